Background: an optimization exercise with open tools, aiming at small area, a short achievable clock period and few clock cycles. Do not read the settings as production practice.
At most, simulation tests tie the RTL to the original design; equivalence was not proved.
Order is by start time. A run may have started before the one above it ended, and the first run may already hold edits.
Some runs may be left out. An edit can pass the tests and still lose a function that they never use.
The RTL of runs 4 to 10, 14 to 24, 33 and 34 was laid out without a check of its function.
No activity file was given, so power comes from the tool's default toggle rates.

File: flow/run.sh
#!/bin/bash
# synth_recipe.tcl (not shown) runs the flow's synth.tcl, then flattens the netlist and writes it again
# the make line also repeats each setting of config.mk as NAME=value (left out here)
make -C /OpenROAD-flow-scripts/flow DESIGN_CONFIG=/design/flow/config.mk WORK_HOME=/design/flow/orfs CLKGATE_MAP_FILE= SYNTH_SCRIPT=/design/flow/synth_recipe.tcl finish
File: flow/config.mk
export PLATFORM = sky130hd
export DESIGN_NAME = interpolation
export DESIGN_NICKNAME = interpolation
export VERILOG_FILES = /design/flow/design.v
export SDC_FILE = /design/flow/constraint.sdc
export NUM_CORES = 4
export LEC_CHECK = 0
export CAP_MARGIN = 20
export CORE_MARGIN = 2
export CORE_UTILIZATION = 40
export PLACE_DENSITY = 0.6
export SLEW_MARGIN = 20
File: flow/constraint.sdc
create_clock -name core_clock -period 12.0 [get_ports {clk}]
set_input_delay 2.4000 -clock core_clock [delete_from_list [all_inputs] [get_ports {clk}]]
set_output_delay 2.4000 -clock core_clock [all_outputs]
set_load 0.01 [all_outputs]
File: flow/design.v
module interpolation (
    input           clk,
    input           RST,
    input           START,
    input   [5:0]   H0,
    input   [5:0]   V0,
    input   [3:0]   SW,
    input   [3:0]   SH,
    output          REN,
    input   [7:0]   R_DATA,
    output  [11:0]  ADDR,
    output  [7:0]   O_DATA,
    output          O_VALID
);
    parameter S_IDLE  = 3'd0;    
    parameter S_START = 3'd1;    
    parameter S_CALC  = 3'd2;    
    parameter S_ASK4  = 3'd3;    
    parameter S_ASK2  = 3'd4;    
    parameter S_FINISH= 3'd5;    
    reg [5:0] h0, h0_next;
    reg [5:0] v0, v0_next;
    reg [3:0] sw, sw_next;
    reg [3:0] sh, sh_next;
    reg [2:0] state, state_next;
    reg [2:0] counter, counter_next;
    reg ren, ren_next;
    reg [11:0] addr, addr_next;
    reg [7:0] o_data, o_data_next;
    reg o_valid, o_valid_next;
    assign REN = ren;
    assign ADDR = addr;
    assign O_DATA = o_data;
    assign O_VALID = o_valid;
    reg [4:0] o_h_index, o_h_index_next;
    reg [4:0] o_v_index, o_v_index_next;
    reg [7:0] left, left_next;
    reg [7:0] right, right_next;
    wire need_ask2;
    Need_ask2 need_ask2_inst(
        .o_h_index(o_h_index),
        .sw(sw),
        .need_ask2(need_ask2)
    );
    wire [3:0] i_h_index, i_v_index, i_v_next_index;
    Edge edge_h(
        .current_index(o_h_index),
        .size(sw),
        .out(i_h_index)
    );
    Edge edge_v(
        .current_index(o_v_index),
        .size(sh),
        .out(i_v_index)
    );
    Edge edge_v_next(
        .current_index(o_v_index + 5'b1),
        .size(sh),
        .out(i_v_next_index)
    );
    wire [7:0] left_interpolate, right_interpolate, middle_interpolate;
    Interpolate2 left_interpolate_inst(
        .o_index(o_v_index),
        .i_index(i_v_index),
        .size(sh),
        .A(left),
        .B(R_DATA),
        .out(left_interpolate)
    );
    Interpolate2 right_interpolate_inst(
        .o_index(o_v_index),
        .i_index(i_v_index),
        .size(sh),
        .A(right),
        .B(R_DATA),
        .out(right_interpolate)
    );
    Interpolate2 middle_interpolate_inst(
        .o_index(o_h_index),
        .i_index(i_h_index),
        .size(sw),
        .A(left),
        .B(right),
        .out(middle_interpolate)
    );
    always @(*) begin
        h0_next = h0;
        v0_next = v0;
        sw_next = sw;
        sh_next = sh;
        if (START) begin
            h0_next = H0;
            v0_next = V0;
            sw_next = SW;
            sh_next = SH;
        end
    end
    always @(*) begin
        state_next = state;
        case (state)
            S_IDLE: begin
                if (START)  state_next = S_START;
                else        state_next = S_IDLE;
            end
            S_START: state_next = S_ASK4;
            S_CALC: begin
                if(o_h_index == 15) begin
                    if(o_v_index == 16) state_next = S_FINISH;
                    else                state_next = S_ASK4;
                end
                else if(need_ask2 == 1) state_next = S_ASK2;
                else                    state_next = S_CALC;
            end
            S_ASK4: begin
                if(counter == 4)    state_next = S_CALC;
                else                state_next = S_ASK4;
            end
            S_ASK2: begin
                if(counter == 2)    state_next = S_CALC;
                else                state_next = S_ASK2;
            end
            S_FINISH: state_next = S_IDLE;
            default: state_next = state;
        endcase
    end
    always @(*) begin
        counter_next = 3'b0;
        case (state)
            S_ASK4: if(counter < 4) counter_next = counter + 1;
            S_ASK2: if(counter < 2) counter_next = counter + 1;
            default: counter_next = 3'b0;
        endcase
    end
    always @(*) begin
        o_h_index_next = o_h_index;
        case (state)
            S_IDLE: o_h_index_next = 5'b0;
            S_CALC: if(o_h_index < 16)                  o_h_index_next = o_h_index + 1;
            S_ASK4: if(counter == 0 && o_h_index == 16) o_h_index_next = 5'b0;
            default: o_h_index_next = o_h_index;
        endcase
    end
    always @(*) begin
        o_v_index_next = o_v_index;
        case (state)
            S_IDLE: o_v_index_next = 5'b0;
            S_ASK4: if(counter == 0 && o_h_index == 16) o_v_index_next = o_v_index + 1;
            default: o_v_index_next = o_v_index;
        endcase
    end
    reg [5:0] h_ask, v_ask;
    always @(*) begin
        h_ask = 7'b0;
        v_ask = 7'b0;
        ren_next = 1'b1;
        addr_next = addr;
        case (state)
            S_START: begin
                ren_next = 1'b0;
                h_ask = h0;
                v_ask = v0;
            end
            S_CALC: begin
                if(o_h_index == 15) begin
                    if(o_v_index < 16) begin
                        ren_next = 1'b0;
                        h_ask = h0;
                        v_ask = v0 + i_v_next_index - 1;
                    end
                end
                else if(need_ask2 == 1) begin
                    ren_next = 1'b0;
                    h_ask = h0 + i_h_index + 1;
                    v_ask = v0 + i_v_index - 1;
                end
            end
            S_ASK4: begin
                case(counter)
                    0: begin
                        if(o_v_index == 15) begin
                            ren_next = 1'b0;
                            h_ask = h0;
                            v_ask = v0 + sh - 1;
                        end
                        else begin
                            ren_next = 1'b0;
                            h_ask = h0;
                            v_ask = v0 + i_v_next_index;
                        end
                    end
                    1: begin
                        ren_next = 1'b0;
                        h_ask = h0 + 1;
                        v_ask = v0 + i_v_index - 1;
                    end
                    2: begin
                        ren_next = 1'b0;
                        h_ask = h0 + 1;
                        v_ask = v0 + i_v_index;
                    end
                endcase
            end
            S_ASK2: begin
                if(counter == 0)begin
                    ren_next = 1'b0;
                    h_ask = h0 + i_h_index;
                    v_ask = v0 + i_v_index;
                end
            end
            default: begin
                ren_next = 1'b1;
                h_ask = 7'b0;
                v_ask = 7'b0;
            end
        endcase
        addr_next = h_ask + (v_ask << 6);
    end
    always @(*) begin
        left_next = left;
        case (state)
            S_ASK4: begin
                case(counter)
                    1: left_next = R_DATA;  
                    2: left_next = left_interpolate;  
                endcase
            end
            S_ASK2: if(counter == 1) left_next = right;  
            default: left_next = left;
        endcase
    end
    always @(*) begin
        right_next = right;
        case (state)
            S_ASK4: begin
                case(counter)
                    3: right_next = R_DATA;  
                    4: right_next = right_interpolate;  
                endcase
            end
            S_ASK2: begin
                case(counter)
                    1: right_next = R_DATA;  
                    2: right_next = right_interpolate;  
                endcase
            end
            default: right_next = right;
        endcase
    end
    always @(*) begin
        o_valid_next = 1'b0;
        o_data_next = o_data;
        case (state)
            S_CALC: begin
                o_valid_next = 1'b1;
                o_data_next = middle_interpolate;
            end
            S_ASK4: begin
                if(counter == 0 && o_h_index == 16) begin
                    o_valid_next = 1'b1;
                    if(sw == 1) o_data_next = left;
                    else        o_data_next = right;       
                end
            end
            S_FINISH: begin
                o_valid_next = 1'b1;
                if(sw == 1) o_data_next = left;
                else        o_data_next = right; 
            end
            default: begin
                o_valid_next = 1'b0;
                o_data_next = o_data;
            end
        endcase
    end
    always @(posedge clk or posedge RST) begin
        if (RST) begin
            h0 <= 6'b0;
            v0 <= 6'b0;
            sw <= 4'b0;
            sh <= 4'b0;
            state <= S_IDLE;
            counter <= 3'b0;
            o_h_index <= 5'b0;
            o_v_index <= 5'b0;
            left <= 8'b0;
            right <= 8'b0;
            ren <= 1'b1;
            addr <= 12'b0;
            o_valid <= 1'b0;
            o_data <= 8'b0;
        end else begin
            h0 <= h0_next;
            v0 <= v0_next;
            sw <= sw_next;
            sh <= sh_next;
            state <= state_next;
            counter <= counter_next;
            o_h_index <= o_h_index_next;
            o_v_index <= o_v_index_next;
            left <= left_next;
            right <= right_next;
            ren <= ren_next;
            addr <= addr_next;
            o_valid <= o_valid_next;
            o_data <= o_data_next;
        end
    end
endmodule
module Need_ask2 (
    input [4:0] o_h_index,
    input [3:0] sw,
    output need_ask2
);
    wire [3:0] edgeNext, edgeCurr;
    Edge edge_next(
        .current_index(o_h_index + 5'b1),
        .size(sw),
        .out(edgeNext)
    );
    Edge edge_curr(
        .current_index(o_h_index),
        .size(sw),
        .out(edgeCurr)
    );
    assign need_ask2 = (edgeNext > edgeCurr) ? 1'b1 : 1'b0;
endmodule
module Edge (
    input [4:0] current_index,
    input [3:0] size,
    output [3:0] out
);
    assign out = (current_index == 16) ? size - 4'b1 : ((current_index * (size - 1)) >> 4) + 4'b1;
endmodule
module Interpolate2 (
    input [4:0] o_index,
    input [3:0] i_index,
    input [3:0] size,
    input [7:0] A,
    input [7:0] B,
    output [7:0] out
);
    wire [11:0] temp;
    assign temp = (B << 4) + ((i_index << 4) - o_index * (size - 4'b1)) * (A - B);
    assign out = temp >> 4;
endmodule
==> summary.txt, run 1 <==
crit path kind reg -> reg; final wirelength 45,190 µm; WP data arrival 11.84 ns; Overflow after GRT 0; syn_area_per_cell 8.424 µm²; clk_skew 0.01810 ns; ANT cells 0; CTS root buf clkbuf_16; FFs w/ async S/R, synth 100.0%; slowest library cell on the worst path fa_1; crit-path max cell delay 0.54 ns; global-route usage over all layers between 20% and 30%; post-synthesis sequential area ratio 10.50%; worst r2r path cells around 50; Die Area 45,840 µm²; reg2reg setup slack 0.43 ns; f_max a little under 90 MHz; min setup slack post-route 0.4302 ns; CP max FO 6; most frequent cells in the layout inv_1, fa_1, nand2_1; Clk Latency, worst-skew pair 0.37 ns; Synth Flop Type dfrtp_1; Ys Warns 1; H-tree depth 3; proportion of layout cells with a drive suffix above 1 about a tenth; antenna-violating nets left 0; First DRT Iteration DRCs about 800; syn nets 2,585; Worst EP required approximately 12 ns; drt wl/cell 16.20 µm; Final setup viols 0; core area 43,360 µm²; Critical Path Sink Type flip-flop; endpoints failing hold 0; pin count of the biggest net entering global routing 75; maxcap violations 0; 1st-pass router iterations 7; end of the worst register-to-register path left[7]; GP Congestion a little over 0.9; Num CTS Buffers 9; TritonCTS clock tree built; IO Port Bufs 52; row count 76; Ports 53; DP HPWL 37,600 µm; slew margin rel. a little under two fifths; HP Class reg -> reg; synthesis-to-finish area growth 14.12%; chip height 214.1 µm; area leader, netlist fa_1; number of hold buffers added after CTS 0; Worst setup startpoint sh[0]; vias in the first global route about 15,000; Place WS -0.1365 ns; Clock Tree Buf Depth 2; min cycle time layout 11.57 ns; FF+latch count, synth 74; DR vias 14,210; Area contributors post-synth fa_1, ha_1, dfrtp_1; synth unique cells 70; number of vias per cell just over 5; run status finished clean; starting density of the core 40.72%; first-pass GRT wire length 76,070 µm; CP Launch Type flip-flop; Worst-path clk slew 0.08 ns; Mapped Cells 2,096; Num Clock Sinks 74; Period Utilization, post-route 96.42%; area share of the largest cell type after synthesis 26.08%; Critical Path End left[7]; die width 214.1 µm; Final Slew Violations 0; EDFF count, synth 0; Final nets around 2,700; most frequent CP cell fa_1; initial antenna violation count 0; Remaining DRCs 0; commonest non-fill, non-tap cell in the layout inv_1; actual slew at the worst max-slew pin 0.9432 ns; FILL cells 4,320; Mapped Area 17,660 µm²; FF-to-FF Start sh[0]
## worst min-delay path by stage
stage              start         to  slack, ns  cells after the start
2_1_floorplan      v0[5]   addr[11]       0.43                      1
3_5_place_dp   o_data[5]  o_data[5]       0.47                      2
4_1_cts        o_data[6]  o_data[6]       0.49                      2
5_1_grt        o_data[0]  o_data[0]       0.52                      2
6_report       o_data[5]  o_data[5]       0.49                      2
3_3_place_gp   o_data[0]  o_data[0]       0.47                      2
## layer usage
layer  up-vias  share of wire [%]  global-route usage, %  routed length (µm)
met5         -                  0                      0                   0
met4         0                2.4                  6.250                1090
met3        60                4.4                  1.986                1992
met2       316                 46                  33.12               20880
met1      6988                 47                  28.61               21230
li1       6845                  -                      -                   -
## flip-flops by register name, indices dropped and copies added (netlist names)
name       count
addr          12
left           8
o_data         8
right          8
h0             6
v0             6
o_h_index      5
o_v_index      5
sh             4
sw             4
counter        3
state          3
o_valid        1
ren            1
## metrics by stage
stage          util, %  hold slack, ns  setup TNS, ns  cells  area [µm²]
2_1_floorplan        -          0.4342              0   2096       17660
3_3_place_gp     44.52          0.4664              0   2761       19300
3_5_place_dp     44.52          0.4748        -0.1365   2761       19300
4_1_cts          45.34          0.4949              0   2777       19660
5_1_grt          46.47          0.5173        -0.1675   2790       20150
6_report         46.47          0.4860              0   2790       20150
## final cells by class
class                      count  area (µm²)  area share, %
sequential                    74        1854          9.203
clock inverter                 7       95.09         0.4719
timing repair buffer         146        1234          6.123
inverter                     423        1589          7.886
multi-input combinational   1546       14420          71.57
tap                          585       732.0          3.633
clock buffer                   9       225.2          1.118
## repair_timing
item / in CTS / in global routing
setup endpoints to repair: 3 / 3
gates resized for setup: 7 / 73
pin swaps: 2 / 49
setup buffers: 0 / 14
## worst max-delay path, delay by kind of cell (launching register included)
| kind | cells | cell delay [ns] |
|---|---|---|
| adders and majority gates | 15 | 6.40 |
| muxes | 1 | 0.28 |
| AOI/OAI and AO/OA | 8 | 1.21 |
| and+or+nand+nor | 6 | 0.82 |
| buffers and inverters | 11 | 0.76 |
| DFF | 1 | 0.39 |
| xor gates and xnor gates | 8 | 1.63 |
## logic make-up after synthesis
group / share of synthesized area (%)
mux: 1.332
simple gates: 15.18
buf+inv: 10.23
xor+xnor: 8.490
compound gates: 12.04
flops: 10.50
fa+ha+maj: 42.24
## Yosys cell counts (5+ instances only)
library cell / n
a31oi_1: 6
clkbuf_1: 50
xor2_1: 43
o22ai_1: 6
a21oi_1: 73
nand2b_1: 61
ha_1: 228
a222oi_1: 6
mux2i_1: 10
and2_1: 43
a221oi_1: 5
xnor2_1: 105
or3_1: 8
nor2_1: 145
xnor3_1: 9
o211ai_1: 12
nor3_1: 21
dfrtp_1: 73
nand2_1: 216
a211oi_1: 15
nand3_1: 18
fa_1: 230
nor2b_1: 30
mux2_2: 11
a21o_1: 28
or2_2: 14
o21a_1: 20
and3_1: 10
o21bai_1: 11
o41ai_1: 5
inv_1: 420
o21ai_1: 13
o21ai_0: 91
Testbench counts, summed over its fixed seeds: cycles 65,313.
Power of run 1 is not shown: default switching activity piles up to over one toggle a cycle in this logic, so the estimate is an artifact.
==> inputs of run 2 (changes only) <==
==> flow/design.v (replaced) <==
module interpolation (
    input           clk,
    input           RST,
    input           START,
    input   [5:0]   H0,
    input   [5:0]   V0,
    input   [3:0]   SW,
    input   [3:0]   SH,
    output          REN,
    input   [7:0]   R_DATA,
    output  [11:0]  ADDR,
    output  [7:0]   O_DATA,
    output          O_VALID
);
    reg [5:0] h0;
    reg [3:0] dh, dv;            
    reg       ract;
    reg [4:0] rrow;
    reg [3:0] rfv;               
    reg [5:0] rtop;              
    reg [3:0] rj;                
    reg       rph;               
    reg [11:0] addr;
    reg       ren;
    reg [2:0] cr;                
    reg [1:0] k1, k2, k3;
    reg [3:0] f1, f2, f3;
    reg [7:0] rd, tp;
    parameter Q = 4;
    reg [7:0] q [0:Q-1];
    wire [7:0] qL = q[0], qR = q[1];
    reg [2:0] cnt;
    reg       oact;
    reg [4:0] oc, orow;
    reg [3:0] ofh;
    reg [7:0] odata;
    reg       ovalid;
    assign REN = ren;
    assign ADDR = addr;
    assign O_DATA = odata;
    assign O_VALID = ovalid;
    function [7:0] lerp;
        input [7:0] a, b;
        input [3:0] f;
        reg [7:0] m0, m1, m2, m3;
        reg [11:0] s;
        begin
            m0 = f[0] ? b : a;
            m1 = f[1] ? b : a;
            m2 = f[2] ? b : a;
            m3 = f[3] ? b : a;
            s = a + m0 + (m1 << 1) + (m2 << 2) + (m3 << 3);
            lerp = s[11:4];
        end
    endfunction
    wire       prod = k3[0];
    wire [7:0] cval = k3[1] ? lerp(tp, rd, f3) : rd;
    wire       need2 = (ofh != 4'd0);
    wire       fire = oact && (cnt != 3'd0) && (!need2 || cnt > 3'd1);
    wire [4:0] hsum = {1'b0, ofh} + {1'b0, dh};
    wire       rowend = (oc == 5'd16);
    wire       shift = fire && (rowend || hsum[4]);
    wire [7:0] oval = need2 ? lerp(qL, qR, ofh) : qL;
    wire       issue_first = ract && !rph && (cr != 3'd0 || shift);
    wire       issue = issue_first || (ract && rph);
    wire       direct = (rfv == 4'd0);
    wire       col_done = rph || (issue_first && direct);
    wire       row_done = col_done && (rj == dh);
    wire [4:0] vsum = {1'b0, rfv} + {1'b0, dv};
    wire [2:0] wslot = cnt - {2'b0, shift};
    always @(posedge clk or posedge RST) begin
        if (RST) begin
            ract <= 1'b0;
            oact <= 1'b0;
            ren <= 1'b1;
            k1 <= 2'd0;
            k2 <= 2'd0;
            k3 <= 2'd0;
            cnt <= 3'd0;
            cr <= Q;
            ovalid <= 1'b0;
        end else begin
            k1 <= issue ? (rph ? 2'd3 : (direct ? 2'd1 : 2'd2)) : 2'd0;
            k2 <= k1;
            k3 <= k2;
            cr <= cr - {2'b0, issue_first} + {2'b0, shift};
            ren <= !issue;
            if (row_done && rrow == 5'd16) ract <= 1'b0;
            ovalid <= fire;
            if (fire && rowend && orow == 5'd16) oact <= 1'b0;
            cnt <= cnt - {2'b0, shift} + {2'b0, prod};
            if (START) begin
                ract <= 1'b1;
                oact <= 1'b1;
            end
        end
    end
    integer i;
    always @(posedge clk) begin
        rd <= R_DATA;
        tp <= rd;
        f1 <= rfv;
        f2 <= f1;
        f3 <= f2;
        if (issue) begin
            if (rph)
                addr <= {addr[11:6] + 6'd1, addr[5:0]};
            else
                addr <= {rtop, (rj == 4'd0) ? h0 : addr[5:0] + 6'd1};
        end
        if (issue_first && !direct) rph <= 1'b1;
        if (col_done) begin
            rph <= 1'b0;
            if (row_done) begin
                rj <= 4'd0;
                rrow <= rrow + 5'd1;
                rfv <= vsum[3:0];
                rtop <= rtop + {5'd0, vsum[4]};
            end else begin
                rj <= rj + 4'd1;
            end
        end
        for (i = 0; i < Q; i = i + 1) begin
            if (prod && wslot == i)
                q[i] <= cval;
            else if (shift && i < Q - 1)
                q[i] <= q[i + 1];
        end
        if (fire) begin
            odata <= oval;
            if (rowend) begin
                oc <= 5'd0;
                ofh <= 4'd0;
                orow <= orow + 5'd1;
            end else begin
                oc <= oc + 5'd1;
                ofh <= hsum[3:0];
            end
        end
        if (START) begin
            h0 <= H0;
            dh <= SW - 4'd1;
            dv <= SH - 4'd1;
            rtop <= V0;
            rfv <= 4'd0;
            rrow <= 5'd0;
            rj <= 4'd0;
            rph <= 1'b0;
            oc <= 5'd0;
            ofh <= 4'd0;
            orow <= 5'd0;
        end
    end
endmodule
==> summary.txt, run 2 <==
First DRT Iteration DRCs about 300; count leader, synth inv_1; Die Area 23,030 µm²; area leader, netlist edfxtp_1; drt wl/cell between 10 and 15 µm; die width about 150 µm; initial antenna violation count 0; commonest non-fill, non-tap cell in the layout inv_1; Remaining DRCs 0; HP Class reg -> reg; antenna-violating nets left 0; IO Port Bufs 52; syn_area_per_cell 10.52 µm²; Final Non-Filler Cells 1,167; slew margin rel. 49.53%; synth unique cells slightly above 60; reg2reg setup slack 7.14 ns; ANT cells 0; post_cts resized 0; first-pass GRT wire length 28,930 µm; TritonCTS clock tree built; Clock Tree Buf Depth 2; DP HPWL 12,440 µm; chip height between 150 and 200 µm; H-tree depth 4; commonest cells in the netlist inv_1, edfxtp_1, nand2_1, dfxtp_1, o21ai_0; EDFF count, synth between 70 and 80; number of vias per cell 5.047; starting density of the core 40.38%; Hold Slack roughly 0.32 ns; global-route usage over all layers 15.92%; setup tns final 0 ns; clk_skew 0.01675 ns; Finished Core Util 46.53%; Final Slew Violations 0; worst r2r path cells 14; CP max FO 8; Num Clock Sinks 144; DR vias just under 6,000; WHS Endpoint f3[3]; Worst EP required about 12 ns; FF+latch count, synth roughly 140; area share of the largest cell type after synthesis between 20% and 30%; run status finished clean; Period Utilization, post-route 40.49%; Area contributors post-synth edfxtp_1, dfxtp_1, fa_1; unrepaired setup endpoints after global routing false; Critical Path Sink Type flip-flop; FF-to-FF Start f3[0]; largest register by flop count q; Placed Cells 1,135; Overflow after GRT 0; Largest register FFs 32; WP data arrival 5.02 ns; min cycle time layout 4.859 ns; pin count of the biggest net entering global routing 55; Synth Flop Type edfxtp_1; FFs w/ async S/R, synth 11.11%; Num CTS Buffers 17; most frequent cells in the layout inv_1, edfxtp_1, nand2_1; Final setup viols 0; endpoints failing hold 0; vias in the first global route 5,837; Mapped Cells 830; syn nets 958; proportion of layout cells with a drive suffix above 1 7.554%; Hold Path Depth 0; 1st-pass router iterations 5; maxcap violations 0; Final nets 1,002; Mapped Area 8731 µm²; Ys Warns 2; final wirelength 16,950 µm; synthesis-to-finish area growth 15.23%; Worst-path clk slew 0.06 ns; GP Congestion 0.7863; post-CTS setup buffer count 0; row count 54; post-synthesis sequential area ratio a little over two fifths; CTS root buf clkbuf_16; Ports 53; end of the worst register-to-register path q[1][7]; crit path kind reg -> reg; hold wc startpoint f2[3]; core area 21,620 µm²; Clk Latency, worst-skew pair 0.43 ns; CP Launch Type flip-flop; f_max ~200 MHz; number of hold buffers added after CTS 0; actual slew at the worst max-slew pin 0.7548 ns
run 2: cell types whose count changed in the layout (fill, tap and decap cells not counted), sizes merged, moves of 59 or more:
cell    delta
dfrtp     -59
edfxtp    +72
xnor2     -82
nor2     -100
fa       -185
buf       -90
inv      -325
nand2    -148
ha       -176
run 2: cell families (layout without fill, tap and decap cells):
group,Yosys count,count (layout),share of synthesized area (%)
XOR/XNOR,42,42,4.213
AO/OA/AOI/OAI,148,148,10.18
multiplexers,68,68,8.054
buffers and inverters,121,178,5.589
flip-flops,144,144,42.22
AND/OR/NAND/NOR,210,210,11.98
adder cells (fa/ha/maj),97,97,17.77
run 2: critical path, stage by stage, from the launching register on:
cell and delay, ns:
dfxtp_1 0.57, mux2i_1 0.18, fa_1 0.53, inv_1 0.06, fa_1 0.52, inv_1 0.06
fa_1 0.53, nand4bb_1 0.17, nor2_1 0.08, fa_1 0.40, a21o_1 0.22, a211o_1 0.34
a2111oi_2 0.66, or4_1 0.22, nand3_1 0.06
run 2: routing by layer:
layer | vias to the layer above | track usage [%] | wire length [µm]
met1 | 2812 | 21.84 | 8089
met5 | - | 0 | 0
met4 | 0 | 4.398 | 197
met3 | 19 | 3.533 | 600
met2 | 97 | 25.45 | 8057
li1 | 2962 | - | -
run 2: final cells by class:
class,instances,area [µm²]
timing repair buffer,55,538.0
inverter,91,341.6
sequential,144,3686
clock inverter,12,115.1
fill,2018,11560
multi-input combinational,565,4562
clock buffer,20,467.9
tap,280,350.3
run 2: stage by stage:
step | instance area, µm² | setup WS, ns
finish | 10060 | 7.141
floorplan | 8731 | 7.464
global route | 10060 | 6.827
detailed placement | 9473 | 7.129
CTS | 10060 | 7.133
global placement | 9473 | 7.276
run 2: worst max-delay path by stage:
stage	start	end	slack (ns)	cells after the start
5_1_grt	f3[0]	q[3][7]	6.83	13
6_report	f3[0]	q[1][7]	7.14	14
2_1_floorplan	f3[1]	q[0][7]	7.46	15
3_5_place_dp	f3[0]	q[3][7]	7.13	13
4_1_cts	f3[0]	q[3][7]	7.13	13
3_3_place_gp	f3[1]	q[2][7]	7.28	14
Testbench counts for the RTL of run 2, summed over its fixed seeds: cycles 32,877.
Power of run 2 is left out for the same reason.
==> inputs of run 3 (changes only) <==
==> flow/flow/run.sh (new file) <==
#!/bin/bash
# Standard layout, with repair_timing aiming well below the clock period.
set -euo pipefail
bash standard.sh SETUP_SLACK_MARGIN=8.5 finish > flow_standard.log 2>&1
==> flow/standard.sh (new file) <==
#!/bin/bash
# synth_recipe.tcl (not shown) runs the flow's synth.tcl, then flattens the netlist and writes it again
# the make line also repeats each setting of config.mk as NAME=value (left out here)
make -C /OpenROAD-flow-scripts/flow DESIGN_CONFIG=/design/flow/config.mk WORK_HOME=/design/flow/orfs CLKGATE_MAP_FILE= SYNTH_SCRIPT=/design/flow/synth_recipe.tcl "${@:-finish}"
removed: flow/run.sh
==> summary.txt, run 3 <==
run status finished clean; hold wc startpoint f2[1]; antenna-violating nets left 0; number of vias per cell 5.033; first-pass GRT wire length around 31,000 µm; CP top delay family adder cells; Worst-path clk slew 0.06 ns; Worst setup startpoint f3[0]; actual slew at the worst max-slew pin 1.039 ns; clk_skew 0.01083 ns; final wirelength 18,080 µm; commonest cells in the netlist inv_1, edfxtp_1, nand2_1, dfxtp_1, o21ai_0; drt wl/cell 14.52 µm; Placed Cells 1,135; Clk Latency, worst-skew pair 0.43 ns; proportion of layout cells with a drive suffix above 1 about a quarter; Largest register FFs 32; Ports 53; Overflow after GRT 0; min cycle time layout 4.117 ns; EDFF count, synth between 70 and 80; FF-to-FF Start f3[0]; Critical Path Sink Type flip-flop; area share of the largest cell type after synthesis 24.76%; Clock Tree Buf Depth 2; initial antenna violation count 0; WP data arrival 4.41 ns; most frequent cells in the layout inv_1, edfxtp_1, buf_4; f_max 242.9 MHz; count leader, synth inv_1; Worst Path Buf+Inv 5; ANT cells 0; DP HPWL 11,630 µm; Final Non-Filler Cells approximately 1,200; IO Port Bufs 52; setup tns final 0 ns; chip height between 150 and 200 µm; post-synthesis sequential area ratio 42.22%; crit-path max cell delay 0.55 ns; Mapped Area 8731 µm²; starting density of the core 40.38%; maxcap violations 0; die width 151.7 µm; CTS root buf clkbuf_16; First DRT Iteration DRCs 275; area leader, netlist edfxtp_1; 1st-pass router iterations 6; Final nets 1,080; TritonCTS clock tree built; vias in the first global route about 6,400; synthesis-to-finish area growth 29.16%; commonest non-fill, non-tap cell in the layout inv_1; FFs w/ async S/R, synth between 10 and 15%; Period Utilization, post-route between 30% and 40%; GP Congestion about 0.75; unrepaired setup endpoints after global routing true; reg2reg setup slack 7.88 ns; HP Class reg -> reg; CP max FO 8; Synth Flop Type edfxtp_1; crit path kind reg -> reg; Area contributors post-synth edfxtp_1, dfxtp_1, fa_1; worst path cell trace buf_4 > buf_4 > mux2_2 > fa_1 > inv_1 > fa_1 > fa_1 > inv_1 > ha_4 > o21a_1 > a2111oi_4 > buf_4 > or4_1 > nand3_1; Worst EP required 12.29 ns; DR vias 6,266; core area 21,620 µm²; pin count of the biggest net entering global routing 55; FF+latch count, synth 144; Remaining DRCs 0; synth unique cells 61; endpoints failing hold 0; syn_area_per_cell 10.52 µm²; slowest library cell on the worst path fa_1; syn nets 958; row count between 50 and 60; Ys Warns 2; CP Launch Type flip-flop; Die Area 23,030 µm²; Num CTS Buffers 17; Mapped Cells 830; slew margin rel. roughly 30%; H-tree depth 4; Final Slew Violations 0; largest register by flop count q; Num Clock Sinks 144; global-route usage over all layers 16.87%; Final setup viols 0
==> run 3: cell counts after synthesis <==
No cell type changed its count.
==> run 3: layout make-up <==
class                   count  area, µm²
repair buffers            129       1097
multi-input cells         569       5140
inverters                  91      351.6
clock inverters            11      140.1
flip-flops and latches    144       3715
clock buffers              21      483.0
well taps                 280      350.3
fillers                  1903      10340
==> run 3: timing repair <==
action | CTS | global route
setup buffers | 53 | 21
pin swaps | 37 | 36
resized for setup | 117 | 76
cloned | 4 | 0
endpoints found under the setup margin | 123 | 102
hold buffers | 0 | 0
==> run 3: cells by family (layout without fill, tap and decap cells) <==
family	after synthesis	after routing	share of synthesized area, %
AO/OA/AOI/OAI	148	148	10.18
adder cells (fa/ha/maj)	97	97	17.77
AND/OR/NAND/NOR	210	214	11.98
XOR/XNOR	42	42	4.213
buffers and inverters	121	252	5.589
multiplexers	68	68	8.054
flip-flops	144	144	42.22
==> run 3: layer usage <==
layer,wire (µm),GRT usage (%),up-vias
met5,0,0,-
met4,260,5.972,0
met3,475,2.874,18
met2,8962,28.20,82
met1,8384,22.13,3018
li1,-,-,3148
==> run 3: per-stage QoR <==
| step | setup slack, ns | hold slack (ns) | cell area (µm²) | utilization [%] |
|---|---|---|---|---|
| after floorplan | 7.897 | 0.3096 | 8917 | - |
| after global placement | 7.227 | 0.3118 | 9632 | 44.55 |
| after detailed placement | 7.040 | 0.3121 | 9632 | 44.55 |
| after CTS | 7.864 | 0.3265 | 10890 | 50.39 |
| after global routing | 7.665 | 0.3340 | 11280 | 52.16 |
| final | 7.883 | 0.3253 | 11280 | 52.16 |
==> run 3: path summary, 6_finish.rpt <==
check,end,depth (start not counted)
worst max-delay path,q[0][7],14
worst min-delay path,f3[1],0
worst max register to register,q[0][7],14
worst min register to register,f3[1],0
max in group asynchronous,k1[0],2
min in group asynchronous,k1[1],2
==> run 3: worst register-to-register path, stage by stage (launching register included) <==
cell and delay [ns]:
dfxtp_4 0.39, buf_4 0.13, buf_4 0.11, mux2_2 0.33
fa_1 0.50, inv_1 0.05, fa_1 0.48, fa_1 0.55
inv_1 0.07, ha_4 0.30, o21a_1 0.21, a2111oi_4 0.09
buf_4 0.17, or4_1 0.53, nand3_1 0.08
Power of run 3 is left out for the same reason.
==> inputs of run 4 (changes only) <==
--- a/flow/design.v
+++ b/flow/design.v
@@ -12,6 +12,7 @@
     output  [7:0]   O_DATA,
     output          O_VALID
 );
+    parameter Q = 5;
     reg [5:0] h0;
     reg [3:0] dh, dv;            
     reg       ract;
@@ -23,44 +24,55 @@
     reg [11:0] addr;
     reg       ren;
     reg [2:0] cr;                
-    reg [1:0] k1, k2, k3;
+    reg [1:0] k1, k2, k3, k4;
     reg [3:0] f1, f2, f3;
     reg [7:0] rd, tp;
-    parameter Q = 4;
+    reg [9:0] vp;
+    reg [9:0] vr;
     reg [7:0] q [0:Q-1];
-    wire [7:0] qL = q[0], qR = q[1];
     reg [2:0] cnt;
-    reg       oact;
-    reg [4:0] oc, orow;
+    reg [4:0] oc;
     reg [3:0] ofh;
+    reg [9:0] hp;
+    reg [9:0] hr;
+    reg       hv;
     reg [7:0] odata;
     reg       ovalid;
     assign REN = ren;
     assign ADDR = addr;
     assign O_DATA = odata;
     assign O_VALID = ovalid;
-    function [7:0] lerp;
+    function [19:0] lerp_a;
         input [7:0] a, b;
         input [3:0] f;
         reg [7:0] m0, m1, m2, m3;
-        reg [11:0] s;
         begin
             m0 = f[0] ? b : a;
             m1 = f[1] ? b : a;
             m2 = f[2] ? b : a;
             m3 = f[3] ? b : a;
-            s = a + m0 + (m1 << 1) + (m2 << 2) + (m3 << 3);
-            lerp = s[11:4];
+            lerp_a[19:10] = {2'b0, a} + {2'b0, m0} + {1'b0, m1, 1'b0};
+            lerp_a[9:0] = {2'b0, m2} + {1'b0, m3, 1'b0};
         end
     endfunction
-    wire       prod = k3[0];
-    wire [7:0] cval = k3[1] ? lerp(tp, rd, f3) : rd;
+    function [7:0] lerp_b;
+        input [9:0] p;
+        input [9:0] r;
+        reg [11:0] s;
+        begin
+            s = {2'b0, p} + {r, 2'b0};
+            lerp_b = s[11:4];
+        end
+    endfunction
+    wire       prod = k4[0];
+    wire [7:0] cval = lerp_b(vp, vr);
+    wire [7:0] qL = q[0];
+    wire [7:0] qR = q[1];
     wire       need2 = (ofh != 4'd0);
-    wire       fire = oact && (cnt != 3'd0) && (!need2 || cnt > 3'd1);
+    wire       fire = (cnt != 3'd0) && (!need2 || cnt > 3'd1);
     wire [4:0] hsum = {1'b0, ofh} + {1'b0, dh};
     wire       rowend = (oc == 5'd16);
     wire       shift = fire && (rowend || hsum[4]);
-    wire [7:0] oval = need2 ? lerp(qL, qR, ofh) : qL;
     wire       issue_first = ract && !rph && (cr != 3'd0 || shift);
     wire       issue = issue_first || (ract && rph);
     wire       direct = (rfv == 4'd0);
@@ -71,34 +83,34 @@
     always @(posedge clk or posedge RST) begin
         if (RST) begin
             ract <= 1'b0;
-            oact <= 1'b0;
             ren <= 1'b1;
             k1 <= 2'd0;
             k2 <= 2'd0;
             k3 <= 2'd0;
+            k4 <= 2'd0;
             cnt <= 3'd0;
             cr <= Q;
+            hv <= 1'b0;
             ovalid <= 1'b0;
         end else begin
             k1 <= issue ? (rph ? 2'd3 : (direct ? 2'd1 : 2'd2)) : 2'd0;
             k2 <= k1;
             k3 <= k2;
+            k4 <= k3;
             cr <= cr - {2'b0, issue_first} + {2'b0, shift};
             ren <= !issue;
             if (row_done && rrow == 5'd16) ract <= 1'b0;
-            ovalid <= fire;
-            if (fire && rowend && orow == 5'd16) oact <= 1'b0;
+            if (START) ract <= 1'b1;
             cnt <= cnt - {2'b0, shift} + {2'b0, prod};
-            if (START) begin
-                ract <= 1'b1;
-                oact <= 1'b1;
-            end
+            hv <= fire;
+            ovalid <= hv;
         end
     end
     integer i;
     always @(posedge clk) begin
         rd <= R_DATA;
         tp <= rd;
+        {vp, vr} <= lerp_a(k3[1] ? tp : rd, rd, k3[1] ? f3 : 4'd0);
         f1 <= rfv;
         f2 <= f1;
         f3 <= f2;
@@ -126,12 +138,12 @@
             else if (shift && i < Q - 1)
                 q[i] <= q[i + 1];
         end
+        {hp, hr} <= lerp_a(qL, qR, ofh);
+        odata <= lerp_b(hp, hr);
         if (fire) begin
-            odata <= oval;
             if (rowend) begin
                 oc <= 5'd0;
                 ofh <= 4'd0;
-                orow <= orow + 5'd1;
             end else begin
                 oc <= oc + 5'd1;
                 ofh <= hsum[3:0];
@@ -148,7 +160,6 @@
             rph <= 1'b0;
             oc <= 5'd0;
             ofh <= 4'd0;
-            orow <= 5'd0;
         end
     end
 endmodule
==> flow/run.sh (new file) <==
#!/bin/bash
# synth_recipe.tcl (not shown) runs the flow's synth.tcl, then flattens the netlist and writes it again
# the make line also repeats each setting of config.mk as NAME=value (left out here)
make -C /OpenROAD-flow-scripts/flow DESIGN_CONFIG=/design/flow/config.mk WORK_HOME=/design/flow/orfs CLKGATE_MAP_FILE= SYNTH_SCRIPT=/design/flow/synth_recipe.tcl finish
removed: flow/flow/run.sh
removed: flow/standard.sh
==> summary.txt, run 4 <==
synthesis-to-finish area growth 15.36%; post-CTS setup buffer count 0; starting density of the core around 41%; clk_skew approximately 0.015 ns; Mapped Cells 834; FF-to-FF Start ofh[2]; Mapped Area between 9000 and 10,000 µm²; Num CTS Buffers 17; core area 22,850 µm²; run status finished clean; pin count of the biggest net entering global routing 44; Final Slew Violations 0; area share of the largest cell type after synthesis between 20% and 30%; TritonCTS clock tree built; syn_area_per_cell ~11 µm²; Ports 53; actual slew at the worst max-slew pin 0.8864 ns; WP data arrival 4.33 ns; Period Utilization, post-route 34.61%; FF+latch count, synth 184; worst path cell trace ha_1 > nor2b_1 > o21a_1 > o21ai_1 > inv_1 > ha_1 > ha_1 > xnor2_1 > nand2_1 > nor3_1 > mux2_2; DP HPWL around 12,000 µm; CP Launch Type flip-flop; Ys Warns 2; first-pass GRT wire length 27,230 µm; Clk Latency, worst-skew pair roughly 0.43 ns; end of the worst register-to-register path q[3][7]; area leader, netlist edfxtp_1; Remaining DRCs 0; Final setup viols 0; global-route usage over all layers ~14%; syn nets between 900 and 1,000; vias in the first global route 5,933; H-tree depth 4; most frequent CP cell ha_1; Hold Path Depth 0; WHS Endpoint f2[1]; synth unique cells 56; Synth Flop Type dfxtp_1; HP Class reg -> reg; Final Non-Filler Cells 1,215; Place WS 7.874 ns; min cycle time layout 4.153 ns; CP max FO 12; row count 55; Overflow after GRT 0; worst r2r path cells 11; maxcap violations 0; Worst setup startpoint ofh[2]; commonest non-fill, non-tap cell in the layout dfxtp_1; FFs w/ async S/R, synth 9.239%; crit-path max cell delay 0.68 ns; EDFF count, synth just over 70; Die Area 24,660 µm²; count leader, synth dfxtp_1; number of vias per cell around 4.8; IO Port Bufs 52; endpoints failing hold 0; Num Clock Sinks 184; slew margin rel. 40.78%; proportion of layout cells with a drive suffix above 1 around 14%; 1st-pass router iterations 4; ANT cells 0; DR vias 5,832; chip height 157.0 µm; largest register by flop count q; min setup slack post-route 7.847 ns; f_max 240.8 MHz; final wirelength 16,050 µm; die width 157.0 µm; unrepaired setup endpoints after global routing false; hold wc startpoint f1[1]; number of hold buffers added after CTS 0; First DRT Iteration DRCs 218; CTS root buf clkbuf_16; Area contributors post-synth edfxtp_1, dfxtp_1, ha_1; most frequent cells in the layout dfxtp_1, nand2_1, mux2_2, edfxtp_1, ha_1; post-synthesis sequential area ratio a little under half; GP Congestion 0.7876; crit path kind reg -> reg; reg2reg setup slack 7.85 ns; drt wl/cell 13.21 µm; Worst-path clk slew 0.07 ns; commonest cells in the netlist dfxtp_1, nand2_1, edfxtp_1, mux2_2, ha_1; antenna-violating nets left 0; Critical Path Sink Type flip-flop; Largest register FFs 40; Final nets 1,008; Clock Tree Buf Depth 2; initial antenna violation count 0; slowest library cell on the worst path dfxtp_1; setup tns final 0 ns; Placed Cells roughly 1,200; Worst EP required 12.17 ns; post_cts resized 0; Hold Slack 0.3291 ns
-- run 4: cell count changes after synthesis, sizes merged, moves of 10 or more --
cell	before	now
nand3	32	14
nand2	68	78
o21ai	57	38
fa	45	21
inv	91	65
a21oi	47	34
dfxtp	56	95
xnor2	23	42
ha	52	67
mux2	18	72
mux2i	50	24
-- run 4: worst max-delay path, delay by kind of cell (launching register included) --
| kind | cells | cell delay, ns |
|---|---|---|
| mux | 1 | 0.41 |
| buf+inv | 1 | 0.12 |
| fa+ha+maj | 3 | 0.77 |
| xor+xnor | 1 | 0.35 |
| compound gates | 2 | 0.64 |
| simple gates | 3 | 0.94 |
| flops | 1 | 0.68 |
-- run 4: cell families (layout without fill, tap and decap cells) --
family,count (synthesis),after routing,synth area share (%)
AND/OR/NAND/NOR,201,201,10.07
multiplexers,96,96,11.22
buffers and inverters,85,153,3.619
XOR/XNOR,67,67,6.264
AO/OA/AOI/OAI,113,113,7.426
adder cells (fa/ha/maj),88,88,13.44
flip-flops,184,184,47.96
-- run 4: routing by layer --
metal / global-route usage (%) / vias to the layer above / wire length (µm)
met5: 0 / - / 0
met3: 2.974 / 12 / 393
li1: - / 3013 / -
met1: 17.44 / 2748 / 7709
met2: 23.93 / 59 / 7799
met4: 3.636 / 0 / 149
-- run 4: area by class of cell --
type	count	area (µm²)
fillers	2162	12040
clock buffers	21	493.0
repair buffers	55	543.0
multi-input cells	565	4536
well taps	313	391.6
clock inverters	11	97.59
flip-flops and latches	184	4493
inverters	66	252.7
-- run 4: metrics by stage --
step / utilization, % / cell area [µm²]
detailed placement: 44.72 / 10220
global route: 47.30 / 10810
finish: 47.30 / 10810
CTS: 47.30 / 10810
global placement: 44.72 / 10220
floorplan: - / 9368
-- run 4: worst max-delay path by stage --
stage	endpoint	slack [ns]	cells past startpoint
2_1_floorplan	q[3][1]	8.56	13
3_3_place_gp	rtop[5]	7.88	3
3_5_place_dp	q[3][7]	7.87	11
4_1_cts	q[1][2]	7.84	11
5_1_grt	q[3][7]	7.49	11
6_report	q[3][7]	7.85	11
Power of run 4 is not shown: the default activity estimate is doubtful for this run.
==> inputs of run 5 (changes only) <==
==> flow/flow/run.sh (new file) <==
#!/bin/bash
# Standard layout, with repair_timing aiming well below the clock period.
set -euo pipefail
bash standard.sh SETUP_SLACK_MARGIN=8.6 finish > flow_standard.log 2>&1
==> flow/standard.sh (new file) <==
#!/bin/bash
# synth_recipe.tcl (not shown) runs the flow's synth.tcl, then flattens the netlist and writes it again
# the make line also repeats each setting of config.mk as NAME=value (left out here)
make -C /OpenROAD-flow-scripts/flow DESIGN_CONFIG=/design/flow/config.mk WORK_HOME=/design/flow/orfs CLKGATE_MAP_FILE= SYNTH_SCRIPT=/design/flow/synth_recipe.tcl "${@:-finish}"
removed: flow/run.sh
==> summary.txt, run 5 <==
initial antenna violation count 0; CTS root buf clkbuf_16; mux cell area share after synthesis 11.22%; Worst EP required ~9.6 ns; final wirelength between 15,000 and 20,000 µm; Final Slew Violations 0; syn nets 953; TritonCTS clock tree built; Critical Path Sink Type primary output; DR vias 5,909; endpoints failing hold 0; unrepaired setup endpoints after global routing true; syn_area_per_cell 11.23 µm²; actual slew at the worst max-slew pin a little under 0.8 ns; f_max 290.1 MHz; Ports 53; global-route usage over all layers 13.98%; CP max FO 1; Worst-path clk slew 0.07 ns; FF-to-FF Start oc[0]; row count 55; Mapped Area 9368 µm²; synthesis-to-finish area growth 16.94%; maxcap violations 0; H-tree depth 4; Period Utilization, post-route 28.72%; crit path kind reg -> out; Overflow after GRT 0; Clk Latency, worst-skew pair ~0.43 ns; slowest library cell on the worst path dfstp_2; Post-Synth Adder-Cell Area roughly 13%; core area 22,850 µm²; Mapped Cells roughly 830; largest register by flop count q; HP Class reg -> reg; ANT cells 0; commonest non-fill, non-tap cell in the layout dfxtp_1; crit-path max cell delay roughly 0.53 ns; Final nets 1,026; Area contributors post-synth edfxtp_1, dfxtp_1, ha_1; run status finished clean; Remaining DRCs 0; starting density of the core 41.00%; post-synthesis compound-gate area fraction 7.426%; FF+latch count, synth 184; First DRT Iteration DRCs 216; Num Clock Sinks 184; IO Port Bufs 52; post-synthesis sequential area ratio 47.96%; Simple-Gate Fraction of Synth Area 10.07%; drt wl/cell 13.27 µm; Die Area 24,660 µm²; pin count of the biggest net entering global routing 44; min cycle time layout 3.447 ns; count leader, synth dfxtp_1; FFs w/ async S/R, synth 9.239%; chip height 157.0 µm; GP Congestion roughly 0.8; CP Launch Type flip-flop; number of hold buffers added after CTS 0; clk_skew 0.01189 ns; Place WS 7.874 ns; setup tns final 0 ns; slew margin rel. 48.48%; die width approximately 160 µm; synth unique cells 56; Post-Synth XOR/XNOR Area 6.264%; number of vias per cell approximately 4.8; Ys Warns 2; Final setup viols 0; area share of the largest cell type after synthesis 23.08%; hold wc startpoint f1[1]; EDFF count, synth 72; Synth Flop Type dfxtp_1; Worst Path Buf+Inv 1; WP data arrival 1.05 ns; 1st-pass router iterations 4; Clock Tree Buf Depth 2; Worst setup startpoint ren; antenna-violating nets left 0; most frequent cells in the layout dfxtp_1, nand2_1, mux2_2, edfxtp_1, ha_1; DP HPWL 11,860 µm; min setup slack post-route 8.553 ns; worst path cell trace buf_6; vias in the first global route 6,013; first-pass GRT wire length 27,610 µm; area leader, netlist edfxtp_1; main combinational cell family by area after synthesis adder cells; commonest cells in the netlist dfxtp_1, nand2_1, edfxtp_1, mux2_2, ha_1; proportion of layout cells with a drive suffix above 1 20.00%; Largest register FFs 40; Num CTS Buffers 17; CP top delay family flip-flops
run 5: changes by cell type in the layout (fill, tap and decap cells not counted), sizes merged:
cell | before | now
clkdlybuf4s50 | 52 | 30
buf | 3 | 34
nand2 | 78 | 79
clkbuf | 21 | 29
run 5: worst paths after layout:
| kind | end | slack, ns | cells after the start |
|---|---|---|---|
| setup / recovery | REN | 8.55 | 1 |
| hold / removal | f2[1] | 0.33 | 0 |
| setup reg to reg | q[1][2] | 8.73 | 13 |
| hold reg to reg | f2[1] | 0.33 | 0 |
| max in group asynchronous | k3[1] | 9.10 | 2 |
| min in group asynchronous | ract | 2.42 | 2 |
run 5: cell type report:
class                   instances  area [µm²]
fillers                      2142       11890
multi-input cells             566        4626
flip-flops and latches        184        4507
repair buffers                 72       586.8
clock buffers                  21       493.0
well taps                     313       391.6
inverters                      66       252.7
clock inverters                11       97.59
run 5: logic make-up after synthesis:
family | after synthesis
DFF | 184
and+or+nand+nor | 201
buffers and inverters | 85
muxes | 96
AOI/OAI and AO/OA | 113
xor gates and xnor gates | 67
adders and majority gates | 88
run 5: through the flow:
step                      hold WS, ns  std cells  cell area, µm²  utilization (%)
after CTS                      0.3322       1228           10920            47.79
final                          0.3291       1233           10950            47.95
after detailed placement       0.3150       1183           10220            44.72
after global routing           0.3351       1233           10950            47.95
after global placement         0.3118       1183           10220            44.72
after floorplan                0.3096        834            9368                -
run 5: per-layer routing:
layer  routed length (µm)  GRT usage [%]  part of all wire (%)  vias up
li1                     -              -                     -     3050
met1                 7816          17.68                    48     2794
met4                  157          3.636                  0.96        0
met2                 8029          24.35                    49       54
met3                  353          2.974                   2.2       11
met5                    0              0                     0        -
run 5: timing repair:
action,in CTS,in global routing
endpoints found under the setup margin,114,89
pin swaps,2,3
buffers inserted,13,4
cloned,0,1
resized for setup,90,23
Power of run 5 is not shown: the default activity estimate is doubtful for this run.
==> inputs of run 6 (changes only) <==
==> flow/flow/run.sh (replaced) <==
#!/bin/bash
set -euo pipefail
bash standard.sh SETUP_SLACK_MARGIN=8.6 "BUFFER_PORTS_ARGS=-buffer_cell sky130_fd_sc_hd__buf_1" finish > flow_standard.log 2>&1
==> summary.txt, run 6 <==
area leader, netlist edfxtp_1; reg2reg setup slack 8.76 ns; met2 wire len 7935 µm; crit path kind reg -> out; Clk Latency, worst-skew pair around 0.43 ns; min cycle time layout 3.451 ns; Die Area 24,660 µm²; Clock Tree Buf Depth 2; WHS Endpoint f3[2]; antenna-violating nets left 0; Largest register FFs 40; Mapped Area 9368 µm²; syn_area_per_cell 11.23 µm²; synth unique cells 56; run status finished clean; WP data arrival 1.05 ns; Mapped Cells 834; Ys Warns 2; multi-input logic area 4612 µm²; worst r2r path cells 13; DR vias 5,966; synthesis-to-finish area growth 16.32%; FF+latch count, synth 184; CP Launch Type flip-flop; chip height 157.0 µm; hold wc startpoint f2[2]; Final Non-Filler Cells 1,248; Period Utilization, post-route 28.76%; CTS root buf clkbuf_16; drt wl/cell 12.97 µm; Hold Slack 0.3292 ns; commonest non-fill, non-tap cell in the layout dfxtp_1; Final Slew Violations 0; CP top delay family flip-flops; row count between 50 and 60; FFs w/ async S/R, synth 9.239%; slew margin rel. 43.21%; Critical Path Sink Type primary output; Remaining DRCs 0; global-route usage over all layers 13.74%; pin count of the biggest net entering global routing 44; EDFF count, synth slightly above 70; unrepaired setup endpoints after global routing true; DP HPWL about 12,000 µm; largest register by flop count q; crit-path max cell delay 0.53 ns; H-tree depth 4; vias in the first global route around 5,800; met3 WL post-DR 315 µm; slowest library cell on the worst path dfstp_2; Worst EP required 9.60 ns; ANT cells 0; worst path cell trace buf_6; endpoints failing hold 0; maxcap violations 0; clk_skew 0.01062 ns; Num CTS Buffers 17; commonest cells in the netlist dfxtp_1, nand2_1, edfxtp_1, mux2_2, ha_1; IO Port Bufs 52; FF-to-FF Start oc[0]; initial antenna violation count 0; Placed Cells 1,182; FILL cells 2,122; count leader, synth dfxtp_1; proportion of layout cells with a drive suffix above 1 about 20%; post-synthesis sequential area ratio 47.96%; actual slew at the worst max-slew pin approximately 0.85 ns; 1st-pass router iterations 4; Overflow after GRT 0; syn nets between 900 and 1,000; core area 22,850 µm²; Hold Path Depth 0; First DRT Iteration DRCs 288; die width 157.0 µm; first-pass GRT wire length 27,260 µm; Worst Path Buf+Inv 1; number of vias per cell 4.780; most frequent cells in the layout dfxtp_1, nand2_1, mux2_2, edfxtp_1, ha_1; Worst-path clk slew 0.07 ns; Ports 53; Num Clock Sinks ~180; f_max 289.7 MHz; Top Metal Used met4; DRT met1 WL 7748 µm; TritonCTS clock tree built; Final nets 1,041; HP Class reg -> reg; area share of the largest cell type after synthesis 23.08%; Seq. cell area approximately 4500 µm²; end of the worst register-to-register path q[1][5]; number of hold buffers added after CTS 0; starting density of the core roughly two fifths; final wirelength 16,190 µm; Synth Flop Type dfxtp_1; Area contributors post-synth edfxtp_1, dfxtp_1, ha_1; Final setup viols 0; GP Congestion about 0.74; CP max FO 1; setup tns final 0 ns
==> run 6: cell counts after synthesis <==
Identical to the previous run, type by type.
==> run 6: worst max-delay path by stage <==
| stage | start | endpoint | slack [ns] | cells after the start |
|---|---|---|---|---|
| floorplan | ofh[1] | q[3][1] | 8.56 | 13 |
| global placement | ofh[2] | q[3][1] | 7.99 | 11 |
| detailed placement | ofh[2] | q[1][1] | 7.88 | 11 |
| CTS | oc[0] | q[2][1] | 8.52 | 13 |
| global route | ren | REN | 8.52 | 1 |
| finish | ren | REN | 8.55 | 1 |
==> run 6: routing by layer <==
metal,vias up,track usage [%]
met5,-,0
met3,12,2.478
met4,0,4.416
met1,2817,17.90
li1,3076,-
met2,61,23.25
==> run 6: cells by family (layout without fill, tap and decap cells) <==
family	after synthesis	after routing	synth area share, %
adders and majority gates	88	88	13.44
AOI/OAI and AO/OA	113	113	7.426
and+or+nand+nor	201	201	10.07
xor gates and xnor gates	67	67	6.264
buffers and inverters	85	186	3.619
muxes	96	96	11.22
DFF	184	184	47.96
==> run 6: metrics by stage <==
stage | utilization (%) | area (µm²) | setup WS (ns)
2_1_floorplan | - | 9368 | 8.562
3_3_place_gp | 43.26 | 9884 | 7.992
3_5_place_dp | 43.26 | 9884 | 7.884
4_1_cts | 46.68 | 10660 | 8.515
5_1_grt | 47.69 | 10900 | 8.518
6_report | 47.69 | 10900 | 8.549
==> run 6: repair_timing <==
item                                   CTS  global route
endpoints found under the hold margin    0             0
pin swaps                                1             4
cloned                                   0             1
setup endpoints to repair               96            86
setup buffers                           12            21
resized for setup                       17            24
==> run 6: cell type report <==
cell class	instances	area share [%]
Multi-Input combinational cell	565	42.32
Sequential cell	184	41.41
Timing Repair Buffer	88	4.765
Tap cell	313	3.594
Inverter	66	2.319
Clock inverter	15	1.688
Clock buffer	17	3.904
==> run 6: worst reg2reg max path: stages, from the launching register on <==
cell and delay (ns):
dfxtp_4 0.36, inv_1 0.04, ha_1 0.19, and4bb_2 0.25, or2_2 0.31, o21ai_4 0.22, inv_1 0.09, ha_1 0.20
ha_2 0.19, xnor2_2 0.22, nand2_2 0.12, nor3b_4 0.29, clkbuf_16 0.19, mux2_2 0.32
Power of run 6 is not shown: the default activity estimate is doubtful for this run.
==> inputs of run 7 (changes only) <==
--- a/flow/config.mk
+++ b/flow/config.mk
@@ -8,5 +8,6 @@
 export CAP_MARGIN = 20
 export CORE_MARGIN = 2
 export CORE_UTILIZATION = 40
+export CTS_BUF_LIST = sky130_fd_sc_hd__clkbuf_8
 export PLACE_DENSITY = 0.6
 export SLEW_MARGIN = 20
==> summary.txt, run 7 <==
drt wl/cell between 10 and 15 µm; Worst setup startpoint ren; Ys Warns 2; Area contributors post-synth edfxtp_1, dfxtp_1, ha_1; FF+latch count, synth 184; Final setup viols 0; slowest library cell on the worst path dfstp_2; clk_skew 0.01651 ns; crit path kind reg -> out; First DRT Iteration DRCs 216; synth unique cells 56; Period Utilization, post-route 29.13%; FF-to-FF Start oc[0]; most frequent cells in the layout dfxtp_1, nand2_1, mux2_2, edfxtp_1, ha_1; IO Port Bufs 52; Mapped Cells 834; Num CTS Buffers 17; proportion of layout cells with a drive suffix above 1 between 15 and 20%; commonest non-fill, non-tap cell in the layout dfxtp_1; Mapped Area around 9400 µm²; setup tns final 0 ns; GP Congestion 0.7377; WP data arrival 1.10 ns; die width 157.0 µm; initial antenna violation count 0; Num Clock Sinks 184; reg2reg setup slack 8.73 ns; maxcap violations 0; Worst Path Buf+Inv 1; Final Slew Violations 0; area leader, netlist edfxtp_1; run status finished clean; CTS root buf clkbuf_8; CP top delay family flip-flops; count leader, synth dfxtp_1; hold wc startpoint f1[2]; Remaining DRCs 0; global-route usage over all layers 13.54%; first-pass GRT wire length 26,850 µm; f_max 286.1 MHz; Worst-path clk slew around 0.1 ns; DR vias 5,908; DP HPWL between 10,000 and 15,000 µm; synthesis-to-finish area growth 13.46%; number of vias per cell around 4.8; number of hold buffers added after CTS 0; syn nets 953; endpoints failing hold 0; HP Class reg -> reg; 1st-pass router iterations 4; chip height 157.0 µm; H-tree depth 4; area share of the largest cell type after synthesis 23.08%; Die Area 24,660 µm²; min cycle time layout 3.495 ns; core area 22,850 µm²; unrepaired setup endpoints after global routing true; largest register by flop count q; Ports 53; antenna-violating nets left 0; syn_area_per_cell ~11 µm²; crit-path max cell delay 0.54 ns; Clk Latency, worst-skew pair 0.47 ns; Clock Tree Buf Depth 2; Worst EP required 9.60 ns; CP max FO 1; starting density of the core 41.00%; Final nets about 1,000; Overflow after GRT 0; EDFF count, synth 72; worst path cell trace buf_6; row count 55; actual slew at the worst max-slew pin 0.8543 ns; Critical Path Sink Type primary output; TritonCTS clock tree built; FFs w/ async S/R, synth 9.239%; CP Launch Type flip-flop; Largest register FFs 40; ANT cells 0; final wirelength 15,930 µm; Synth Flop Type dfxtp_1; post-synthesis sequential area ratio between 40% and 50%; commonest cells in the netlist dfxtp_1, nand2_1, edfxtp_1, mux2_2, ha_1; pin count of the biggest net entering global routing 44; vias in the first global route 5,735; slew margin rel. 42.93%
[run 7: area by class of cell]
class                           count  area [µm²]
Fill cell                        2165       12220
Timing Repair Buffer               80       449.2
Multi-Input combinational cell    566        4608
Tap cell                          313       391.6
Inverter                           66       252.7
Clock inverter                     15       183.9
Clock buffer                       17       234.0
Sequential cell                   184        4509
[run 7: cells by family after synthesis]
kind of cell	count (synthesis)	share of synthesized area, %
fa+ha+maj	88	13.44
xor+xnor	67	6.264
compound gates	113	7.426
mux	96	11.22
simple gates	201	10.07
flops	184	47.96
buf+inv	85	3.619
[run 7: worst paths after layout]
path                                end  cells after the start
worst max-delay path                REN                      1
worst min-delay path              f2[2]                      0
worst max register to register  q[1][1]                     13
worst min register to register    f2[2]                      0
max in group asynchronous         k3[1]                      2
min in group asynchronous         k1[0]                      2
[run 7: what timing repair did]
action	in CTS	in global routing
pin swaps	1	4
endpoints found under the setup margin	98	91
buffers inserted	12	14
cloned	0	1
gates resized for setup	18	28
[run 7: per-layer routing]
layer	share of wire [%]	vias to the layer above	GRT usage, %
met4	0.69	0	4.026
li1	-	3064	-
met2	49	66	22.68
met3	2.3	7	2.726
met1	48	2771	17.77
met5	0	-	0
[run 7: metrics by stage]
stage	cell area, µm²	instances	worst slack, ns	utilization (%)	hold slack [ns]
6_report	10630	1241	8.505	46.52	0.3358
5_1_grt	10630	1241	8.462	46.52	0.3412
4_1_cts	10470	1226	8.470	45.84	0.3362
3_5_place_dp	9884	1182	7.884	43.26	0.3121
3_3_place_gp	9884	1182	7.992	43.26	0.3107
2_1_floorplan	9368	834	8.562	-	0.3096
Power of run 7 is not shown: the default activity estimate is doubtful for this run.
==> inputs of run 8 (changes only) <==
--- a/flow/config.mk
+++ b/flow/config.mk
@@ -8,6 +8,6 @@
 export CAP_MARGIN = 20
 export CORE_MARGIN = 2
 export CORE_UTILIZATION = 40
-export CTS_BUF_LIST = sky130_fd_sc_hd__clkbuf_8
+export CTS_BUF_LIST = sky130_fd_sc_hd__clkbuf_4 sky130_fd_sc_hd__clkbuf_8
 export PLACE_DENSITY = 0.6
 export SLEW_MARGIN = 20
==> summary.txt, run 8 <==
run status finished clean; core area about 23,000 µm²; largest register by flop count q; HP Class reg -> reg; Final nets 1,034; min cycle time layout 3.495 ns; slew margin rel. 42.93%; GP Congestion 0.7377; ANT cells 0; die width 157.0 µm; Final Slew Violations 0; setup tns final 0 ns; commonest non-fill, non-tap cell in the layout dfxtp_1; CP top delay family flip-flops; syn_area_per_cell 11.23 µm²; Worst EP required 9.60 ns; CP max FO 1; Final setup viols 0; TritonCTS clock tree built; row count 55; Num CTS Buffers 17; Ports 53; starting density of the core 41.00%; actual slew at the worst max-slew pin 0.8543 ns; antenna-violating nets left 0; post-synthesis sequential area ratio 47.96%; drt wl/cell between 10 and 15 µm; Mapped Area 9368 µm²; endpoints failing hold 0; 1st-pass router iterations 4; Worst-path clk slew 0.10 ns; commonest cells in the netlist dfxtp_1, nand2_1, edfxtp_1, mux2_2, ha_1; Clk Latency, worst-skew pair around 0.47 ns; H-tree depth 4; number of vias per cell 4.761; worst path cell trace buf_6; Overflow after GRT 0; pin count of the biggest net entering global routing 44; first-pass GRT wire length 26,850 µm; FF+latch count, synth between 150 and 200; Num Clock Sinks between 150 and 200; FFs w/ async S/R, synth 9.239%; slowest library cell on the worst path dfstp_2; Period Utilization, post-route 29.13%; syn nets 953; Critical Path Sink Type primary output; Largest register FFs 40; maxcap violations 0; Mapped Cells about 830; DP HPWL around 12,000 µm; First DRT Iteration DRCs 216; IO Port Bufs 52; Worst Path Buf+Inv 1; Clock Tree Buf Depth 2; clk_skew approximately 0.017 ns; crit-path max cell delay 0.54 ns; initial antenna violation count 0; CTS root buf clkbuf_8; WP data arrival 1.10 ns; Synth Flop Type dfxtp_1; DR vias between 5,000 and 6,000; Ys Warns 2; synth unique cells 56; final wirelength 15,930 µm; area leader, netlist edfxtp_1; f_max 286.1 MHz; proportion of layout cells with a drive suffix above 1 19.94%; CP Launch Type flip-flop; chip height 157.0 µm; area share of the largest cell type after synthesis 23.08%; vias in the first global route 5,735; EDFF count, synth 72; Die Area 24,660 µm²; Area contributors post-synth edfxtp_1, dfxtp_1, ha_1; count leader, synth dfxtp_1; most frequent cells in the layout dfxtp_1, nand2_1, mux2_2, edfxtp_1, ha_1; crit path kind reg -> out; Remaining DRCs 0; global-route usage over all layers a little over an eighth; unrepaired setup endpoints after global routing true; FILL cells approximately 2,200; synthesis-to-finish area growth 13.46%
-- run 8: repair_timing --
item / 4_1_cts / 5_1_grt
buffers inserted: 12 / 14
cloned: 0 / 1
pin swaps: 1 / 4
endpoints found under the setup margin: 98 / 91
hold buffers: 0 / 0
resized for setup: 18 / 28
-- run 8: metrics by stage --
step | hold slack [ns] | utilization [%] | setup WS [ns] | area [µm²] | instances
2_1_floorplan | 0.3096 | - | 8.562 | 9368 | 834
3_3_place_gp | 0.3107 | 43.26 | 7.992 | 9884 | 1182
3_5_place_dp | 0.3121 | 43.26 | 7.884 | 9884 | 1182
4_1_cts | 0.3362 | 45.84 | 8.470 | 10470 | 1226
5_1_grt | 0.3412 | 46.52 | 8.462 | 10630 | 1241
6_report | 0.3358 | 46.52 | 8.505 | 10630 | 1241
-- run 8: layer usage --
metal | vias to the layer above | part of all wire, % | global-route usage [%]
li1 | 3064 | - | -
met1 | 2771 | 48 | 17.77
met2 | 66 | 49 | 22.68
met3 | 7 | 2.3 | 2.726
met4 | 0 | 0.69 | 4.026
met5 | - | 0 | 0
-- run 8: layout make-up --
cell class | instances | area (µm²) | share of cell area (%)
Tap cell | 313 | 391.6 | 3.685
Inverter | 66 | 252.7 | 2.378
Multi-Input combinational cell | 566 | 4608 | 43.36
Timing Repair Buffer | 80 | 449.2 | 4.226
Sequential cell | 184 | 4509 | 42.43
Clock inverter | 15 | 183.9 | 1.730
Clock buffer | 17 | 234.0 | 2.201
-- run 8: final timing paths --
kind	startpoint	to	slack [ns]	cells past startpoint
max in group asynchronous	RST	k3[1]	9.50	2
worst max-delay path	ren	REN	8.50	1
worst max register to register	oc[0]	q[1][1]	8.73	13
min in group asynchronous	RST	k1[0]	2.02	2
worst min-delay path	f1[2]	f2[2]	0.34	0
worst min register to register	f1[2]	f2[2]	0.34	0
-- run 8: logic make-up after synthesis --
| logic type | synth area share, % |
|---|---|
| and+or+nand+nor | 10.07 |
| DFF | 47.96 |
| AOI/OAI and AO/OA | 7.426 |
| muxes | 11.22 |
| adders and majority gates | 13.44 |
| buffers and inverters | 3.619 |
| xor gates and xnor gates | 6.264 |
Power of run 8 is not shown: the default activity estimate is doubtful for this run.
==> inputs of run 9 (changes only) <==
--- a/flow/design.v
+++ b/flow/design.v
@@ -16,7 +16,7 @@
     reg [5:0] h0;
     reg [3:0] dh, dv;            
     reg       ract;
-    reg [4:0] rrow;
+    reg [4:0] rrow;              
     reg [3:0] rfv;               
     reg [5:0] rtop;              
     reg [3:0] rj;                
@@ -24,14 +24,14 @@
     reg [11:0] addr;
     reg       ren;
     reg [2:0] cr;                
-    reg [1:0] k1, k2, k3, k4;
+    reg       b1, v2, b2, v3, b3, p4;
     reg [3:0] f1, f2, f3;
     reg [7:0] rd, tp;
     reg [9:0] vp;
     reg [9:0] vr;
     reg [7:0] q [0:Q-1];
     reg [2:0] cnt;
-    reg [4:0] oc;
+    reg [4:0] oc;                
     reg [3:0] ofh;
     reg [9:0] hp;
     reg [9:0] hr;
@@ -42,6 +42,11 @@
     assign ADDR = addr;
     assign O_DATA = odata;
     assign O_VALID = ovalid;
+    localparam [4:0] FIRST = 5'd1, LAST = 5'd24;
+    function [4:0] step;
+        input [4:0] x;
+        step = {x[3:0], x[4] ^ x[2]};
+    endfunction
     function [19:0] lerp_a;
         input [7:0] a, b;
         input [3:0] f;
@@ -64,14 +69,14 @@
             lerp_b = s[11:4];
         end
     endfunction
-    wire       prod = k4[0];
+    wire       prod = p4;
     wire [7:0] cval = lerp_b(vp, vr);
     wire [7:0] qL = q[0];
     wire [7:0] qR = q[1];
     wire       need2 = (ofh != 4'd0);
     wire       fire = (cnt != 3'd0) && (!need2 || cnt > 3'd1);
     wire [4:0] hsum = {1'b0, ofh} + {1'b0, dh};
-    wire       rowend = (oc == 5'd16);
+    wire       rowend = (oc == LAST);
     wire       shift = fire && (rowend || hsum[4]);
     wire       issue_first = ract && !rph && (cr != 3'd0 || shift);
     wire       issue = issue_first || (ract && rph);
@@ -79,27 +84,26 @@
     wire       col_done = rph || (issue_first && direct);
     wire       row_done = col_done && (rj == dh);
     wire [4:0] vsum = {1'b0, rfv} + {1'b0, dv};
+    wire [5:0] rbot = rtop + 6'd1;
     wire [2:0] wslot = cnt - {2'b0, shift};
     always @(posedge clk or posedge RST) begin
         if (RST) begin
             ract <= 1'b0;
             ren <= 1'b1;
-            k1 <= 2'd0;
-            k2 <= 2'd0;
-            k3 <= 2'd0;
-            k4 <= 2'd0;
+            v2 <= 1'b0;
+            v3 <= 1'b0;
+            p4 <= 1'b0;
             cnt <= 3'd0;
             cr <= Q;
             hv <= 1'b0;
             ovalid <= 1'b0;
         end else begin
-            k1 <= issue ? (rph ? 2'd3 : (direct ? 2'd1 : 2'd2)) : 2'd0;
-            k2 <= k1;
-            k3 <= k2;
-            k4 <= k3;
+            v2 <= !ren;
+            v3 <= v2;
+            p4 <= v3 && (b3 || f3 == 4'd0);
             cr <= cr - {2'b0, issue_first} + {2'b0, shift};
             ren <= !issue;
-            if (row_done && rrow == 5'd16) ract <= 1'b0;
+            if (row_done && rrow == LAST) ract <= 1'b0;
             if (START) ract <= 1'b1;
             cnt <= cnt - {2'b0, shift} + {2'b0, prod};
             hv <= fire;
@@ -110,13 +114,16 @@
     always @(posedge clk) begin
         rd <= R_DATA;
         tp <= rd;
-        {vp, vr} <= lerp_a(k3[1] ? tp : rd, rd, k3[1] ? f3 : 4'd0);
+        b1 <= rph;
+        b2 <= b1;
+        b3 <= b2;
+        {vp, vr} <= lerp_a(b3 ? tp : rd, rd, f3);
         f1 <= rfv;
         f2 <= f1;
         f3 <= f2;
         if (issue) begin
             if (rph)
-                addr <= {addr[11:6] + 6'd1, addr[5:0]};
+                addr <= {rbot, addr[5:0]};
             else
                 addr <= {rtop, (rj == 4'd0) ? h0 : addr[5:0] + 6'd1};
         end
@@ -125,9 +132,9 @@
             rph <= 1'b0;
             if (row_done) begin
                 rj <= 4'd0;
-                rrow <= rrow + 5'd1;
+                rrow <= step(rrow);
                 rfv <= vsum[3:0];
-                rtop <= rtop + {5'd0, vsum[4]};
+                if (vsum[4]) rtop <= rbot;
             end else begin
                 rj <= rj + 4'd1;
             end
@@ -142,10 +149,10 @@
         odata <= lerp_b(hp, hr);
         if (fire) begin
             if (rowend) begin
-                oc <= 5'd0;
+                oc <= FIRST;
                 ofh <= 4'd0;
             end else begin
-                oc <= oc + 5'd1;
+                oc <= step(oc);
                 ofh <= hsum[3:0];
             end
         end
@@ -155,10 +162,10 @@
             dv <= SH - 4'd1;
             rtop <= V0;
             rfv <= 4'd0;
-            rrow <= 5'd0;
+            rrow <= FIRST;
             rj <= 4'd0;
             rph <= 1'b0;
-            oc <= 5'd0;
+            oc <= FIRST;
             ofh <= 4'd0;
         end
     end
==> flow/flow/run.sh (replaced) <==
#!/bin/bash
# The standard layout, with repair_timing aiming below the clock period and
# port buffers of the smallest buffer cell.
set -euo pipefail
bash standard.sh SETUP_SLACK_MARGIN=8.6 "BUFFER_PORTS_ARGS=-buffer_cell sky130_fd_sc_hd__buf_1"  finish > flow_standard.log 2>&1
--- a/flow/config.mk
+++ b/flow/config.mk
@@ -8,6 +8,6 @@
 export CAP_MARGIN = 20
 export CORE_MARGIN = 2
 export CORE_UTILIZATION = 40
-export CTS_BUF_LIST = sky130_fd_sc_hd__clkbuf_4 sky130_fd_sc_hd__clkbuf_8
+export CTS_BUF_LIST = sky130_fd_sc_hd__clkbuf_8
 export PLACE_DENSITY = 0.6
 export SLEW_MARGIN = 20
==> summary.txt, run 9 <==
run status finished clean; static leakage power ~0.004 µW; Hold Path Depth 0; worst path cell trace buf_6; slew margin rel. 43.87%; antenna-violating nets left 0; final wirelength 15,370 µm; Ports 53; Final nets roughly 980; end of the worst register-to-register path q[3][1]; drt wl/cell around 13 µm; Clock Tree Buf Depth 2; synthesis-to-finish area growth 11.82%; number of vias per cell 4.901; area share of the largest cell type after synthesis 23.53%; GP Congestion between 0.7 and 0.8; Period Utilization, post-route 29.11%; syn_area_per_cell between 10 and 15 µm²; Mapped Area 9188 µm²; Die Area 24,200 µm²; Worst Path Buf+Inv 1; post-synthesis sequential area ratio 48.47%; crit path kind reg -> out; largest register by flop count q; starting density of the core approximately two fifths; f_max 286.3 MHz; core area 22,570 µm²; Mapped Cells 793; global-route usage over all layers 13.29%; most frequent cells in the layout dfxtp_1, mux2_2, edfxtp_1; Final Slew Violations 0; H-tree depth 4; area leader, netlist edfxtp_1; worst vdd ir roughly 0.000065 V; 1st-pass router iterations 4; pin count of the biggest net entering global routing 50; slowest library cell on the worst path dfstp_2; worst r2r path cells 14; Clk Latency, worst-skew pair 0.45 ns; endpoints failing hold 0; FF-to-FF Start dh[0]; IO Port Bufs 52; vias in the first global route 5,556; DR vias 5,690; EDFF count, synth between 70 and 80; syn nets between 900 and 1,000; setup tns final 0 ns; PwrDens ~130 nW/µm²; Finished Core Util approximately 46%; WP data arrival 1.09 ns; Largest register FFs 40; CP max FO 2; Synth Flop Type dfxtp_1; Area contributors post-synth edfxtp_1, dfxtp_1, mux2_2; Num Clock Sinks 183; Num CTS Buffers 17; unrepaired setup endpoints after global routing true; Hold Slack 0.3299 ns; First DRT Iteration DRCs 265; Overflow after GRT 0; commonest non-fill, non-tap cell in the layout dfxtp_1; Worst EP required 9.60 ns; initial antenna violation count 0; WHS Endpoint b3; Remaining DRCs 0; CTS root buf clkbuf_8; min cycle time layout approximately 3.5 ns; reg2reg setup slack between 8 and 9 ns; Ys Warns 2; HP Class reg -> reg; ANT cells 0; row count 55; CP top delay family flip-flops; Worst-path clk slew 0.09 ns; maxcap violations 0; proportion of layout cells with a drive suffix above 1 20.55%; clk_skew 0.01671 ns; crit-path max cell delay 0.55 ns; synth unique cells between 50 and 60; Critical Path Sink Type primary output; hold wc startpoint b2; chip height 155.6 µm; die width 155.6 µm; Worst setup startpoint ren; first-pass GRT wire length between 20,000 and 30,000 µm; Final setup viols 0; TritonCTS clock tree built; actual slew at the worst max-slew pin 0.8342 ns; Levels on crit path 1; commonest cells in the netlist dfxtp_1, mux2_2, edfxtp_1, ha_1, inv_1; count leader, synth dfxtp_1; CP Launch Type flip-flop; DP HPWL around 11,000 µm; FF+latch count, synth 183; FFs w/ async S/R, synth 7.104%
run 9: report_power, final:
part	switching, µW	total, µW	internal [µW]
combinational	127	206	78.6
sequential	12.2	692	680
clock	231	400	169
total	370	1300	928
run 9: worst max-delay path by stage:
stage	endpoint
after global routing	REN
after floorplan	q[2][0]
after detailed placement	q[3][2]
after global placement	q[3][0]
final	REN
after CTS	REN
run 9: repair_timing:
item / in CTS / in global routing
hold buffers: 0 / 0
pin swaps: 3 / 1
setup buffers: 12 / 6
gates resized for setup: 14 / 19
endpoints found under the setup margin: 81 / 71
cloned: 0 / 0
run 9: cells by family (layout without fill, tap and decap cells):
family	after synthesis	in the layout	share of synthesized area (%)
adders and majority gates	83	83	13.02
DFF	183	183	48.47
muxes	102	102	12.30
xor gates and xnor gates	63	63	6.006
and+or+nand+nor	170	170	9.002
AOI/OAI and AO/OA	114	114	7.858
buffers and inverters	78	161	3.350
run 9: cell type report:
type                            instances  area [µm²]
Clock buffer                           17       234.0
Clock inverter                         15       146.4
Fill cell                            2112       12300
Inverter                               57       214.0
Multi-Input combinational cell        532        4476
Sequential cell                       183        4464
Tap cell                              285       356.6
Timing Repair Buffer                   72       382.9
run 9: stage by stage:
stage / std cells / setup WS, ns / total power [µW] / area [µm²]
finish: 1161 / 8.507 / 1299 / 10270
global route: 1161 / 8.447 / 1366 / 10270
CTS: 1155 / 8.465 / 1317 / 10190
detailed placement: 1111 / 8.044 / 913.2 / 9662
global placement: 1111 / 8.143 / 912.7 / 9662
floorplan: 793 / 8.570 / 853.8 / 9189
run 9: layer usage:
metal	vias up	wire length (µm)	track usage, %
met3	18	343	2.417
met4	0	257	5.068
met2	63	7266	22.25
met1	2659	7504	17.19
met5	-	0	0
li1	2950	-	-
==> inputs of run 10 (changes only) <==
==> flow/flow/run.sh (replaced) <==
#!/bin/bash
# The standard layout, with repair_timing aiming below the clock period and
# port buffers of the smallest buffer cell.
set -euo pipefail
bash standard.sh SETUP_SLACK_MARGIN=8.4 "BUFFER_PORTS_ARGS=-buffer_cell sky130_fd_sc_hd__buf_1"  finish > flow_standard.log 2>&1
==> summary.txt, run 10 <==
run status finished clean; Overflow after GRT 0; H-tree depth 4; core area 22,570 µm²; GP Congestion 0.7783; Mapped Cells 793; First DRT Iteration DRCs 228; most frequent cells in the layout dfxtp_1, mux2_2, edfxtp_1; FF-to-FF Start ofh[0]; Die Area 24,200 µm²; die width roughly 160 µm; Ports 53; starting density of the core 40.70%; setup tns final 0 ns; WHS Endpoint f2[1]; met3 WL post-DR between 300 and 400 µm; worst r2r path cells 14; Period Utilization, post-route around 29%; EDFF count, synth between 70 and 80; Num CTS Buffers 17; Worst Path Buf+Inv 1; synth unique cells 58; area leader, netlist edfxtp_1; Critical Path Sink Type primary output; worst vdd ir 0.00006519 V; 1st-pass router iterations 4; DRT met1 WL 7324 µm; unrepaired setup endpoints after global routing false; synthesis-to-finish area growth 10.50%; vias in the first global route 5,433; maxcap violations 0; WP data arrival 1.13 ns; CP Launch Type flip-flop; worst path cell trace buf_6; Final setup viols 0; Worst-path clk slew 0.10 ns; slew margin rel. between 30% and 40%; Worst EP required 9.60 ns; Top Metal Used met4; CP top delay family flip-flops; global-route usage over all layers 13.23%; DR vias 5,584; Design Area, Final 10,150 µm²; proportion of layout cells with a drive suffix above 1 17.56%; Synth Flop Type dfxtp_1; f_max roughly 280 MHz; static leakage power slightly below 0.004 µW; Num Clock Sinks around 180; number of vias per cell between 4 and 5; CTS root buf clkbuf_8; post-synthesis sequential area ratio 48.47%; row count between 50 and 60; syn_area_per_cell 11.59 µm²; antenna-violating nets left 0; Area contributors post-synth edfxtp_1, dfxtp_1, mux2_2; Hold Slack approximately 0.33 ns; IO Port Bufs 52; final wirelength 14,990 µm; HP Class reg -> reg; PwrDens 129.3 nW/µm²; met2 wire len 7149 µm; min cycle time layout 3.531 ns; reg2reg setup slack 8.60 ns; drt wl/cell 13.09 µm; end of the worst register-to-register path q[3][1]; count leader, synth dfxtp_1; slowest library cell on the worst path dfstp_2; clk_skew 0.01651 ns; DP Area 9654 µm²; commonest non-fill, non-tap cell in the layout dfxtp_1; FFs w/ async S/R, synth 7.104%; Largest register FFs 40; Hold Path Depth 0; FF+latch count, synth approximately 180; chip height ~160 µm; actual slew at the worst max-slew pin about 1 ns; Final Slew Violations 0; pin count of the biggest net entering global routing 50; Ys Warns 2; first-pass GRT wire length ~26,000 µm; Remaining DRCs 0; crit path kind reg -> out; hold wc startpoint f1[1]; area share of the largest cell type after synthesis 23.53%; crit-path max cell delay 0.57 ns; Final nets 961; Mapped Area 9188 µm²; largest register by flop count q; ANT cells 0; DP HPWL between 10,000 and 15,000 µm; endpoints failing hold 0; CP max FO 2; syn nets 907; Clock Tree Buf Depth 2; commonest cells in the netlist dfxtp_1, mux2_2, edfxtp_1, ha_1, inv_1; TritonCTS clock tree built; Clk Latency, worst-skew pair 0.46 ns; initial antenna violation count 0
[run 10: cell counts after synthesis]
Identical to the previous run, type by type.
[run 10: area by class of cell]
type	instances	area, µm²
Fill cell	2083	12420
Sequential cell	183	4461
Multi-Input combinational cell	532	4457
Tap cell	285	356.6
Clock buffer	20	275.3
Timing Repair Buffer	56	259.0
Inverter	57	214.0
Clock inverter	12	130.1
[run 10: how the worst max path moves through the flow]
stage | cells past startpoint | slack, ns | startpoint | to
global route | 1 | 8.40 | ren | REN
global placement | 3 | 8.05 | START | ract
finish | 1 | 8.47 | ren | REN
detailed placement | 3 | 8.04 | START | ract
floorplan | 13 | 8.57 | ofh[1] | q[2][0]
CTS | 12 | 8.41 | ofh[0] | q[1][1]
[run 10: logic make-up after synthesis]
family | share of synthesized area [%]
mux | 12.30
fa+ha+maj | 13.02
xor+xnor | 6.006
flops | 48.47
compound gates | 7.858
buf+inv | 3.350
simple gates | 9.002
[run 10: power breakdown]
group	switching, µW	internal (µW)	leakage (µW)
combinational	125	78.6	0.00208
sequential	12.6	681	0.00164
clock	228	188	0.000210
total	365	947	0.00394
[run 10: what timing repair did]
| item | CTS | global route |
|---|---|---|
| gates resized for setup | 9 | 5 |
| cloned | 0 | 0 |
| hold endpoints to repair | 0 | 0 |
| pin swaps | 2 | 1 |
| buffers inserted | 2 | 1 |
| hold buffers | 0 | 0 |
| setup endpoints to repair | 64 | 62 |
[run 10: worst register-to-register path, delay by kind of cell (launching register included)]
family / cells / cell delay [ns]
AO/OA/AOI/OAI: 2 / 0.39
XOR/XNOR: 1 / 0.18
adder cells (fa/ha/maj): 4 / 0.90
buffers and inverters: 3 / 0.35
flip-flops: 1 / 0.44
multiplexers: 1 / 0.33
AND/OR/NAND/NOR: 3 / 0.54
[run 10: layer usage]
layer / vias to the layer above / track usage (%)
met3: 15 / 3.278
met4: 0 / 4.107
met5: - / 0
li1: 2912 / -
met2: 49 / 21.55
met1: 2608 / 17.42
[run 10: metrics by stage]
stage | setup slack [ns] | util (%) | instances | total power, µW
global placement | 8.050 | 42.77 | 1110 | 911.9
floorplan | 8.570 | - | 793 | 853.7
finish | 8.469 | 44.98 | 1145 | 1312
global route | 8.400 | 44.98 | 1145 | 1388
CTS | 8.410 | 44.86 | 1144 | 1334
detailed placement | 8.042 | 42.77 | 1110 | 913.0
==> inputs of run 11 (changes only) <==
--- a/flow/design.v
+++ b/flow/design.v
@@ -33,6 +33,7 @@
     reg [2:0] cnt;
     reg [4:0] oc;                
     reg [3:0] ofh;
+    reg       hz, hc, hl;        
     reg [9:0] hp;
     reg [9:0] hr;
     reg       hv;
@@ -73,11 +74,11 @@
     wire [7:0] cval = lerp_b(vp, vr);
     wire [7:0] qL = q[0];
     wire [7:0] qR = q[1];
-    wire       need2 = (ofh != 4'd0);
-    wire       fire = (cnt != 3'd0) && (!need2 || cnt > 3'd1);
+    wire       fire = (cnt != 3'd0) && (hz || cnt > 3'd1);
+    wire       shift = fire && (hl || hc);
     wire [4:0] hsum = {1'b0, ofh} + {1'b0, dh};
-    wire       rowend = (oc == LAST);
-    wire       shift = fire && (rowend || hsum[4]);
+    wire [4:0] hnext = {1'b0, hsum[3:0]} + {1'b0, dh};
+    wire [4:0] ocnext = step(oc);
     wire       issue_first = ract && !rph && (cr != 3'd0 || shift);
     wire       issue = issue_first || (ract && rph);
     wire       direct = (rfv == 4'd0);
@@ -89,7 +90,6 @@
     always @(posedge clk or posedge RST) begin
         if (RST) begin
             ract <= 1'b0;
-            ren <= 1'b1;
             v2 <= 1'b0;
             v3 <= 1'b0;
             p4 <= 1'b0;
@@ -102,7 +102,6 @@
             v3 <= v2;
             p4 <= v3 && (b3 || f3 == 4'd0);
             cr <= cr - {2'b0, issue_first} + {2'b0, shift};
-            ren <= !issue;
             if (row_done && rrow == LAST) ract <= 1'b0;
             if (START) ract <= 1'b1;
             cnt <= cnt - {2'b0, shift} + {2'b0, prod};
@@ -121,12 +120,8 @@
         f1 <= rfv;
         f2 <= f1;
         f3 <= f2;
-        if (issue) begin
-            if (rph)
-                addr <= {rbot, addr[5:0]};
-            else
-                addr <= {rtop, (rj == 4'd0) ? h0 : addr[5:0] + 6'd1};
-        end
+        ren <= !issue;
+        addr <= {rph ? rbot : rtop, h0 + {2'b0, rj}};
         if (issue_first && !direct) rph <= 1'b1;
         if (col_done) begin
             rph <= 1'b0;
@@ -148,12 +143,18 @@
         {hp, hr} <= lerp_a(qL, qR, ofh);
         odata <= lerp_b(hp, hr);
         if (fire) begin
-            if (rowend) begin
+            if (hl) begin
                 oc <= FIRST;
                 ofh <= 4'd0;
+                hz <= 1'b1;
+                hc <= 1'b0;
+                hl <= 1'b0;
             end else begin
-                oc <= step(oc);
+                oc <= ocnext;
                 ofh <= hsum[3:0];
+                hz <= (hsum[3:0] == 4'd0);
+                hc <= hnext[4];
+                hl <= (ocnext == LAST);
             end
         end
         if (START) begin
@@ -167,6 +168,9 @@
             rph <= 1'b0;
             oc <= FIRST;
             ofh <= 4'd0;
+            hz <= 1'b1;
+            hc <= 1'b0;
+            hl <= 1'b0;
         end
     end
 endmodule
==> flow/flow/run.sh (replaced) <==
#!/bin/bash
# The standard layout, with repair_timing aiming below the clock period and
# port buffers of the smallest buffer cell.
set -euo pipefail
bash standard.sh SETUP_SLACK_MARGIN=8.8 "BUFFER_PORTS_ARGS=-buffer_cell sky130_fd_sc_hd__buf_1"  finish > flow_standard.log 2>&1
==> summary.txt, run 11 <==
run status finished clean; First DRT Iteration DRCs 209; f_max 295.7 MHz; DP HPWL roughly 12,000 µm; slowest library cell on the worst path dfrtp_1; most frequent cells in the layout dfxtp_1, mux2_2, inv_1; initial antenna violation count 0; drt wl/cell 13.04 µm; Worst setup startpoint ovalid; H-tree depth 4; setup tns final 0 ns; row count between 50 and 60; FF-to-FF Start cnt[0]; actual slew at the worst max-slew pin ~0.71 ns; Clk Latency, worst-skew pair 0.47 ns; min cycle time layout roughly 3.4 ns; Worst Path Buf+Inv 1; crit-path max cell delay 0.40 ns; final wirelength around 16,000 µm; area share of the largest cell type after synthesis around 24%; hold wc startpoint b2; EDFF count, synth 60; clk_skew just under 0.02 ns; Levels on crit path 1; CP top delay family flip-flops; Final nets just over 1,000; Ys Warns 2; commonest non-fill, non-tap cell in the layout dfxtp_1; CTS root buf clkbuf_8; TritonCTS clock tree built; synthesis-to-finish area growth 11.40%; worst r2r path cells 11; DR vias between 5,000 and 6,000; core area around 23,000 µm²; multi-input logic area between 4000 and 5000 µm²; synth unique cells 65; Worst-path clk slew 0.08 ns; Final setup viols 0; post-synthesis sequential area ratio 47.06%; number of vias per cell 4.794; Die Area 24,540 µm²; WP data arrival 0.98 ns; Period Utilization, post-route 28.18%; IO Port Bufs between 50 and 60; global-route usage over all layers 14.23%; vias in the first global route between 5,000 and 6,000; CP max FO 1; proportion of layout cells with a drive suffix above 1 19.23%; Clock Tree Buf Depth 2; Critical Path Sink Type primary output; endpoints failing hold 0; starting density of the core roughly two fifths; Mapped Area slightly above 9000 µm²; 1st-pass router iterations 4; Final Slew Violations 0; slew margin rel. 52.72%; first-pass GRT wire length 28,180 µm; HP Class reg -> reg; Ports 53; FILL cells 2,123; count leader, synth dfxtp_1; FFs w/ async S/R, synth around 6.5%; commonest cells in the netlist dfxtp_1, mux2_2, inv_1, ha_1, edfxtp_1; antenna-violating nets left 0; Area contributors post-synth dfxtp_1, edfxtp_1, mux2_2; Overflow after GRT 0; largest register by flop count q; Seq. cell area 4397 µm²; syn nets about 950; area leader, netlist dfxtp_1; Num Clock Sinks ~190; syn_area_per_cell 11.18 µm²; chip height 156.7 µm; unrepaired setup endpoints after global routing true; DP Area 9828 µm²; maxcap violations 0; GP Congestion 0.7580; Synth Flop Type dfxtp_1; Num CTS Buffers 17; pin count of the biggest net entering global routing 55; crit path kind reg -> out; Remaining DRCs 0; Mapped Cells around 830; worst path cell trace buf_6; Hold Path Depth 0; Worst EP required 9.60 ns; die width 156.7 µm; Largest register FFs 40; FF+latch count, synth 186; Design Area, Final roughly 10,000 µm²; ANT cells 0; CP Launch Type flip-flop
==> run 11: cell type report <==
cell class | count | share of cell area, %
sequential | 186 | 42.34
tap | 313 | 3.772
clock inverter | 14 | 1.494
clock buffer | 18 | 2.386
timing repair buffer | 62 | 3.374
multi-input combinational | 555 | 44.10
inverter | 70 | 2.530
==> run 11: cells by family (layout without fill, tap and decap cells) <==
logic type / Yosys count / after routing / share of synthesized area [%]
DFF: 186 / 186 / 47.06
and+or+nand+nor: 166 / 166 / 8.792
xor gates and xnor gates: 62 / 62 / 5.906
buffers and inverters: 93 / 164 / 3.933
AOI/OAI and AO/OA: 150 / 150 / 10.13
adders and majority gates: 89 / 89 / 13.72
muxes: 88 / 88 / 10.46
==> run 11: through the flow <==
stage / hold slack (ns) / cells / setup WS [ns] / util, %
2_1_floorplan: 0.3096 / 834 / 8.809 / -
3_3_place_gp: 0.3100 / 1179 / 8.378 / 43.15
3_5_place_dp: 0.3121 / 1179 / 8.368 / 43.15
4_1_cts: 0.3321 / 1216 / 8.590 / 45.32
5_1_grt: 0.3338 / 1218 / 8.569 / 45.59
6_report: 0.3286 / 1218 / 8.619 / 45.59
==> run 11: path summary, 6_finish.rpt <==
| check | end | slack, ns |
|---|---|---|
| worst max-delay path | O_VALID | 8.62 |
| worst min-delay path | b3 | 0.33 |
| worst max register to register | q[0][3] | 9.01 |
| worst min register to register | b3 | 0.33 |
| max in group asynchronous | cr[0] | 9.78 |
| min in group asynchronous | ract | 1.90 |
==> run 11: routing by layer <==
layer / GRT usage (%) / part of all wire, %
met5: 0 / 0
met1: 18.74 / 49
met3: 2.991 / 2.8
met4: 5.111 / 1.6
met2: 23.18 / 47
==> run 11: repair_timing <==
| action | 4_1_cts | 5_1_grt |
|---|---|---|
| endpoints found under the hold margin | 0 | 0 |
| cloned | 0 | 1 |
| hold buffers | 0 | 0 |
| pin swaps | 3 | 1 |
| setup endpoints to repair | 85 | 79 |
| setup buffers | 5 | 1 |
| resized for setup | 27 | 17 |
Testbench counts for the RTL of run 11, summed over its fixed seeds: cycles 32,963.
Power of run 11 is not shown: the default activity estimate is doubtful for this run.
==> inputs of run 12 (changes only) <==
==> flow/flow/run.sh (replaced) <==
#!/bin/bash
# The standard layout, with repair_timing aiming below the clock period and
# port buffers of the smallest buffer cell.
set -euo pipefail
bash standard.sh SETUP_SLACK_MARGIN=8.6 "BUFFER_PORTS_ARGS=-buffer_cell sky130_fd_sc_hd__buf_1"  finish > flow_standard.log 2>&1
==> summary.txt, run 12 <==
slowest library cell on the worst path dfrtp_1; setup tns final 0 ns; unrepaired setup endpoints after global routing true; synthesis-to-finish area growth 10.68%; chip height roughly 160 µm; Ports 53; Worst Path Buf+Inv 1; count leader, synth dfxtp_1; proportion of layout cells with a drive suffix above 1 16.57%; slew margin rel. 52.97%; number of hold buffers added after CTS 0; CTS root buf clkbuf_8; IO Port Bufs 52; Finished Core Util 45.30%; Final nets 1,012; post-synthesis compound-gate area fraction 10.13%; crit-path max cell delay about 0.40 ns; number of vias per cell 4.796; endpoints failing hold 0; DP HPWL 11,580 µm; EDFF count, synth 60; HP Class reg -> reg; Overflow after GRT 0; DP Area 9828 µm²; synth unique cells 65; post-synthesis sequential area ratio 47.06%; Post-Synth XOR/XNOR Area 5.906%; DR vias 5,842; Clock Tree Buf Depth 2; area share of the largest cell type after synthesis 24.48%; mux cell area share after synthesis 10.46%; global-route usage over all layers 14.19%; Area contributors post-synth dfxtp_1, edfxtp_1, mux2_2; 1st-pass router iterations 4; CP top delay family flip-flops; Clk Latency, worst-skew pair 0.46 ns; TritonCTS clock tree built; most frequent cells in the layout dfxtp_1, mux2_2, inv_1; main combinational cell family by area after synthesis adder cells; Final Slew Violations 0; Final setup viols 0; Num Clock Sinks 186; Worst EP required 9.60 ns; drt wl/cell 12.91 µm; FF+latch count, synth 186; min cycle time layout around 3.4 ns; f_max ~300 MHz; largest register by flop count q; first-pass GRT wire length between 20,000 and 30,000 µm; initial antenna violation count 0; Ys Warns 2; FFs w/ async S/R, synth 6.452%; area leader, netlist dfxtp_1; Simple-Gate Fraction of Synth Area between 8 and 9%; First DRT Iteration DRCs 244; Hold Slack 0.3301 ns; Remaining DRCs 0; Synth Flop Type dfxtp_1; syn nets 954; antenna-violating nets left 0; CP Launch Type flip-flop; Design Area, Final 10,320 µm²; run status finished clean; vias in the first global route 5,928; core area between 20,000 and 25,000 µm²; worst path cell trace buf_6; Mapped Area roughly 9300 µm²; Largest register FFs 40; row count 55; WP data arrival 0.98 ns; ANT cells 0; H-tree depth 4; Period Utilization, post-route 28.15%; Die Area 24,540 µm²; clk_skew 0.01987 ns; commonest non-fill, non-tap cell in the layout dfxtp_1; pin count of the biggest net entering global routing 55; die width 156.7 µm; Critical Path Sink Type primary output; Post-Synth Adder-Cell Area a little over an eighth; Mapped Cells 834; actual slew at the worst max-slew pin 0.7029 ns; starting density of the core between 40 and 50%; maxcap violations 0; final wirelength between 15,000 and 20,000 µm; Num CTS Buffers 17; Worst-path clk slew around 0.08 ns; GP Congestion 0.7580; crit path kind reg -> out; commonest cells in the netlist dfxtp_1, mux2_2, inv_1, ha_1, edfxtp_1; CP max FO 1; syn_area_per_cell roughly 11 µm²
[run 12: changes by cell type in the layout (fill, tap and decap cells not counted), sizes merged]
cell / change
clkbuf: +3
buf: -3
[run 12: area by class of cell]
cell class / instances / area [µm²]
fillers: 2123 / 12460
multi-input cells: 555 / 4571
flip-flops and latches: 186 / 4389
well taps: 313 / 391.6
repair buffers: 62 / 300.3
inverters: 70 / 262.8
clock buffers: 18 / 247.7
clock inverters: 14 / 155.1
[run 12: metrics by stage]
stage | setup slack (ns) | std cells
2_1_floorplan | 8.809 | 834
3_3_place_gp | 8.378 | 1179
3_5_place_dp | 8.368 | 1179
4_1_cts | 8.590 | 1211
5_1_grt | 8.569 | 1218
6_report | 8.622 | 1218
[run 12: layer usage]
layer	up-vias	wire, µm	part of all wire [%]	track usage (%)
li1	3021	-	-	-
met3	17	428	2.7	2.963
met4	0	203	1.3	5.111
met5	-	0	0	0
met2	79	7368	47	23.16
met1	2725	7721	49	18.65
[run 12: repair_timing]
item / CTS / global route
setup endpoints to repair: 5 / 71
pin swaps: 0 / 4
resized for setup: 2 / 10
setup buffers: 0 / 7
cloned: 0 / 0
[run 12: cell families after synthesis]
kind of cell	after synthesis
and+or+nand+nor	166
buffers and inverters	93
DFF	186
AOI/OAI and AO/OA	150
adders and majority gates	89
muxes	88
xor gates and xnor gates	62
[run 12: worst paths after layout]
| kind | from | endpoint | slack, ns | depth (start not counted) |
|---|---|---|---|---|
| min in group asynchronous | RST | ract | 1.90 | 2 |
| min reg2reg | b2 | b3 | 0.33 | 0 |
| max reg2reg | cnt[0] | q[2][1] | 8.84 | 12 |
| max in group asynchronous | RST | cr[0] | 9.78 | 2 |
| max | ovalid | O_VALID | 8.62 | 1 |
| min | b2 | b3 | 0.33 | 0 |
Power of run 12 is not shown: the default activity estimate is doubtful for this run.
==> inputs of run 13 (changes only) <==
--- a/flow/config.mk
+++ b/flow/config.mk
@@ -5,6 +5,7 @@
 export SDC_FILE = /design/flow/constraint.sdc
 export NUM_CORES = 4
 export LEC_CHECK = 0
+export ABC_AREA = 1
 export CAP_MARGIN = 20
 export CORE_MARGIN = 2
 export CORE_UTILIZATION = 40
==> summary.txt, run 13 <==
TritonCTS clock tree built; proportion of layout cells with a drive suffix above 1 6.571%; run status finished clean; starting density of the core ~41%; DR vias 7,090; commonest cells in the netlist nand2_1, inv_1, dfxtp_1, o21ai_0, ha_1; Worst EP required 9.60 ns; row count 56; crit path kind reg -> out; synthesis-to-finish area growth 10.17%; endpoints failing hold 0; first-pass GRT wire length about 31,000 µm; First DRT Iteration DRCs 291; Clk Latency, worst-skew pair 0.47 ns; IO Port Bufs 52; Num CTS Buffers 17; H-tree depth 4; CP top delay family flip-flops; Hold Path Depth 0; initial antenna violation count 0; Mapped Cells between 1,000 and 1,500; post-synthesis sequential area ratio 45.37%; CP max FO 1; Overflow after GRT 0; area leader, netlist dfxtp_1; commonest non-fill, non-tap cell in the layout nand2_1; min cycle time layout 3.368 ns; final wirelength about 18,000 µm; die width 159.5 µm; Ports 53; Period Utilization, post-route 28.07%; Area contributors post-synth dfxtp_1, edfxtp_1, nand2_1; Remaining DRCs 0; WP data arrival 0.97 ns; actual slew at the worst max-slew pin 0.8273 ns; Clock Tree Buf Depth 2; Final setup viols 0; Critical Path Sink Type primary output; syn nets 1,239; 1st-pass router iterations 5; number of hold buffers added after CTS 0; global-route usage over all layers about 15%; GP Congestion 0.7798; ANT cells 0; Die Area 25,430 µm²; core area 23,610 µm²; unrepaired setup endpoints after global routing true; worst path cell trace buf_6; f_max roughly 300 MHz; EDFF count, synth 60; area share of the largest cell type after synthesis 23.61%; count leader, synth nand2_1; Levels on crit path 1; maxcap violations 0; Mapped Area 9668 µm²; FF+latch count, synth 186; FILL cells roughly 2,300; Final nets between 1,000 and 1,500; worst r2r path cells 10; most frequent cells in the layout nand2_1, inv_1, dfxtp_1; clk_skew 0.01995 ns; Largest register FFs 40; synth unique cells between 40 and 50; drt wl/cell about 12 µm; Ys Warns 2; CP Launch Type flip-flop; slew margin rel. roughly 45%; syn_area_per_cell about 8.6 µm²; FFs w/ async S/R, synth 6.452%; Synth Flop Type dfxtp_1; setup tns final 0 ns; Worst-path clk slew 0.11 ns; largest register by flop count q; Final Slew Violations 0; slowest library cell on the worst path dfrtp_1; vias in the first global route 6,820; Num Clock Sinks 186; pin count of the biggest net entering global routing 41; DP HPWL 13,480 µm; chip height between 150 and 200 µm; crit-path max cell delay 0.39 ns; HP Class reg -> reg; antenna-violating nets left 0; number of vias per cell 4.708; Worst Path Buf+Inv 1; CTS root buf clkbuf_8
[run 13: changes by cell type in the layout (fill, tap and decap cells not counted), moves of 12 or more]
cell and change:
inv_1 +68, mux2_2 -75, mux2i_1 -12, nand2_1 +266, nand3_1 +58, nor2_1 -26
o21ai_0 +38, xnor2_1 -23, xor2_1 +14
[run 13: layout make-up]
type,count,area (µm²),area share (%)
multi-input cells,767,4629,43.46
well taps,319,399.1,3.747
inverters,146,556.8,5.227
clock inverters,15,196.4,1.844
repair buffers,56,245.2,2.302
flip-flops and latches,186,4390,41.22
clock buffers,17,234.0,2.197
[run 13: cells by family after synthesis]
logic type                 Yosys count  share of synthesized area, %
AOI/OAI and AO/OA                  174                         9.538
xor gates and xnor gates            52                         4.711
adders and majority gates           89                         13.23
buffers and inverters              166                         6.820
DFF                                186                         45.37
muxes                                1                        0.1035
and+or+nand+nor                    451                         20.23
[run 13: timing repair]
action | in CTS | in global routing
resized for setup | 5 | 14
pin swaps | 0 | 0
setup buffers | 0 | 3
setup endpoints to repair | 3 | 18
hold endpoints to repair | 0 | 0
[run 13: worst paths after layout]
check	start	end	slack, ns
min in group asynchronous	RST	cnt[1]	1.93
worst min-delay path	b2	b3	0.33
worst max register to register	cnt[1]	q[0][3]	8.89
max in group asynchronous	RST	cr[0]	9.72
worst min register to register	b2	b3	0.33
worst max-delay path	ovalid	O_VALID	8.63
[run 13: metal layers]
layer,GRT usage (%),part of all wire (%)
met5,0,0
met4,4.380,1.0
met3,2.579,3.0
met2,23.71,45
met1,19.64,51
[run 13: metrics by stage]
| stage | worst slack (ns) | instances | hold slack (ns) | area (µm²) | util (%) |
|---|---|---|---|---|---|
| after floorplan | 8.650 | 1119 | 0.3096 | 9672 | - |
| after global placement | 8.133 | 1471 | 0.3105 | 10170 | 43.06 |
| after detailed placement | 8.114 | 1471 | 0.3132 | 10170 | 43.06 |
| after CTS | 8.590 | 1503 | 0.3402 | 10610 | 44.93 |
| after global routing | 8.583 | 1506 | 0.3439 | 10650 | 45.11 |
| final | 8.632 | 1506 | 0.3343 | 10650 | 45.11 |
Power of run 13 is not shown: the default activity estimate is doubtful for this run.
==> inputs of run 14 (changes only) <==
--- a/flow/design.v
+++ b/flow/design.v
@@ -26,7 +26,7 @@
     reg [2:0] cr;                
     reg       b1, v2, b2, v3, b3, p4;
     reg [3:0] f1, f2, f3;
-    reg [7:0] rd, tp;
+    reg [7:0] rd, ta;              
     reg [9:0] vp;
     reg [9:0] vr;
     reg [7:0] q [0:Q-1];
@@ -112,11 +112,11 @@
     integer i;
     always @(posedge clk) begin
         rd <= R_DATA;
-        tp <= rd;
+        ta <= b2 ? rd : R_DATA;
         b1 <= rph;
         b2 <= b1;
         b3 <= b2;
-        {vp, vr} <= lerp_a(b3 ? tp : rd, rd, f3);
+        {vp, vr} <= lerp_a(ta, rd, f3);
         f1 <= rfv;
         f2 <= f1;
         f3 <= f2;
--- a/flow/config.mk
+++ b/flow/config.mk
@@ -5,10 +5,10 @@
 export SDC_FILE = /design/flow/constraint.sdc
 export NUM_CORES = 4
 export LEC_CHECK = 0
-export ABC_AREA = 1
 export CAP_MARGIN = 20
 export CORE_MARGIN = 2
 export CORE_UTILIZATION = 40
 export CTS_BUF_LIST = sky130_fd_sc_hd__clkbuf_8
+export CTS_CLUSTER_SIZE = 30
 export PLACE_DENSITY = 0.6
 export SLEW_MARGIN = 20
==> summary.txt, run 14 <==
run status finished clean; number of vias per cell 4.801; worst vdd ir 0.00006850 V; EDFF count, synth 60; Ports 53; slew margin rel. about 50%; Mapped Area 9346 µm²; TritonCTS clock tree built; chip height 156.9 µm; switching pwr ~370 µW; static leakage power 0.004148 µW; endpoints failing hold 0; GP Congestion about 0.73; largest register by flop count q; global-route usage over all layers 13.05%; CP top delay family flip-flops; slowest library cell on the worst path dfrtp_1; Worst-path clk slew about 0.1 ns; Final Slew Violations 0; Top Metal Used met4; syn nets 961; clk_skew 0.01819 ns; DRT met1 WL roughly 7500 µm; row count 55; 1st-pass router iterations 4; IO Port Bufs 52; min cycle time layout 3.361 ns; number of hold buffers added after CTS 0; CP Launch Type flip-flop; total power approximately 1300 µW; Worst Path Buf+Inv 1; final wirelength 15,070 µm; worst path cell trace buf_6; first-pass GRT wire length around 26,000 µm; Period Utilization, post-route 28.01%; starting density of the core 41.03%; post-synthesis sequential area ratio about 47%; Num CTS Buffers 17; crit-path max cell delay approximately 0.4 ns; Clk pwr share 30.3%; met3 WL post-DR 356 µm; HP Class reg -> reg; actual slew at the worst max-slew pin approximately 0.76 ns; FFs w/ async S/R, synth 6.452%; area leader, netlist dfxtp_1; DP Area 9849 µm²; synthesis-to-finish area growth 10.29%; Num Clock Sinks 186; syn_area_per_cell 11.11 µm²; synth unique cells 66; Synth Flop Type dfxtp_1; FF+latch count, synth 186; H-tree depth 4; hold wc startpoint f2[1]; vias in the first global route 5,580; antenna-violating nets left 0; DR vias roughly 6,000; Clk Latency, worst-skew pair about 0.45 ns; First DRT Iteration DRCs 244; f_max 297.6 MHz; CP max FO 1; multi-input logic area around 4600 µm²; Final nets 1,012; cell-internal power 950.5 µW; unrepaired setup endpoints after global routing true; power share of the combinational group 16.8%; initial antenna violation count 0; FF-to-FF Start cnt[0]; CTS root buf clkbuf_8; Ys Warns 2; pin count of the biggest net entering global routing 54; drt wl/cell 12.37 µm; Area contributors post-synth dfxtp_1, edfxtp_1, ha_1; Remaining DRCs 0; PwrDens 128.5 nW/µm²; Final Non-Filler Cells around 1,200; Overflow after GRT 0; Worst EP required between 9 and 10 ns; count leader, synth dfxtp_1; Largest register FFs 40; Seq. cell area 4392 µm²; Mapped Cells 841; crit path kind reg -> out; Final setup viols 0; Clock Tree Buf Depth 2; Worst setup startpoint ovalid; WP data arrival 0.96 ns; ANT cells 0; Critical Path Sink Type primary output; Reg power frac 52.9%; maxcap violations 0; core area 22,780 µm²; FILL cells 2,122; most frequent cells in the layout dfxtp_1, inv_1, mux2_2; setup tns final 0 ns; commonest cells in the netlist dfxtp_1, inv_1, mux2_2, ha_1, edfxtp_1; proportion of layout cells with a drive suffix above 1 roughly 15%; Die Area 24,610 µm²; DP HPWL 11,180 µm; Design Area, Final around 10,000 µm²; die width between 150 and 200 µm; met2 wire len 7175 µm; Placed Cells ~1,200; area share of the largest cell type after synthesis 24.42%; sw frac 28.25%; commonest non-fill, non-tap cell in the layout dfxtp_1
run 14: area by class of cell:
class | instances | share of cell area, %
Clock buffer | 19 | 2.537
Multi-Input combinational cell | 560 | 44.92
Clock inverter | 13 | 1.141
Tap cell | 313 | 3.799
Sequential cell | 186 | 42.60
Timing Repair Buffer | 56 | 2.415
Inverter | 71 | 2.585
run 14: cells by family after synthesis:
kind of cell	share of synthesized area [%]
compound gates	9.264
xor+xnor	5.435
simple gates	9.585
flops	46.93
buf+inv	3.976
mux	11.12
fa+ha+maj	13.68
run 14: layer usage:
layer  GRT usage [%]  vias to the layer above
li1                -                     3041
met1           17.30                     2754
met2           21.60                       49
met3           2.825                        4
met4           3.495                        0
met5               0                        -
run 14: final timing paths:
path	end	cells after the start	slack, ns
setup / recovery	O_VALID	1	8.64
hold / removal	f3[1]	0	0.33
setup reg to reg	q[3][5]	11	8.85
hold reg to reg	f3[1]	0	0.33
max in group asynchronous	cr[0]	2	9.74
min in group asynchronous	ract	2	1.92
run 14: metrics by stage:
| step | hold slack, ns | utilization, % | worst slack (ns) |
|---|---|---|---|
| after global placement | 0.3130 | 43.24 | 8.305 |
| after detailed placement | 0.3132 | 43.24 | 8.136 |
| after CTS | 0.3358 | 44.97 | 8.485 |
| after global routing | 0.3333 | 45.26 | 8.595 |
| after floorplan | 0.3096 | - | 8.807 |
| final | 0.3287 | 45.26 | 8.639 |
run 14: what timing repair did:
action / in CTS / in global routing
buffers inserted: 0 / 2
gates resized for setup: 5 / 11
pin swaps: 0 / 2
endpoints found under the setup margin: 50 / 68
run 14: power groups by stage:
| stage | Clock, µW | Combinational, µW | Sequential [µW] |
|---|---|---|---|
| global route | 439 | 255 | 705 |
| floorplan | 0 | 165 | 713 |
| global placement | 0 | 217 | 715 |
| finish | 402 | 222 | 701 |
| CTS | 415 | 223 | 701 |
| detailed placement | 0 | 221 | 716 |
==> inputs of run 15 (changes only) <==
--- a/flow/config.mk
+++ b/flow/config.mk
@@ -9,6 +9,6 @@
 export CORE_MARGIN = 2
 export CORE_UTILIZATION = 40
 export CTS_BUF_LIST = sky130_fd_sc_hd__clkbuf_8
-export CTS_CLUSTER_SIZE = 30
+export CTS_CLUSTER_SIZE = 22
 export PLACE_DENSITY = 0.6
 export SLEW_MARGIN = 20
==> summary.txt, run 15 <==
run status finished clean; Final Slew Violations 0; DP HPWL 11,180 µm; switching pwr 374.2 µW; EDFF count, synth 60; Finished Core Util a little under half; main combinational cell family by area after synthesis adder cells; WP data arrival between 0.9 and 1 ns; most frequent cells in the layout dfxtp_1, inv_1, mux2_2; end of the worst register-to-register path q[3][5]; chip height 156.9 µm; worst r2r path cells 11; post-synthesis sequential area ratio 46.93%; Area contributors post-synth dfxtp_1, edfxtp_1, ha_1; Post-Synth Adder-Cell Area 13.68%; min cycle time layout 3.361 ns; power share of the combinational group 16.8%; min setup slack post-route 8.639 ns; vias in the first global route 5,580; f_max about 300 MHz; Simple-Gate Fraction of Synth Area a little under a tenth; count leader, synth dfxtp_1; maxcap violations 0; slowest library cell on the worst path dfrtp_1; Largest register FFs 40; FF-to-FF Start cnt[0]; row count 55; FFs w/ async S/R, synth around 6.5%; Clk Latency, worst-skew pair between 0.4 and 0.5 ns; Period Utilization, post-route 28.01%; reg2reg setup slack 8.85 ns; synthesis-to-finish area growth 10.29%; Final nets around 1,000; Post-Synth XOR/XNOR Area 5.435%; Mapped Cells ~840; Final Non-Filler Cells 1,218; commonest non-fill, non-tap cell in the layout dfxtp_1; Worst EP required 9.60 ns; Ports 53; TritonCTS clock tree built; Final setup viols 0; HP Class reg -> reg; number of vias per cell 4.801; slew margin rel. 49.58%; commonest cells in the netlist dfxtp_1, inv_1, mux2_2, ha_1, edfxtp_1; H-tree depth 4; Clock Tree Buf Depth 2; syn nets just under 1,000; CP max FO 1; syn_area_per_cell 11.11 µm²; worst vdd ir 0.00006850 V; area leader, netlist dfxtp_1; sw frac 28.25%; number of hold buffers added after CTS 0; Synth Flop Type dfxtp_1; worst path cell trace buf_6; Reg power frac 52.9%; starting density of the core about two fifths; unrepaired setup endpoints after global routing true; pin count of the biggest net entering global routing 54; mux cell area share after synthesis between 10% and 20%; clk_skew 0.01819 ns; crit path kind reg -> out; Critical Path Sink Type primary output; Hold Path Depth 0; Num Clock Sinks 186; proportion of layout cells with a drive suffix above 1 14.59%; First DRT Iteration DRCs approximately 240; Num CTS Buffers 17; setup tns final 0 ns; core area 22,780 µm²; Worst-path clk slew 0.10 ns; static leakage power around 0.0041 µW; first-pass GRT wire length 25,950 µm; IO Port Bufs 52; Overflow after GRT 0; DR vias approximately 5,800; Remaining DRCs 0; Place WS 8.136 ns; WHS Endpoint f3[1]; antenna-violating nets left 0; PwrDens about 130 nW/µm²; global-route usage over all layers 13.05%; area share of the largest cell type after synthesis 24.42%; hold wc startpoint f2[1]; endpoints failing hold 0; cell-internal power around 950 µW; die width about 160 µm; crit-path max cell delay around 0.39 ns; initial antenna violation count 0; FF+latch count, synth 186; Mapped Area 9346 µm²; Ys Warns 2; CTS root buf clkbuf_8; GP Congestion between 0.7 and 0.8; largest register by flop count q; synth unique cells 66; actual slew at the worst max-slew pin 0.7555 ns; final wirelength around 15,000 µm; post-synthesis compound-gate area fraction 9.264%; Clk pwr share 30.3%; CP top delay family flip-flops; Worst Path Buf+Inv 1; drt wl/cell 12.37 µm; ANT cells 0; Die Area 24,610 µm²; CP Launch Type flip-flop; 1st-pass router iterations 4; Placed Cells ~1,200
-- run 15: area by class of cell --
class / count / area, µm²
Tap cell: 313 / 391.6
Inverter: 71 / 266.5
Clock inverter: 13 / 117.6
Sequential cell: 186 / 4392
Timing Repair Buffer: 56 / 249.0
Multi-Input combinational cell: 560 / 4631
Fill cell: 2122 / 12470
Clock buffer: 19 / 261.5
-- run 15: cell families after synthesis --
| family | after synthesis |
|---|---|
| compound gates | 140 |
| xor+xnor | 58 |
| fa+ha+maj | 89 |
| buf+inv | 95 |
| flops | 186 |
| mux | 95 |
| simple gates | 178 |
-- run 15: metal layers --
metal,vias to the layer above,wire [µm],track usage (%)
li1,3041,-,-
met2,49,7175,21.60
met3,4,356,2.825
met4,0,76,3.495
met5,-,0,0
met1,2754,7462,17.30
-- run 15: what timing repair did --
action,CTS,global route
hold endpoints to repair,0,0
setup endpoints to repair,50,68
gates resized for setup,5,11
pin swaps,0,2
cloned,0,0
setup buffers,0,2
-- run 15: worst max path at each step --
stage               startpoint       to  slack [ns]  cells past startpoint
finish                  ovalid  O_VALID        8.64                      1
global route            ovalid  O_VALID        8.60                      1
CTS                     cnt[0]  q[2][3]        8.48                     11
detailed placement      cnt[0]  q[2][6]        8.14                     11
global placement        cnt[0]  q[3][6]        8.31                     11
floorplan                START  rtop[0]        8.81                      2
-- run 15: power by group through the flow --
| stage | registers [µW] | logic [µW] | clock network [µW] |
|---|---|---|---|
| 6_report | 701 | 222 | 402 |
| 5_1_grt | 705 | 255 | 439 |
| 4_1_cts | 701 | 223 | 415 |
| 3_5_place_dp | 716 | 221 | 0 |
| 3_3_place_gp | 715 | 217 | 0 |
| 2_1_floorplan | 713 | 165 | 0 |
-- run 15: metrics by stage --
| step | instance area [µm²] | hold slack [ns] | total power (µW) |
|---|---|---|---|
| 2_1_floorplan | 9346 | 0.3096 | 877.8 |
| 3_3_place_gp | 9849 | 0.3130 | 931.7 |
| 3_5_place_dp | 9849 | 0.3132 | 936.9 |
| 4_1_cts | 10240 | 0.3358 | 1339 |
| 5_1_grt | 10310 | 0.3333 | 1398 |
| 6_report | 10310 | 0.3287 | 1325 |
==> inputs of run 16 (changes only) <==
--- a/flow/design.v
+++ b/flow/design.v
@@ -27,8 +27,7 @@
     reg       b1, v2, b2, v3, b3, p4;
     reg [3:0] f1, f2, f3;
     reg [7:0] rd, ta;              
-    reg [9:0] vp;
-    reg [9:0] vr;
+    reg [7:0] cv;
     reg [7:0] q [0:Q-1];
     reg [2:0] cnt;
     reg [4:0] oc;                
@@ -61,6 +60,15 @@
             lerp_a[9:0] = {2'b0, m2} + {1'b0, m3, 1'b0};
         end
     endfunction
+    function [7:0] lerp;
+        input [7:0] a, b;
+        input [3:0] f;
+        reg [19:0] pr;
+        begin
+            pr = lerp_a(a, b, f);
+            lerp = lerp_b(pr[19:10], pr[9:0]);
+        end
+    endfunction
     function [7:0] lerp_b;
         input [9:0] p;
         input [9:0] r;
@@ -71,7 +79,7 @@
         end
     endfunction
     wire       prod = p4;
-    wire [7:0] cval = lerp_b(vp, vr);
+    wire [7:0] cval = cv;
     wire [7:0] qL = q[0];
     wire [7:0] qR = q[1];
     wire       fire = (cnt != 3'd0) && (hz || cnt > 3'd1);
@@ -116,7 +124,7 @@
         b1 <= rph;
         b2 <= b1;
         b3 <= b2;
-        {vp, vr} <= lerp_a(ta, rd, f3);
+        cv <= lerp(ta, rd, f3);
         f1 <= rfv;
         f2 <= f1;
         f3 <= f2;
--- a/flow/config.mk
+++ b/flow/config.mk
@@ -9,6 +9,5 @@
 export CORE_MARGIN = 2
 export CORE_UTILIZATION = 40
 export CTS_BUF_LIST = sky130_fd_sc_hd__clkbuf_8
-export CTS_CLUSTER_SIZE = 22
 export PLACE_DENSITY = 0.6
 export SLEW_MARGIN = 20
==> summary.txt, run 16 <==
FFs w/ async S/R, synth 6.818%; Post-Synth Adder-Cell Area about 15%; vias in the first global route ~5,400; actual slew at the worst max-slew pin ~0.68 ns; pin count of the biggest net entering global routing 55; Ports 53; CTS root buf clkbuf_8; Clock Tree Buf Depth 2; GP Congestion 0.7834; Simple-Gate Fraction of Synth Area 8.429%; Period Utilization, post-route between 30 and 40%; worst r2r path cells 17; endpoints failing hold 0; core area 22,430 µm²; min cycle time layout 4.011 ns; H-tree depth 4; TritonCTS clock tree built; synth unique cells 60; maxcap violations 0; Final setup viols 0; WP data arrival 4.34 ns; EDFF count, synth 60; Synth Flop Type dfxtp_1; area leader, netlist dfxtp_1; Final nets 971; Num Clock Sinks ~180; FILL cells 2,084; crit path kind reg -> reg; drt wl/cell 13.05 µm; synthesis-to-finish area growth 12.66%; IO Port Bufs 52; 1st-pass router iterations 4; Worst-path clk slew 0.09 ns; main combinational cell family by area after synthesis adder cells; DP HPWL 10,820 µm; antenna-violating nets left 0; count leader, synth dfxtp_1; CP max FO 5; Worst EP required 12.33 ns; unrepaired setup endpoints after global routing true; FF-to-FF Start f3[3]; Final Slew Violations 0; proportion of layout cells with a drive suffix above 1 21.69%; hold wc startpoint b1; chip height 154.7 µm; Num CTS Buffers 17; CP Launch Type flip-flop; WHS Endpoint b2; Overflow after GRT 0; clk_skew roughly 0.022 ns; end of the worst register-to-register path cv[7]; f_max 249.3 MHz; area share of the largest cell type after synthesis a little under a quarter; First DRT Iteration DRCs roughly 230; slew margin rel. 54.43%; number of vias per cell 4.807; commonest non-fill, non-tap cell in the layout dfxtp_1; Hold Path Depth 0; Mapped Cells 785; Area contributors post-synth dfxtp_1, edfxtp_1, mux2_2; Mapped Area approximately 9000 µm²; commonest cells in the netlist dfxtp_1, mux2_2, inv_1, ha_1, edfxtp_1; syn_area_per_cell 11.57 µm²; die width 154.7 µm; Die Area 23,930 µm²; DR vias 5,514; HP Class reg -> reg; Critical Path Sink Type flip-flop; mux cell area share after synthesis around an eighth; reg2reg setup slack between 7 and 8 ns; FF+latch count, synth 176; Clk Latency, worst-skew pair 0.46 ns; first-pass GRT wire length 25,550 µm; most frequent cells in the layout dfxtp_1, mux2_2, inv_1; final wirelength 14,970 µm; Seq. cell area around 4200 µm²; post-synthesis compound-gate area fraction 7.947%; largest register by flop count q; Post-Synth XOR/XNOR Area 6.060%; global-route usage over all layers 13.20%; syn nets roughly 910; ANT cells 0; Worst setup startpoint f3[3]; multi-input logic area roughly 4700 µm²; setup tns final 0 ns; Remaining DRCs 0; run status finished clean; initial antenna violation count 0; post-synthesis sequential area ratio 46.08%; starting density of the core around two fifths; Largest register FFs 40; row count 55; Ys Warns 2
run 16: critical path, cell delays in order, from the launching register on:
cell and delay [ns]:
dfxtp_4 0.41, mux2_4 0.32, ha_4 0.17, inv_2 0.05
fa_2 0.21, nor2b_2 0.05, o21a_1 0.20, nor3_2 0.12
nor2_1 0.07, fa_1 0.52, inv_2 0.04, fa_1 0.52
inv_2 0.05, ha_4 0.21, and3_4 0.15, a221o_1 0.32
a221o_1 0.33, xor2_1 0.15
run 16: area by class of cell:
cell class	count	share of cell area, %
multi-input combinational	517	46.05
tap	285	3.484
clock inverter	15	1.235
inverter	70	2.567
clock buffer	17	2.286
sequential	176	41.03
timing repair buffer	67	3.350
run 16: through the flow:
stage                     utilization [%]  area, µm²  cells  setup WS (ns)  hold slack [ns]
after CTS                           45.24      10150   1143          7.979           0.3381
after global placement              42.99       9644   1101          7.872           0.3124
final                               45.62      10230   1147          7.989           0.3350
after floorplan                         -       9225    785          8.010           0.3095
after global routing                45.62      10230   1147          7.865           0.3412
after detailed placement            42.99       9644   1101          7.806           0.3150
run 16: timing repair:
item                       CTS  global route
setup endpoints to repair   80            45
hold buffers                 0             0
resized for setup           18            12
buffers inserted             9             4
pin swaps                    8             9
cloned                       1             0
run 16: worst max path at each step:
| stage | endpoint | slack, ns |
|---|---|---|
| floorplan | cv[7] | 8.01 |
| global placement | cv[7] | 7.87 |
| detailed placement | cv[7] | 7.81 |
| CTS | cv[7] | 7.98 |
| global route | cv[7] | 7.87 |
| finish | cv[7] | 7.99 |
run 16: cell families after synthesis:
| kind of cell | count (synthesis) |
|---|---|
| XOR/XNOR | 62 |
| AND/OR/NAND/NOR | 148 |
| AO/OA/AOI/OAI | 112 |
| adder cells (fa/ha/maj) | 91 |
| flip-flops | 176 |
| multiplexers | 103 |
| buffers and inverters | 93 |
run 16: routing by layer:
layer,vias to the layer above,track usage [%],routed length (µm)
met3,8,3.502,448
met2,58,21.77,7045
met5,-,0,0
met1,2579,17.35,7346
met4,0,3.307,125
li1,2869,-,-
Power of run 16 is not shown: the default activity estimate is doubtful for this run.
==> inputs of run 17 (changes only) <==
--- a/flow/design.v
+++ b/flow/design.v
@@ -33,9 +33,6 @@
     reg [4:0] oc;                
     reg [3:0] ofh;
     reg       hz, hc, hl;        
-    reg [9:0] hp;
-    reg [9:0] hr;
-    reg       hv;
     reg [7:0] odata;
     reg       ovalid;
     assign REN = ren;
@@ -103,7 +100,6 @@
             p4 <= 1'b0;
             cnt <= 3'd0;
             cr <= Q;
-            hv <= 1'b0;
             ovalid <= 1'b0;
         end else begin
             v2 <= !ren;
@@ -113,8 +109,7 @@
             if (row_done && rrow == LAST) ract <= 1'b0;
             if (START) ract <= 1'b1;
             cnt <= cnt - {2'b0, shift} + {2'b0, prod};
-            hv <= fire;
-            ovalid <= hv;
+            ovalid <= fire;
         end
     end
     integer i;
@@ -148,8 +143,7 @@
             else if (shift && i < Q - 1)
                 q[i] <= q[i + 1];
         end
-        {hp, hr} <= lerp_a(qL, qR, ofh);
-        odata <= lerp_b(hp, hr);
+        odata <= lerp(qL, qR, ofh);
         if (fire) begin
             if (hl) begin
                 oc <= FIRST;
==> summary.txt, run 17 <==
FFs w/ async S/R, synth 7.006%; most frequent cells in the layout dfxtp_1, inv_1, mux2_2; number of hold buffers added after CTS 0; slowest library cell on the worst path fa_1; Clk pwr share a little under a third; Clk Latency, worst-skew pair approximately 0.47 ns; area leader, netlist edfxtp_1; commonest cells in the netlist dfxtp_1, inv_1, mux2_2, ha_1, edfxtp_1; min cycle time layout ~3.7 ns; Area contributors post-synth edfxtp_1, dfxtp_1, mux2_2; IO Port Bufs 52; initial antenna violation count 0; post-synthesis sequential area ratio 44.02%; first-pass GRT wire length 26,970 µm; Final setup viols 0; row count 53; Reg power frac 49.2%; worst path cell trace mux2_4 > ha_4 > fa_2 > a21o_1 > a21oi_4 > xnor2_2 > fa_1 > inv_2 > fa_1 > inv_2 > ha_4 > and3_4 > o31ai_4 > a31oi_1 > xor2_1; Num Clock Sinks between 150 and 200; Worst EP required 12.40 ns; die width 150.9 µm; Mapped Cells 767; Placed Cells ~1,100; slew margin rel. 47.74%; TritonCTS clock tree built; Clock Tree Buf Depth 2; core area 21,090 µm²; Final Slew Violations 0; synthesis-to-finish area growth 18.74%; largest register by flop count q; Period Utilization, post-route a little under a third; Final nets 980; starting density of the core 40.95%; maxcap violations 0; drt wl/cell ~14 µm; CP top delay family adder cells; Overflow after GRT 0; actual slew at the worst max-slew pin approximately 0.8 ns; crit-path max cell delay a little over 0.5 ns; CTS root buf clkbuf_8; GP Congestion roughly 0.8; static leakage power roughly 0.004 µW; commonest non-fill, non-tap cell in the layout dfxtp_1; antenna-violating nets left 0; Final Non-Filler Cells between 1,000 and 1,500; Worst-path clk slew ~0.09 ns; Synth Flop Type dfxtp_1; synth unique cells 58; Die Area about 23,000 µm²; f_max 270.0 MHz; Finished Core Util 48.62%; global-route usage over all layers 15.07%; Mapped Area 8635 µm²; count leader, synth dfxtp_1; 1st-pass router iterations 4; HP Class reg -> reg; unrepaired setup endpoints after global routing true; Remaining DRCs 0; Largest register FFs 40; Ys Warns 2; Critical Path Sink Type flip-flop; Worst Path Buf+Inv 2; CP Launch Type flip-flop; Hold Slack ~0.33 ns; vias in the first global route ~5,600; power share of the combinational group 19.7%; chip height 150.9 µm; final wirelength 16,080 µm; Design Area, Final between 10,000 and 15,000 µm²; setup tns final 0 ns; worst vdd ir 0.00008855 V; pin count of the biggest net entering global routing 54; CP max FO 4; DP Area 9326 µm²; switching pwr around 370 µW; DR vias 5,622; area share of the largest cell type after synthesis 20.87%; ANT cells 0; proportion of layout cells with a drive suffix above 1 26.93%; syn nets 891; H-tree depth 4; run status finished clean; Ports 53; DP HPWL 11,530 µm; WP data arrival 4.10 ns; PwrDens 121.9 nW/µm²; syn_area_per_cell 11.26 µm²; number of vias per cell 4.914; FF+latch count, synth 157; clk_skew about 0.017 ns; First DRT Iteration DRCs 251; Num CTS Buffers 17; sw frac 29.30%; crit path kind reg -> reg; endpoints failing hold 0; EDFF count, synth 60; cell-internal power 883.8 µW
run 17: changes by cell type after synthesis, sizes merged, moves of 4 or more:
cell,previous run,this run
or3,7,2
fa,27,32
xnor2,43,34
nand2b,3,7
mux2,78,70
o21ai,32,37
a211oi,9,5
nor2b,11,6
nand3,6,10
inv,70,80
dfxtp,104,86
nor3,20,15
run 17: cell families (layout without fill, tap and decap cells):
| family | count (synthesis) | after routing | synth area share (%) |
|---|---|---|---|
| buffers and inverters | 102 | 204 | 4.565 |
| adders and majority gates | 93 | 93 | 16.26 |
| xor gates and xnor gates | 55 | 55 | 5.666 |
| DFF | 157 | 157 | 44.02 |
| and+or+nand+nor | 151 | 151 | 9.231 |
| muxes | 98 | 98 | 12.38 |
| AOI/OAI and AO/OA | 111 | 111 | 7.883 |
run 17: repair_timing:
| action | 4_1_cts | 5_1_grt |
|---|---|---|
| setup endpoints to repair | 32 | 70 |
| buffers inserted | 26 | 11 |
| gates resized for setup | 36 | 26 |
| pin swaps | 33 | 22 |
run 17: metrics by stage:
step	power, µW	worst slack [ns]
floorplan	779.8	8.250
global placement	831.3	8.059
detailed placement	834.6	7.980
CTS	1246	8.271
global route	1324	8.153
finish	1250	8.296
run 17: final timing paths:
check / to / cells after the start / startpoint / slack [ns]
max: cv[6] / 15 / f3[2] / 8.30
min in group asynchronous: ract / 2 / RST / 1.93
max in group asynchronous: cr[2] / 2 / RST / 9.74
max reg2reg: cv[6] / 15 / f3[2] / 8.30
min reg2reg: f3[1] / 0 / f2[1] / 0.33
min: f3[1] / 0 / f2[1] / 0.33
run 17: worst register-to-register path: cells and delay by family (launching register included):
family / cells / cell delay (ns)
AOI/OAI and AO/OA: 4 / 0.63
DFF: 1 / 0.38
muxes: 1 / 0.31
xor gates and xnor gates: 2 / 0.24
buffers and inverters: 2 / 0.09
and+or+nand+nor: 1 / 0.19
adders and majority gates: 5 / 1.78
run 17: power by group through the flow:
stage | combinational [µW] | sequential [µW] | clock (µW)
after floorplan | 165 | 615 | 0
after global placement | 203 | 629 | 0
after detailed placement | 205 | 629 | 0
after CTS | 231 | 616 | 399
after global routing | 279 | 621 | 424
final | 246 | 615 | 389
run 17: layer usage:
layer / part of all wire, % / up-vias / track usage (%)
li1: - / 2844 / -
met1: 47 / 2706 / 19.02
met2: 49 / 50 / 25.80
met3: 2.2 / 22 / 3.313
met4: 1.5 / 0 / 4.766
met5: 0 / - / 0
run 17: cell type report:
| class | count | area (µm²) |
|---|---|---|
| Sequential cell | 157 | 3817 |
| Clock inverter | 14 | 131.4 |
| Multi-Input combinational cell | 508 | 4867 |
| Inverter | 80 | 300.3 |
| Timing Repair Buffer | 92 | 544.3 |
| Clock buffer | 18 | 247.7 |
| Tap cell | 275 | 344.1 |
| Fill cell | 1925 | 10840 |
==> inputs of run 18 (changes only) <==
--- a/flow/design.v
+++ b/flow/design.v
@@ -27,12 +27,16 @@
     reg       b1, v2, b2, v3, b3, p4;
     reg [3:0] f1, f2, f3;
     reg [7:0] rd, ta;              
-    reg [7:0] cv;
+    reg [9:0] vp;
+    reg [9:0] vr;
     reg [7:0] q [0:Q-1];
     reg [2:0] cnt;
     reg [4:0] oc;                
     reg [3:0] ofh;
     reg       hz, hc, hl;        
+    reg [9:0] hp;
+    reg [9:0] hr;
+    reg       hv;
     reg [7:0] odata;
     reg       ovalid;
     assign REN = ren;
@@ -57,15 +61,6 @@
             lerp_a[9:0] = {2'b0, m2} + {1'b0, m3, 1'b0};
         end
     endfunction
-    function [7:0] lerp;
-        input [7:0] a, b;
-        input [3:0] f;
-        reg [19:0] pr;
-        begin
-            pr = lerp_a(a, b, f);
-            lerp = lerp_b(pr[19:10], pr[9:0]);
-        end
-    endfunction
     function [7:0] lerp_b;
         input [9:0] p;
         input [9:0] r;
@@ -76,7 +71,7 @@
         end
     endfunction
     wire       prod = p4;
-    wire [7:0] cval = cv;
+    wire [7:0] cval = lerp_b(vp, vr);
     wire [7:0] qL = q[0];
     wire [7:0] qR = q[1];
     wire       fire = (cnt != 3'd0) && (hz || cnt > 3'd1);
@@ -100,6 +95,7 @@
             p4 <= 1'b0;
             cnt <= 3'd0;
             cr <= Q;
+            hv <= 1'b0;
             ovalid <= 1'b0;
         end else begin
             v2 <= !ren;
@@ -109,7 +105,8 @@
             if (row_done && rrow == LAST) ract <= 1'b0;
             if (START) ract <= 1'b1;
             cnt <= cnt - {2'b0, shift} + {2'b0, prod};
-            ovalid <= fire;
+            hv <= fire;
+            ovalid <= hv;
         end
     end
     integer i;
@@ -119,7 +116,7 @@
         b1 <= rph;
         b2 <= b1;
         b3 <= b2;
-        cv <= lerp(ta, rd, f3);
+        {vp, vr} <= lerp_a(ta, rd, f3);
         f1 <= rfv;
         f2 <= f1;
         f3 <= f2;
@@ -143,7 +140,8 @@
             else if (shift && i < Q - 1)
                 q[i] <= q[i + 1];
         end
-        odata <= lerp(qL, qR, ofh);
+        {hp, hr} <= lerp_a(qL, qR, ofh);
+        odata <= lerp_b(hp, hr);
         if (fire) begin
             if (hl) begin
                 oc <= FIRST;
--- a/flow/config.mk
+++ b/flow/config.mk
@@ -5,6 +5,7 @@
 export SDC_FILE = /design/flow/constraint.sdc
 export NUM_CORES = 4
 export LEC_CHECK = 0
+export ABC_CLOCK_PERIOD_IN_PS = 3000
 export CAP_MARGIN = 20
 export CORE_MARGIN = 2
 export CORE_UTILIZATION = 40
==> summary.txt, run 18 <==
Top Metal Used met4; Num CTS Buffers 17; commonest cells in the netlist dfxtp_1, inv_1, mux2_2, ha_1, edfxtp_1; Area contributors post-synth dfxtp_1, edfxtp_1, ha_1; clk_skew 0.01819 ns; proportion of layout cells with a drive suffix above 1 14.59%; PwrDens roughly 130 nW/µm²; WP data arrival roughly 0.96 ns; run status finished clean; final wirelength 15,070 µm; crit path kind reg -> out; CP max FO 1; actual slew at the worst max-slew pin 0.7555 ns; slew margin rel. 49.58%; most frequent cells in the layout dfxtp_1, inv_1, mux2_2; Critical Path Sink Type primary output; synth unique cells 66; min setup slack post-route 8.639 ns; number of hold buffers added after CTS 0; Final nets 1,012; starting density of the core 41.03%; met2 wire len 7175 µm; antenna-violating nets left 0; Final setup viols 0; chip height 156.9 µm; Ys Warns 2; core area roughly 23,000 µm²; global-route usage over all layers 13.05%; pin count of the biggest net entering global routing 54; 1st-pass router iterations 4; First DRT Iteration DRCs 244; Period Utilization, post-route 28.01%; Clock Tree Buf Depth 2; CP Launch Type flip-flop; endpoints failing hold 0; Clk Latency, worst-skew pair 0.45 ns; syn_area_per_cell 11.11 µm²; EDFF count, synth 60; FF+latch count, synth approximately 190; Hold Slack 0.3287 ns; Mapped Cells 841; met3 WL post-DR 356 µm; static leakage power 0.004148 µW; DP HPWL 11,180 µm; Worst EP required 9.60 ns; HP Class reg -> reg; drt wl/cell 12.37 µm; Worst-path clk slew 0.10 ns; first-pass GRT wire length ~26,000 µm; die width between 150 and 200 µm; Ports 53; Overflow after GRT 0; worst vdd ir 0.00006850 V; H-tree depth 4; commonest non-fill, non-tap cell in the layout dfxtp_1; row count 55; synthesis-to-finish area growth 10.29%; TritonCTS clock tree built; IO Port Bufs between 50 and 60; Largest register FFs 40; slowest library cell on the worst path dfrtp_1; Synth Flop Type dfxtp_1; Die Area 24,610 µm²; initial antenna violation count 0; syn nets between 900 and 1,000; post-synthesis sequential area ratio about 47%; crit-path max cell delay 0.39 ns; CP top delay family flip-flops; number of vias per cell 4.801; min cycle time layout 3.361 ns; unrepaired setup endpoints after global routing true; Num Clock Sinks 186; worst path cell trace buf_6; DRT met1 WL 7462 µm; maxcap violations 0; ANT cells 0; largest register by flop count q; GP Congestion 0.7314; Remaining DRCs 0; DR vias 5,848; setup tns final 0 ns; f_max slightly below 300 MHz; Mapped Area just over 9000 µm²; Worst Path Buf+Inv 1; FFs w/ async S/R, synth 6.452%; Place WS 8.136 ns; vias in the first global route 5,580; area leader, netlist dfxtp_1; area share of the largest cell type after synthesis 24.42%; Final Slew Violations 0; count leader, synth dfxtp_1; CTS root buf clkbuf_8
[run 18: timing repair]
action,in CTS,in global routing
buffers inserted,0,2
endpoints found under the hold margin,0,0
gates resized for setup,5,11
endpoints found under the setup margin,50,68
pin swaps,0,2
[run 18: final timing paths]
check / from / end / slack [ns] / depth (start not counted)
max: ovalid / O_VALID / 8.64 / 1
min: f2[1] / f3[1] / 0.33 / 0
max in group asynchronous: RST / cr[0] / 9.74 / 2
min reg2reg: f2[1] / f3[1] / 0.33 / 0
max reg2reg: cnt[0] / q[3][5] / 8.85 / 11
min in group asynchronous: RST / ract / 1.92 / 2
[run 18: final cells by class]
type                            count  area, µm²
Sequential cell                   186       4392
Inverter                           71      266.5
Timing Repair Buffer               56      249.0
Tap cell                          313      391.6
Clock inverter                     13      117.6
Clock buffer                       19      261.5
Multi-Input combinational cell    560       4631
Fill cell                        2122      12470
[run 18: worst register-to-register path, stage by stage, from the launching register on]
cell,delay (ns)
dfrtp_1,0.42
a211oi_2,0.22
buf_4,0.26
inv_1,0.12
o21ai_2,0.12
inv_1,0.12
ha_1,0.19
ha_1,0.20
xnor2_2,0.26
nand2_1,0.21
nor3_4,0.40
mux2_2,0.39
[run 18: through the flow]
stage	total power (µW)	area (µm²)	cells	utilization (%)
after CTS	1339	10240	1216	44.97
after global placement	931.7	9849	1184	43.24
final	1325	10310	1218	45.26
after detailed placement	936.9	9849	1184	43.24
after floorplan	877.8	9346	841	-
after global routing	1398	10310	1218	45.26
[run 18: kinds of logic (layout without fill, tap and decap cells)]
group	count (synthesis)	in the layout	share of synthesized area, %
xor+xnor	58	58	5.435
simple gates	178	178	9.585
flops	186	186	46.93
buf+inv	95	159	3.976
fa+ha+maj	89	89	13.68
mux	95	95	11.12
compound gates	140	140	9.264
[run 18: report_power, final]
part,leakage [µW],total [µW],switching [µW],internal [µW]
clock network,0.000197,402,224,177
logic,0.00229,222,135,86.7
registers,0.00166,701,14.5,686
[run 18: metal layers]
layer  global-route usage [%]  vias to the layer above
met5                        0                        -
met4                    3.495                        0
met3                    2.825                        4
met2                    21.60                       49
met1                    17.30                     2754
li1                         -                     3041
==> inputs of run 19 (changes only) <==
--- a/flow/config.mk
+++ b/flow/config.mk
@@ -5,7 +5,7 @@
 export SDC_FILE = /design/flow/constraint.sdc
 export NUM_CORES = 4
 export LEC_CHECK = 0
-export ABC_CLOCK_PERIOD_IN_PS = 3000
+export ABC_CLOCK_PERIOD_IN_PS = 6000
 export CAP_MARGIN = 20
 export CORE_MARGIN = 2
 export CORE_UTILIZATION = 40
==> summary.txt, run 19 <==
run status finished clean; Clk pwr share approximately 30%; IO Port Bufs 52; endpoints failing hold 0; First DRT Iteration DRCs 244; Seq. cell area 4392 µm²; number of vias per cell 4.801; worst path cell trace buf_6; Worst Path Buf+Inv 1; TritonCTS clock tree built; final wirelength 15,070 µm; switching pwr between 300 and 400 µW; Mapped Cells 841; pin count of the biggest net entering global routing 54; slowest library cell on the worst path dfrtp_1; Ys Warns 2; proportion of layout cells with a drive suffix above 1 14.59%; vias in the first global route 5,580; syn nets 961; count leader, synth dfxtp_1; Remaining DRCs 0; initial antenna violation count 0; post-synthesis sequential area ratio 46.93%; slew margin rel. 49.58%; min cycle time layout ~3.4 ns; actual slew at the worst max-slew pin 0.7555 ns; CP Launch Type flip-flop; Final Slew Violations 0; FF+latch count, synth 186; cell-internal power 950.5 µW; worst vdd ir a little under 0.00007 V; sw frac 28.25%; Final nets about 1,000; starting density of the core 41.03%; multi-input logic area 4631 µm²; number of hold buffers added after CTS 0; WP data arrival 0.96 ns; Worst-path clk slew 0.10 ns; CTS root buf clkbuf_8; most frequent cells in the layout dfxtp_1, inv_1, mux2_2; synth unique cells 66; Final setup viols 0; Clock Tree Buf Depth 2; Largest register FFs 40; chip height 156.9 µm; Ports 53; maxcap violations 0; FFs w/ async S/R, synth 6.452%; Synth Flop Type dfxtp_1; EDFF count, synth 60; ANT cells 0; die width 156.9 µm; Num CTS Buffers 17; Worst EP required 9.60 ns; commonest non-fill, non-tap cell in the layout dfxtp_1; core area 22,780 µm²; commonest cells in the netlist dfxtp_1, inv_1, mux2_2, ha_1, edfxtp_1; first-pass GRT wire length between 20,000 and 30,000 µm; Clk Latency, worst-skew pair 0.45 ns; clk_skew between 0.015 and 0.02 ns; synthesis-to-finish area growth 10.29%; setup tns final 0 ns; Placed Cells 1,184; Num Clock Sinks 186; area share of the largest cell type after synthesis 24.42%; global-route usage over all layers roughly an eighth; FILL cells 2,122; Period Utilization, post-route 28.01%; GP Congestion ~0.73; area leader, netlist dfxtp_1; Area contributors post-synth dfxtp_1, edfxtp_1, ha_1; syn_area_per_cell 11.11 µm²; crit path kind reg -> out; Mapped Area 9346 µm²; largest register by flop count q; Final Non-Filler Cells approximately 1,200; CP max FO 1; HP Class reg -> reg; Hold Slack between 0.3 and 0.4 ns; H-tree depth 4; drt wl/cell 12.37 µm; power share of the combinational group 16.8%; 1st-pass router iterations 4; Reg power frac a little over half; unrepaired setup endpoints after global routing true; Overflow after GRT 0; DR vias 5,848; row count 55; f_max 297.6 MHz; DP HPWL ~11,000 µm; antenna-violating nets left 0; static leakage power 0.004148 µW; Die Area 24,610 µm²; PwrDens around 130 nW/µm²; CP top delay family flip-flops; Critical Path Sink Type primary output; crit-path max cell delay 0.39 ns
run 19: cell counts in the layout (fill, tap and decap cells not counted):
Identical to the previous run, type by type.
run 19: worst paths after layout:
path	slack, ns	endpoint	start	cells past startpoint
min in group asynchronous	1.92	ract	RST	2
setup / recovery	8.64	O_VALID	ovalid	1
max in group asynchronous	9.74	cr[0]	RST	2
setup reg to reg	8.85	q[3][5]	cnt[0]	11
hold / removal	0.33	f3[1]	f2[1]	0
hold reg to reg	0.33	f3[1]	f2[1]	0
run 19: per-stage QoR:
step | util [%] | power [µW] | setup slack [ns] | cell area, µm²
2_1_floorplan | - | 877.8 | 8.807 | 9346
3_3_place_gp | 43.24 | 931.7 | 8.305 | 9849
3_5_place_dp | 43.24 | 936.9 | 8.136 | 9849
4_1_cts | 44.97 | 1339 | 8.485 | 10240
5_1_grt | 45.26 | 1398 | 8.595 | 10310
6_report | 45.26 | 1325 | 8.639 | 10310
run 19: cells by family (layout without fill, tap and decap cells):
| logic type | Yosys count | count (layout) | synth area share [%] |
|---|---|---|---|
| DFF | 186 | 186 | 46.93 |
| and+or+nand+nor | 178 | 178 | 9.585 |
| AOI/OAI and AO/OA | 140 | 140 | 9.264 |
| muxes | 95 | 95 | 11.12 |
| buffers and inverters | 95 | 159 | 3.976 |
| adders and majority gates | 89 | 89 | 13.68 |
| xor gates and xnor gates | 58 | 58 | 5.435 |
run 19: power groups by stage:
stage,Sequential [µW],Combinational [µW],Clock (µW)
6_report,701,222,402
5_1_grt,705,255,439
4_1_cts,701,223,415
3_5_place_dp,716,221,0
3_3_place_gp,715,217,0
2_1_floorplan,713,165,0
run 19: metal layers:
layer  GRT usage (%)  up-vias  wire, µm
met3           2.825        4       356
li1                -     3041         -
met4           3.495        0        76
met5               0        -         0
met2           21.60       49      7175
met1           17.30     2754      7462
run 19: layout make-up:
type / instances / share of cell area (%)
flip-flops and latches: 186 / 42.60
clock buffers: 19 / 2.537
repair buffers: 56 / 2.415
inverters: 71 / 2.585
well taps: 313 / 3.799
multi-input cells: 560 / 44.92
clock inverters: 13 / 1.141
run 19: repair_timing:
action | 4_1_cts | 5_1_grt
resized for setup | 5 | 11
setup endpoints to repair | 50 | 68
buffers inserted | 0 | 2
pin swaps | 0 | 2
gates cloned | 0 | 0
==> inputs of run 20 (changes only) <==
==> flow/flow/run.sh (replaced) <==
#!/bin/bash
# The standard layout, with repair_timing aiming below the clock period and
# port buffers of the smallest buffer cell.
set -euo pipefail
bash standard.sh SETUP_SLACK_MARGIN=8.6 "BUFFER_PORTS_ARGS=-buffer_cell sky130_fd_sc_hd__buf_1" "CTS_ARGS=-sink_clustering_enable -repair_clock_nets -buf_list sky130_fd_sc_hd__clkbuf_16 -root_buf sky130_fd_sc_hd__clkbuf_16 -sink_clustering_size 50 -sink_clustering_max_diameter 300 -dont_use_dummy_load" finish > flow_standard.log 2>&1
--- a/flow/config.mk
+++ b/flow/config.mk
@@ -5,7 +5,6 @@
 export SDC_FILE = /design/flow/constraint.sdc
 export NUM_CORES = 4
 export LEC_CHECK = 0
-export ABC_CLOCK_PERIOD_IN_PS = 6000
 export CAP_MARGIN = 20
 export CORE_MARGIN = 2
 export CORE_UTILIZATION = 40
==> summary.txt, run 20 <==
First DRT Iteration DRCs ~210; reg2reg setup slack 8.89 ns; Largest register FFs 40; Overflow after GRT 0; CTS root buf clkbuf_16; global-route usage over all layers 13.13%; FF+latch count, synth 186; crit path kind reg -> out; Worst EP required 9.60 ns; Ys Warns 2; switching pwr 348.9 µW; syn_area_per_cell 11.11 µm²; vias in the first global route between 5,000 and 6,000; Die Area 24,610 µm²; die width 156.9 µm; Num Clock Sinks 186; most frequent cells in the layout dfxtp_1, inv_1, mux2_2; Period Utilization, post-route 27.67%; Synth Flop Type dfxtp_1; sw frac 25.48%; count leader, synth dfxtp_1; Mapped Area 9346 µm²; FF-to-FF Start cnt[0]; TritonCTS clock tree built; power share of the combinational group between 15 and 20%; first-pass GRT wire length 25,930 µm; post-synthesis sequential area ratio 46.93%; slew margin rel. 49.73%; Finished Core Util 45.50%; drt wl/cell 12.45 µm; Area contributors post-synth dfxtp_1, edfxtp_1, ha_1; actual slew at the worst max-slew pin 0.7532 ns; proportion of layout cells with a drive suffix above 1 13.36%; DP HPWL 11,180 µm; EDFF count, synth 60; Top Metal Used met4; Mapped Cells 841; setup tns final 0 ns; hold wc startpoint f1[3]; synthesis-to-finish area growth 10.90%; H-tree depth 4; slowest library cell on the worst path dfxtp_1; 1st-pass router iterations 4; synth unique cells 66; commonest cells in the netlist dfxtp_1, inv_1, mux2_2, ha_1, edfxtp_1; commonest non-fill, non-tap cell in the layout dfxtp_1; f_max 301.2 MHz; run status finished clean; GP Congestion 0.7314; area share of the largest cell type after synthesis roughly a quarter; cell-internal power 1020 µW; DRT met1 WL 7417 µm; Hold Path Depth 0; Worst-path clk slew 0.06 ns; FFs w/ async S/R, synth 6.452%; initial antenna violation count 0; Remaining DRCs 0; Clk pwr share 32.6%; met3 WL post-DR 373 µm; final wirelength approximately 15,000 µm; Clock Tree Buf Depth 2; min cycle time layout 3.320 ns; clk_skew roughly 0.022 ns; Ports 53; met2 wire len 7013 µm; IO Port Bufs 52; end of the worst register-to-register path q[3][1]; ANT cells 0; largest register by flop count q; Reg power frac between 50% and 60%; Worst Path Buf+Inv 1; Final setup viols 0; area leader, netlist dfxtp_1; starting density of the core 41.03%; WP data arrival 0.92 ns; chip height 156.9 µm; endpoints failing hold 0; FILL cells 2,107; DR vias 5,780; worst r2r path cells 12; CP top delay family flip-flops; PwrDens 132.1 nW/µm²; Final nets 1,013; crit-path max cell delay 0.32 ns; Final Slew Violations 0; CP Launch Type flip-flop; core area 22,780 µm²; unrepaired setup endpoints after global routing false; syn nets 961; Clk Latency, worst-skew pair 0.42 ns; Critical Path Sink Type primary output; worst vdd ir 0.00008315 V; number of vias per cell a little under 5; static leakage power about 0.0042 µW; Num CTS Buffers 17; HP Class reg -> reg; pin count of the biggest net entering global routing 54; worst path cell trace buf_1; row count 55; maxcap violations 0; CP max FO 2; WHS Endpoint f2[3]; antenna-violating nets left 0
run 20: changes by cell type in the layout (fill, tap and decap cells not counted), sizes merged:
cell | previous run | this run
inv | 76 | 71
buf | 54 | 56
clkbuf | 21 | 18
clkinv | 7 | 0
bufinv | 1 | 0
run 20: layer usage:
layer / track usage (%) / up-vias
met2: 21.55 / 56
met4: 4.238 / 0
met1: 17.25 / 2678
li1: - / 3029
met3: 2.852 / 17
met5: 0 / -
run 20: power by group through the flow:
stage	registers [µW]	clock network (µW)	logic, µW
after detailed placement	716	0	221
final	702	446	221
after global routing	705	484	254
after global placement	715	0	217
after CTS	702	462	223
after floorplan	713	0	165
run 20: per-stage QoR:
stage / area, µm² / hold WS (ns) / instances / power (µW) / setup slack (ns)
floorplan: 9346 / 0.3096 / 841 / 877.8 / 8.807
global placement: 9849 / 0.3130 / 1184 / 931.7 / 8.305
detailed placement: 9849 / 0.3132 / 1184 / 936.9 / 8.136
CTS: 10290 / 0.3202 / 1201 / 1388 / 8.490
global route: 10360 / 0.3222 / 1204 / 1444 / 8.633
finish: 10360 / 0.3165 / 1204 / 1369 / 8.680
run 20: worst max-delay path by stage:
stage	start	slack (ns)	cells past startpoint	end
after floorplan	START	8.81	2	rtop[0]
after global placement	cnt[0]	8.31	11	q[3][6]
after detailed placement	cnt[0]	8.14	11	q[2][6]
after CTS	cnt[0]	8.49	11	q[3][1]
after global routing	addr[6]	8.63	1	ADDR[6]
final	ren	8.68	1	REN
run 20: logic make-up after synthesis:
group                      synth area share [%]
AOI/OAI and AO/OA                         9.264
xor gates and xnor gates                  5.435
adders and majority gates                 13.68
buffers and inverters                     3.976
DFF                                       46.93
muxes                                     11.12
and+or+nand+nor                           9.585
run 20: layout make-up:
cell class	instances	area [µm²]	share of cell area [%]
Clock buffer	17	425.4	4.104
Inverter	71	266.5	2.571
Multi-Input combinational cell	560	4631	44.68
Sequential cell	186	4392	42.37
Tap cell	313	391.6	3.778
Timing Repair Buffer	57	259.0	2.499
run 20: repair_timing:
item	in CTS	in global routing
setup buffers	0	3
pin swaps	0	3
setup endpoints to repair	48	66
hold endpoints to repair	0	0
hold buffers	0	0
gates resized for setup	3	9
==> inputs of run 21 (changes only) <==
==> flow/flow/run.sh (replaced) <==
#!/bin/bash
# The standard layout, with repair_timing aiming below the clock period and
# port buffers of the smallest buffer cell.
set -euo pipefail
bash standard.sh SETUP_SLACK_MARGIN=8.6 "BUFFER_PORTS_ARGS=-buffer_cell sky130_fd_sc_hd__buf_1" "CTS_ARGS=-sink_clustering_enable -repair_clock_nets -buf_list sky130_fd_sc_hd__clkbuf_8 -root_buf sky130_fd_sc_hd__clkbuf_16 -sink_clustering_size 30 -sink_clustering_max_diameter 300 -sink_buffer_max_cap_derate 1.0 -dont_use_dummy_load" finish > flow_standard.log 2>&1
==> summary.txt, run 21 <==
run status finished clean; FFs w/ async S/R, synth 6.452%; DR vias 5,790; min setup slack post-route 8.709 ns; largest register by flop count q; CP top delay family flip-flops; Mapped Cells 841; Final setup viols 0; DP HPWL 11,180 µm; Worst EP required 9.60 ns; Critical Path End REN; reg2reg setup slack 8.88 ns; initial antenna violation count 0; Clock Tree Buf Depth 2; starting density of the core 41.03%; worst vdd ir 0.00006078 V; end of the worst register-to-register path q[3][1]; Overflow after GRT 0; setup tns final 0 ns; min cycle time layout between 3 and 4 ns; Levels on crit path 1; vias in the first global route about 5,500; chip height 156.9 µm; core area about 23,000 µm²; WP data arrival 0.89 ns; First DRT Iteration DRCs 203; Final Slew Violations 0; Synth Flop Type dfxtp_1; area leader, netlist dfxtp_1; Ys Warns 2; GP Congestion 0.7314; Remaining DRCs 0; endpoints failing hold 0; clk_skew roughly 0.035 ns; Period Utilization, post-route 27.42%; Place WS 8.136 ns; IO Port Bufs 52; Placed Cells 1,184; Ports 53; synthesis-to-finish area growth 8.970%; Final nets 1,013; Num Clock Sinks 186; Die Area 24,610 µm²; PwrDens between 100 and 150 nW/µm²; Final Non-Filler Cells 1,204; final wirelength 14,970 µm; CP Launch Type flip-flop; pin count of the biggest net entering global routing between 50 and 60; ANT cells 0; global-route usage over all layers 13.02%; FF-to-FF Start cnt[0]; proportion of layout cells with a drive suffix above 1 13.36%; die width 156.9 µm; Worst setup startpoint ren; commonest non-fill, non-tap cell in the layout dfxtp_1; synth unique cells 66; Clk Latency, worst-skew pair 0.38 ns; FILL cells 2,137; commonest cells in the netlist dfxtp_1, inv_1, mux2_2, ha_1, edfxtp_1; actual slew at the worst max-slew pin 0.7584 ns; CP max FO 2; number of hold buffers added after CTS 0; TritonCTS clock tree built; most frequent cells in the layout dfxtp_1, inv_1, mux2_2; static leakage power approximately 0.0041 µW; f_max 303.9 MHz; slowest library cell on the worst path dfxtp_1; Hold Slack 0.3086 ns; Worst-path clk slew 0.09 ns; drt wl/cell around 12 µm; EDFF count, synth 60; unrepaired setup endpoints after global routing false; row count 55; slew margin rel. 49.39%; area share of the largest cell type after synthesis between 20% and 30%; first-pass GRT wire length 25,740 µm; Mapped Area 9346 µm²; Critical Path Sink Type primary output; Largest register FFs 40; Area contributors post-synth dfxtp_1, edfxtp_1, ha_1; syn nets 961; crit path kind reg -> out; worst r2r path cells 12; H-tree depth 4; CTS root buf clkbuf_16; Num CTS Buffers 17; worst path cell trace buf_1; syn_area_per_cell 11.11 µm²; count leader, synth dfxtp_1; maxcap violations 0; crit-path max cell delay between 0.3 and 0.4 ns; post-synthesis sequential area ratio 46.93%; antenna-violating nets left 0; number of vias per cell slightly below 5; Worst Path Buf+Inv 1; HP Class reg -> reg; FF+latch count, synth 186; 1st-pass router iterations 5
## run 21: routing by layer
metal	GRT usage (%)	up-vias	part of all wire, %
met3	3.102	10	2.8
met1	17.27	2703	50
met4	3.451	0	0.71
li1	-	3023	-
met2	21.32	54	47
met5	0	-	0
## run 21: where the power goes
group	internal, µW	switching [µW]
Combinational	86.7	134
Clock	134	186
Sequential	687	14.5
Total	908	335
## run 21: metrics by stage
step | area [µm²] | total power (µW) | util (%)
final | 10180 | 1242 | 44.71
after CTS | 10110 | 1257 | 44.37
after floorplan | 9346 | 877.8 | -
after global placement | 9849 | 931.7 | 43.24
after global routing | 10180 | 1315 | 44.71
after detailed placement | 9849 | 936.9 | 43.24
## run 21: kinds of logic after synthesis
logic type / count (synthesis) / synth area share, %
and+or+nand+nor: 178 / 9.585
muxes: 95 / 11.12
AOI/OAI and AO/OA: 140 / 9.264
xor gates and xnor gates: 58 / 5.435
DFF: 186 / 46.93
buffers and inverters: 95 / 3.976
adders and majority gates: 89 / 13.68
## run 21: cell type report
type | count | area [µm²] | area share, %
clock buffer | 17 | 245.2 | 2.408
tap | 313 | 391.6 | 3.845
inverter | 71 | 266.5 | 2.617
multi-input combinational | 560 | 4631 | 45.47
sequential | 186 | 4392 | 43.12
timing repair buffer | 57 | 259.0 | 2.543
## run 21: how the worst min path moves through the flow
stage | start | to | slack, ns | cells after the start
detailed placement | f2[2] | f3[2] | 0.31 | 0
global placement | f2[0] | f3[0] | 0.31 | 0
CTS | f1[2] | f2[2] | 0.32 | 0
finish | f2[1] | f3[1] | 0.31 | 0
floorplan | b1 | b2 | 0.31 | 0
global route | f1[2] | f2[2] | 0.32 | 0
## run 21: repair_timing
action                                  in CTS  in global routing
setup buffers                                0                  3
gates resized for setup                      3                  9
pin swaps                                    0                  3
endpoints found under the setup margin      48                 66
==> inputs of run 22 (changes only) <==
==> flow/flow/run.sh (replaced) <==
#!/bin/bash
# The standard layout, with repair_timing aiming below the clock period and
# port buffers of the smallest buffer cell.
set -euo pipefail
bash standard.sh SETUP_SLACK_MARGIN=8.6 "BUFFER_PORTS_ARGS=-buffer_cell sky130_fd_sc_hd__buf_1" "CTS_ARGS=-sink_clustering_enable -repair_clock_nets -buf_list sky130_fd_sc_hd__clkbuf_16 -root_buf sky130_fd_sc_hd__clkbuf_16 -sink_clustering_size 30 -sink_clustering_max_diameter 300 -sink_buffer_max_cap_derate 1.0 -dont_use_dummy_load" finish > flow_standard.log 2>&1
==> summary.txt, run 22 <==
Period Utilization, post-route 27.67%; chip height ~160 µm; slew margin rel. between 40% and 50%; TritonCTS clock tree built; EDFF count, synth 60; setup tns final 0 ns; slowest library cell on the worst path dfxtp_1; syn_area_per_cell 11.11 µm²; Mapped Cells 841; Final nets 1,013; syn nets 961; Clk Latency, worst-skew pair 0.42 ns; Num Clock Sinks 186; crit path kind reg -> out; H-tree depth 4; DP HPWL 11,180 µm; CP Launch Type flip-flop; post-synthesis sequential area ratio a little under half; Ports 53; Critical Path Sink Type primary output; largest register by flop count q; unrepaired setup endpoints after global routing false; Synth Flop Type dfxtp_1; starting density of the core 41.03%; FILL cells around 2,100; Worst-path clk slew 0.06 ns; most frequent cells in the layout dfxtp_1, inv_1, mux2_2; CTS root buf clkbuf_16; commonest non-fill, non-tap cell in the layout dfxtp_1; Die Area 24,610 µm²; ANT cells 0; area leader, netlist dfxtp_1; Num CTS Buffers 17; final wirelength 14,990 µm; Final Slew Violations 0; Worst Path Buf+Inv 1; core area 22,780 µm²; Remaining DRCs 0; worst vdd ir between 0.00008 and 0.00009 V; FFs w/ async S/R, synth 6.452%; Clock Tree Buf Depth 2; Area contributors post-synth dfxtp_1, edfxtp_1, ha_1; clk_skew 0.02239 ns; global-route usage over all layers 13.13%; min cycle time layout 3.320 ns; number of vias per cell 4.801; GP Congestion approximately 0.73; antenna-violating nets left 0; Overflow after GRT 0; DR vias around 5,800; commonest cells in the netlist dfxtp_1, inv_1, mux2_2, ha_1, edfxtp_1; Final setup viols 0; row count 55; vias in the first global route 5,557; first-pass GRT wire length 25,930 µm; Largest register FFs 40; 1st-pass router iterations 4; static leakage power 0.004160 µW; die width 156.9 µm; First DRT Iteration DRCs 211; maxcap violations 0; worst path cell trace buf_1; Hold Slack about 0.32 ns; pin count of the biggest net entering global routing 54; CP max FO 2; FF+latch count, synth 186; count leader, synth dfxtp_1; run status finished clean; PwrDens 132.1 nW/µm²; f_max 301.2 MHz; Mapped Area between 9000 and 10,000 µm²; proportion of layout cells with a drive suffix above 1 13.36%; number of hold buffers added after CTS 0; HP Class reg -> reg; CP top delay family flip-flops; Ys Warns 2; total power 1369 µW; endpoints failing hold 0; actual slew at the worst max-slew pin between 0.7 and 0.8 ns; initial antenna violation count 0; area share of the largest cell type after synthesis between 20 and 25%; synth unique cells 66; Worst EP required 9.60 ns; synthesis-to-finish area growth 10.90%; IO Port Bufs 52; crit-path max cell delay approximately 0.32 ns; WP data arrival 0.92 ns; drt wl/cell 12.45 µm
==> run 22: power breakdown <==
part / switching (µW) / internal, µW
Combinational: 135 / 86.7
Sequential: 14.6 / 688
Clock: 200 / 246
==> run 22: metal layers <==
| layer | part of all wire, % | track usage, % | vias to the layer above |
|---|---|---|---|
| met2 | 47 | 21.55 | 56 |
| met1 | 49 | 17.25 | 2678 |
| met3 | 2.5 | 2.852 | 17 |
| met4 | 1.2 | 4.238 | 0 |
| met5 | 0 | 0 | - |
| li1 | - | - | 3029 |
==> run 22: worst paths after layout <==
| check | depth (start not counted) | to | slack [ns] | start |
|---|---|---|---|---|
| min in group asynchronous | 2 | ract | 1.95 | RST |
| hold reg to reg | 0 | f2[3] | 0.32 | f1[3] |
| setup / recovery | 1 | REN | 8.68 | ren |
| max in group asynchronous | 2 | cr[0] | 9.71 | RST |
| hold / removal | 0 | f2[3] | 0.32 | f1[3] |
| setup reg to reg | 12 | q[3][1] | 8.89 | cnt[0] |
==> run 22: layout make-up <==
class | instances | area, µm² | share of cell area [%]
repair buffers | 57 | 259.0 | 2.499
multi-input cells | 560 | 4631 | 44.68
clock buffers | 17 | 425.4 | 4.104
flip-flops and latches | 186 | 4392 | 42.37
inverters | 71 | 266.5 | 2.571
well taps | 313 | 391.6 | 3.778
==> run 22: repair_timing <==
| action | 4_1_cts | 5_1_grt |
|---|---|---|
| setup buffers | 0 | 3 |
| pin swaps | 0 | 3 |
| resized for setup | 3 | 9 |
| endpoints found under the setup margin | 48 | 66 |
| endpoints found under the hold margin | 0 | 0 |
==> run 22: through the flow <==
stage | setup WS (ns) | instance area (µm²) | utilization [%] | std cells
finish | 8.680 | 10360 | 45.50 | 1204
global route | 8.633 | 10360 | 45.50 | 1204
CTS | 8.490 | 10290 | 45.16 | 1201
detailed placement | 8.136 | 9849 | 43.24 | 1184
global placement | 8.305 | 9849 | 43.24 | 1184
floorplan | 8.807 | 9346 | - | 841
==> run 22: kinds of logic after synthesis <==
logic type	Yosys count	synth area share [%]
DFF	186	46.93
and+or+nand+nor	178	9.585
AOI/OAI and AO/OA	140	9.264
buffers and inverters	95	3.976
muxes	95	11.12
adders and majority gates	89	13.68
xor gates and xnor gates	58	5.435
==> inputs of run 23 (changes only) <==
==> flow/flow/run.sh (replaced) <==
#!/bin/bash
# The standard layout, with repair_timing aiming below the clock period and
# port buffers of the smallest buffer cell.
set -euo pipefail
bash standard.sh SETUP_SLACK_MARGIN=8.6 "BUFFER_PORTS_ARGS=-buffer_cell sky130_fd_sc_hd__buf_1" "CTS_ARGS=-sink_clustering_enable -repair_clock_nets -buf_list sky130_fd_sc_hd__clkbuf_8 -root_buf sky130_fd_sc_hd__clkbuf_16 -sink_clustering_size 20 -sink_clustering_max_diameter 100 -dont_use_dummy_load" finish > flow_standard.log 2>&1
==> summary.txt, run 23 <==
slew margin rel. 49.39%; actual slew at the worst max-slew pin 0.7584 ns; setup tns final 0 ns; Num CTS Buffers 17; global-route usage over all layers 13.02%; WP data arrival 0.89 ns; FILL cells 2,137; power share of the combinational group about 18%; largest register by flop count q; endpoints failing hold 0; area share of the largest cell type after synthesis 24.42%; 1st-pass router iterations 5; static leakage power 0.004077 µW; Die Area 24,610 µm²; Reg power frac 56.4%; Area contributors post-synth dfxtp_1, edfxtp_1, ha_1; clk_skew 0.03465 ns; f_max ~300 MHz; FFs w/ async S/R, synth 6.452%; post-synthesis compound-gate area fraction 9.264%; slowest library cell on the worst path dfxtp_1; HP Class reg -> reg; syn nets 961; commonest cells in the netlist dfxtp_1, inv_1, mux2_2, ha_1, edfxtp_1; Mapped Area 9346 µm²; initial antenna violation count 0; FF+latch count, synth 186; switching pwr around 330 µW; crit path kind reg -> out; vias in the first global route around 5,500; GP Congestion 0.7314; CP top delay family flip-flops; Critical Path Sink Type primary output; row count 55; run status finished clean; Overflow after GRT 0; H-tree depth 4; die width between 150 and 200 µm; Synth Flop Type dfxtp_1; CP Launch Type flip-flop; DP HPWL 11,180 µm; Worst EP required 9.60 ns; mux cell area share after synthesis 11.12%; TritonCTS clock tree built; Worst-path clk slew 0.09 ns; count leader, synth dfxtp_1; Clk pwr share 25.8%; CP max FO 2; Num Clock Sinks 186; Clock Tree Buf Depth 2; antenna-violating nets left 0; chip height 156.9 µm; core area 22,780 µm²; worst vdd ir 0.00006078 V; syn_area_per_cell 11.11 µm²; Final setup viols 0; drt wl/cell 12.43 µm; Simple-Gate Fraction of Synth Area 9.585%; main combinational cell family by area after synthesis adder cells; area leader, netlist dfxtp_1; Final nets about 1,000; maxcap violations 0; Mapped Cells ~840; number of vias per cell 4.809; Period Utilization, post-route between 20 and 30%; cell-internal power 907.7 µW; Worst Path Buf+Inv 1; ANT cells 0; first-pass GRT wire length 25,740 µm; min cycle time layout 3.291 ns; Clk Latency, worst-skew pair approximately 0.38 ns; most frequent cells in the layout dfxtp_1, inv_1, mux2_2; CTS root buf clkbuf_16; IO Port Bufs 52; crit-path max cell delay 0.33 ns; commonest non-fill, non-tap cell in the layout dfxtp_1; DR vias 5,790; Finished Core Util around 45%; Post-Synth XOR/XNOR Area 5.435%; worst path cell trace buf_1; Post-Synth Adder-Cell Area 13.68%; synthesis-to-finish area growth 8.970%; post-synthesis sequential area ratio 46.93%; First DRT Iteration DRCs 203; PwrDens between 100 and 150 nW/µm²; EDFF count, synth 60; Ports between 50 and 60; pin count of the biggest net entering global routing 54; Hold Slack between 0.3 and 0.4 ns; unrepaired setup endpoints after global routing false; starting density of the core between 40% and 50%; synth unique cells 66; proportion of layout cells with a drive suffix above 1 approximately an eighth; sw frac 26.94%; Largest register FFs 40; final wirelength 14,970 µm; Final Slew Violations 0; Remaining DRCs 0; Ys Warns 2
run 23: path summary, 6_finish.rpt:
check / start / endpoint / slack, ns / cells after the start
worst max register to register: cnt[0] / q[3][1] / 8.88 / 12
min in group asynchronous: RST / ract / 1.98 / 2
worst max-delay path: ren / REN / 8.71 / 1
worst min-delay path: f2[1] / f3[1] / 0.31 / 0
worst min register to register: f2[1] / f3[1] / 0.31 / 0
max in group asynchronous: RST / cr[0] / 9.67 / 2
run 23: logic make-up (layout without fill, tap and decap cells):
| group | Yosys count | after routing |
|---|---|---|
| AO/OA/AOI/OAI | 140 | 140 |
| XOR/XNOR | 58 | 58 |
| adder cells (fa/ha/maj) | 89 | 89 |
| buffers and inverters | 95 | 145 |
| flip-flops | 186 | 186 |
| multiplexers | 95 | 95 |
| AND/OR/NAND/NOR | 178 | 178 |
run 23: worst reg2reg max path: cells and delay by family (launching register included):
kind / cells / cell delay, ns
XOR/XNOR: 1 / 0.26
adder cells (fa/ha/maj): 2 / 0.39
AO/OA/AOI/OAI: 2 / 0.34
AND/OR/NAND/NOR: 2 / 0.45
buffers and inverters: 4 / 0.65
multiplexers: 1 / 0.34
flip-flops: 1 / 0.41
run 23: metrics by stage:
| step | cell area [µm²] | std cells | setup slack [ns] | power (µW) |
|---|---|---|---|---|
| final | 10180 | 1204 | 8.709 | 1242 |
| after global routing | 10180 | 1204 | 8.640 | 1315 |
| after CTS | 10110 | 1201 | 8.471 | 1257 |
| after detailed placement | 9849 | 1184 | 8.136 | 936.9 |
| after global placement | 9849 | 1184 | 8.305 | 931.7 |
| after floorplan | 9346 | 841 | 8.807 | 877.8 |
run 23: power groups by stage:
stage / sequential (µW) / clock [µW] / combinational, µW
global placement: 715 / 0 / 217
CTS: 701 / 333 / 223
global route: 705 / 356 / 254
finish: 701 / 320 / 221
floorplan: 713 / 0 / 165
detailed placement: 716 / 0 / 221
run 23: final cells by class:
cell class	instances	area, µm²	area share (%)
Clock buffer	17	245.2	2.408
Inverter	71	266.5	2.617
Multi-Input combinational cell	560	4631	45.47
Sequential cell	186	4392	43.12
Tap cell	313	391.6	3.845
Timing Repair Buffer	57	259.0	2.543
run 23: per-layer routing:
layer / routed length [µm] / track usage (%)
met4: 106 / 3.451
met3: 423 / 3.102
met2: 7003 / 21.32
met1: 7433 / 17.27
met5: 0 / 0
run 23: what timing repair did:
action | 4_1_cts | 5_1_grt
hold buffers | 0 | 0
pin swaps | 0 | 3
gates resized for setup | 3 | 9
setup buffers | 0 | 3
setup endpoints to repair | 48 | 66
hold endpoints to repair | 0 | 0
==> inputs of run 24 (changes only) <==
--- a/flow/design.v
+++ b/flow/design.v
@@ -27,15 +27,13 @@
     reg       b1, v2, b2, v3, b3, p4;
     reg [3:0] f1, f2, f3;
     reg [7:0] rd, ta;              
-    reg [9:0] vp;
-    reg [9:0] vr;
+    reg [10:0] vp;
     reg [7:0] q [0:Q-1];
     reg [2:0] cnt;
     reg [4:0] oc;                
     reg [3:0] ofh;
-    reg       hz, hc, hl;        
-    reg [9:0] hp;
-    reg [9:0] hr;
+    reg       hc, hl;            
+    reg [10:0] hp;
     reg       hv;
     reg [7:0] odata;
     reg       ovalid;
@@ -48,32 +46,36 @@
         input [4:0] x;
         step = {x[3:0], x[4] ^ x[2]};
     endfunction
-    function [19:0] lerp_a;
+    function [10:0] lerp_a;
         input [7:0] a, b;
         input [3:0] f;
         reg [7:0] m0, m1, m2, m3;
+        reg [9:0] p, r;
+        reg [6:0] lo;
         begin
             m0 = f[0] ? b : a;
             m1 = f[1] ? b : a;
             m2 = f[2] ? b : a;
             m3 = f[3] ? b : a;
-            lerp_a[19:10] = {2'b0, a} + {2'b0, m0} + {1'b0, m1, 1'b0};
-            lerp_a[9:0] = {2'b0, m2} + {1'b0, m3, 1'b0};
+            p = {2'b0, a} + {2'b0, m0} + {1'b0, m1, 1'b0};
+            r = {2'b0, m2} + {1'b0, m3, 1'b0};
+            lo = {1'b0, p[7:2]} + {1'b0, r[5:0]};
+            lerp_a = {p[9:8], r[9:6], lo[6], lo[5:2]};
         end
     endfunction
     function [7:0] lerp_b;
-        input [9:0] p;
-        input [9:0] r;
-        reg [11:0] s;
+        input [10:0] x;
+        reg [3:0] hi;
         begin
-            s = {2'b0, p} + {r, 2'b0};
-            lerp_b = s[11:4];
+            hi = {2'b0, x[10:9]} + x[8:5] + {3'b0, x[4]};
+            lerp_b = {hi, x[3:0]};
         end
     endfunction
     wire       prod = p4;
-    wire [7:0] cval = lerp_b(vp, vr);
+    wire [7:0] cval = lerp_b(vp);
     wire [7:0] qL = q[0];
     wire [7:0] qR = q[1];
+    wire       hz = (ofh == 4'd0);
     wire       fire = (cnt != 3'd0) && (hz || cnt > 3'd1);
     wire       shift = fire && (hl || hc);
     wire [4:0] hsum = {1'b0, ofh} + {1'b0, dh};
@@ -116,7 +118,7 @@
         b1 <= rph;
         b2 <= b1;
         b3 <= b2;
-        {vp, vr} <= lerp_a(ta, rd, f3);
+        vp <= lerp_a(ta, rd, f3);
         f1 <= rfv;
         f2 <= f1;
         f3 <= f2;
@@ -140,19 +142,17 @@
             else if (shift && i < Q - 1)
                 q[i] <= q[i + 1];
         end
-        {hp, hr} <= lerp_a(qL, qR, ofh);
-        odata <= lerp_b(hp, hr);
+        hp <= lerp_a(qL, qR, ofh);
+        odata <= lerp_b(hp);
         if (fire) begin
             if (hl) begin
                 oc <= FIRST;
                 ofh <= 4'd0;
-                hz <= 1'b1;
                 hc <= 1'b0;
                 hl <= 1'b0;
             end else begin
                 oc <= ocnext;
                 ofh <= hsum[3:0];
-                hz <= (hsum[3:0] == 4'd0);
                 hc <= hnext[4];
                 hl <= (ocnext == LAST);
             end
@@ -168,7 +168,6 @@
             rph <= 1'b0;
             oc <= FIRST;
             ofh <= 4'd0;
-            hz <= 1'b1;
             hc <= 1'b0;
             hl <= 1'b0;
         end
==> flow/flow/run.sh (replaced) <==
#!/bin/bash
# The standard layout, with repair_timing aiming below the clock period and
# port buffers of the smallest buffer cell.
set -euo pipefail
bash standard.sh SETUP_SLACK_MARGIN=8.6 "BUFFER_PORTS_ARGS=-buffer_cell sky130_fd_sc_hd__buf_1" "CTS_ARGS=-sink_clustering_enable -repair_clock_nets -buf_list sky130_fd_sc_hd__clkbuf_8 -root_buf sky130_fd_sc_hd__clkbuf_16 -sink_clustering_size 30 -sink_clustering_max_diameter 300 -sink_buffer_max_cap_derate 1.0 -dont_use_dummy_load" finish > flow_standard.log 2>&1
==> summary.txt, run 24 <==
min cycle time layout 3.299 ns; Worst EP required 9.60 ns; antenna-violating nets left 0; synth unique cells 47; setup tns final 0 ns; Num CTS Buffers 17; die width around 150 µm; Clock Tree Buf Depth 2; row count 54; drt wl/cell 13.47 µm; unrepaired setup endpoints after global routing true; slew margin rel. a little under three fifths; first-pass GRT wire length 26,230 µm; DP HPWL 11,120 µm; worst r2r path cells 12; Overflow after GRT 0; starting density of the core 40.52%; Design Area, Final 9828 µm²; CP top delay family flip-flops; run status finished clean; Ports 53; slowest library cell on the worst path dfxtp_1; clk_skew approximately 0.040 ns; CTS root buf clkbuf_16; Final setup viols 0; Area contributors post-synth dfxtp_1, edfxtp_1, ha_1; Ys Warns 2; multi-input logic area ~4600 µm²; core area between 20,000 and 25,000 µm²; initial antenna violation count 0; Final Slew Violations 0; count leader, synth dfxtp_1; Levels on crit path 1; commonest non-fill, non-tap cell in the layout dfxtp_1; min setup slack post-route 8.701 ns; vias in the first global route about 5,500; final wirelength 15,310 µm; endpoints failing hold 0; commonest cells in the netlist dfxtp_1, mux2_2, ha_1, edfxtp_1, inv_1; syn_area_per_cell 11.13 µm²; number of vias per cell 4.888; Synth Flop Type dfxtp_1; HP Class reg -> reg; Mapped Cells 792; chip height between 150 and 200 µm; DR vias 5,558; Largest register FFs 40; Remaining DRCs 0; f_max 303.1 MHz; Critical Path Sink Type primary output; IO Port Bufs 52; Seq. cell area 4105 µm²; crit-path max cell delay between 0.3 and 0.4 ns; GP Congestion 0.7694; CP max FO 2; proportion of layout cells with a drive suffix above 1 17.62%; CP Launch Type flip-flop; Hold Path Depth 0; H-tree depth 4; 1st-pass router iterations 4; synthesis-to-finish area growth 11.50%; crit path kind reg -> out; First DRT Iteration DRCs 198; Place WS 7.842 ns; Final nets 981; Mapped Area 8815 µm²; Worst-path clk slew 0.07 ns; worst path cell trace buf_1; Num Clock Sinks 171; Period Utilization, post-route between 20 and 30%; maxcap violations 0; syn nets 914; FFs w/ async S/R, synth between 7 and 8%; area share of the largest cell type after synthesis 22.48%; pin count of the biggest net entering global routing 55; Clk Latency, worst-skew pair approximately 0.39 ns; FF-to-FF Start q[1][2]; EDFF count, synth 60; TritonCTS clock tree built; DP Area about 9300 µm²; area leader, netlist dfxtp_1; Worst setup startpoint ren; Worst Path Buf+Inv 1; actual slew at the worst max-slew pin about 0.67 ns; ANT cells 0; FILL cells 2,095; largest register by flop count q; most frequent cells in the layout dfxtp_1, mux2_2, ha_1; global-route usage over all layers a little over an eighth; FF+latch count, synth 171; Die Area 23,240 µm²; WP data arrival 0.90 ns; hold wc startpoint hp[1]; post-synthesis sequential area ratio 46.36%
[run 24: routing by layer]
metal  global-route usage (%)  share of wire (%)  vias up
met3                    3.015                2.8       15
met4                    4.365                1.3        0
li1                         -                  -     2886
met1                    17.99                 49     2578
met2                    22.50                 47       79
met5                        0                  0        -
[run 24: logic make-up after synthesis]
group | synth area share (%)
fa+ha+maj | 15.13
flops | 46.36
mux | 10.19
simple gates | 9.241
compound gates | 9.738
xor+xnor | 5.962
buf+inv | 3.378
[run 24: layout make-up]
cell class,count,share of cell area [%]
Clock buffer,17,2.495
Multi-Input combinational cell,542,46.35
Sequential cell,171,41.77
Inverter,55,2.139
Tap cell,280,3.565
Timing Repair Buffer,72,3.679
[run 24: path summary, 6_finish.rpt]
check	to	slack (ns)
worst min register to register	odata[1]	0.33
min in group asynchronous	v2	2.00
max in group asynchronous	hv	9.61
worst max register to register	hp[3]	8.71
worst max-delay path	REN	8.70
worst min-delay path	odata[1]	0.33
[run 24: stage by stage]
step | cells | hold WS, ns | util [%]
global placement | 1101 | 0.3118 | 42.67
finish | 1137 | 0.3275 | 45.17
global route | 1137 | 0.3445 | 45.17
detailed placement | 1101 | 0.3144 | 42.67
CTS | 1124 | 0.3318 | 44.32
floorplan | 792 | 0.3096 | -
[run 24: what timing repair did]
| action | in CTS | in global routing |
|---|---|---|
| buffers inserted | 6 | 13 |
| pin swaps | 2 | 18 |
| hold buffers | 0 | 0 |
| resized for setup | 20 | 24 |
| setup endpoints to repair | 75 | 75 |
| gates cloned | 0 | 0 |
Power of run 24 is not shown: default switching activity piles up to over one toggle a cycle in this logic, so the estimate is an artifact.
==> inputs of run 25 (changes only) <==
--- a/flow/design.v
+++ b/flow/design.v
@@ -27,13 +27,13 @@
     reg       b1, v2, b2, v3, b3, p4;
     reg [3:0] f1, f2, f3;
     reg [7:0] rd, ta;              
-    reg [10:0] vp;
+    reg [12:0] vp;
     reg [7:0] q [0:Q-1];
     reg [2:0] cnt;
     reg [4:0] oc;                
     reg [3:0] ofh;
     reg       hc, hl;            
-    reg [10:0] hp;
+    reg [12:0] hp;
     reg       hv;
     reg [7:0] odata;
     reg       ovalid;
@@ -46,12 +46,12 @@
         input [4:0] x;
         step = {x[3:0], x[4] ^ x[2]};
     endfunction
-    function [10:0] lerp_a;
+    function [12:0] lerp_a;
         input [7:0] a, b;
         input [3:0] f;
         reg [7:0] m0, m1, m2, m3;
         reg [9:0] p, r;
-        reg [6:0] lo;
+        reg [4:0] lo;
         begin
             m0 = f[0] ? b : a;
             m1 = f[1] ? b : a;
@@ -59,16 +59,16 @@
             m3 = f[3] ? b : a;
             p = {2'b0, a} + {2'b0, m0} + {1'b0, m1, 1'b0};
             r = {2'b0, m2} + {1'b0, m3, 1'b0};
-            lo = {1'b0, p[7:2]} + {1'b0, r[5:0]};
-            lerp_a = {p[9:8], r[9:6], lo[6], lo[5:2]};
+            lo = {1'b0, p[5:2]} + {1'b0, r[3:0]};
+            lerp_a = {p[9:6], r[9:4], lo[4], lo[3:2]};
         end
     endfunction
     function [7:0] lerp_b;
-        input [10:0] x;
-        reg [3:0] hi;
+        input [12:0] x;
+        reg [5:0] hi;
         begin
-            hi = {2'b0, x[10:9]} + x[8:5] + {3'b0, x[4]};
-            lerp_b = {hi, x[3:0]};
+            hi = {2'b0, x[12:9]} + x[8:3] + {5'b0, x[2]};
+            lerp_b = {hi, x[1:0]};
         end
     endfunction
     wire       prod = p4;
==> summary.txt, run 25 <==
post-synthesis compound-gate area fraction ~9.6%; GP Congestion about 0.75; count leader, synth dfxtp_1; Area contributors post-synth dfxtp_1, edfxtp_1, mux2_2; final wirelength 15,040 µm; crit path kind reg -> out; met2 demand-to-capacity share in global routing 21.80%; number of hold buffers added after CTS 0; antenna-violating nets left 0; Final Slew Violations 0; setup tns final 0 ns; FFs w/ async S/R, synth 6.857%; synthesis-to-finish area growth 8.534%; Synth Flop Type dfxtp_1; DP HPWL 11,060 µm; min setup slack post-route 8.705 ns; Mapped Area 8944 µm²; Mapped Cells 807; Clock Tree Buf Depth 2; starting density of the core 40.86%; unrepaired setup endpoints after global routing true; worst path cell trace buf_1; post-synthesis sequential area ratio 46.59%; main combinational cell family by area after synthesis adder cells; Die Area 23,570 µm²; Post-Synth XOR/XNOR Area 6.463%; CP Launch Type flip-flop; syn_area_per_cell approximately 11 µm²; Num CTS Buffers 17; First DRT Iteration DRCs 251; GRT Max-Usage Layer met2; CTS root buf clkbuf_16; met1 Resource Use GR 17.47%; f_max 303.5 MHz; run status finished clean; Placed Cells 1,118; syn nets 929; met3 usage between 3 and 4%; commonest cells in the netlist dfxtp_1, mux2_2, ha_1, edfxtp_1, inv_1; ANT cells 0; Place WS 8.332 ns; synth unique cells 48; first-pass GRT wire length 25,460 µm; reg2reg setup slack 8.78 ns; FF+latch count, synth 175; slowest library cell on the worst path dfxtp_1; chip height between 150 and 200 µm; DR vias 5,568; Final setup viols 0; crit-path max cell delay between 0.3 and 0.4 ns; EDFF count, synth 60; Critical Path End REN; 1st-pass router iterations 4; commonest non-fill, non-tap cell in the layout dfxtp_1; IO Port Bufs 52; Clk Latency, worst-skew pair 0.39 ns; area share of the largest cell type after synthesis 23.06%; number of vias per cell 4.901; Worst setup startpoint ren; pin count of the biggest net entering global routing 55; most frequent cells in the layout dfxtp_1, mux2_2, ha_1; Overflow after GRT 0; Finished Core Util between 40% and 50%; global-route usage over all layers 13.27%; Remaining DRCs 0; mux cell area share after synthesis 10.00%; maxcap violations 0; worst r2r path cells 10; Simple-Gate Fraction of Synth Area 8.842%; Final Non-Filler Cells 1,136; Num Clock Sinks 175; drt wl/cell roughly 13 µm; Critical Path Sink Type primary output; proportion of layout cells with a drive suffix above 1 13.79%; Period Utilization, post-route a little over a quarter; CP top delay family flip-flops; Largest register FFs 40; end of the worst register-to-register path q[0][3]; Levels on crit path 1; Worst Path Buf+Inv 1; WP data arrival 0.89 ns; Worst EP required 9.60 ns; endpoints failing hold 0; HP Class reg -> reg; die width 153.5 µm; TritonCTS clock tree built; CP max FO 2; initial antenna violation count 0; Post-Synth Adder-Cell Area 14.91%; actual slew at the worst max-slew pin 0.7012 ns; vias in the first global route 5,397; H-tree depth 4; min cycle time layout 3.295 ns; clk_skew 0.03943 ns; row count 54; Worst-path clk slew 0.07 ns; core area around 22,000 µm²; Ys Warns 2; FF-to-FF Start ofh[0]; Ports 53; largest register by flop count q; slew margin rel. 53.08%; Final nets 980; area leader, netlist dfxtp_1
run 25: changes by cell type in the layout (fill, tap and decap cells not counted), sizes merged, moves of 4 or more:
cell	before	now
mux2i	11	5
buf	71	54
xnor2	35	44
o21a	13	7
a21o	15	20
inv	54	60
dfxtp	99	103
nand2	46	57
mux2	70	75
run 25: cells by family (layout without fill, tap and decap cells):
group           Yosys count  count (layout)
simple gates            171             171
mux                      80              80
buf+inv                  83             132
flops                   175             175
compound gates          141             141
fa+ha+maj                91              91
xor+xnor                 66              66
run 25: worst reg2reg max path, cell delays in order, from the launching register on:
cell,delay [ns]
dfxtp_2,0.40
or3_1,0.42
o31a_4,0.38
inv_1,0.21
o21ai_2,0.17
inv_1,0.10
ha_1,0.14
ha_1,0.18
xnor2_2,0.17
and4_2,0.43
mux2_2,0.37
run 25: worst min path at each step:
stage / slack (ns) / start / cells after the start / end
finish: 0.32 / hp[1] / 0 / odata[1]
global route: 0.33 / hp[0] / 0 / odata[0]
CTS: 0.33 / hp[1] / 0 / odata[1]
detailed placement: 0.31 / hp[1] / 0 / odata[1]
global placement: 0.31 / hp[1] / 0 / odata[1]
floorplan: 0.31 / b1 / 0 / b2
run 25: area by class of cell:
cell class                 count  area [µm²]
fill                        2115       12180
multi-input combinational    549        4493
sequential                   175        4174
tap                          280       350.3
clock buffer                  17       245.2
inverter                      60       225.2
timing repair buffer          55       219.0
run 25: repair_timing:
action	4_1_cts	5_1_grt
cloned	0	0
endpoints found under the hold margin	0	0
buffers inserted	1	0
endpoints found under the setup margin	59	59
pin swaps	0	0
gates resized for setup	10	4
run 25: per-stage QoR:
step | instance area (µm²) | hold slack [ns]
global placement | 9417 | 0.3104
finish | 9707 | 0.3244
detailed placement | 9417 | 0.3132
CTS | 9693 | 0.3274
global route | 9707 | 0.3342
floorplan | 8944 | 0.3096
run 25: per-layer routing:
layer | wire, µm | part of all wire [%]
met1 | 7425 | 49
met2 | 7081 | 47
met3 | 424 | 2.8
met4 | 106 | 0.70
met5 | 0 | 0
Testbench counts for the RTL of run 25, summed over its fixed seeds: cycles 32,963.
Power of run 25 is not shown: the default activity estimate is doubtful for this run.
==> inputs of run 26 (changes only) <==
--- a/flow/config.mk
+++ b/flow/config.mk
@@ -7,7 +7,7 @@
 export LEC_CHECK = 0
 export CAP_MARGIN = 20
 export CORE_MARGIN = 2
-export CORE_UTILIZATION = 40
+export CORE_UTILIZATION = 60
 export CTS_BUF_LIST = sky130_fd_sc_hd__clkbuf_8
-export PLACE_DENSITY = 0.6
+export PLACE_DENSITY = 0.8
 export SLEW_MARGIN = 20
==> summary.txt, run 26 <==
area share of the largest cell type after synthesis 23.06%; ANT cells 0; DP Area between 9000 and 10,000 µm²; Worst EP required between 9 and 10 ns; run status finished clean; worst path cell trace buf_1; hold wc startpoint f2[2]; Remaining DRCs 0; vias in the first global route around 5,600; Clk Latency, worst-skew pair between 0.3 and 0.4 ns; crit path kind reg -> out; CP Launch Type flip-flop; Period Utilization, post-route between 20% and 30%; IO Port Bufs 52; Final setup viols 0; Final Non-Filler Cells 1,040; CP top delay family flip-flops; FF+latch count, synth 175; syn nets 929; DR vias about 5,700; count leader, synth dfxtp_1; Hold Path Depth 0; Largest register FFs 40; proportion of layout cells with a drive suffix above 1 13.67%; syn_area_per_cell 11.08 µm²; commonest cells in the netlist dfxtp_1, mux2_2, ha_1, edfxtp_1, inv_1; Design Area, Final 9593 µm²; Ports 53; Num Clock Sinks 175; die width 126.1 µm; pin count of the biggest net entering global routing 55; worst r2r path cells 10; global-route usage over all layers 19.52%; endpoints failing hold 0; core area 14,530 µm²; end of the worst register-to-register path q[0][1]; antenna-violating nets left 0; CP max FO 2; Area contributors post-synth dfxtp_1, edfxtp_1, mux2_2; number of vias per cell 5.474; Synth Flop Type dfxtp_1; Place WS 8.111 ns; HP Class reg -> reg; Num CTS Buffers 17; synthesis-to-finish area growth 7.261%; reg2reg setup slack 8.75 ns; Worst Path Buf+Inv 1; Critical Path Sink Type primary output; WP data arrival approximately 0.9 ns; initial antenna violation count 0; slowest library cell on the worst path dfxtp_1; EDFF count, synth 60; WHS Endpoint f3[2]; largest register by flop count q; Ys Warns 2; starting density of the core 61.54%; maxcap violations 0; First DRT Iteration DRCs 280; first-pass GRT wire length 25,270 µm; chip height 126.1 µm; most frequent cells in the layout dfxtp_1, mux2_2, ha_1; row count 44; post-synthesis sequential area ratio 46.59%; f_max 300.8 MHz; Mapped Area roughly 8900 µm²; DP HPWL 11,150 µm; setup tns final 0 ns; Final nets a little under 1,000; min cycle time layout 3.324 ns; synth unique cells 48; min setup slack post-route between 8 and 9 ns; Overflow after GRT 0; Die Area 15,900 µm²; area leader, netlist dfxtp_1; drt wl/cell between 10 and 15 µm; TritonCTS clock tree built; 1st-pass router iterations 4; CTS root buf clkbuf_16; clk_skew 0.02330 ns; Clock Tree Buf Depth 2; Placed Cells 1,021; unrepaired setup endpoints after global routing true; Final Slew Violations 0; crit-path max cell delay 0.34 ns; final wirelength 14,770 µm; FF-to-FF Start ofh[0]; actual slew at the worst max-slew pin 0.6668 ns; H-tree depth 4; commonest non-fill, non-tap cell in the layout dfxtp_1; Mapped Cells 807; Worst-path clk slew roughly 0.080 ns; slew margin rel. a little under three fifths; FFs w/ async S/R, synth approximately 6.9%; GP Congestion ~0.83
## run 26: cell types whose count changed in the layout (fill, tap and decap cells not counted)
cell / change
nand2_2: -2
nor4_2: -1
clkbuf_2: -1
clkbuf_4: +1
nor4_1: +1
nand2_4: +2
## run 26: logic make-up (layout without fill, tap and decap cells)
kind of cell / after synthesis / after routing / share of synthesized area, %
compound gates: 141 / 141 / 9.611
xor+xnor: 66 / 66 / 6.463
fa+ha+maj: 91 / 91 / 14.91
buf+inv: 83 / 132 / 3.581
flops: 175 / 175 / 46.59
mux: 80 / 80 / 10.00
simple gates: 171 / 171 / 8.842
## run 26: per-stage QoR
stage	hold WS (ns)	util (%)
after global placement	0.3126	63.87
after CTS	0.3198	65.84
after detailed placement	0.3121	63.87
final	0.3187	66.00
after floorplan	0.3096	-
after global routing	0.3257	66.00
## run 26: how the worst max path moves through the flow
stage / from / endpoint / slack [ns] / cells past startpoint
after floorplan: START / rtop[0] / 8.83 / 2
after global placement: START / rtop[1] / 8.11 / 2
after detailed placement: START / rtop[1] / 8.11 / 2
after CTS: ofh[0] / q[3][4] / 8.62 / 12
after global routing: ofh[0] / q[2][5] / 8.52 / 12
final: ren / REN / 8.68 / 1
## run 26: area by class of cell
type / count / area, µm²
multi-input cells: 549 / 4497
flip-flops and latches: 175 / 4174
inverters: 60 / 225.2
repair buffers: 55 / 221.5
well taps: 184 / 230.2
fillers: 1138 / 4941
clock buffers: 17 / 245.2
## run 26: timing repair
action / CTS / global route
resized for setup: 11 / 6
setup buffers: 2 / 0
endpoints found under the setup margin: 63 / 57
hold buffers: 0 / 0
endpoints found under the hold margin: 0 / 0
pin swaps: 1 / 0
## run 26: metal layers
metal  GRT usage (%)  wire length, µm  vias to the layer above
met5               0                0                        -
met2           33.78             7505                       85
met1           24.49             6587                     2689
met4           5.882              200                        0
li1                -                -                     2900
met3           4.460              473                       19
Power of run 26 is not shown: the default activity estimate is doubtful for this run.
==> inputs of run 27 (changes only) <==
==> flow/flow/run.sh (replaced) <==
#!/bin/bash
# The standard layout, with repair_timing aiming below the clock period and
# port buffers of the smallest buffer cell.
set -euo pipefail
bash standard.sh SETUP_SLACK_MARGIN=8.8 "BUFFER_PORTS_ARGS=-buffer_cell sky130_fd_sc_hd__buf_1" "CTS_ARGS=-sink_clustering_enable -repair_clock_nets -buf_list sky130_fd_sc_hd__clkbuf_8 -root_buf sky130_fd_sc_hd__clkbuf_16 -sink_clustering_size 30 -sink_clustering_max_diameter 300 -sink_buffer_max_cap_derate 1.0 -dont_use_dummy_load" finish > flow_standard.log 2>&1
--- a/flow/config.mk
+++ b/flow/config.mk
@@ -7,7 +7,7 @@
 export LEC_CHECK = 0
 export CAP_MARGIN = 20
 export CORE_MARGIN = 2
-export CORE_UTILIZATION = 60
+export CORE_UTILIZATION = 40
 export CTS_BUF_LIST = sky130_fd_sc_hd__clkbuf_8
-export PLACE_DENSITY = 0.8
+export PLACE_DENSITY = 0.6
 export SLEW_MARGIN = 20
==> summary.txt, run 27 <==
run status finished clean; ANT cells 0; Clk Latency, worst-skew pair slightly below 0.4 ns; Overflow after GRT 0; commonest cells in the netlist dfxtp_1, mux2_2, ha_1, edfxtp_1, inv_1; slew margin rel. 60.32%; Critical Path Sink Type primary output; First DRT Iteration DRCs around 260; Die Area 23,570 µm²; worst path cell trace buf_6; TritonCTS clock tree built; FFs w/ async S/R, synth approximately 6.9%; core area 21,890 µm²; Worst-path clk slew about 0.080 ns; crit path kind reg -> out; EDFF count, synth 60; Remaining DRCs 0; CP top delay family flip-flops; Num CTS Buffers 17; syn_area_per_cell 11.08 µm²; HP Class reg -> reg; number of hold buffers added after CTS 0; FF+latch count, synth roughly 180; Hold Path Depth 0; clk_skew ~0.038 ns; synth unique cells 48; crit-path max cell delay roughly 0.38 ns; starting density of the core about two fifths; commonest non-fill, non-tap cell in the layout dfxtp_1; first-pass GRT wire length approximately 26,000 µm; Final setup viols 0; initial antenna violation count 0; syn nets about 930; min cycle time layout 3.268 ns; Num Clock Sinks 175; count leader, synth dfxtp_1; proportion of layout cells with a drive suffix above 1 18.29%; antenna-violating nets left 0; Worst EP required 9.60 ns; maxcap violations 0; post-synthesis sequential area ratio 46.59%; DP HPWL 11,060 µm; Period Utilization, post-route 27.23%; min setup slack post-route 8.732 ns; FILL cells 2,102; CP max FO 1; global-route usage over all layers 13.32%; most frequent cells in the layout dfxtp_1, mux2_2, ha_1; vias in the first global route 5,435; GP Congestion 0.7526; Place WS 8.332 ns; chip height 153.5 µm; pin count of the biggest net entering global routing 55; row count 54; drt wl/cell 13.36 µm; largest register by flop count q; Area contributors post-synth dfxtp_1, edfxtp_1, mux2_2; Levels on crit path 1; CP Launch Type flip-flop; CTS root buf clkbuf_16; unrepaired setup endpoints after global routing true; Synth Flop Type dfxtp_1; Worst Path Buf+Inv 1; reg2reg setup slack 8.97 ns; number of vias per cell 4.914; Largest register FFs 40; Ys Warns 2; DR vias 5,622; final wirelength 15,280 µm; area leader, netlist dfxtp_1; IO Port Bufs 52; worst r2r path cells 10; slowest library cell on the worst path dfrtp_1; WP data arrival 0.87 ns; actual slew at the worst max-slew pin ~0.59 ns; Mapped Area 8944 µm²; Final nets 988; f_max 306.0 MHz; Clock Tree Buf Depth 2; area share of the largest cell type after synthesis 23.06%; endpoints failing hold 0; synthesis-to-finish area growth 10.80%; Ports 53; setup tns final 0 ns; H-tree depth 4; Mapped Cells 807; die width around 150 µm; Final Slew Violations 0; 1st-pass router iterations 4
run 27: cell count changes in the layout (fill, tap and decap cells not counted), sizes merged:
| cell | previous run | this run |
|---|---|---|
| buf | 54 | 62 |
| clkinvlp | 0 | 1 |
| inv | 60 | 59 |
run 27: metal layers:
| layer | GRT usage (%) | vias to the layer above | share of wire, % |
|---|---|---|---|
| met3 | 3.439 | 6 | 2.9 |
| met5 | 0 | - | 0 |
| li1 | - | 2914 | - |
| met2 | 21.95 | 63 | 48 |
| met1 | 17.50 | 2639 | 49 |
| met4 | 3.539 | 0 | 0.68 |
run 27: cell type report:
| class | count | area, µm² | area share (%) |
|---|---|---|---|
| multi-input combinational | 549 | 4552 | 45.93 |
| sequential | 175 | 4192 | 42.30 |
| clock buffer | 17 | 245.2 | 2.475 |
| tap | 280 | 350.3 | 3.535 |
| inverter | 60 | 229.0 | 2.311 |
| timing repair buffer | 63 | 341.6 | 3.447 |
run 27: final timing paths:
path | start | to
min reg2reg | hp[1] | odata[1]
max reg2reg | f3[0] | vp[2]
min | hp[1] | odata[1]
max | ovalid | O_VALID
min in group asynchronous | RST | v2
max in group asynchronous | RST | cr[2]
run 27: logic make-up (layout without fill, tap and decap cells):
logic type / after synthesis / after routing / synth area share [%]
AO/OA/AOI/OAI: 141 / 141 / 9.611
flip-flops: 175 / 175 / 46.59
adder cells (fa/ha/maj): 91 / 91 / 14.91
multiplexers: 80 / 80 / 10.00
buffers and inverters: 83 / 140 / 3.581
XOR/XNOR: 66 / 66 / 6.463
AND/OR/NAND/NOR: 171 / 171 / 8.842
run 27: what timing repair did:
item / in CTS / in global routing
gates resized for setup: 43 / 22
pin swaps: 3 / 3
endpoints found under the setup margin: 98 / 102
buffers inserted: 3 / 6
run 27: through the flow:
stage	hold slack [ns]	area (µm²)	utilization [%]	std cells
after floorplan	0.3096	8944	-	807
after global placement	0.3104	9417	43.02	1118
after detailed placement	0.3132	9417	43.02	1118
after CTS	0.3274	9777	44.66	1138
after global routing	0.3342	9910	45.27	1144
final	0.3242	9910	45.27	1144
Power of run 27 is not shown: the default activity estimate is doubtful for this run.
==> inputs of run 28 (changes only) <==
==> flow/flow/run.sh (replaced) <==
#!/bin/bash
# The standard layout, with repair_timing aiming below the clock period and
# port buffers of the smallest buffer cell.
set -euo pipefail
bash standard.sh SETUP_SLACK_MARGIN=9.0 "BUFFER_PORTS_ARGS=-buffer_cell sky130_fd_sc_hd__buf_1" "CTS_ARGS=-sink_clustering_enable -repair_clock_nets -buf_list sky130_fd_sc_hd__clkbuf_8 -root_buf sky130_fd_sc_hd__clkbuf_16 -sink_clustering_size 30 -sink_clustering_max_diameter 300 -sink_buffer_max_cap_derate 1.0 -dont_use_dummy_load" finish > flow_standard.log 2>&1
==> summary.txt, run 28 <==
run status finished clean; commonest non-fill, non-tap cell in the layout dfxtp_1; maxcap violations 0; Seq. cell area 4193 µm²; Worst EP required 9.60 ns; Hold Path Depth 0; Hold Slack 0.3159 ns; mux cell area share after synthesis 10.00%; Synth Flop Type dfxtp_1; Area contributors post-synth dfxtp_1, edfxtp_1, mux2_2; Overflow after GRT 0; first-pass GRT wire length 26,920 µm; starting density of the core 40.86%; CP Launch Type flip-flop; count leader, synth dfxtp_1; number of hold buffers added after CTS 0; Ys Warns 2; final wirelength about 16,000 µm; worst path cell trace clkbuf_2; crit path kind reg -> out; DP Area 9429 µm²; antenna-violating nets left 0; Ports between 50 and 60; IO Port Bufs 52; chip height roughly 150 µm; pin count of the biggest net entering global routing 55; Mapped Cells 807; syn nets ~930; post-synthesis compound-gate area fraction 9.611%; global-route usage over all layers 13.90%; Design Area, Final 10,180 µm²; Num Clock Sinks 175; FILL cells 2,044; f_max 302.6 MHz; synthesis-to-finish area growth 13.84%; die width 153.5 µm; slew margin rel. approximately 60%; crit-path max cell delay 0.41 ns; Die Area 23,570 µm²; Num CTS Buffers 17; Worst-path clk slew around 0.080 ns; Levels on crit path 1; number of vias per cell 4.898; syn_area_per_cell 11.08 µm²; end of the worst register-to-register path q[1][5]; main combinational cell family by area after synthesis adder cells; vias in the first global route 5,657; CP top delay family flip-flops; multi-input logic area around 4700 µm²; Worst setup startpoint ovalid; clk_skew 0.02652 ns; DR vias 5,662; slowest library cell on the worst path dfrtp_1; Simple-Gate Fraction of Synth Area 8.842%; synth unique cells 48; area share of the largest cell type after synthesis between 20 and 25%; most frequent cells in the layout dfxtp_1, mux2_2, edfxtp_1; 1st-pass router iterations 4; Final setup viols 0; Critical Path Sink Type primary output; First DRT Iteration DRCs around 260; HP Class reg -> reg; Clk Latency, worst-skew pair ~0.37 ns; drt wl/cell 14.02 µm; area leader, netlist dfxtp_1; reg2reg setup slack about 9 ns; CP max FO 1; unrepaired setup endpoints after global routing true; EDFF count, synth 60; min cycle time layout roughly 3.3 ns; commonest cells in the netlist dfxtp_1, mux2_2, ha_1, edfxtp_1, inv_1; actual slew at the worst max-slew pin 0.5924 ns; largest register by flop count q; FFs w/ async S/R, synth under 10%; Post-Synth XOR/XNOR Area between 6 and 7%; endpoints failing hold 0; Final Slew Violations 0; worst r2r path cells 10; proportion of layout cells with a drive suffix above 1 21.58%; FF+latch count, synth 175; initial antenna violation count 0; Remaining DRCs 0; Post-Synth Adder-Cell Area 14.91%; core area 21,890 µm²; DP HPWL 11,240 µm; ANT cells 0; Worst Path Buf+Inv 1; Clock Tree Buf Depth 2; Largest register FFs 40; post-synthesis sequential area ratio 46.59%; TritonCTS clock tree built; setup tns final 0 ns; GP Congestion 0.7455; H-tree depth 4; row count between 50 and 60; FF-to-FF Start ofh[0]; CTS root buf clkbuf_16; Period Utilization, post-route 27.54%; Mapped Area between 8000 and 9000 µm²; hold wc startpoint hp[0]; WHS Endpoint odata[0]; Final nets about 1,000; WP data arrival 0.90 ns
## run 28: cell counts after synthesis
Identical to the previous run, type by type.
## run 28: timing repair
action                                  in CTS  in global routing
gates cloned                                 1                  2
gates resized for setup                     61                 30
setup buffers                                7                 11
endpoints found under the setup margin     110                 95
pin swaps                                    3                  7
## run 28: per-stage QoR
| stage | utilization (%) | instances | worst slack, ns |
|---|---|---|---|
| 6_report | 46.51 | 1156 | 8.695 |
| 5_1_grt | 46.51 | 1156 | 8.660 |
| 4_1_cts | 45.19 | 1143 | 8.673 |
| 3_5_place_dp | 43.07 | 1118 | 8.368 |
| 3_3_place_gp | 43.07 | 1118 | 8.382 |
| 2_1_floorplan | - | 807 | 9.007 |
## run 28: worst max path at each step
stage / to
finish: O_VALID
global route: O_VALID
CTS: O_VALID
detailed placement: rtop[1]
global placement: rtop[1]
floorplan: dh[1]
## run 28: per-layer routing
layer | GRT usage (%) | wire (µm)
met4 | 4.107 | 178
met3 | 3.241 | 471
met2 | 23.45 | 7863
met1 | 17.85 | 7695
met5 | 0 | 0
## run 28: kinds of logic after synthesis
kind of cell             after synthesis
flip-flops                           175
AND/OR/NAND/NOR                      171
AO/OA/AOI/OAI                        141
adder cells (fa/ha/maj)               91
buffers and inverters                 83
multiplexers                          80
XOR/XNOR                              66
## run 28: layout make-up
class	instances	share of cell area, %
Multi-Input combinational cell	550	45.99
Sequential cell	175	41.18
Timing Repair Buffer	74	4.731
Tap cell	280	3.441
Clock buffer	17	2.409
Inverter	60	2.249
Power of run 28 is not shown: the default activity estimate is doubtful for this run.
==> inputs of run 29 (changes only) <==
--- a/flow/design.v
+++ b/flow/design.v
@@ -23,6 +23,7 @@
     reg       rph;               
     reg [11:0] addr;
     reg       ren;
+    reg       iss;               
     reg [2:0] cr;                
     reg       b1, v2, b2, v3, b3, p4;
     reg [3:0] f1, f2, f3;
@@ -92,6 +93,7 @@
     always @(posedge clk or posedge RST) begin
         if (RST) begin
             ract <= 1'b0;
+            iss <= 1'b0;
             v2 <= 1'b0;
             v3 <= 1'b0;
             p4 <= 1'b0;
@@ -100,7 +102,8 @@
             hv <= 1'b0;
             ovalid <= 1'b0;
         end else begin
-            v2 <= !ren;
+            iss <= issue;
+            v2 <= iss;
             v3 <= v2;
             p4 <= v3 && (b3 || f3 == 4'd0);
             cr <= cr - {2'b0, issue_first} + {2'b0, shift};
==> flow/flow/run.sh (replaced) <==
#!/bin/bash
# The standard layout, with repair_timing aiming below the clock period and
# port buffers of the smallest buffer cell.
set -euo pipefail
bash standard.sh SETUP_SLACK_MARGIN=8.7 "BUFFER_PORTS_ARGS=-buffer_cell sky130_fd_sc_hd__buf_1" "CTS_ARGS=-sink_clustering_enable -repair_clock_nets -buf_list sky130_fd_sc_hd__clkbuf_8 -root_buf sky130_fd_sc_hd__clkbuf_16 -sink_clustering_size 30 -sink_clustering_max_diameter 300 -sink_buffer_max_cap_derate 1.0 -dont_use_dummy_load" finish > flow_standard.log 2>&1
==> summary.txt, run 29 <==
run status finished clean; Num Clock Sinks 176; Period Utilization, post-route between 20% and 30%; count leader, synth dfxtp_1; area leader, netlist dfxtp_1; Critical Path Sink Type primary output; FF-to-FF Start cnt[2]; clk_skew 0.03967 ns; syn nets 930; core area 21,890 µm²; First DRT Iteration DRCs 284; die width between 150 and 200 µm; FFs w/ async S/R, synth 7.386%; commonest non-fill, non-tap cell in the layout dfxtp_1; DP HPWL 11,360 µm; H-tree depth 4; post-synthesis sequential area ratio 46.72%; slowest library cell on the worst path dfrtp_1; area share of the largest cell type after synthesis 22.98%; unrepaired setup endpoints after global routing true; global-route usage over all layers 13.71%; worst path cell trace clkbuf_2; Mapped Area around 9000 µm²; Finished Core Util between 40% and 50%; maxcap violations 0; CTS root buf clkbuf_16; final wirelength 15,570 µm; number of vias per cell 4.940; min cycle time layout 3.311 ns; crit path kind reg -> out; actual slew at the worst max-slew pin about 0.66 ns; Clock Tree Buf Depth 2; 1st-pass router iterations 4; Largest register FFs 40; hold wc startpoint f2[3]; starting density of the core approximately two fifths; EDFF count, synth 60; synth unique cells 48; Die Area 23,640 µm²; commonest cells in the netlist dfxtp_1, mux2_2, ha_1, edfxtp_1, inv_1; Worst Path Buf+Inv 1; CP max FO 1; f_max 302.0 MHz; syn_area_per_cell 11.10 µm²; IO Port Bufs 52; crit-path max cell delay just over 0.4 ns; endpoints failing hold 0; chip height 153.8 µm; Final Slew Violations 0; CP Launch Type flip-flop; Num CTS Buffers 17; slew margin rel. 55.81%; row count 54; GP Congestion 0.7855; Area contributors post-synth dfxtp_1, edfxtp_1, mux2_2; Remaining DRCs 0; Final nets 981; HP Class reg -> reg; Ys Warns 2; synthesis-to-finish area growth 9.275%; reg2reg setup slack 8.90 ns; Worst setup startpoint ovalid; largest register by flop count q; Clk Latency, worst-skew pair 0.39 ns; TritonCTS clock tree built; vias in the first global route 5,545; Synth Flop Type dfxtp_1; number of hold buffers added after CTS 0; drt wl/cell between 10 and 15 µm; first-pass GRT wire length 26,320 µm; DR vias 5,617; Worst-path clk slew 0.08 ns; Mapped Cells ~810; setup tns final 0 ns; CP top delay family flip-flops; Final setup viols 0; ANT cells 0; proportion of layout cells with a drive suffix above 1 15.40%; most frequent cells in the layout dfxtp_1, mux2_2, ha_1; initial antenna violation count 0; Ports 53; pin count of the biggest net entering global routing 55; WP data arrival around 0.9 ns; FF+latch count, synth between 150 and 200; Overflow after GRT 0; antenna-violating nets left 0; Worst EP required 9.60 ns
-- run 29: cell types whose count changed in the layout (fill, tap and decap cells not counted), moves of 6 or more --
cell     before  now
buf_1        29   44
buf_4        17    3
buf_2        15    2
buf_6         8    0
ha_1         58   65
dfxtp_1      90   96
-- run 29: area by class of cell --
class	count	area, µm²
fill	2073	12090
multi-input combinational	549	4543
sequential	176	4208
tap	280	350.3
clock buffer	17	245.2
inverter	60	229.0
timing repair buffer	55	227.7
-- run 29: cells by family after synthesis --
family / count (synthesis) / synth area share [%]
simple gates: 171 / 8.815
fa+ha+maj: 91 / 14.87
buf+inv: 83 / 3.570
xor+xnor: 66 / 6.443
flops: 176 / 46.72
mux: 80 / 9.972
compound gates: 141 / 9.610
-- run 29: final timing paths --
| path | endpoint | cells past startpoint |
|---|---|---|
| max in group asynchronous | v3 | 2 |
| worst min register to register | f3[3] | 0 |
| worst max register to register | q[0][3] | 9 |
| worst min-delay path | f3[3] | 0 |
| min in group asynchronous | cr[1] | 2 |
| worst max-delay path | O_VALID | 1 |
-- run 29: metrics by stage --
| step | instance area [µm²] | hold slack [ns] | cells | setup WS [ns] |
|---|---|---|---|---|
| 6_report | 9803 | 0.3047 | 1137 | 8.689 |
| 3_3_place_gp | 9444 | 0.3124 | 1119 | 8.380 |
| 5_1_grt | 9803 | 0.3205 | 1137 | 8.654 |
| 3_5_place_dp | 9444 | 0.3128 | 1119 | 8.375 |
| 2_1_floorplan | 8971 | 0.3096 | 808 | 8.834 |
| 4_1_cts | 9733 | 0.3045 | 1137 | 8.672 |
-- run 29: layer usage --
metal | wire length (µm) | vias to the layer above | track usage, %
met2 | 7382 | 71 | 22.75
met3 | 419 | 19 | 2.565
li1 | - | 2896 | -
met5 | 0 | - | 0
met4 | 281 | 0 | 5.199
met1 | 7490 | 2631 | 17.86
-- run 29: timing repair --
| item | 4_1_cts | 5_1_grt |
|---|---|---|
| setup buffers | 1 | 0 |
| resized for setup | 14 | 23 |
| hold endpoints to repair | 0 | 0 |
| endpoints found under the setup margin | 63 | 55 |
| pin swaps | 1 | 0 |
Testbench counts for the RTL of run 29, summed over its fixed seeds: cycles 32,963.
Power of run 29 is not shown: the default activity estimate is doubtful for this run.
==> inputs of run 30 (changes only) <==
==> flow/flow/run.sh (replaced) <==
#!/bin/bash
# The standard layout, with repair_timing aiming below the clock period and
# port buffers of the smallest buffer cell.
set -euo pipefail
bash standard.sh SETUP_SLACK_MARGIN=8.6 "BUFFER_PORTS_ARGS=-buffer_cell sky130_fd_sc_hd__buf_1" "CTS_ARGS=-sink_clustering_enable -repair_clock_nets -buf_list sky130_fd_sc_hd__clkbuf_8 -root_buf sky130_fd_sc_hd__clkbuf_16 -sink_clustering_size 30 -sink_clustering_max_diameter 300 -sink_buffer_max_cap_derate 1.0 -dont_use_dummy_load" finish > flow_standard.log 2>&1
==> summary.txt, run 30 <==
setup tns final 0 ns; Place WS ~8.4 ns; Critical Path End O_VALID; final wirelength 15,570 µm; crit path kind reg -> out; Simple-Gate Fraction of Synth Area 8.815%; Final setup viols 0; GP Congestion 0.7855; commonest non-fill, non-tap cell in the layout dfxtp_1; proportion of layout cells with a drive suffix above 1 13.65%; Placed Cells 1,119; 1st-pass router iterations 4; Worst Path Buf+Inv 1; ANT cells 0; First DRT Iteration DRCs 232; worst path cell trace buf_1; multi-input logic area 4488 µm²; first-pass GRT wire length 26,310 µm; vias in the first global route 5,542; Remaining DRCs 0; main combinational cell family by area after synthesis adder cells; Mapped Area 8971 µm²; largest register by flop count q; post-synthesis compound-gate area fraction between 9 and 10%; syn_area_per_cell ~11 µm²; IO Port Bufs 52; min cycle time layout approximately 3.3 ns; Ys Warns 2; WP data arrival 0.92 ns; Num Clock Sinks 176; Num CTS Buffers 17; H-tree depth 4; FFs w/ async S/R, synth 7.386%; actual slew at the worst max-slew pin between 0.6 and 0.7 ns; CTS root buf clkbuf_16; slowest library cell on the worst path dfrtp_1; commonest cells in the netlist dfxtp_1, mux2_2, ha_1, edfxtp_1, inv_1; Final Slew Violations 0; CP top delay family flip-flops; Worst EP required 9.60 ns; end of the worst register-to-register path q[3][0]; number of hold buffers added after CTS 0; TritonCTS clock tree built; Seq. cell area 4199 µm²; mux cell area share after synthesis 9.972%; Post-Synth Adder-Cell Area 14.87%; FF+latch count, synth 176; EDFF count, synth 60; worst r2r path cells 12; initial antenna violation count 0; area leader, netlist dfxtp_1; run status finished clean; Clock Tree Buf Depth 2; reg2reg setup slack 8.75 ns; f_max 301.6 MHz; DP HPWL 11,360 µm; row count 54; antenna-violating nets left 0; min setup slack post-route 8.685 ns; CP Launch Type flip-flop; Post-Synth XOR/XNOR Area 6.444%; die width 153.8 µm; Period Utilization, post-route between 20% and 30%; DR vias 5,625; Worst-path clk slew 0.08 ns; count leader, synth dfxtp_1; number of vias per cell 4.947; synthesis-to-finish area growth 8.424%; Ports 53; drt wl/cell 13.69 µm; most frequent cells in the layout dfxtp_1, mux2_2, ha_1; Levels on crit path 1; Area contributors post-synth dfxtp_1, edfxtp_1, mux2_2; slew margin rel. 54.01%; Final nets about 980; Critical Path Sink Type primary output; Mapped Cells 808; HP Class reg -> reg; core area 21,890 µm²; maxcap violations 0; Clk Latency, worst-skew pair 0.39 ns; Overflow after GRT 0; area share of the largest cell type after synthesis a little under a quarter; global-route usage over all layers 13.71%; Die Area 23,640 µm²; CP max FO 1; unrepaired setup endpoints after global routing true; post-synthesis sequential area ratio 46.72%; synth unique cells 48; Largest register FFs 40; pin count of the biggest net entering global routing 55; syn nets 930; crit-path max cell delay roughly 0.38 ns; Final Non-Filler Cells 1,137; FF-to-FF Start ofh[0]; chip height between 150 and 200 µm; starting density of the core 40.98%; Worst setup startpoint ovalid; clk_skew 0.03948 ns; Hold Slack a little over 0.3 ns; FILL cells 2,080; Synth Flop Type dfxtp_1; endpoints failing hold 0
==> run 30: worst min-delay path by stage <==
stage | from | to | cells after the start
2_1_floorplan | b1 | b2 | 0
3_3_place_gp | f1[2] | f2[2] | 0
5_1_grt | f2[3] | f3[3] | 0
4_1_cts | f2[3] | f3[3] | 0
6_report | f2[3] | f3[3] | 0
3_5_place_dp | hp[1] | odata[1] | 0
==> run 30: cell families (layout without fill, tap and decap cells) <==
logic type                 count (synthesis)  after routing
DFF                                      176            176
and+or+nand+nor                          171            171
AOI/OAI and AO/OA                        141            141
muxes                                     80             80
adders and majority gates                 91             91
xor gates and xnor gates                  66             66
buffers and inverters                     83            132
==> run 30: final cells by class <==
cell class | count | share of cell area (%)
sequential | 176 | 43.17
timing repair buffer | 55 | 2.251
tap | 280 | 3.602
inverter | 60 | 2.315
clock buffer | 17 | 2.521
multi-input combinational | 549 | 46.14
==> run 30: timing repair <==
action | in CTS | in global routing
endpoints found under the setup margin | 58 | 47
gates resized for setup | 8 | 5
buffers inserted | 1 | 0
==> run 30: per-layer routing <==
layer | vias up | wire length (µm) | part of all wire (%) | GRT usage [%]
met5 | - | 0 | 0 | 0
met4 | 0 | 281 | 1.8 | 5.199
met3 | 21 | 351 | 2.3 | 2.508
met1 | 2648 | 7568 | 49 | 17.86
met2 | 64 | 7365 | 47 | 22.77
li1 | 2892 | - | - | -
==> run 30: metrics by stage <==
step	area [µm²]	utilization (%)
2_1_floorplan	8971	-
3_3_place_gp	9444	43.14
3_5_place_dp	9444	43.14
4_1_cts	9716	44.38
5_1_grt	9727	44.43
6_report	9727	44.43
Power of run 30 is not shown: the default activity estimate is doubtful for this run.
==> inputs of run 31 (changes only) <==
--- a/flow/design.v
+++ b/flow/design.v
@@ -28,13 +28,13 @@
     reg       b1, v2, b2, v3, b3, p4;
     reg [3:0] f1, f2, f3;
     reg [7:0] rd, ta;              
-    reg [12:0] vp;
+    reg [11:0] vp;
     reg [7:0] q [0:Q-1];
     reg [2:0] cnt;
     reg [4:0] oc;                
     reg [3:0] ofh;
     reg       hc, hl;            
-    reg [12:0] hp;
+    reg [11:0] hp;
     reg       hv;
     reg [7:0] odata;
     reg       ovalid;
@@ -47,12 +47,12 @@
         input [4:0] x;
         step = {x[3:0], x[4] ^ x[2]};
     endfunction
-    function [12:0] lerp_a;
+    function [11:0] lerp_a;
         input [7:0] a, b;
         input [3:0] f;
         reg [7:0] m0, m1, m2, m3;
         reg [9:0] p, r;
-        reg [4:0] lo;
+        reg [5:0] lo;
         begin
             m0 = f[0] ? b : a;
             m1 = f[1] ? b : a;
@@ -60,16 +60,16 @@
             m3 = f[3] ? b : a;
             p = {2'b0, a} + {2'b0, m0} + {1'b0, m1, 1'b0};
             r = {2'b0, m2} + {1'b0, m3, 1'b0};
-            lo = {1'b0, p[5:2]} + {1'b0, r[3:0]};
-            lerp_a = {p[9:6], r[9:4], lo[4], lo[3:2]};
+            lo = {1'b0, p[6:2]} + {1'b0, r[4:0]};
+            lerp_a = {p[9:7], r[9:5], lo[5], lo[4:2]};
         end
     endfunction
     function [7:0] lerp_b;
-        input [12:0] x;
-        reg [5:0] hi;
+        input [11:0] x;
+        reg [4:0] hi;
         begin
-            hi = {2'b0, x[12:9]} + x[8:3] + {5'b0, x[2]};
-            lerp_b = {hi, x[1:0]};
+            hi = {2'b0, x[11:9]} + x[8:4] + {4'b0, x[3]};
+            lerp_b = {hi, x[2:0]};
         end
     endfunction
     wire       prod = p4;
==> summary.txt, run 31 <==
largest register by flop count q; FILL cells 2,076; setup tns final 0 ns; Clk Latency, worst-skew pair 0.37 ns; global-route usage over all layers 13.32%; worst r2r path cells 12; actual slew at the worst max-slew pin around 0.69 ns; Remaining DRCs 0; crit-path max cell delay 0.33 ns; syn_area_per_cell between 10 and 15 µm²; unrepaired setup endpoints after global routing false; Num Clock Sinks approximately 170; first-pass GRT wire length 25,790 µm; Hold Slack 0.3293 ns; reg2reg setup slack 8.81 ns; endpoints failing hold 0; Largest register FFs 40; Place WS roughly 8.4 ns; area share of the largest cell type after synthesis 22.80%; DP HPWL 10,940 µm; Levels on crit path 1; CP Launch Type flip-flop; Period Utilization, post-route 27.18%; drt wl/cell between 10 and 15 µm; pin count of the biggest net entering global routing 55; Mapped Area between 8000 and 9000 µm²; proportion of layout cells with a drive suffix above 1 14.70%; antenna-violating nets left 0; run status finished clean; Overflow after GRT 0; Worst EP required between 9 and 10 ns; min setup slack post-route 8.738 ns; end of the worst register-to-register path hp[3]; Worst setup startpoint ren; Ys Warns 2; number of vias per cell 4.869; Worst-path clk slew about 0.09 ns; CTS root buf clkbuf_16; FFs w/ async S/R, synth roughly 7.5%; Critical Path End REN; Critical Path Sink Type primary output; row count 54; H-tree depth 4; die width 152.9 µm; Worst Path Buf+Inv 1; post-synthesis sequential area ratio a little under half; Final nets just under 1,000; synthesis-to-finish area growth 9.536%; initial antenna violation count 0; CP max FO 1; worst path cell trace buf_1; Ports 53; Final Slew Violations 0; 1st-pass router iterations 4; CP top delay family flip-flops; IO Port Bufs 52; GP Congestion between 0.7 and 0.8; EDFF count, synth 60; slew margin rel. 53.27%; min cycle time layout roughly 3.3 ns; f_max 306.6 MHz; First DRT Iteration DRCs 235; Area contributors post-synth dfxtp_1, edfxtp_1, ha_1; Final setup viols 0; slowest library cell on the worst path dfxtp_1; core area 21,820 µm²; most frequent cells in the layout dfxtp_1, mux2_2, ha_1; chip height 152.9 µm; FF-to-FF Start ofh[1]; Synth Flop Type dfxtp_1; count leader, synth dfxtp_1; Mapped Cells 810; starting density of the core 40.64%; Clock Tree Buf Depth 2; HP Class reg -> reg; final wirelength 14,800 µm; ANT cells 0; FF+latch count, synth about 170; WP data arrival 0.86 ns; Die Area 23,380 µm²; clk_skew ~0.028 ns; Num CTS Buffers 17; DR vias 5,570; vias in the first global route between 5,000 and 6,000; synth unique cells 49; syn nets 932; maxcap violations 0; commonest non-fill, non-tap cell in the layout dfxtp_1; commonest cells in the netlist dfxtp_1, mux2_2, ha_1, nand2_1, edfxtp_1; crit path kind reg -> out; TritonCTS clock tree built; area leader, netlist dfxtp_1
run 31: how the worst min path moves through the flow:
stage | from | endpoint | slack (ns) | cells after the start
6_report | f2[0] | f3[0] | 0.33 | 0
5_1_grt | hp[1] | odata[1] | 0.34 | 0
4_1_cts | f2[0] | f3[0] | 0.33 | 0
3_5_place_dp | f2[0] | f3[0] | 0.31 | 0
3_3_place_gp | f2[2] | f3[2] | 0.31 | 0
2_1_floorplan | b1 | b2 | 0.31 | 0
run 31: area by class of cell:
type | count | area (µm²) | area share [%]
multi-input combinational | 554 | 4462 | 45.92
sequential | 174 | 4169 | 42.91
tap | 280 | 350.3 | 3.606
timing repair buffer | 62 | 271.5 | 2.795
clock buffer | 17 | 245.2 | 2.524
inverter | 57 | 217.7 | 2.241
run 31: cells by family after synthesis:
kind of cell / share of synthesized area [%]
AND/OR/NAND/NOR: 9.705
flip-flops: 46.80
multiplexers: 9.550
XOR/XNOR: 5.727
AO/OA/AOI/OAI: 9.691
adder cells (fa/ha/maj): 15.04
buffers and inverters: 3.484
run 31: layer usage:
layer / global-route usage, % / wire length, µm / up-vias
met5: 0 / 0 / -
met4: 2.998 / 115 / 0
met3: 3.402 / 343 / 6
met2: 21.46 / 6909 / 41
met1: 18.18 / 7426 / 2612
li1: - / - / 2911
run 31: worst reg2reg max path: cells and delay by family (launching register included):
family / cells / cell delay [ns]
multiplexers: 1 / 0.37
flip-flops: 1 / 0.44
AND/OR/NAND/NOR: 3 / 0.35
XOR/XNOR: 1 / 0.16
AO/OA/AOI/OAI: 4 / 0.64
adder cells (fa/ha/maj): 3 / 1.13
run 31: metrics by stage:
step,instances,cell area [µm²],utilization [%]
after CTS,1138,9627,44.11
after global routing,1144,9716,44.52
after detailed placement,1119,9343,42.81
final,1144,9716,44.52
after floorplan,810,8870,-
after global placement,1119,9343,42.81
run 31: what timing repair did:
item | CTS | global route
setup endpoints to repair | 60 | 68
hold buffers | 0 | 0
buffers inserted | 2 | 6
resized for setup | 11 | 14
pin swaps | 0 | 0
Testbench counts for the RTL of run 31, summed over its fixed seeds: cycles 32,963.
Power of run 31 is not shown: the default activity estimate is doubtful for this run.
==> inputs of run 32 (changes only) <==
==> flow/flow/run.sh (replaced) <==
#!/bin/bash
# The standard layout, with repair_timing aiming below the clock period and
# port buffers of the smallest buffer cell.
set -euo pipefail
bash standard.sh SETUP_SLACK_MARGIN=8.5 "BUFFER_PORTS_ARGS=-buffer_cell sky130_fd_sc_hd__buf_1" "CTS_ARGS=-sink_clustering_enable -repair_clock_nets -buf_list sky130_fd_sc_hd__clkbuf_8 -root_buf sky130_fd_sc_hd__clkbuf_16 -sink_clustering_size 30 -sink_clustering_max_diameter 300 -sink_buffer_max_cap_derate 1.0 -dont_use_dummy_load" finish > flow_standard.log 2>&1
==> summary.txt, run 32 <==
global-route usage over all layers 13.32%; Remaining DRCs 0; count leader, synth dfxtp_1; unrepaired setup endpoints after global routing false; most frequent CP cell fa_1; commonest cells in the netlist dfxtp_1, mux2_2, ha_1, nand2_1, edfxtp_1; crit path kind reg -> reg; post-synthesis sequential area ratio 46.80%; Mapped Cells 810; commonest non-fill, non-tap cell in the layout dfxtp_1; post-synthesis compound-gate area fraction 9.691%; chip height 152.9 µm; Worst EP required about 12 ns; Simple-Gate Fraction of Synth Area 9.705%; min setup slack post-route 8.713 ns; maxcap violations 0; final wirelength about 15,000 µm; number of vias per cell 4.880; mux cell area share after synthesis around a tenth; main combinational cell family by area after synthesis adder cells; synth unique cells between 40 and 50; slowest library cell on the worst path dfxtp_2; IO Port Bufs 52; Die Area around 23,000 µm²; DR vias ~5,600; syn_area_per_cell 10.95 µm²; Final nets 982; Clock Tree Buf Depth 2; Mapped Area 8870 µm²; pin count of the biggest net entering global routing 55; Overflow after GRT 0; Ys Warns 2; drt wl/cell 12.94 µm; CP max FO 13; clk_skew about 0.028 ns; min cycle time layout 3.287 ns; CP Launch Type flip-flop; ANT cells 0; H-tree depth 4; HP Class reg -> reg; FFs w/ async S/R, synth 7.471%; number of hold buffers added after CTS 0; Critical Path Sink Type flip-flop; first-pass GRT wire length 25,790 µm; most frequent cells in the layout dfxtp_1, mux2_2, ha_1; TritonCTS clock tree built; initial antenna violation count 0; EDFF count, synth 60; Post-Synth XOR/XNOR Area about 5.7%; DP Area between 9000 and 10,000 µm²; 1st-pass router iterations 4; Place WS between 8 and 9 ns; synthesis-to-finish area growth 8.845%; First DRT Iteration DRCs 224; worst path cell trace mux2_2 > fa_1 > nand2_1 > a21oi_1 > fa_1 > xor2_1 > ha_1 > a31o_2 > and2_1 > o21a_1 > o21ai_0 > nand2b_1; setup tns final 0 ns; largest register by flop count q; endpoints failing hold 0; Period Utilization, post-route 27.39%; Final Slew Violations 0; FF+latch count, synth 174; proportion of layout cells with a drive suffix above 1 13.64%; Worst-path clk slew 0.09 ns; starting density of the core approximately 41%; Final setup viols 0; f_max 304.2 MHz; GP Congestion 0.7713; Num Clock Sinks 174; row count 54; Synth Flop Type dfxtp_1; core area 21,820 µm²; slew margin rel. 54.51%; actual slew at the worst max-slew pin 0.6761 ns; area share of the largest cell type after synthesis 22.80%; WP data arrival 3.54 ns; Largest register FFs 40; run status finished clean; Area contributors post-synth dfxtp_1, edfxtp_1, ha_1; Num CTS Buffers 17; Ports 53; Post-Synth Adder-Cell Area 15.04%; antenna-violating nets left 0; Design Area, Final 9654 µm²; area leader, netlist dfxtp_1; Clk Latency, worst-skew pair approximately 0.37 ns; DP HPWL approximately 11,000 µm; crit-path max cell delay ~0.50 ns; CTS root buf clkbuf_16; vias in the first global route ~5,500; syn nets between 900 and 1,000; die width 152.9 µm
-- run 32: cell counts after synthesis --
Identical to the previous run, type by type.
-- run 32: critical path: cells and delay by family, from the launching register on --
kind | cells | cell delay [ns]
muxes | 1 | 0.39
and+or+nand+nor | 3 | 0.34
DFF | 1 | 0.50
xor gates and xnor gates | 1 | 0.16
AOI/OAI and AO/OA | 4 | 0.66
adders and majority gates | 3 | 1.13
-- run 32: area by class of cell --
class,count,area [µm²]
clock buffer,17,245.2
fill,2083,12170
inverter,57,217.7
multi-input combinational,554,4448
sequential,174,4167
tap,280,350.3
timing repair buffer,56,226.5
-- run 32: per-layer routing --
| layer | vias to the layer above | wire length (µm) | global-route usage (%) |
|---|---|---|---|
| li1 | 2904 | - | - |
| met1 | 2590 | 7417 | 18.18 |
| met2 | 50 | 6785 | 21.46 |
| met3 | 9 | 399 | 3.402 |
| met4 | 0 | 126 | 2.998 |
| met5 | - | 0 | 0 |
-- run 32: metrics by stage --
stage	hold WS, ns	instances	util (%)
global route	0.3372	1138	44.24
CTS	0.3363	1138	44.07
finish	0.3296	1138	44.24
floorplan	0.3096	810	-
global placement	0.3130	1119	42.81
detailed placement	0.3136	1119	42.81
-- run 32: logic make-up after synthesis --
| logic type | after synthesis |
|---|---|
| mux | 76 |
| compound gates | 142 |
| flops | 174 |
| simple gates | 187 |
| fa+ha+maj | 91 |
| xor+xnor | 58 |
| buf+inv | 82 |
-- run 32: final timing paths --
| kind | cells after the start | slack [ns] | to | startpoint |
|---|---|---|---|---|
| worst max-delay path | 12 | 8.71 | hp[3] | ofh[1] |
| worst min-delay path | 0 | 0.33 | f3[0] | f2[0] |
| worst max register to register | 12 | 8.71 | hp[3] | ofh[1] |
| worst min register to register | 0 | 0.33 | f3[0] | f2[0] |
| max in group asynchronous | 2 | 9.63 | hv | RST |
| min in group asynchronous | 2 | 2.01 | ract | RST |
-- run 32: timing repair --
item                                    4_1_cts  5_1_grt
buffers inserted                              2        0
gates resized for setup                       5       14
endpoints found under the setup margin       44       63
Power of run 32 is not shown: the default activity estimate is doubtful for this run.
==> inputs of run 33 (changes only) <==
--- a/flow/design.v
+++ b/flow/design.v
@@ -34,7 +34,7 @@
     reg [4:0] oc;                
     reg [3:0] ofh;
     reg       hc, hl;            
-    reg [11:0] hp;
+    reg [12:0] hp;
     reg       hv;
     reg [7:0] odata;
     reg       ovalid;
@@ -47,7 +47,32 @@
         input [4:0] x;
         step = {x[3:0], x[4] ^ x[2]};
     endfunction
-    function [11:0] lerp_a;
+    function [12:0] lerp_a;
+        input [7:0] a, b;
+        input [3:0] f;
+        reg [7:0] m0, m1, m2, m3;
+        reg [9:0] p, r;
+        reg [4:0] lo;
+        begin
+            m0 = f[0] ? b : a;
+            m1 = f[1] ? b : a;
+            m2 = f[2] ? b : a;
+            m3 = f[3] ? b : a;
+            p = {2'b0, a} + {2'b0, m0} + {1'b0, m1, 1'b0};
+            r = {2'b0, m2} + {1'b0, m3, 1'b0};
+            lo = {1'b0, p[5:2]} + {1'b0, r[3:0]};
+            lerp_a = {p[9:6], r[9:4], lo[4], lo[3:2]};
+        end
+    endfunction
+    function [7:0] lerp_b;
+        input [12:0] x;
+        reg [5:0] hi;
+        begin
+            hi = {2'b0, x[12:9]} + x[8:3] + {5'b0, x[2]};
+            lerp_b = {hi, x[1:0]};
+        end
+    endfunction
+    function [11:0] lerp6_a;
         input [7:0] a, b;
         input [3:0] f;
         reg [7:0] m0, m1, m2, m3;
@@ -61,19 +86,19 @@
             p = {2'b0, a} + {2'b0, m0} + {1'b0, m1, 1'b0};
             r = {2'b0, m2} + {1'b0, m3, 1'b0};
             lo = {1'b0, p[6:2]} + {1'b0, r[4:0]};
-            lerp_a = {p[9:7], r[9:5], lo[5], lo[4:2]};
-        end
-    endfunction
-    function [7:0] lerp_b;
+            lerp6_a = {p[9:7], r[9:5], lo[5], lo[4:2]};
+        end
+    endfunction
+    function [7:0] lerp6_b;
         input [11:0] x;
         reg [4:0] hi;
         begin
             hi = {2'b0, x[11:9]} + x[8:4] + {4'b0, x[3]};
-            lerp_b = {hi, x[2:0]};
+            lerp6_b = {hi, x[2:0]};
         end
     endfunction
     wire       prod = p4;
-    wire [7:0] cval = lerp_b(vp);
+    wire [7:0] cval = lerp6_b(vp);
     wire [7:0] qL = q[0];
     wire [7:0] qR = q[1];
     wire       hz = (ofh == 4'd0);
@@ -121,7 +146,7 @@
         b1 <= rph;
         b2 <= b1;
         b3 <= b2;
-        vp <= lerp_a(ta, rd, f3);
+        vp <= lerp6_a(ta, rd, f3);
         f1 <= rfv;
         f2 <= f1;
         f3 <= f2;
==> flow/flow/run.sh (replaced) <==
#!/bin/bash
# The standard layout, with repair_timing aiming below the clock period and
# port buffers of the smallest buffer cell.
set -euo pipefail
bash standard.sh SETUP_SLACK_MARGIN=8.6 "BUFFER_PORTS_ARGS=-buffer_cell sky130_fd_sc_hd__buf_1" "CTS_ARGS=-sink_clustering_enable -repair_clock_nets -buf_list sky130_fd_sc_hd__clkbuf_8 -root_buf sky130_fd_sc_hd__clkbuf_16 -sink_clustering_size 30 -sink_clustering_max_diameter 300 -sink_buffer_max_cap_derate 1.0 -dont_use_dummy_load" finish > flow_standard.log 2>&1
==> summary.txt, run 33 <==
run status finished clean; largest register by flop count q; IO Port Bufs 52; Seq. cell area 4184 µm²; number of hold buffers added after CTS 0; pin count of the biggest net entering global routing 55; synthesis-to-finish area growth 9.275%; multi-input logic area approximately 4500 µm²; H-tree depth 4; Mapped Cells 791; Ys Warns 2; Area contributors post-synth dfxtp_1, edfxtp_1, mux2_2; maxcap violations 0; global-route usage over all layers 13.29%; actual slew at the worst max-slew pin 0.6597 ns; CTS root buf clkbuf_16; commonest cells in the netlist dfxtp_1, mux2_2, ha_1, edfxtp_1, inv_1; EDFF count, synth 60; syn_area_per_cell 11.27 µm²; Critical Path Sink Type primary output; chip height 153.3 µm; slowest library cell on the worst path dfxtp_1; CP top delay family flip-flops; slew margin rel. between 50% and 60%; min cycle time layout 3.254 ns; FF+latch count, synth 175; row count 54; Overflow after GRT 0; initial antenna violation count 0; unrepaired setup endpoints after global routing false; post-synthesis sequential area ratio 46.78%; starting density of the core between 40% and 50%; FILL cells 2,072; Num CTS Buffers 17; Mapped Area 8917 µm²; proportion of layout cells with a drive suffix above 1 15.84%; post-synthesis compound-gate area fraction 9.639%; FFs w/ async S/R, synth 7.429%; area share of the largest cell type after synthesis a little under a quarter; Ports 53; Largest register FFs 40; HP Class reg -> reg; Post-Synth Adder-Cell Area 14.96%; number of vias per cell 4.915; setup tns final 0 ns; crit path kind reg -> out; main combinational cell family by area after synthesis adder cells; Final nets 970; core area 21,820 µm²; commonest non-fill, non-tap cell in the layout dfxtp_1; most frequent cells in the layout dfxtp_1, mux2_2, ha_1; first-pass GRT wire length 25,630 µm; Period Utilization, post-route 27.11%; Final setup viols 0; Simple-Gate Fraction of Synth Area a little over 8%; Final Slew Violations 0; vias in the first global route between 5,000 and 6,000; 1st-pass router iterations 6; Num Clock Sinks 175; DR vias 5,534; antenna-violating nets left 0; Remaining DRCs 0; Worst-path clk slew 0.10 ns; Clock Tree Buf Depth 2; Post-Synth XOR/XNOR Area around 6.1%; CP max FO 1; count leader, synth dfxtp_1; Worst EP required 9.60 ns; Place WS 8.288 ns; worst path cell trace buf_1; WP data arrival 0.85 ns; First DRT Iteration DRCs 177; area leader, netlist dfxtp_1; GP Congestion 0.8114; die width approximately 150 µm; drt wl/cell 13.33 µm; ANT cells 0; CP Launch Type flip-flop; Worst Path Buf+Inv 1; Die Area 23,500 µm²; synth unique cells 48; syn nets 913; crit-path max cell delay roughly 0.32 ns; Synth Flop Type dfxtp_1; clk_skew 0.04453 ns; f_max 307.3 MHz; Clk Latency, worst-skew pair 0.39 ns; mux cell area share after synthesis 10.79%; endpoints failing hold 0; min setup slack post-route approximately 9 ns; DP HPWL 11,060 µm; final wirelength 15,010 µm; TritonCTS clock tree built
run 33: timing repair:
item	4_1_cts	5_1_grt
pin swaps	0	0
gates resized for setup	13	7
setup buffers	0	6
setup endpoints to repair	59	63
run 33: cells by family (layout without fill, tap and decap cells):
| family | after synthesis | count (layout) |
|---|---|---|
| adders and majority gates | 91 | 91 |
| and+or+nand+nor | 158 | 158 |
| AOI/OAI and AO/OA | 140 | 140 |
| buffers and inverters | 79 | 134 |
| DFF | 175 | 175 |
| xor gates and xnor gates | 62 | 62 |
| muxes | 86 | 86 |
run 33: path summary, 6_finish.rpt:
kind | start | slack (ns) | cells after the start | endpoint
max reg2reg | f3[0] | 8.81 | 12 | vp[3]
min reg2reg | f2[2] | 0.32 | 0 | f3[2]
min in group asynchronous | RST | 2.04 | 2 | ract
min | f2[2] | 0.32 | 0 | f3[2]
max | addr[7] | 8.75 | 1 | ADDR[7]
max in group asynchronous | RST | 9.57 | 2 | cnt[2]
run 33: per-layer routing:
metal	vias up	GRT usage, %	wire [µm]
met5	-	0	0
met4	0	3.968	204
met3	13	3.176	432
met2	77	21.94	6994
met1	2591	17.36	7374
li1	2853	-	-
run 33: worst register-to-register path, cell delays in order (launching register included):
cell,delay (ns)
dfxtp_4,0.43
mux2_2,0.37
fa_1,0.44
nand2_1,0.10
a21oi_1,0.07
fa_1,0.41
xor2_1,0.16
ha_1,0.29
a31o_2,0.21
and2_1,0.18
o21a_1,0.19
o21ai_0,0.16
nand2b_1,0.07
run 33: metrics by stage:
| stage | utilization, % | hold slack, ns | instances | area (µm²) |
|---|---|---|---|---|
| after floorplan | - | 0.3096 | 791 | 8917 |
| after global placement | 43.06 | 0.3118 | 1103 | 9397 |
| after detailed placement | 43.06 | 0.3132 | 1103 | 9397 |
| after CTS | 44.31 | 0.3226 | 1120 | 9671 |
| after global routing | 44.65 | 0.3188 | 1126 | 9744 |
| final | 44.65 | 0.3160 | 1126 | 9744 |
run 33: area by class of cell:
class	instances	area share, %
multi-input cells	537	46.05
flip-flops and latches	175	42.94
well taps	280	3.595
repair buffers	61	2.709
clock buffers	17	2.517
inverters	56	2.196
Power of run 33 is not shown: the default activity estimate is doubtful for this run.
==> inputs of run 34 (changes only) <==
--- a/flow/design.v
+++ b/flow/design.v
@@ -28,13 +28,13 @@
     reg       b1, v2, b2, v3, b3, p4;
     reg [3:0] f1, f2, f3;
     reg [7:0] rd, ta;              
-    reg [11:0] vp;
+    reg [12:0] vp;
     reg [7:0] q [0:Q-1];
     reg [2:0] cnt;
     reg [4:0] oc;                
     reg [3:0] ofh;
     reg       hc, hl;            
-    reg [12:0] hp;
+    reg [11:0] hp;
     reg       hv;
     reg [7:0] odata;
     reg       ovalid;
@@ -98,7 +98,7 @@
         end
     endfunction
     wire       prod = p4;
-    wire [7:0] cval = lerp6_b(vp);
+    wire [7:0] cval = lerp_b(vp);
     wire [7:0] qL = q[0];
     wire [7:0] qR = q[1];
     wire       hz = (ofh == 4'd0);
@@ -146,7 +146,7 @@
         b1 <= rph;
         b2 <= b1;
         b3 <= b2;
-        vp <= lerp6_a(ta, rd, f3);
+        vp <= lerp_a(ta, rd, f3);
         f1 <= rfv;
         f2 <= f1;
         f3 <= f2;
@@ -170,8 +170,8 @@
             else if (shift && i < Q - 1)
                 q[i] <= q[i + 1];
         end
-        hp <= lerp_a(qL, qR, ofh);
-        odata <= lerp_b(hp);
+        hp <= lerp6_a(qL, qR, ofh);
+        odata <= lerp6_b(hp);
         if (fire) begin
             if (hl) begin
                 oc <= FIRST;
==> summary.txt, run 34 <==
run status finished clean; starting density of the core 40.76%; syn nets 922; count leader, synth dfxtp_1; TritonCTS clock tree built; worst r2r path cells 12; post-synthesis sequential area ratio 46.75%; most frequent cells in the layout dfxtp_1, mux2_2, ha_1; number of vias per cell 4.932; min cycle time layout 3.252 ns; setup tns final 0 ns; die width approximately 150 µm; maxcap violations 0; FF-to-FF Start cnt[2]; CP max FO 1; Final nets 974; clk_skew 0.01987 ns; proportion of layout cells with a drive suffix above 1 about 14%; core area 21,890 µm²; actual slew at the worst max-slew pin 0.7662 ns; end of the worst register-to-register path q[2][6]; IO Port Bufs between 50 and 60; CTS root buf clkbuf_16; f_max 307.5 MHz; H-tree depth 4; WP data arrival 0.85 ns; commonest non-fill, non-tap cell in the layout dfxtp_1; Remaining DRCs 0; DP HPWL 10,950 µm; CP Launch Type flip-flop; 1st-pass router iterations 4; global-route usage over all layers 13.17%; largest register by flop count q; Mapped Area 8922 µm²; Ports 53; final wirelength 14,720 µm; Area contributors post-synth dfxtp_1, edfxtp_1, mux2_2; WHS Endpoint f2[0]; Num CTS Buffers 17; Clock Tree Buf Depth 2; FFs w/ async S/R, synth 7.429%; DR vias about 5,600; initial antenna violation count 0; Final Slew Violations 0; HP Class reg -> reg; Mapped Cells 800; Num Clock Sinks 175; ANT cells 0; Worst Path Buf+Inv 1; multi-input logic area 4483 µm²; Largest register FFs 40; CP top delay family flip-flops; row count 54; Ys Warns 2; drt wl/cell 13.02 µm; Worst EP required 9.60 ns; commonest cells in the netlist dfxtp_1, mux2_2, ha_1, edfxtp_1, inv_1; Synth Flop Type dfxtp_1; crit-path max cell delay around 0.33 ns; Seq. cell area 4184 µm²; slowest library cell on the worst path dfxtp_1; syn_area_per_cell about 11 µm²; Period Utilization, post-route 27.10%; worst path cell trace buf_1; Critical Path Sink Type primary output; Hold Path Depth 0; area leader, netlist dfxtp_1; Clk Latency, worst-skew pair ~0.38 ns; First DRT Iteration DRCs 208; GP Congestion 0.7967; vias in the first global route 5,452; Worst-path clk slew 0.09 ns; crit path kind reg -> out; synthesis-to-finish area growth 8.919%; synth unique cells 48; endpoints failing hold 0; hold wc startpoint f1[0]; Die Area around 24,000 µm²; antenna-violating nets left 0; unrepaired setup endpoints after global routing false; FILL cells 2,089; first-pass GRT wire length 25,360 µm; Overflow after GRT 0; EDFF count, synth 60; reg2reg setup slack 8.84 ns; pin count of the biggest net entering global routing between 50 and 60; Final setup viols 0; FF+latch count, synth 175; slew margin rel. 48.45%; chip height 153.4 µm; area share of the largest cell type after synthesis 22.89%
[run 34: changes by cell type in the layout (fill, tap and decap cells not counted), sizes merged, moves of 3 or more]
cell	previous run	this run
a21oi	52	41
nand4	3	7
nor2b	10	13
xnor2	38	42
o21ai	37	54
mux2	81	75
o21a	11	7
a21o	19	16
nor2	50	43
buf	60	56
inv	54	57
nand2	40	51
or2	3	0
[run 34: logic make-up after synthesis]
kind of cell	share of synthesized area, %
simple gates	8.652
buf+inv	3.548
fa+ha+maj	14.95
flops	46.75
mux	10.25
xor+xnor	6.282
compound gates	9.564
[run 34: layout make-up]
class | count | area share [%]
clock buffers | 17 | 2.523
flip-flops and latches | 175 | 43.05
multi-input cells | 543 | 46.13
repair buffers | 57 | 2.408
well taps | 280 | 3.605
inverters | 58 | 2.279
[run 34: per-stage QoR]
| step | hold slack (ns) | util (%) | instances | setup slack [ns] | cell area, µm² |
|---|---|---|---|---|---|
| floorplan | 0.3096 | - | 800 | 8.719 | 8922 |
| global placement | 0.3131 | 42.90 | 1110 | 8.365 | 9392 |
| detailed placement | 0.3138 | 42.90 | 1110 | 8.316 | 9392 |
| CTS | 0.3135 | 44.20 | 1129 | 8.614 | 9676 |
| global route | 0.3094 | 44.39 | 1130 | 8.613 | 9718 |
| finish | 0.3124 | 44.39 | 1130 | 8.748 | 9718 |
[run 34: routing by layer]
layer	up-vias	GRT usage (%)	share of wire (%)
met1	2621	17.35	49
met5	-	0	0
met4	0	4.063	1.0
li1	2889	-	-
met3	9	3.204	2.7
met2	54	21.51	47
[run 34: repair_timing]
action	4_1_cts	5_1_grt
pin swaps	1	0
resized for setup	9	13
hold buffers	0	0
setup endpoints to repair	65	36
buffers inserted	2	1
[run 34: worst max path at each step]
stage             start        to  depth (start not counted)
3_3_place_gp      START   rtop[1]                          3
2_1_floorplan    ofh[1]     hp[3]                         13
5_1_grt          ofh[0]     hp[3]                         12
4_1_cts          ofh[0]   q[2][5]                         12
6_report       addr[11]  ADDR[11]                          1
3_5_place_dp     ofh[1]   q[0][5]                         10
Power of run 34 is not shown: the default activity estimate is doubtful for this run.
==> inputs of run 35 (changes only) <==
--- a/flow/design.v
+++ b/flow/design.v
@@ -28,7 +28,7 @@
     reg       b1, v2, b2, v3, b3, p4;
     reg [3:0] f1, f2, f3;
     reg [7:0] rd, ta;              
-    reg [12:0] vp;
+    reg [11:0] vp;
     reg [7:0] q [0:Q-1];
     reg [2:0] cnt;
     reg [4:0] oc;                
@@ -47,32 +47,7 @@
         input [4:0] x;
         step = {x[3:0], x[4] ^ x[2]};
     endfunction
-    function [12:0] lerp_a;
-        input [7:0] a, b;
-        input [3:0] f;
-        reg [7:0] m0, m1, m2, m3;
-        reg [9:0] p, r;
-        reg [4:0] lo;
-        begin
-            m0 = f[0] ? b : a;
-            m1 = f[1] ? b : a;
-            m2 = f[2] ? b : a;
-            m3 = f[3] ? b : a;
-            p = {2'b0, a} + {2'b0, m0} + {1'b0, m1, 1'b0};
-            r = {2'b0, m2} + {1'b0, m3, 1'b0};
-            lo = {1'b0, p[5:2]} + {1'b0, r[3:0]};
-            lerp_a = {p[9:6], r[9:4], lo[4], lo[3:2]};
-        end
-    endfunction
-    function [7:0] lerp_b;
-        input [12:0] x;
-        reg [5:0] hi;
-        begin
-            hi = {2'b0, x[12:9]} + x[8:3] + {5'b0, x[2]};
-            lerp_b = {hi, x[1:0]};
-        end
-    endfunction
-    function [11:0] lerp6_a;
+    function [11:0] lerp_a;
         input [7:0] a, b;
         input [3:0] f;
         reg [7:0] m0, m1, m2, m3;
@@ -86,15 +61,15 @@
             p = {2'b0, a} + {2'b0, m0} + {1'b0, m1, 1'b0};
             r = {2'b0, m2} + {1'b0, m3, 1'b0};
             lo = {1'b0, p[6:2]} + {1'b0, r[4:0]};
-            lerp6_a = {p[9:7], r[9:5], lo[5], lo[4:2]};
+            lerp_a = {p[9:7], r[9:5], lo[5], lo[4:2]};
         end
     endfunction
-    function [7:0] lerp6_b;
+    function [7:0] lerp_b;
         input [11:0] x;
         reg [4:0] hi;
         begin
             hi = {2'b0, x[11:9]} + x[8:4] + {4'b0, x[3]};
-            lerp6_b = {hi, x[2:0]};
+            lerp_b = {hi, x[2:0]};
         end
     endfunction
     wire       prod = p4;
@@ -170,8 +145,8 @@
             else if (shift && i < Q - 1)
                 q[i] <= q[i + 1];
         end
-        hp <= lerp6_a(qL, qR, ofh);
-        odata <= lerp6_b(hp);
+        hp <= lerp_a(qL, qR, ofh);
+        odata <= lerp_b(hp);
         if (fire) begin
             if (hl) begin
                 oc <= FIRST;
--- a/flow/config.mk
+++ b/flow/config.mk
@@ -11,3 +11,4 @@
 export CTS_BUF_LIST = sky130_fd_sc_hd__clkbuf_8
 export PLACE_DENSITY = 0.6
 export SLEW_MARGIN = 20
+export TNS_END_PERCENT = 20
==> summary.txt, run 35 <==
setup tns final 0 ns; DR vias about 5,600; die width 152.9 µm; clk_skew between 0.02 and 0.03 ns; proportion of layout cells with a drive suffix above 1 14.37%; Mapped Cells 810; met3 usage around 3.4%; worst path cell trace buf_1; Mapped Area 8870 µm²; Final Slew Violations 0; Num CTS Buffers 17; FILL cells 2,074; H-tree depth 4; HP Class reg -> reg; Largest register FFs 40; Num Clock Sinks 174; CP max FO 1; commonest cells in the netlist dfxtp_1, mux2_2, ha_1, nand2_1, edfxtp_1; first-pass GRT wire length 25,760 µm; DP HPWL ~11,000 µm; run status finished clean; vias in the first global route 5,529; Area contributors post-synth dfxtp_1, edfxtp_1, ha_1; EDFF count, synth 60; CP top delay family flip-flops; number of hold buffers added after CTS 0; Final setup viols 0; met2 demand-to-capacity share in global routing 21.42%; Worst EP required 9.60 ns; Design Area, Final between 9000 and 10,000 µm²; Ports 53; Worst-path clk slew 0.09 ns; Period Utilization, post-route 27.19%; largest register by flop count q; actual slew at the worst max-slew pin between 0.6 and 0.7 ns; Clk Latency, worst-skew pair 0.37 ns; IO Port Bufs 52; Remaining DRCs 0; post-synthesis sequential area ratio 46.80%; unrepaired setup endpoints after global routing true; Critical Path Sink Type primary output; Seq. cell area 4169 µm²; final wirelength 14,760 µm; syn_area_per_cell roughly 11 µm²; min cycle time layout 3.262 ns; Ys Warns 2; area leader, netlist dfxtp_1; crit-path max cell delay approximately 0.33 ns; Die Area 23,380 µm²; synth unique cells 49; Synth Flop Type dfxtp_1; global-route usage over all layers 13.32%; slowest library cell on the worst path dfxtp_1; Hold Slack between 0.3 and 0.4 ns; syn nets 932; area share of the largest cell type after synthesis roughly 23%; synthesis-to-finish area growth 9.381%; initial antenna violation count 0; FF+latch count, synth 174; DP Area 9343 µm²; multi-input logic area 4456 µm²; met1 Resource Use GR 18.20%; Overflow after GRT 0; Worst Path Buf+Inv 1; drt wl/cell roughly 13 µm; f_max about 300 MHz; Clock Tree Buf Depth 2; commonest non-fill, non-tap cell in the layout dfxtp_1; First DRT Iteration DRCs 248; min setup slack post-route 8.738 ns; 1st-pass router iterations 4; GRT Max-Usage Layer met2; FFs w/ async S/R, synth 7.471%; maxcap violations 0; Final nets between 900 and 1,000; ANT cells 0; row count 54; core area approximately 22,000 µm²; CTS root buf clkbuf_16; CP Launch Type flip-flop; endpoints failing hold 0; crit path kind reg -> out; starting density of the core 40.64%; count leader, synth dfxtp_1; WP data arrival about 0.86 ns; GP Congestion 0.7713; TritonCTS clock tree built; pin count of the biggest net entering global routing 55; most frequent cells in the layout dfxtp_1, mux2_2, ha_1; chip height 152.9 µm; antenna-violating nets left 0; number of vias per cell between 4 and 5; slew margin rel. 53.46%; Place WS 8.355 ns
[run 35: changes by cell type in the layout (fill, tap and decap cells not counted), sizes merged, moves of 4 or more]
cell,delta
a21oi,+12
nor2,+11
o21ai,-11
nand2,+10
mux2,-6
o21a,+6
xnor2,-6
buf,+4
nor2b,-4
[run 35: cells by family after synthesis]
family / Yosys count / synth area share, %
buffers and inverters: 82 / 3.484
XOR/XNOR: 58 / 5.727
AO/OA/AOI/OAI: 142 / 9.691
multiplexers: 76 / 9.550
adder cells (fa/ha/maj): 91 / 15.04
flip-flops: 174 / 46.80
AND/OR/NAND/NOR: 187 / 9.705
[run 35: area by class of cell]
class,count,share of cell area (%)
flip-flops and latches,174,42.97
repair buffers,61,2.721
inverters,57,2.244
clock buffers,17,2.528
well taps,280,3.611
multi-input cells,554,45.92
[run 35: worst reg2reg max path, stage by stage (launching register included)]
cell and delay (ns):
dfxtp_4 0.44, mux2_2 0.37, fa_1 0.45, nand2_1 0.10, a21oi_2 0.05, fa_1 0.41, xor2_1 0.16, ha_1 0.30
a31o_2 0.24, and2_1 0.18, o21a_1 0.20, o21ai_0 0.15, nand2b_1 0.07
[run 35: layer usage]
layer | vias to the layer above | part of all wire [%]
li1 | 2915 | -
met3 | 7 | 3.0
met4 | 0 | 0.60
met2 | 59 | 47
met1 | 2601 | 50
met5 | - | 0
[run 35: worst paths after layout]
| path | start | endpoint | slack [ns] | cells past startpoint |
|---|---|---|---|---|
| max | ren | REN | 8.74 | 1 |
| min | f2[0] | f3[0] | 0.33 | 0 |
| max reg2reg | ofh[0] | hp[3] | 8.78 | 12 |
| min reg2reg | f2[0] | f3[0] | 0.33 | 0 |
| max in group asynchronous | RST | hv | 9.63 | 2 |
| min in group asynchronous | RST | ract | 2.01 | 2 |
[run 35: through the flow]
| step | cells | util, % |
|---|---|---|
| after global routing | 1143 | 44.46 |
| final | 1143 | 44.46 |
| after global placement | 1119 | 42.81 |
| after floorplan | 810 | - |
| after detailed placement | 1119 | 42.81 |
| after CTS | 1136 | 43.98 |
[run 35: repair_timing]
item	in CTS	in global routing
resized for setup	2	20
buffers inserted	0	7
pin swaps	0	1
endpoints found under the setup margin	60	80
Testbench counts for the RTL of run 35, summed over its fixed seeds: cycles 32,963.
Power of run 35 is not shown: the default activity estimate is doubtful for this run.
==> inputs of run 36 (changes only) <==
--- a/flow/config.mk
+++ b/flow/config.mk
@@ -11,4 +11,4 @@
 export CTS_BUF_LIST = sky130_fd_sc_hd__clkbuf_8
 export PLACE_DENSITY = 0.6
 export SLEW_MARGIN = 20
-export TNS_END_PERCENT = 20
+export TNS_END_PERCENT = 50
==> summary.txt, run 36 <==
Period Utilization, post-route a little over a quarter; synthesis-to-finish area growth 9.367%; multi-input logic area 4462 µm²; CP max FO 1; Simple-Gate Fraction of Synth Area 9.705%; antenna-violating nets left 0; CP top delay family flip-flops; synth unique cells 49; Overflow after GRT 0; commonest cells in the netlist dfxtp_1, mux2_2, ha_1, nand2_1, edfxtp_1; reg2reg setup slack 8.78 ns; EDFF count, synth 60; global-route usage over all layers a little over an eighth; maxcap violations 0; count leader, synth dfxtp_1; Post-Synth XOR/XNOR Area 5.727%; H-tree depth 4; IO Port Bufs 52; final wirelength 14,780 µm; area leader, netlist dfxtp_1; pin count of the biggest net entering global routing 55; Final nets 986; CTS root buf clkbuf_16; vias in the first global route 5,539; TritonCTS clock tree built; main combinational cell family by area after synthesis adder cells; clk_skew 0.02668 ns; Die Area 23,380 µm²; number of vias per cell 4.863; crit path kind reg -> out; min cycle time layout 3.264 ns; syn nets 932; DP HPWL 10,940 µm; Worst EP required 9.60 ns; First DRT Iteration DRCs 225; FFs w/ async S/R, synth 7.471%; die width between 150 and 200 µm; crit-path max cell delay between 0.3 and 0.4 ns; post-synthesis compound-gate area fraction under 10%; unrepaired setup endpoints after global routing true; worst path cell trace buf_1; HP Class reg -> reg; chip height 152.9 µm; Largest register FFs 40; 1st-pass router iterations 4; ANT cells 0; DR vias between 5,000 and 6,000; largest register by flop count q; Final setup viols 0; Final Slew Violations 0; FILL cells 2,078; CP Launch Type flip-flop; WP data arrival 0.86 ns; post-synthesis sequential area ratio 46.80%; core area 21,820 µm²; proportion of layout cells with a drive suffix above 1 between 10 and 15%; initial antenna violation count 0; number of hold buffers added after CTS 0; Ys Warns 2; syn_area_per_cell ~11 µm²; Num Clock Sinks between 150 and 200; Mapped Area 8870 µm²; Synth Flop Type dfxtp_1; f_max ~310 MHz; endpoints failing hold 0; Ports 53; slowest library cell on the worst path dfxtp_1; GP Congestion 0.7713; Area contributors post-synth dfxtp_1, edfxtp_1, ha_1; first-pass GRT wire length 25,790 µm; slew margin rel. 53.49%; mux cell area share after synthesis 9.550%; area share of the largest cell type after synthesis 22.80%; most frequent cells in the layout dfxtp_1, mux2_2, ha_1; row count between 50 and 60; drt wl/cell 12.94 µm; Critical Path Sink Type primary output; commonest non-fill, non-tap cell in the layout dfxtp_1; Clk Latency, worst-skew pair 0.37 ns; Num CTS Buffers 17; actual slew at the worst max-slew pin 0.6913 ns; Post-Synth Adder-Cell Area 15.04%; Clock Tree Buf Depth 2; setup tns final 0 ns; starting density of the core a little over 40%; Seq. cell area 4169 µm²; run status finished clean; Mapped Cells between 800 and 900; Worst Path Buf+Inv 1; Worst-path clk slew 0.09 ns; Remaining DRCs 0; FF+latch count, synth 174
-- run 36: final timing paths --
kind                        start     to  cells after the start
min in group asynchronous     RST   ract                      2
max in group asynchronous     RST     hv                      2
setup / recovery              ren    REN                      1
setup reg to reg           ofh[0]  hp[3]                     12
hold / removal              f2[0]  f3[0]                      0
hold reg to reg             f2[0]  f3[0]                      0
-- run 36: layer usage --
| metal | up-vias | GRT usage (%) | part of all wire (%) |
|---|---|---|---|
| li1 | 2907 | - | - |
| met1 | 2599 | 18.18 | 50 |
| met2 | 42 | 21.46 | 47 |
| met3 | 6 | 3.402 | 2.7 |
| met4 | 0 | 2.998 | 0.78 |
| met5 | - | 0 | 0 |
-- run 36: area by class of cell --
type                    count  share of cell area (%)
clock buffers              17                   2.528
inverters                  57                   2.244
multi-input cells         554                   46.00
flip-flops and latches    174                   42.98
well taps                 280                   3.612
repair buffers             60                   2.644
-- run 36: stage by stage --
| stage | cell area [µm²] | std cells | utilization [%] | setup slack (ns) | hold WS (ns) |
|---|---|---|---|---|---|
| global route | 9701 | 1142 | 44.45 | 8.588 | 0.3372 |
| finish | 9701 | 1142 | 44.45 | 8.736 | 0.3297 |
| detailed placement | 9343 | 1119 | 42.81 | 8.355 | 0.3136 |
| CTS | 9617 | 1138 | 44.07 | 8.514 | 0.3363 |
| floorplan | 8870 | 810 | - | 8.637 | 0.3096 |
| global placement | 9343 | 1119 | 42.81 | 8.375 | 0.3130 |
-- run 36: logic make-up after synthesis --
group | after synthesis
AOI/OAI and AO/OA | 142
xor gates and xnor gates | 58
and+or+nand+nor | 187
buffers and inverters | 82
adders and majority gates | 91
DFF | 174
muxes | 76
-- run 36: timing repair --
item                                    4_1_cts  5_1_grt
endpoints found under the setup margin       60       79
setup buffers                                 2        4
resized for setup                             5       20
Power of run 36 is not shown: the default activity estimate is doubtful for this run.
==> inputs of run 37 (changes only) <==
--- a/flow/design.v
+++ b/flow/design.v
@@ -27,7 +27,7 @@
     reg [2:0] cr;                
     reg       b1, v2, b2, v3, b3, p4;
     reg [3:0] f1, f2, f3;
-    reg [7:0] rd, ta;              
+    reg [7:0] rd, tp;              
     reg [11:0] vp;
     reg [7:0] q [0:Q-1];
     reg [2:0] cnt;
@@ -117,16 +117,16 @@
     integer i;
     always @(posedge clk) begin
         rd <= R_DATA;
-        ta <= b2 ? rd : R_DATA;
+        tp <= rd;
         b1 <= rph;
         b2 <= b1;
         b3 <= b2;
-        vp <= lerp_a(ta, rd, f3);
+        vp <= lerp_a(rd, tp, f3);
         f1 <= rfv;
         f2 <= f1;
         f3 <= f2;
         ren <= !issue;
-        addr <= {rph ? rbot : rtop, h0 + {2'b0, rj}};
+        addr <= {(rph || direct) ? rtop : rbot, h0 + {2'b0, rj}};
         if (issue_first && !direct) rph <= 1'b1;
         if (col_done) begin
             rph <= 1'b0;
--- a/flow/config.mk
+++ b/flow/config.mk
@@ -11,4 +11,3 @@
 export CTS_BUF_LIST = sky130_fd_sc_hd__clkbuf_8
 export PLACE_DENSITY = 0.6
 export SLEW_MARGIN = 20
-export TNS_END_PERCENT = 50
==> summary.txt, run 37 <==
FF+latch count, synth 174; number of hold buffers added after CTS 0; final wirelength 14,800 µm; Final nets 965; IO Port Bufs 52; vias in the first global route around 5,400; reg2reg setup slack 8.80 ns; Levels on crit path 1; min cycle time layout ~3.3 ns; largest register by flop count q; row count 54; Hold Slack approximately 0.33 ns; area leader, netlist dfxtp_1; Clk Latency, worst-skew pair 0.39 ns; Num CTS Buffers 17; TritonCTS clock tree built; CP max FO 1; Worst Path Buf+Inv 1; count leader, synth dfxtp_1; Clock Tree Buf Depth 2; f_max 306.4 MHz; Largest register FFs 40; WP data arrival 0.86 ns; Mapped Cells 787; pin count of the biggest net entering global routing 55; met3 WL post-DR 333 µm; commonest cells in the netlist dfxtp_1, mux2_2, ha_1, edfxtp_1, inv_1; synth unique cells 46; Post-Synth Adder-Cell Area 15.19%; slowest library cell on the worst path dfxtp_1; Area contributors post-synth dfxtp_1, edfxtp_1, ha_1; Period Utilization, post-route 27.20%; starting density of the core roughly two fifths; CP top delay family flip-flops; run status finished clean; synthesis-to-finish area growth 9.976%; DRT met1 WL just over 7000 µm; end of the worst register-to-register path hp[2]; slew margin rel. 50.31%; Final Slew Violations 0; DP HPWL 10,930 µm; Ys Warns 2; GP Congestion 0.7756; maxcap violations 0; unrepaired setup endpoints after global routing false; H-tree depth 4; Place WS between 7 and 8 ns; Synth Flop Type dfxtp_1; Die Area 23,150 µm²; global-route usage over all layers 13.23%; Top Metal Used met4; worst r2r path cells 12; worst path cell trace buf_1; commonest non-fill, non-tap cell in the layout dfxtp_1; DP Area approximately 9200 µm²; syn nets 909; Ports 53; post-synthesis compound-gate area fraction 9.734%; DR vias 5,516; Worst EP required 9.60 ns; most frequent cells in the layout dfxtp_1, mux2_2, ha_1; chip height approximately 150 µm; initial antenna violation count 0; drt wl/cell ~13 µm; Remaining DRCs 0; first-pass GRT wire length 24,850 µm; min setup slack post-route 8.736 ns; main combinational cell family by area after synthesis adder cells; Overflow after GRT 0; First DRT Iteration DRCs 218; crit-path max cell delay 0.32 ns; endpoints failing hold 0; number of vias per cell 4.921; Final setup viols 0; Critical Path End REN; ANT cells 0; setup tns final 0 ns; crit path kind reg -> out; Design Area, Final ~9700 µm²; actual slew at the worst max-slew pin 0.7393 ns; EDFF count, synth 60; core area 21,690 µm²; FFs w/ async S/R, synth 7.471%; FILL cells 2,049; clk_skew 0.03469 ns; Critical Path Sink Type primary output; HP Class reg -> reg; Post-Synth XOR/XNOR Area 5.786%; FF-to-FF Start q[0][1]; Simple-Gate Fraction of Synth Area under 10%; Mapped Area a little under 9000 µm²; Num Clock Sinks 174; area share of the largest cell type after synthesis 23.03%; mux cell area share after synthesis 9.505%; met2 wire len between 6000 and 7000 µm; Worst-path clk slew 0.10 ns; CTS root buf clkbuf_16; die width between 150 and 200 µm; syn_area_per_cell 11.16 µm²; antenna-violating nets left 0; post-synthesis sequential area ratio a little under half; proportion of layout cells with a drive suffix above 1 roughly 15%; Worst setup startpoint ren; 1st-pass router iterations 4; CP Launch Type flip-flop
==> run 37: logic make-up (layout without fill, tap and decap cells) <==
logic type | after synthesis | count (layout)
multiplexers | 75 | 75
adder cells (fa/ha/maj) | 91 | 91
buffers and inverters | 80 | 134
flip-flops | 174 | 174
AO/OA/AOI/OAI | 140 | 140
XOR/XNOR | 58 | 58
AND/OR/NAND/NOR | 169 | 169
==> run 37: cell type report <==
class,instances,area [µm²],area share [%]
Multi-Input combinational cell,533,4409,45.67
Sequential cell,174,4169,43.18
Tap cell,280,350.3,3.628
Timing Repair Buffer,60,264.0,2.734
Clock buffer,17,245.2,2.540
Inverter,57,217.7,2.255
==> run 37: repair_timing <==
action                                  in CTS  in global routing
hold endpoints to repair                     0                  0
gates cloned                                 0                  0
endpoints found under the setup margin      63                 62
pin swaps                                    1                  0
gates resized for setup                     14                 17
buffers inserted                             1                  6
==> run 37: how the worst min path moves through the flow <==
stage           from  endpoint  slack (ns)  depth (start not counted)
2_1_floorplan     b1        b2        0.31                          0
3_3_place_gp      b2        b3        0.31                          0
3_5_place_dp   f2[1]     f3[1]        0.31                          0
4_1_cts        f2[0]     f3[0]        0.33                          0
5_1_grt        f2[0]     f3[0]        0.34                          0
6_report       f2[0]     f3[0]        0.33                          0
==> run 37: through the flow <==
step / util, % / instances
final: 44.52 / 1121
after global routing: 44.52 / 1121
after CTS: 44.02 / 1115
after detailed placement: 42.63 / 1097
after global placement: 42.63 / 1097
after floorplan: - / 787
==> run 37: routing by layer <==
| metal | vias up | GRT usage (%) |
|---|---|---|
| met5 | - | 0 |
| met3 | 23 | 3.015 |
| met1 | 2588 | 17.44 |
| li1 | 2851 | - |
| met2 | 54 | 21.45 |
| met4 | 0 | 4.762 |
Testbench counts for the RTL of run 37, summed over its fixed seeds: cycles 32,963.
Power of run 37 is not shown: the default activity estimate is doubtful for this run.

[static timing again, ports no longer ideal]
Ports are ideal in the flow. The routed layouts listed here were re-timed in OpenROAD.
Step 1 assumes that a clkbuf_16 drives the clock port and a buf_2 every other input.
Step 2, shift: input delay + t, output delay - t, t = (earliest + latest rising clock arrival at the registers) / 2. This alone moves slack from input paths to output paths.
Slacks: ideal ports / drivers / drivers and shift; pairs: ideal ports / drivers.
run | t (ns) | slack for setup (ns) | worst setup path after step 2 | worst slew at a driven data input, ns
run 1 | 0.400 | 0.430 / 0.430 / 0.430 | register to register | 0.04
run 2 | 0.460 | 7.141 / 7.141 / 7.141 | register to register | 0.05
run 3 | 0.474 | 7.883 / 7.883 / 7.883 | register to register | 0.04
run 4 | 0.469 | 7.847 / 7.847 / 7.847 | register to register | 0.04
run 5 | 0.467 | 8.553 / 8.510 / 8.178 | input to register | 0.04
run 6 | 0.470 | 8.549 / 8.503 / 8.326 | input to register | 0.04
run 7 | 0.493 | 8.505 / 8.468 / 8.336 | input to register | 0.04
run 8 | 0.493 | 8.505 / 8.468 / 8.336 | input to register | 0.04
run 9 | 0.486 | 8.507 / 8.467 / 8.381 | input to register | 0.03
run 10 | 0.495 | 8.469 / 8.431 / 8.060 | input to register | 0.04
run 11 | 0.499 | 8.619 / 8.576 / 8.391 | input to register | 0.04
run 12 | 0.496 | 8.622 / 8.579 / 8.395 | input to register | 0.04
run 13 | 0.499 | 8.632 / 8.590 / 8.228 | input to register | 0.04
run 14 | 0.481 | 8.639 / 8.603 / 8.393 | input to register | 0.04
run 15 | 0.481 | 8.639 / 8.603 / 8.393 | input to register | 0.04
run 16 | 0.490 | 7.989 / 7.989 / 7.989 | register to register | 0.04
run 17 | 0.503 | 8.296 / 8.296 / 8.296 | register to register | 0.03
run 18 | 0.481 | 8.639 / 8.603 / 8.393 | input to register | 0.04
run 19 | 0.481 | 8.639 / 8.603 / 8.393 | input to register | 0.04
run 20 | 0.455 | 8.680 / 8.638 / 8.385 | input to register | 0.04
run 21 | 0.408 | 8.709 / 8.667 / 8.406 | input to register | 0.04
run 22 | 0.455 | 8.680 / 8.638 / 8.385 | input to register | 0.04
run 23 | 0.408 | 8.709 / 8.667 / 8.406 | input to register | 0.04
run 24 | 0.417 | 8.701 / 8.654 / 8.458 | input to register | 0.03
run 25 | 0.415 | 8.705 / 8.661 / 8.397 | input to register | 0.04
run 26 | 0.410 | 8.676 / 8.634 / 8.449 | input to register | 0.04
run 27 | 0.413 | 8.732 / 8.688 / 8.525 | input to register | 0.04
run 28 | 0.407 | 8.695 / 8.650 / 8.644 | input to register | 0.04
run 29 | 0.413 | 8.689 / 8.645 / 8.427 | input to register | 0.03
run 30 | 0.413 | 8.685 / 8.641 / 8.420 | input to register | 0.03
run 31 | 0.399 | 8.738 / 8.696 / 8.386 | input to register | 0.04
run 32 | 0.402 | 8.713 / 8.695 / 8.369 | input to register | 0.04
run 33 | 0.407 | 8.746 / 8.704 / 8.391 | input to register | 0.03
run 34 | 0.411 | 8.748 / 8.704 / 8.394 | input to register | 0.04
run 35 | 0.400 | 8.738 / 8.696 / 8.380 | input to register | 0.04
run 36 | 0.400 | 8.736 / 8.695 / 8.371 | input to register | 0.04
run 37 | 0.410 | 8.736 / 8.694 / 8.405 | input to register | 0.04
After both steps every run listed still meets setup and hold. For run 10, which loses most, drivers alone change the setup slack by -0.038 ns; drivers and shift together by -0.409 ns.
